Source: an optimization exercise on an open RTL-to-GDS flow (aim: small area and few clock cycles). Production flows keep margins and buffers that such runs may drop. The RTL was checked by simulation tests, not by an equivalence proof against the original design. Order is by start time. A run may have started before the one above it ended, and the first run may already hold edits. Not every run is shown, and edits may drop behaviour that the tests do not exercise.

===== design/flow/run.sh =====
#!/bin/bash
# synth_recipe.tcl (not shown) runs the flow's synth.tcl, then flattens the netlist and writes it again
# the make line also repeats each setting of config.mk as NAME=value (left out here)
make -C /OpenROAD-flow-scripts/flow DESIGN_CONFIG=/design/flow/config.mk WORK_HOME=/design/flow/orfs CLKGATE_MAP_FILE= SYNTH_SCRIPT=/design/flow/synth_recipe.tcl finish

===== design/flow/config.mk =====
export PLATFORM = sky130hd
export DESIGN_NAME = uBlock_enc_top
export DESIGN_NICKNAME = uBlock_enc_top
export VERILOG_FILES = /design/flow/design.v
export SDC_FILE = /design/flow/constraint.sdc
export NUM_CORES = 4
export LEC_CHECK = 0
export CAP_MARGIN = 20
export CORE_MARGIN = 2
export CORE_UTILIZATION = 40
export SLEW_MARGIN = 20

===== design/flow/constraint.sdc =====
create_clock -name core_clock -period 10.0 [get_ports {clk}]
set_input_delay 2.0000 -clock core_clock [delete_from_list [all_inputs] [get_ports {clk}]]
set_output_delay 2.0000 -clock core_clock [all_outputs]
set_load 0.01 [all_outputs]

===== design/flow/design.v =====
`timescale 1ns / 1ps
module round_constant_gen(
	input 			clk,
    input 			rst_n,
    input 			round_const_ena,
    output [31:0] 	round_constant
    );
	wire [7:0] 	round_constant_p3, round_constant_p2, round_constant_p1, round_constant_p0;
	wire [8:0] 	LFSR_d;
	reg  [7:0] 	LFSR_q;
	assign LFSR_d = {LFSR_q,
                 LFSR_q[7] ^ LFSR_q[6] ^ LFSR_q[2] ^ LFSR_q[1]
    };
	assign round_constant_p3 = {LFSR_d[7], ~LFSR_d[6], LFSR_d[5:0]};
	assign round_constant_p2 = {LFSR_d[7], ~LFSR_d[6], LFSR_d[5], ~LFSR_d[4], LFSR_d[3], ~LFSR_d[2], LFSR_d[1:0]};
	assign round_constant_p1 = {LFSR_d[7:5], ~LFSR_d[4], LFSR_d[3:1], ~LFSR_d[0]};
	assign round_constant_p0 = {LFSR_d[7:3], ~LFSR_d[2], LFSR_d[1], ~LFSR_d[0]};
	assign round_constant = {round_constant_p3,
							round_constant_p2,
							round_constant_p1,
							round_constant_p0
	};
	always@(posedge clk or negedge rst_n) begin
		if (!rst_n) begin
			LFSR_q <= 8'b0;
		end        
		else if (!round_const_ena) begin
			LFSR_q <= 8'b01101100;
		end
		else if (round_const_ena) begin
			LFSR_q <= LFSR_d[7:0];
		end
	end
endmodule
`timescale 1ns / 1ps
module shared_block_left_circular_shift_20bit(
	input [63:0] block_left_circular_shift_input0,
	input [63:0] block_left_circular_shift_input1,
    output [63:0] block_left_circular_shift_output0,
    output [63:0] block_left_circular_shift_output1
    );
	genvar i;
	generate
	for (i=0 ;i<2;i=i+1) begin: for_shift_block
		assign block_left_circular_shift_output0[(i+1)*32-1:i*32] = {block_left_circular_shift_input0[(i+1)*32-21:i*32], 
																	 block_left_circular_shift_input0[(i+1)*32-1:(i+1)*32-20]
																	};
		assign block_left_circular_shift_output1[(i+1)*32-1:i*32] = {block_left_circular_shift_input1[(i+1)*32-21:i*32], 
																	 block_left_circular_shift_input1[(i+1)*32-1:(i+1)*32-20]
																	};
	end
	endgenerate
endmodule
`timescale 1ns / 1ps
module shared_block_left_circular_shift_4bit(
	input 	[63:0] block_left_circular_shift_input0,
	input 	[63:0] block_left_circular_shift_input1,
    output 	[63:0] block_left_circular_shift_output0,
    output 	[63:0] block_left_circular_shift_output1
    );
	genvar i;
	generate
	for (i=0 ;i<2;i=i+1) begin: for_shift_block
		assign block_left_circular_shift_output0[(i+1)*32-1:i*32] = {block_left_circular_shift_input0[(i+1)*32-5:i*32], 
																	 block_left_circular_shift_input0[(i+1)*32-1:(i+1)*32-4]};
		assign block_left_circular_shift_output1[(i+1)*32-1:i*32] = {block_left_circular_shift_input1[(i+1)*32-5:i*32], 
																	 block_left_circular_shift_input1[(i+1)*32-1:(i+1)*32-4]};
	end
	endgenerate
endmodule
`timescale 1ns / 1ps
module shared_block_left_circular_shift_8bit(
	input [63:0] block_left_circular_shift_input0,
	input [63:0] block_left_circular_shift_input1,
    output [63:0] block_left_circular_shift_output0,
    output [63:0] block_left_circular_shift_output1
    );
	genvar i;
	generate
	for (i=0 ;i<2;i=i+1) begin: for_shift_block
		assign block_left_circular_shift_output0[(i+1)*32-1:i*32] = {block_left_circular_shift_input0[(i+1)*32-9:i*32], 
																	 block_left_circular_shift_input0[(i+1)*32-1:(i+1)*32-8]
																	};
		assign block_left_circular_shift_output1[(i+1)*32-1:i*32] = {block_left_circular_shift_input1[(i+1)*32-9:i*32], 
																	 block_left_circular_shift_input1[(i+1)*32-1:(i+1)*32-8]
																	};															
	end
	endgenerate
endmodule
`timescale 1ns / 1ps
module shared_permutation_key(
	input	[63:0]	permutation_input0,
	input	[63:0]	permutation_input1,
	output	[63:0]	permutation_output0,
	output	[63:0]	permutation_output1
    );
	assign permutation_output0[63:60] = permutation_input0[39:36];
	assign permutation_output0[59:56] = permutation_input0[63:60];
	assign permutation_output0[55:52] = permutation_input0[31:28];
	assign permutation_output0[51:48] = permutation_input0[11:08];
	assign permutation_output0[47:44] = permutation_input0[59:56];
	assign permutation_output0[43:40] = permutation_input0[03:00];
	assign permutation_output0[39:36] = permutation_input0[43:40];
	assign permutation_output0[35:32] = permutation_input0[23:20];
	assign permutation_output0[31:28] = permutation_input0[47:44];
	assign permutation_output0[27:24] = permutation_input0[27:24];
	assign permutation_output0[23:20] = permutation_input0[15:12];
	assign permutation_output0[19:16] = permutation_input0[55:52];
	assign permutation_output0[15:12] = permutation_input0[19:16];
	assign permutation_output0[11:08] = permutation_input0[51:48];
	assign permutation_output0[07:04] = permutation_input0[35:32];
	assign permutation_output0[03:00] = permutation_input0[07:04];
	assign permutation_output1[63:60] = permutation_input1[39:36];
	assign permutation_output1[59:56] = permutation_input1[63:60];
	assign permutation_output1[55:52] = permutation_input1[31:28];
	assign permutation_output1[51:48] = permutation_input1[11:08];
	assign permutation_output1[47:44] = permutation_input1[59:56];
	assign permutation_output1[43:40] = permutation_input1[03:00];
	assign permutation_output1[39:36] = permutation_input1[43:40];
	assign permutation_output1[35:32] = permutation_input1[23:20];
	assign permutation_output1[31:28] = permutation_input1[47:44];
	assign permutation_output1[27:24] = permutation_input1[27:24];
	assign permutation_output1[23:20] = permutation_input1[15:12];
	assign permutation_output1[19:16] = permutation_input1[55:52];
	assign permutation_output1[15:12] = permutation_input1[19:16];
	assign permutation_output1[11:08] = permutation_input1[51:48];
	assign permutation_output1[07:04] = permutation_input1[35:32];
	assign permutation_output1[03:00] = permutation_input1[07:04];
endmodule
`timescale 1ns / 1ps
module shared_permutation_left(
	input [63:0] permutation_input0,
	input [63:0] permutation_input1,
    output [63:0] permutation_output0,
    output [63:0] permutation_output1
    );
	assign permutation_output0 = {permutation_input0[55:48],
								  permutation_input0[39:32],
								  permutation_input0[31:24],
								  permutation_input0[15:08],
								  permutation_input0[63:56],
								  permutation_input0[47:40],
								  permutation_input0[07:00],
								  permutation_input0[23:16]
    };
	assign permutation_output1 = {permutation_input1[55:48],
                                  permutation_input1[39:32],
                                  permutation_input1[31:24],
                                  permutation_input1[15:08],
                                  permutation_input1[63:56],
                                  permutation_input1[47:40],
                                  permutation_input1[07:00],
                                  permutation_input1[23:16]
    };
endmodule
`timescale 1ns / 1ps
module shared_permutation_right(
	input [63:0] permutation_input0,
	input [63:0] permutation_input1,
    output [63:0] permutation_output0,
    output [63:0] permutation_output1
    );
	assign permutation_output0 = {permutation_input0[47:40],
                                  permutation_input0[07:00],
                                  permutation_input0[23:16],
                                  permutation_input0[63:56],
                                  permutation_input0[55:48],
                                  permutation_input0[15:08],
                                  permutation_input0[31:24],
                                  permutation_input0[39:32]
    };
	assign permutation_output1 = {permutation_input1[47:40],
                                  permutation_input1[07:00],
                                  permutation_input1[23:16],
                                  permutation_input1[63:56],
                                  permutation_input1[55:48],
                                  permutation_input1[15:08],
                                  permutation_input1[31:24],
                                  permutation_input1[39:32]
    };
endmodule
`timescale 1ns / 1ps
module shared_transformation_array(
	input	[31:00]	transformation_array_input0,
	input	[31:00]	transformation_array_input1,
	output	[31:00]	transformation_array_output0,
	output	[31:00]	transformation_array_output1
    );
	shared_transformation shared_transformation_Inst0(
	.transformation_input0		(transformation_array_input0[31:28]),
	.transformation_input1		(transformation_array_input1[31:28]),
	.transformation_output0		(transformation_array_output0[31:28]),
	.transformation_output1		(transformation_array_output1[31:28])
	);
	shared_transformation shared_transformation_Inst1(
	.transformation_input0		(transformation_array_input0[27:24]),
	.transformation_input1		(transformation_array_input1[27:24]),
	.transformation_output0		(transformation_array_output0[27:24]),
	.transformation_output1		(transformation_array_output1[27:24])
	);
	shared_transformation shared_transformation_Inst2(
	.transformation_input0		(transformation_array_input0[23:20]),
	.transformation_input1		(transformation_array_input1[23:20]),
	.transformation_output0		(transformation_array_output0[23:20]),
	.transformation_output1		(transformation_array_output1[23:20])
	);
	shared_transformation shared_transformation_Inst3(
	.transformation_input0		(transformation_array_input0[19:16]),
	.transformation_input1		(transformation_array_input1[19:16]),
	.transformation_output0		(transformation_array_output0[19:16]),
	.transformation_output1		(transformation_array_output1[19:16])
	);
	shared_transformation shared_transformation_Inst4(
	.transformation_input0		(transformation_array_input0[15:12]),
	.transformation_input1		(transformation_array_input1[15:12]),
	.transformation_output0		(transformation_array_output0[15:12]),
	.transformation_output1		(transformation_array_output1[15:12])
	);
	shared_transformation shared_transformation_Inst5(
	.transformation_input0		(transformation_array_input0[11:08]),
	.transformation_input1		(transformation_array_input1[11:08]),
	.transformation_output0		(transformation_array_output0[11:08]),
	.transformation_output1		(transformation_array_output1[11:08])
	);
	shared_transformation shared_transformation_Inst6(
	.transformation_input0		(transformation_array_input0[07:04]),
	.transformation_input1		(transformation_array_input1[07:04]),
	.transformation_output0		(transformation_array_output0[07:04]),
	.transformation_output1		(transformation_array_output1[07:04])
	);
	shared_transformation shared_transformation_Inst7(
	.transformation_input0		(transformation_array_input0[03:00]),
	.transformation_input1		(transformation_array_input1[03:00]),
	.transformation_output0		(transformation_array_output0[03:00]),
	.transformation_output1		(transformation_array_output1[03:00])
	);
endmodule
module shared_transformation(
	input	[03:00]	transformation_input0,
	input	[03:00]	transformation_input1,
	output reg	[03:00]	transformation_output0,
	output reg	[03:00]	transformation_output1
	);
	always @(transformation_input0) 
	begin
		if(transformation_input0[3] == 1'b1)
			transformation_output0 = {transformation_input0[2:0], 1'b0} ^ 4'b0011;
		else 
			transformation_output0 = {transformation_input0[2:0], 1'b0};
	end
	always @(transformation_input1) 
	begin
		if(transformation_input1[3] == 1'b1)
			transformation_output1 = {transformation_input1[2:0], 1'b0} ^ 4'b0011;
		else
			transformation_output1 = {transformation_input1[2:0], 1'b0};
	end
endmodule
`timescale 1ns / 1ps
module shared_sbox(
	input				clk,
	input	[03:00]		d0c0b0a0,
	input	[03:00]		d1c1b1a1,
	input	[09:00]		guards,
	output	[03:00]		h0g0f0e0,
	output	[03:00]		h1g1f1e1
    );
	wire 				d0, d1;
	wire 				c0, c1;
	wire 				b0, b1;
	wire 				a0, a1;
	wire				e0, e1, e2, e3;
	wire				f0, f1, f2, f3;
	wire				f4, f5, f6, f7;
	wire				g0, g1, g2, g3;
	wire				g4, g5, g6, g7;
	wire				h0, h1, h2, h3;
	reg					e0_r, e1_r, e2_r, e3_r;
	reg					f0_r, f1_r, f2_r, f3_r;
	reg					f4_r, f5_r, f6_r, f7_r;
	reg					g0_r, g1_r, g2_r, g3_r;
	reg					g4_r, g5_r, g6_r, g7_r;
	reg					h0_r, h1_r, h2_r, h3_r;
	wire				e0e1, e2e3;
	wire				f0f1f2f3, f4f5f6f7;
	wire				g0g1g2g3, g4g5g6g7;
	wire				h0h1, h2h3;
	wire 				rj;
	wire 				ri;
	wire 				rh;
	wire 				rg;
	wire 				rf;
	wire 				re;
	wire 				rd;
	wire 				rc;
	wire 				rb;
	wire 				ra;
	assign rj = guards[9];
	assign ri = guards[8];
	assign rh = guards[7];
	assign rg = guards[6];
	assign rf = guards[5];
	assign re = guards[4];
	assign rd = guards[3];
	assign rc = guards[2];
	assign rb = guards[1];
	assign ra = guards[0];
	assign d0 = d0c0b0a0[3];
	assign c0 = d0c0b0a0[2];
	assign b0 = d0c0b0a0[1];
	assign a0 = d0c0b0a0[0];
	assign d1 = d1c1b1a1[3];
	assign c1 = d1c1b1a1[2];
	assign b1 = d1c1b1a1[1];
	assign a1 = d1c1b1a1[0];
	assign e0 = (c0 & d0) ^ 1'b1 ^ rj;
	assign e1 = (c1 & d1) ^ a0   ^ rj;
	assign e2 = (c0 & d1)        ^ rj;
	assign e3 = (c1 & d0) ^ a1   ^ rj;
	assign f0 = (a0 & b0 & c0) ^ (a0 & b0) ^ (a0 & d0)                         ^ a0 ^ 1'b1    ^ rh ^ rg;
	assign f1 = (a0 & b0 & c1)                         ^ (b0 & c1)             ^ a0 ^ c1      ^ rg ^ rf;
	assign f2 = (a0 & b1 & c0)             ^ (a0 & c0)                         ^ a0 ^ d1      ^ rf ^ re;
	assign f3 = (a0 & b1 & c1) ^ (a0 & b1) ^ (a0 & c1) ^ (b1 & c1) ^ (a0 & d1) ^ b1 ^ c1 ^ d1 ^ re ^ rh;
	assign f4 = (a1 & b0 & c0) ^ (a1 & d0) ^ (c0 & d0) 						   ^ a1 ^ c0 ^ d0 ^ rh ^ rg;
	assign f5 = (a1 & b0 & c1) ^ (a1 & b0) ^ (b0 & c1) ^ (c1 & d0) 			   ^ b0 ^ d0      ^ rg ^ rf;
	assign f6 = (a1 & b1 & c0) ^ (a1 & b1) ^ (a1 & c0) ^ (a1 & d1) ^ (c0 & d1) ^ c0           ^ rf ^ re;
	assign f7 = (a1 & b1 & c1) ^ (a1 & c1) ^ (b1 & c1) ^ (c1 & d1)                            ^ re ^ rh;
	assign g0 = (b0 & c0 & d1) ^ (c0 & d1) 											^ 1'b1    ^ rd ^ rc;
	assign g1 = (b1 & c0 & d0) ^ a0 ^ b1 ^ d0 												  ^ rc ^ rb;
	assign g2 = (b0 & c1 & d0) ^ (b0 & c1) 													  ^ rb ^ ra;
	assign g3 = (b1 & c1 & d1) ^ (b1 & c1) ^ (c1 & d1) ^ a1 ^ c1 ^ d1 						  ^ ra ^ rd;
	assign g4 = (b0 & c0 & d0) ^ (a0 & b0) ^ a0 ^ b0 										  ^ rd ^ rc;
	assign g5 = (b1 & c0 & d1) ^ (a0 & b1) ^ (c0 & d1) ^ b1 ^ c0 ^ d1 						  ^ rc ^ rb;
	assign g6 = (b0 & c1 & d1) ^ (a1 & b0) ^ (b0 & c1) ^ (c1 & d1) 							  ^ rb ^ ra;
	assign g7 = (b1 & c1 & d0) ^ (a1 & b1) ^ (b1 & c1) ^ a1 ^ b1 ^ d0 						  ^ ra ^ rd;
	assign h0 = (b0 & c0)           ^ ri;
	assign h1 = (b0 & c1) ^ b0 ^ d1 ^ ri;
	assign h2 = (b1 & c0) ^ c0 ^ d0 ^ ri;
	assign h3 = (b1 & c1) ^ b1 ^ c1 ^ ri;
	always @(posedge clk) e0_r <= e0;
	always @(posedge clk) e1_r <= e1;
	always @(posedge clk) e2_r <= e2;
	always @(posedge clk) e3_r <= e3;
	always @(posedge clk) f0_r <= f0;
	always @(posedge clk) f1_r <= f1;
	always @(posedge clk) f2_r <= f2;
	always @(posedge clk) f3_r <= f3;
	always @(posedge clk) f4_r <= f4;
	always @(posedge clk) f5_r <= f5;
	always @(posedge clk) f6_r <= f6;
	always @(posedge clk) f7_r <= f7;
	always @(posedge clk) g0_r <= g0;
	always @(posedge clk) g1_r <= g1;
	always @(posedge clk) g2_r <= g2;
	always @(posedge clk) g3_r <= g3;
	always @(posedge clk) g4_r <= g4;
	always @(posedge clk) g5_r <= g5;
	always @(posedge clk) g6_r <= g6;
	always @(posedge clk) g7_r <= g7;
	always @(posedge clk) h0_r <= h0;
	always @(posedge clk) h1_r <= h1;
	always @(posedge clk) h2_r <= h2;
	always @(posedge clk) h3_r <= h3;
	assign e0e1 = e0_r ^ e1_r;
	assign e2e3 = e2_r ^ e3_r;
	assign f0f1f2f3 = f0_r ^ f1_r ^ f2_r ^ f3_r;
	assign f4f5f6f7 = f4_r ^ f5_r ^ f6_r ^ f7_r;
	assign g0g1g2g3 = g0_r ^ g1_r ^ g2_r ^ g3_r;
	assign g4g5g6g7 = g4_r ^ g5_r ^ g6_r ^ g7_r;
	assign h0h1 = h0_r ^ h1_r;
	assign h2h3 = h2_r ^ h3_r;
	assign h0g0f0e0 = {h0h1, g0g1g2g3, f0f1f2f3, e0e1};
	assign h1g1f1e1 = {h2h3, g4g5g6g7, f4f5f6f7, e2e3};
endmodule
`timescale 1ns / 1ps
module shared_s_box_array(
	input			clk,
	input	[63:0]	sbox_array_input0,
	input	[63:0]	sbox_array_input1,
	output	[63:0]	sbox_array_output0,
	output	[63:0]	sbox_array_output1
    );
	shared_sbox shared_sbox_Inst0(
	.clk			(clk),
	.d0c0b0a0		(sbox_array_input0[63:60]),
	.d1c1b1a1		(sbox_array_input1[63:60]),
	.guards			(sbox_array_input0[59:50]),
	.h0g0f0e0		(sbox_array_output0[63:60]),
	.h1g1f1e1		(sbox_array_output1[63:60])
    );
	shared_sbox shared_sbox_Inst1(
	.clk			(clk),
	.d0c0b0a0		(sbox_array_input0[59:56]),
	.d1c1b1a1		(sbox_array_input1[59:56]),
	.guards			(sbox_array_input0[55:46]),
	.h0g0f0e0		(sbox_array_output0[59:56]),
	.h1g1f1e1		(sbox_array_output1[59:56])
    );
	shared_sbox shared_sbox_Inst2(
	.clk			(clk),
	.d0c0b0a0		(sbox_array_input0[55:52]),
	.d1c1b1a1		(sbox_array_input1[55:52]),
	.guards			(sbox_array_input0[51:42]),
	.h0g0f0e0		(sbox_array_output0[55:52]),
	.h1g1f1e1		(sbox_array_output1[55:52])
    );
	shared_sbox shared_sbox_Inst3(
	.clk			(clk),
	.d0c0b0a0		(sbox_array_input0[51:48]),
	.d1c1b1a1		(sbox_array_input1[51:48]),
	.guards			(sbox_array_input0[47:38]),
	.h0g0f0e0		(sbox_array_output0[51:48]),
	.h1g1f1e1		(sbox_array_output1[51:48])
    );
	shared_sbox shared_sbox_Inst4(
	.clk			(clk),
	.d0c0b0a0		(sbox_array_input0[47:44]),
	.d1c1b1a1		(sbox_array_input1[47:44]),
	.guards			(sbox_array_input0[43:34]),
	.h0g0f0e0		(sbox_array_output0[47:44]),
	.h1g1f1e1		(sbox_array_output1[47:44])
    );
	shared_sbox shared_sbox_Inst5(
	.clk			(clk),
	.d0c0b0a0		(sbox_array_input0[43:40]),
	.d1c1b1a1		(sbox_array_input1[43:40]),
	.guards			(sbox_array_input0[39:30]),
	.h0g0f0e0		(sbox_array_output0[43:40]),
	.h1g1f1e1		(sbox_array_output1[43:40])
    );
	shared_sbox shared_sbox_Inst6(
	.clk			(clk),
	.d0c0b0a0		(sbox_array_input0[39:36]),
	.d1c1b1a1		(sbox_array_input1[39:36]),
	.guards			(sbox_array_input0[35:26]),
	.h0g0f0e0		(sbox_array_output0[39:36]),
	.h1g1f1e1		(sbox_array_output1[39:36])
    );
	shared_sbox shared_sbox_Inst7(
	.clk			(clk),
	.d0c0b0a0		(sbox_array_input0[35:32]),
	.d1c1b1a1		(sbox_array_input1[35:32]),
	.guards			(sbox_array_input0[31:22]),
	.h0g0f0e0		(sbox_array_output0[35:32]),
	.h1g1f1e1		(sbox_array_output1[35:32])
    );
	shared_sbox shared_sbox_Inst8(
	.clk			(clk),
	.d0c0b0a0		(sbox_array_input0[31:28]),
	.d1c1b1a1		(sbox_array_input1[31:28]),
	.guards			(sbox_array_input0[27:18]),
	.h0g0f0e0		(sbox_array_output0[31:28]),
	.h1g1f1e1		(sbox_array_output1[31:28])
    );
	shared_sbox shared_sbox_Inst9(
	.clk			(clk),
	.d0c0b0a0		(sbox_array_input0[27:24]),
	.d1c1b1a1		(sbox_array_input1[27:24]),
	.guards			(sbox_array_input0[23:14]),
	.h0g0f0e0		(sbox_array_output0[27:24]),
	.h1g1f1e1		(sbox_array_output1[27:24])
    );
	shared_sbox shared_sbox_Insta(
	.clk			(clk),
	.d0c0b0a0		(sbox_array_input0[23:20]),
	.d1c1b1a1		(sbox_array_input1[23:20]),
	.guards			(sbox_array_input0[19:10]),
	.h0g0f0e0		(sbox_array_output0[23:20]),
	.h1g1f1e1		(sbox_array_output1[23:20])
    );
	shared_sbox shared_sbox_Instb(
	.clk			(clk),
	.d0c0b0a0		(sbox_array_input0[19:16]),
	.d1c1b1a1		(sbox_array_input1[19:16]),
	.guards			(sbox_array_input0[15: 6]),
	.h0g0f0e0		(sbox_array_output0[19:16]),
	.h1g1f1e1		(sbox_array_output1[19:16])
    );
	shared_sbox shared_sbox_Instc(
	.clk			(clk),
	.d0c0b0a0		(sbox_array_input0[15:12]),
	.d1c1b1a1		(sbox_array_input1[15:12]),
	.guards			(sbox_array_input0[11: 2]),
	.h0g0f0e0		(sbox_array_output0[15:12]),
	.h1g1f1e1		(sbox_array_output1[15:12])
    );
	shared_sbox shared_sbox_Instd(
	.clk			(clk),
	.d0c0b0a0		(sbox_array_input0[11:08]),
	.d1c1b1a1		(sbox_array_input1[11:08]),
	.guards			({sbox_array_input0[07:00], sbox_array_input0[63:62]}),
	.h0g0f0e0		(sbox_array_output0[11:08]),
	.h1g1f1e1		(sbox_array_output1[11:08])
    );
	shared_sbox shared_sbox_Inste(
	.clk			(clk),
	.d0c0b0a0		(sbox_array_input0[07:04]),
	.d1c1b1a1		(sbox_array_input1[07:04]),
	.guards			({sbox_array_input0[03:00], sbox_array_input0[63:58]}),
	.h0g0f0e0		(sbox_array_output0[07:04]),
	.h1g1f1e1		(sbox_array_output1[07:04])
    );
	shared_sbox shared_sbox_Instf(
	.clk			(clk),
	.d0c0b0a0		(sbox_array_input0[03:00]),
	.d1c1b1a1		(sbox_array_input1[03:00]),
	.guards			(sbox_array_input0[63:54]),
	.h0g0f0e0		(sbox_array_output0[03:00]),
	.h1g1f1e1		(sbox_array_output1[03:00])
    );
endmodule
`timescale 1ns / 1ps
module shared_sbox_array_for_key(
	input				clk,
	input	[31:0]	sbox_array_input0,
	input	[31:0]	sbox_array_input1,
	output	[31:0]	sbox_array_output0,
	output	[31:0]	sbox_array_output1
    );
	shared_sbox shared_sbox_Inst0(
	.clk			(clk),
	.d0c0b0a0		(sbox_array_input0[31:28]),
	.d1c1b1a1		(sbox_array_input1[31:28]),
	.guards			(sbox_array_input0[27:18]),
	.h0g0f0e0		(sbox_array_output0[31:28]),
	.h1g1f1e1		(sbox_array_output1[31:28])
    );
	shared_sbox shared_sbox_Inst1(
	.clk			(clk),
	.d0c0b0a0		(sbox_array_input0[27:24]),
	.d1c1b1a1		(sbox_array_input1[27:24]),
	.guards			(sbox_array_input0[23:14]),
	.h0g0f0e0		(sbox_array_output0[27:24]),
	.h1g1f1e1		(sbox_array_output1[27:24])
    );
	shared_sbox shared_sbox_Inst2(
	.clk			(clk),
	.d0c0b0a0		(sbox_array_input0[23:20]),
	.d1c1b1a1		(sbox_array_input1[23:20]),
	.guards			(sbox_array_input0[19:10]),
	.h0g0f0e0		(sbox_array_output0[23:20]),
	.h1g1f1e1		(sbox_array_output1[23:20])
    );
	shared_sbox shared_sbox_Inst3(
	.clk			(clk),
	.d0c0b0a0		(sbox_array_input0[19:16]),
	.d1c1b1a1		(sbox_array_input1[19:16]),
	.guards			(sbox_array_input0[15:06]),
	.h0g0f0e0		(sbox_array_output0[19:16]),
	.h1g1f1e1		(sbox_array_output1[19:16])
    );
	shared_sbox shared_sbox_Inst4(
	.clk			(clk),
	.d0c0b0a0		(sbox_array_input0[15:12]),
	.d1c1b1a1		(sbox_array_input1[15:12]),
	.guards			(sbox_array_input0[11:02]),
	.h0g0f0e0		(sbox_array_output0[15:12]),
	.h1g1f1e1		(sbox_array_output1[15:12])
    );
	shared_sbox shared_sbox_Inst5(
	.clk			(clk),
	.d0c0b0a0		(sbox_array_input0[11:08]),
	.d1c1b1a1		(sbox_array_input1[11:08]),
	.guards			({sbox_array_input0[07:00], sbox_array_input0[31:30]}),
	.h0g0f0e0		(sbox_array_output0[11:08]),
	.h1g1f1e1		(sbox_array_output1[11:08])
    );
	shared_sbox shared_sbox_Inst6(
	.clk			(clk),
	.d0c0b0a0		(sbox_array_input0[07:04]),
	.d1c1b1a1		(sbox_array_input1[07:04]),
	.guards			({sbox_array_input0[03:00], sbox_array_input0[31:26]}),
	.h0g0f0e0		(sbox_array_output0[07:04]),
	.h1g1f1e1		(sbox_array_output1[07:04])
    );
	shared_sbox shared_sbox_Inst7(
	.clk			(clk),
	.d0c0b0a0		(sbox_array_input0[03:00]),
	.d1c1b1a1		(sbox_array_input1[03:00]),
	.guards			(sbox_array_input0[31:22]),
	.h0g0f0e0		(sbox_array_output0[03:00]),
	.h1g1f1e1		(sbox_array_output1[03:00])
    );
endmodule
`timescale 1ns / 1ps
module shared_enc_round_func(
	input				clk,
	input		[127:0]	round_input0,
	input		[127:0]	round_input1,
	input		[127:0]	round_key0,
	input		[127:0]	round_key1,
	output		[127:0]	round_output0,
	output		[127:0]	round_output1
    );
	wire	[63:0]	text_msb_00;
	wire	[63:0]	text_msb_01;
	wire	[63:0]	text_lsb_00;
	wire	[63:0]	text_lsb_01;
	wire	[63:0]	text_msb_10;
	wire	[63:0]	text_msb_11;
	wire	[63:0]	text_lsb_10;
	wire	[63:0]	text_lsb_11;
	wire	[63:0]	text_msb_20;
	wire	[63:0]	text_msb_21;
	wire	[63:0]	text_lsb_20;
	wire	[63:0]	text_lsb_21;
	wire	[63:0]	text_msb_30;
	wire	[63:0]	text_msb_31;
	wire	[63:0]	text_lsb_30;
	wire	[63:0]	text_lsb_31;
	wire	[63:0]	text_msb_40;
	wire	[63:0]	text_msb_41;
	wire	[63:0]	text_lsb_40;
	wire	[63:0]	text_lsb_41;
	wire	[63:0]	text_msb_50;
	wire	[63:0]	text_msb_51;
	wire	[63:0]	text_lsb_50;
	wire	[63:0]	text_lsb_51;
	wire	[63:0]	text_msb_60;
	wire	[63:0]	text_msb_61;
	wire	[63:0]	text_lsb_60;
	wire	[63:0]	text_lsb_61;
	wire	[63:0]	text_msb_70;
	wire	[63:0]	text_msb_71;
	wire	[63:0]	text_lsb_70;
	wire	[63:0]	text_lsb_71;
	assign text_msb_00 = round_input0[127:64] ^ round_key0[127:64];
	assign text_msb_01 = round_input1[127:64] ^ round_key1[127:64];
	assign text_lsb_00 = round_input0[63:00] ^ round_key0[63:00];
	assign text_lsb_01 = round_input1[63:00] ^ round_key1[63:00];
	assign text_lsb_20 = text_msb_10 ^ text_lsb_10;
	assign text_lsb_21 = text_msb_11 ^ text_lsb_11;
	assign text_msb_20 = text_msb_10 ^ text_lsb_30;
	assign text_msb_21 = text_msb_11 ^ text_lsb_31;
	assign text_lsb_40 = text_msb_30 ^ text_lsb_20;
	assign text_lsb_41 = text_msb_31 ^ text_lsb_21;
	assign text_msb_40 = text_msb_20 ^ text_lsb_50;
	assign text_msb_41 = text_msb_21 ^ text_lsb_51;
	assign text_lsb_60 = text_msb_50 ^ text_lsb_40;
	assign text_lsb_61 = text_msb_51 ^ text_lsb_41;
	assign text_msb_60 = text_msb_40 ^ text_lsb_60;
	assign text_msb_61 = text_msb_41 ^ text_lsb_61;
	assign round_output0[127:64] = text_msb_70;
	assign round_output1[127:64] = text_msb_71;
	assign round_output0[63:00] = text_lsb_70;
	assign round_output1[63:00] = text_lsb_71;
	shared_s_box_array shared_s_box_array_msb(
	.clk				(clk),
	.sbox_array_input0	(text_msb_00),
	.sbox_array_input1	(text_msb_01),
	.sbox_array_output0	(text_msb_10),
	.sbox_array_output1	(text_msb_11)
    );
	shared_s_box_array shared_s_box_array_lsb(
	.clk				(clk),
	.sbox_array_input0	(text_lsb_00),
	.sbox_array_input1	(text_lsb_01),
	.sbox_array_output0	(text_lsb_10),
	.sbox_array_output1	(text_lsb_11)
    );
	shared_block_left_circular_shift_4bit shared_block_left_circular_shift_4bit_Inst(
	.block_left_circular_shift_input0		(text_lsb_20),
	.block_left_circular_shift_input1		(text_lsb_21),
    .block_left_circular_shift_output0		(text_lsb_30),
    .block_left_circular_shift_output1		(text_lsb_31)
    );
	shared_block_left_circular_shift_8bit shared_block_left_circular_shift_8bit_Inst0(
	.block_left_circular_shift_input0		(text_msb_20),
	.block_left_circular_shift_input1		(text_msb_21),
    .block_left_circular_shift_output0		(text_msb_30),
    .block_left_circular_shift_output1		(text_msb_31)
    );
	shared_block_left_circular_shift_8bit shared_block_left_circular_shift_8bit_Inst1(
	.block_left_circular_shift_input0		(text_lsb_40),
	.block_left_circular_shift_input1		(text_lsb_41),
    .block_left_circular_shift_output0		(text_lsb_50),
    .block_left_circular_shift_output1		(text_lsb_51)
    );
	shared_block_left_circular_shift_20bit shared_block_left_circular_shift_20bit_Inst(
	.block_left_circular_shift_input0		(text_msb_40),
	.block_left_circular_shift_input1		(text_msb_41),
    .block_left_circular_shift_output0		(text_msb_50),
    .block_left_circular_shift_output1		(text_msb_51)
    );
	shared_permutation_left shared_permutation_left_Inst(
	.permutation_input0						(text_msb_60),
	.permutation_input1						(text_msb_61),
    .permutation_output0					(text_msb_70),
    .permutation_output1					(text_msb_71)
    );
	shared_permutation_right shared_permutation_right_Inst(
	.permutation_input0						(text_lsb_60),
	.permutation_input1						(text_lsb_61),
    .permutation_output0					(text_lsb_70),
    .permutation_output1					(text_lsb_71)
    );
endmodule
`timescale 1ns / 1ps
module shared_enc_core(
	input				clk,
	input				rstn,
	input				enc_ena,
	input		[04:00]	enc_round_cnt,
	input		[127:0]	plain0,
	input		[127:0]	plain1,
	input		[127:0]	round_key0,
	input		[127:0]	round_key1,
	output  	[127:0]	cipher0,
	output 	 	[127:0]	cipher1
    );
	wire		[127:0]	enc_round_result_q0;
	wire		[127:0]	enc_round_result_q1;
	wire		[127:0]	enc_round_result_d0;
	wire		[127:0]	enc_round_result_d1;
	assign enc_round_result_q0 = (enc_round_cnt == 5'd0) ? plain0 : enc_round_result_d0;
	assign enc_round_result_q1 = (enc_round_cnt == 5'd0) ? plain1 : enc_round_result_d1;
	assign cipher0 = enc_round_result_d0 ^ round_key0;
	assign cipher1 = enc_round_result_d1 ^ round_key1;
	shared_enc_round_func shared_enc_round_func_Inst(
	.clk				(clk),
	.round_input0		(enc_round_result_q0),
	.round_input1		(enc_round_result_q1),
	.round_key0			(round_key0),
	.round_key1			(round_key1),
	.round_output0		(enc_round_result_d0),
	.round_output1		(enc_round_result_d1)
    );
endmodule
`timescale 1ns / 1ps
module shared_key_expansion_round_func(
	input			clk,
	input			rstn,
	input			round_const_ena,
	input	[127:0]	full_pre_round_key_input0,
	input	[127:0]	full_pre_round_key_input1,
	input	[127:0]	full_round_key_input0,
	input	[127:0]	full_round_key_input1,
	output	[127:0]	full_round_key_output0,
	output	[127:0]	full_round_key_output1
    );
	wire	[31:0]	round_constant;
	wire	[31:0]	inter_round_key_p3_00;
	wire	[31:0]	inter_round_key_p3_01;
	wire	[31:0]	inter_pre_round_key_p3_00;
	wire	[31:0]	inter_pre_round_key_p3_01;
	wire	[31:0]	inter_round_key_p3_10;
	wire	[31:0]	inter_round_key_p3_11;
	wire	[31:0]	inter_round_key_p3_20;
	wire	[31:0]	inter_round_key_p3_21;
	wire	[31:0]	inter_round_key_p2_00;
	wire	[31:0]	inter_round_key_p2_01;
	wire	[31:0]	inter_pre_round_key_p2_00;
	wire	[31:0]	inter_pre_round_key_p2_01;
	wire	[31:0]	inter_pre_round_key_p2_10;
	wire	[31:0]	inter_pre_round_key_p2_11;
	wire	[31:0]	inter_round_key_p1_00;
	wire	[31:0]	inter_round_key_p1_01;
	wire	[31:0]	inter_round_key_p0_00;
	wire	[31:0]	inter_round_key_p0_01;
	assign inter_round_key_p3_10 = inter_round_key_p3_00 ^ round_constant;
	assign inter_round_key_p3_11 = inter_round_key_p3_01;
	assign inter_round_key_p1_00 = inter_round_key_p3_20 ^ full_pre_round_key_input0[63:32];
	assign inter_round_key_p1_01 = inter_round_key_p3_21 ^ full_pre_round_key_input1[63:32];
	assign inter_round_key_p0_00 = inter_pre_round_key_p2_10 ^ full_pre_round_key_input0[31:00];
	assign inter_round_key_p0_01 = inter_pre_round_key_p2_11 ^ full_pre_round_key_input1[31:00];
	assign full_round_key_output0[127:096] = inter_round_key_p1_00;
	assign full_round_key_output0[095:064] = inter_round_key_p0_00;
	assign full_round_key_output0[063:032] = inter_pre_round_key_p2_00;
	assign full_round_key_output0[031:000] = inter_pre_round_key_p3_00;
	assign full_round_key_output1[127:096] = inter_round_key_p1_01;
	assign full_round_key_output1[095:064] = inter_round_key_p0_01;
	assign full_round_key_output1[063:032] = inter_pre_round_key_p2_01;
	assign full_round_key_output1[031:000] = inter_pre_round_key_p3_01;
	shared_permutation_key shared_permutation_key_Inst0(
	.permutation_input0				(full_round_key_input0[127:64]),
	.permutation_input1				(full_round_key_input1[127:64]),
	.permutation_output0			({inter_round_key_p3_00, inter_round_key_p2_00}),
	.permutation_output1			({inter_round_key_p3_01, inter_round_key_p2_01})
    );
	shared_permutation_key shared_permutation_key_Inst1(
	.permutation_input0				(full_pre_round_key_input0[127:64]),
	.permutation_input1				(full_pre_round_key_input1[127:64]),
	.permutation_output0			({inter_pre_round_key_p3_00, inter_pre_round_key_p2_00}),
	.permutation_output1			({inter_pre_round_key_p3_01, inter_pre_round_key_p2_01})
    );
	round_constant_gen round_constant_gen_Inst(
	.clk							(clk),
    .rst_n							(rstn),
    .round_const_ena				(round_const_ena),
    .round_constant					(round_constant)
    );
	shared_sbox_array_for_key shared_sbox_array_for_key_Inst(
	.clk							(clk),
	.sbox_array_input0				(inter_round_key_p3_10),
	.sbox_array_input1				(inter_round_key_p3_11),
	.sbox_array_output0				(inter_round_key_p3_20),
	.sbox_array_output1				(inter_round_key_p3_21)
    );
	shared_transformation_array shared_transformation_array_Inst(
	.transformation_array_input0	(inter_pre_round_key_p2_00),
	.transformation_array_input1	(inter_pre_round_key_p2_01),
	.transformation_array_output0	(inter_pre_round_key_p2_10),
	.transformation_array_output1	(inter_pre_round_key_p2_11)
    );
endmodule
`timescale 1ns / 1ps
module shared_key_expansion(
	input					clk,
	input					rstn,
	input					key_exp_ena,
	input		[04:00]		key_exp_round_cnt,
	input		[127:0]		mkey0,
	input		[127:0]		mkey1,
	output 		[127:0]		full_round_key0,
	output 		[127:0]		full_round_key1
    );
	wire		[127:0]		full_round_key_q0;
	wire		[127:0]		full_round_key_q1;
	wire		[127:0]		full_round_key_d0;
	wire		[127:0]		full_round_key_d1;
	reg 		[127:0]		full_round_keyr_0;
	reg 		[127:0]		full_round_keyr_1;
	assign full_round_key0 = (key_exp_round_cnt == 5'd0) ? mkey0 : full_round_key_d0;
	assign full_round_key1 = (key_exp_round_cnt == 5'd0) ? mkey1 : full_round_key_d1;
	assign full_round_key_q0 = (key_exp_round_cnt == 5'd0) ? mkey0 : full_round_key_d0;
	assign full_round_key_q1 = (key_exp_round_cnt == 5'd0) ? mkey1 : full_round_key_d1;
	shared_key_expansion_round_func shared_key_expansion_round_func_Inst(
	.clk						(clk),
	.rstn						(rstn),
	.round_const_ena			(key_exp_ena),
	.full_pre_round_key_input0	(full_round_keyr_0),
	.full_pre_round_key_input1	(full_round_keyr_1),
	.full_round_key_input0		(full_round_key_q0),
	.full_round_key_input1		(full_round_key_q1),
	.full_round_key_output0		(full_round_key_d0),
	.full_round_key_output1		(full_round_key_d1)
    );
	always @(posedge clk or negedge rstn)
	begin
		if(~rstn) begin
			full_round_keyr_0 <= 128'd0;
			full_round_keyr_1 <= 128'd0;
		end
		else if(key_exp_round_cnt == 0) begin
			full_round_keyr_0 <= mkey0;
			full_round_keyr_1 <= mkey1;
		end
		else begin
			full_round_keyr_0 <= full_round_key_d0;
			full_round_keyr_1 <= full_round_key_d1;
		end
	end
endmodule
`timescale 1ns / 1ps
module uBlock_enc_top(
	input			clk,
	input			rstn,
	input	[127:0]	plain0,
	input	[127:0]	plain1,
	input	[127:0]	key0,
	input	[127:0]	key1,
	input			start,
	output	[127:0]	cipher0,
	output	[127:0]	cipher1,
	output			done,
	output	reg		occupied
    );
	wire	[127:0]	enc_full_round_key0;
	wire	[127:0]	enc_full_round_key1;
	reg		[04:00]	round_cnt;
	assign done = (round_cnt == 16) ? 1'b1 : 1'b0;
	shared_key_expansion shared_key_expansion_Inst(
	.clk				(clk),
	.rstn				(rstn),
	.key_exp_ena		(occupied),
	.key_exp_round_cnt	(round_cnt),
	.mkey0				(key0),
	.mkey1				(key1),
	.full_round_key0	(enc_full_round_key0),
	.full_round_key1	(enc_full_round_key1)
    );
	shared_enc_core shared_enc_core_Inst(
	.clk				(clk),
	.rstn				(rstn),
	.enc_ena			(occupied),
	.enc_round_cnt		(round_cnt),
	.plain0				(plain0),
	.plain1				(plain1),
	.round_key0			(enc_full_round_key0),
	.round_key1			(enc_full_round_key1),
	.cipher0			(cipher0),
	.cipher1			(cipher1)
    );
	always @(posedge clk or negedge rstn)
	begin
		if(~rstn) begin
			occupied <= 1'b0;
		end
		else if(start & ~occupied) begin
			occupied <= 1'b1;
		end
		else if(done) begin
			occupied <= 1'b0;
		end
		else begin
			occupied <= occupied;
		end
	end
	always @(posedge clk or negedge rstn)
	begin
		if(~rstn) begin
			round_cnt <= 0;
		end
		else if(round_cnt == 5'd16) begin
			round_cnt <= 5'd0;
		end
		else if(occupied) begin
			round_cnt <= round_cnt + 1'b1;
		end
		else begin
			round_cnt <= 5'd0;
		end
	end
endmodule

==> results of run 1 <==
-- stage by stage --
step / instances / worst slack [ns]
floorplan: 8233 / 4.931
global placement: 11640 / 3.295
detailed placement: 11640 / 3.285
CTS: 11920 / 2.495
global route: 11930 / 2.478
finish: 11940 / 2.464
-- cell usage in the layout (no fill, tap or decap), drive strengths merged, types with 71 or more instances in the layout --
master	synthesis	layout
dfxtp	960	960
nor3	87	87
a21oi	355	355
xor2	902	902
buf	187	350
xnor2	2805	2805
mux2i	347	347
xnor3	111	111
clkdlybuf4s50	0	771
dfrtp	270	270
nand2	498	498
clkbuf	178	247
nand3	71	71
inv	276	280
nor2	545	545
o21ai	231	231
-- critical path: cells and delay by family, from the launching register on --
family,cells,cell delay [ns]
XOR/XNOR,7,3.70
buffers and inverters,1,0.68
flip-flops,1,0.30
-- path summary, 6_finish.rpt --
kind | startpoint | slack (ns) | depth (start not counted) | endpoint
hold / removal | round_cnt[0] | 0.49 | 1 | round_cnt[0]
setup / recovery | flip-flop | 2.46 | 8 | cipher1[118]
setup reg to reg | round_cnt[0] | 4.32 | 15 | flip-flop
min in group asynchronous | rstn | 1.22 | 1 | shared_key_expansion_Inst.full_round_keyr_1[70]
hold reg to reg | round_cnt[0] | 0.49 | 1 | round_cnt[0]
max in group asynchronous | rstn | 6.60 | 3 | shared_key_expansion_Inst.full_round_keyr_0[25]
-- layout make-up --
| type | count | area, µm² | area share, % |
|---|---|---|---|
| antenna | 12 | 30.03 | 0.03054 |
| clock buffer | 247 | 4659 | 4.739 |
| inverter | 287 | 1077 | 1.096 |
| timing repair buffer | 1121 | 10430 | 10.61 |
| tap | 2656 | 3323 | 3.380 |
| sequential | 1230 | 25970 | 26.42 |
| clock inverter | 31 | 400.4 | 0.4072 |
| multi-input combinational | 6351 | 52440 | 53.33 |
-- Yosys cell counts, types with 13 or more instances --
master,number
mux2i_1,328
xnor2_2,189
and2_1,18
o21ai_1,35
xnor3_1,105
buf_1,42
xnor2_1,2591
dfxtp_1,960
xor2_1,852
o22ai_1,19
nor2b_1,58
nor3_1,87
xor3_1,26
a21oi_1,351
nor2_1,545
nand2b_1,39
o21a_1,13
a31oi_1,37
xnor2_4,25
clkbuf_1,178
buf_2,135
xor2_2,49
nand2_1,498
dfrtp_1,270
and3_1,18
o21ai_0,194
inv_1,266
nand3_1,71
or3_1,23
nand3b_1,13
nor3b_1,23
-- routing by layer --
layer	routed length (µm)	track usage [%]	vias up
li1	-	-	27850
met1	159200	47.22	31330
met2	186100	61.59	3022
met3	28470	6.986	821
met4	46460	37.05	6
met5	42	0	-
-- cell families after synthesis --
logic type	count (synthesis)	synth area share (%)
AOI/OAI and AO/OA	724	4.945
buffers and inverters	652	3.299
DFF	1230	32.29
muxes	353	4.566
adders and majority gates	2	0.03110
xor gates and xnor gates	3847	47.16
and+or+nand+nor	1425	7.712
==> flow_summary.json, run 1 <==
{
  "globalRouteOverflowTotal": 0,
  "drive_above_1_share_pct": 10.69,
  "layout.nets": 9659,
  "ys_seq_area_share_pct": 32.29,
  "num_rows": 164,
  "hold_viol_final": 0,
  "drtPass1Iterations": 6,
  "tightest_slew_ns": 1.288,
  "grt.total_usage_pct": 39.96,
  "fin_area_um2": 98330,
  "dieArea_um2": 204700,
  "cts_tree": "done",
  "holdCritPathClass": "reg -> reg",
  "synthFlopType": "dfxtp_1",
  "hold_slack_ns": 0.4946,
  "synthArstFlopShare_pct": 21.95,
  "dieWidth_um": 452.5,
  "end_kind": "output pin",
  "pin_count": 773,
  "clk_pin_slew_ns": 0.06,
  "max_freq_ghz": 0.1327,
  "final_core_util_pct": 49.20,
  "synth_area_um2": 80450,
  "drc": 0,
  "place_area_um2": 93140,
  "start_kind": "flip-flop",
  "arrival_ns": 5.54,
  "clock_path_buffers": 3,
  "max-slew-margin-rel_pct": 13.54,
  "antenna_found_initial": 32,
  "ys_ff_latch": 1230,
  "hold_buffers": 0,
  "ys_warn_count": 5,
  "clkSinkCount": 1230,
  "status": "complete, no violations",
  "crit_slowest_cell": "xnor2_1",
  "syn_avg_cell_area_um2": 9.772,
  "final-setup-viol-count": 0,
  "yosysTopAreaCellShare_pct": 28.21,
  "synth_top_area_cell": "xnor2_1",
  "drt_wl_total_mm": 420.3,
  "portBuffers": 772,
  "grt_start_max_net_pins": 122,
  "required_ns": 8.00,
  "cts_made_buffers": 151,
  "slowest_delay_ns": 0.75,
  "synth_nets": 8750,
  "syn_to_final_growth_pct": 22.22,
  "core_region_area_um2": 199900,
  "skew_ns": 0.03985,
  "post_cts_resized": 0,
  "postCtsSetupRepairBufs": 0,
  "fin_setup_tns_ns": 0,
  "wl_per_cell_um": 35.21,
  "place_congestion": 1.059,
  "vias": 63030,
  "critical_path.max_fanout": 4,
  "synth.area.top_cells": "xnor2_1 28%, dfxtp_1 24%, xor2_1 9.3%",
  "synth_cell_types": 75,
  "final_max_slew_viol_count": 0,
  "period_needed_ns": 7.536,
  "drt-initial-drc-count": 6964,
  "fill_cells": 18880,
  "clock_latency_ns": 0.84,
  "cts-root-buf": "clkbuf_16",
  "start_util_pct": 40.25,
  "drtAntennaViolNets": 0,
  "syn_inst": 8233,
  "grt_pass1_vias": 60310,
  "criticalPathCategory": "reg -> out",
  "fin_crit_sh_pct": 75.36,
  "die_y_um": 452.5,
  "grt_pass1_wl_mm": 547.0,
  "maxCapViolations": 0,
  "htreeDepth": 4,
  "dp_hpwl_mm": 353.0,
  "viasPerCell": 5.281,
  "rsz0062_at_grt": "false",
  "crit_chain": "xor2_1 -> xnor2_2 -> xnor3_1 -> xor3_1 -> xor2_1 -> xnor2_1 -> xnor2_1 -> clkdlybuf4s50_1",
  "synth_edf_count": 0
}
Testbench counts, summed over its fixed seeds: cycles 6,912.
Power of run 1 is left out: the tool's default activity adds up to more than one toggle a clock period on the data nets, which glitch-free logic cannot reach.
==> inputs of run 2 (changes only) <==
--- a/design/flow/design.v
+++ b/design/flow/design.v
@@ -1,36 +1,20 @@
 `timescale 1ns / 1ps
 module round_constant_gen(
 	input 			clk,
-    input 			rst_n,
-    input 			round_const_ena,
+    input 			advance,
+	output reg [7:0] lfsr,
     output [31:0] 	round_constant
     );
 	wire [7:0] 	round_constant_p3, round_constant_p2, round_constant_p1, round_constant_p0;
-	wire [8:0] 	LFSR_d;
-	reg  [7:0] 	LFSR_q;
-	assign LFSR_d = {LFSR_q,
-                 LFSR_q[7] ^ LFSR_q[6] ^ LFSR_q[2] ^ LFSR_q[1]
-    };
+	wire [7:0] 	LFSR_d;
+	assign LFSR_d = {lfsr[6:0], lfsr[7] ^ lfsr[6] ^ lfsr[2] ^ lfsr[1]};
 	assign round_constant_p3 = {LFSR_d[7], ~LFSR_d[6], LFSR_d[5:0]};
 	assign round_constant_p2 = {LFSR_d[7], ~LFSR_d[6], LFSR_d[5], ~LFSR_d[4], LFSR_d[3], ~LFSR_d[2], LFSR_d[1:0]};
 	assign round_constant_p1 = {LFSR_d[7:5], ~LFSR_d[4], LFSR_d[3:1], ~LFSR_d[0]};
 	assign round_constant_p0 = {LFSR_d[7:3], ~LFSR_d[2], LFSR_d[1], ~LFSR_d[0]};
-	assign round_constant = {round_constant_p3,
-							round_constant_p2,
-							round_constant_p1,
-							round_constant_p0
-	};
-	always@(posedge clk or negedge rst_n) begin
-		if (!rst_n) begin
-			LFSR_q <= 8'b0;
-		end        
-		else if (!round_const_ena) begin
-			LFSR_q <= 8'b01101100;
-		end
-		else if (round_const_ena) begin
-			LFSR_q <= LFSR_d[7:0];
-		end
-	end
+	assign round_constant = {round_constant_p3, round_constant_p2, round_constant_p1, round_constant_p0};
+	always @(posedge clk)
+		lfsr <= advance ? LFSR_d : 8'b01101100;
 endmodule
 `timescale 1ns / 1ps
 module shared_block_left_circular_shift_20bit(
@@ -585,49 +569,23 @@
 `timescale 1ns / 1ps
 module shared_enc_round_func(
 	input				clk,
-	input		[127:0]	round_input0,
-	input		[127:0]	round_input1,
-	input		[127:0]	round_key0,
-	input		[127:0]	round_key1,
+	input		[127:0]	sbox_input0,
+	input		[127:0]	sbox_input1,
 	output		[127:0]	round_output0,
 	output		[127:0]	round_output1
     );
-	wire	[63:0]	text_msb_00;
-	wire	[63:0]	text_msb_01;
-	wire	[63:0]	text_lsb_00;
-	wire	[63:0]	text_lsb_01;
-	wire	[63:0]	text_msb_10;
-	wire	[63:0]	text_msb_11;
-	wire	[63:0]	text_lsb_10;
-	wire	[63:0]	text_lsb_11;
-	wire	[63:0]	text_msb_20;
-	wire	[63:0]	text_msb_21;
-	wire	[63:0]	text_lsb_20;
-	wire	[63:0]	text_lsb_21;
-	wire	[63:0]	text_msb_30;
-	wire	[63:0]	text_msb_31;
-	wire	[63:0]	text_lsb_30;
-	wire	[63:0]	text_lsb_31;
-	wire	[63:0]	text_msb_40;
-	wire	[63:0]	text_msb_41;
-	wire	[63:0]	text_lsb_40;
-	wire	[63:0]	text_lsb_41;
-	wire	[63:0]	text_msb_50;
-	wire	[63:0]	text_msb_51;
-	wire	[63:0]	text_lsb_50;
-	wire	[63:0]	text_lsb_51;
-	wire	[63:0]	text_msb_60;
-	wire	[63:0]	text_msb_61;
-	wire	[63:0]	text_lsb_60;
-	wire	[63:0]	text_lsb_61;
-	wire	[63:0]	text_msb_70;
-	wire	[63:0]	text_msb_71;
-	wire	[63:0]	text_lsb_70;
-	wire	[63:0]	text_lsb_71;
-	assign text_msb_00 = round_input0[127:64] ^ round_key0[127:64];
-	assign text_msb_01 = round_input1[127:64] ^ round_key1[127:64];
-	assign text_lsb_00 = round_input0[63:00] ^ round_key0[63:00];
-	assign text_lsb_01 = round_input1[63:00] ^ round_key1[63:00];
+	wire	[63:0]	text_msb_10, text_msb_11;
+	wire	[63:0]	text_lsb_10, text_lsb_11;
+	wire	[63:0]	text_msb_20, text_msb_21;
+	wire	[63:0]	text_lsb_20, text_lsb_21;
+	wire	[63:0]	text_msb_30, text_msb_31;
+	wire	[63:0]	text_lsb_30, text_lsb_31;
+	wire	[63:0]	text_msb_40, text_msb_41;
+	wire	[63:0]	text_lsb_40, text_lsb_41;
+	wire	[63:0]	text_msb_50, text_msb_51;
+	wire	[63:0]	text_lsb_50, text_lsb_51;
+	wire	[63:0]	text_msb_60, text_msb_61;
+	wire	[63:0]	text_lsb_60, text_lsb_61;
 	assign text_lsb_20 = text_msb_10 ^ text_lsb_10;
 	assign text_lsb_21 = text_msb_11 ^ text_lsb_11;
 	assign text_msb_20 = text_msb_10 ^ text_lsb_30;
@@ -640,21 +598,17 @@
 	assign text_lsb_61 = text_msb_51 ^ text_lsb_41;
 	assign text_msb_60 = text_msb_40 ^ text_lsb_60;
 	assign text_msb_61 = text_msb_41 ^ text_lsb_61;
-	assign round_output0[127:64] = text_msb_70;
-	assign round_output1[127:64] = text_msb_71;
-	assign round_output0[63:00] = text_lsb_70;
-	assign round_output1[63:00] = text_lsb_71;
 	shared_s_box_array shared_s_box_array_msb(
 	.clk				(clk),
-	.sbox_array_input0	(text_msb_00),
-	.sbox_array_input1	(text_msb_01),
+	.sbox_array_input0	(sbox_input0[127:64]),
+	.sbox_array_input1	(sbox_input1[127:64]),
 	.sbox_array_output0	(text_msb_10),
 	.sbox_array_output1	(text_msb_11)
     );
 	shared_s_box_array shared_s_box_array_lsb(
 	.clk				(clk),
-	.sbox_array_input0	(text_lsb_00),
-	.sbox_array_input1	(text_lsb_01),
+	.sbox_array_input0	(sbox_input0[63:0]),
+	.sbox_array_input1	(sbox_input1[63:0]),
 	.sbox_array_output0	(text_lsb_10),
 	.sbox_array_output1	(text_lsb_11)
     );
@@ -685,22 +639,20 @@
 	shared_permutation_left shared_permutation_left_Inst(
 	.permutation_input0						(text_msb_60),
 	.permutation_input1						(text_msb_61),
-    .permutation_output0					(text_msb_70),
-    .permutation_output1					(text_msb_71)
+    .permutation_output0					(round_output0[127:64]),
+    .permutation_output1					(round_output1[127:64])
     );
 	shared_permutation_right shared_permutation_right_Inst(
 	.permutation_input0						(text_lsb_60),
 	.permutation_input1						(text_lsb_61),
-    .permutation_output0					(text_lsb_70),
-    .permutation_output1					(text_lsb_71)
+    .permutation_output0					(round_output0[63:0]),
+    .permutation_output1					(round_output1[63:0])
     );
 endmodule
 `timescale 1ns / 1ps
 module shared_enc_core(
 	input				clk,
-	input				rstn,
-	input				enc_ena,
-	input		[04:00]	enc_round_cnt,
+	input				busy,
 	input		[127:0]	plain0,
 	input		[127:0]	plain1,
 	input		[127:0]	round_key0,
@@ -708,148 +660,107 @@
 	output  	[127:0]	cipher0,
 	output 	 	[127:0]	cipher1
     );
-	wire		[127:0]	enc_round_result_q0;
-	wire		[127:0]	enc_round_result_q1;
-	wire		[127:0]	enc_round_result_d0;
-	wire		[127:0]	enc_round_result_d1;
-	assign enc_round_result_q0 = (enc_round_cnt == 5'd0) ? plain0 : enc_round_result_d0;
-	assign enc_round_result_q1 = (enc_round_cnt == 5'd0) ? plain1 : enc_round_result_d1;
-	assign cipher0 = enc_round_result_d0 ^ round_key0;
-	assign cipher1 = enc_round_result_d1 ^ round_key1;
+	wire		[127:0]	state0;
+	wire		[127:0]	state1;
+	wire		[127:0]	sin0;
+	wire		[127:0]	sin1;
+	assign sin0 = (busy ? state0 : plain0) ^ round_key0;
+	assign sin1 = (busy ? state1 : plain1) ^ round_key1;
+	assign cipher0 = sin0;
+	assign cipher1 = sin1;
 	shared_enc_round_func shared_enc_round_func_Inst(
 	.clk				(clk),
-	.round_input0		(enc_round_result_q0),
-	.round_input1		(enc_round_result_q1),
-	.round_key0			(round_key0),
-	.round_key1			(round_key1),
-	.round_output0		(enc_round_result_d0),
-	.round_output1		(enc_round_result_d1)
+	.sbox_input0		(sin0),
+	.sbox_input1		(sin1),
+	.round_output0		(state0),
+	.round_output1		(state1)
     );
 endmodule
 `timescale 1ns / 1ps
 module shared_key_expansion_round_func(
 	input			clk,
-	input			rstn,
-	input			round_const_ena,
-	input	[127:0]	full_pre_round_key_input0,
-	input	[127:0]	full_pre_round_key_input1,
-	input	[127:0]	full_round_key_input0,
-	input	[127:0]	full_round_key_input1,
-	output	[127:0]	full_round_key_output0,
-	output	[127:0]	full_round_key_output1
-    );
-	wire	[31:0]	round_constant;
-	wire	[31:0]	inter_round_key_p3_00;
-	wire	[31:0]	inter_round_key_p3_01;
-	wire	[31:0]	inter_pre_round_key_p3_00;
-	wire	[31:0]	inter_pre_round_key_p3_01;
-	wire	[31:0]	inter_round_key_p3_10;
-	wire	[31:0]	inter_round_key_p3_11;
-	wire	[31:0]	inter_round_key_p3_20;
-	wire	[31:0]	inter_round_key_p3_21;
-	wire	[31:0]	inter_round_key_p2_00;
-	wire	[31:0]	inter_round_key_p2_01;
-	wire	[31:0]	inter_pre_round_key_p2_00;
-	wire	[31:0]	inter_pre_round_key_p2_01;
-	wire	[31:0]	inter_pre_round_key_p2_10;
-	wire	[31:0]	inter_pre_round_key_p2_11;
-	wire	[31:0]	inter_round_key_p1_00;
-	wire	[31:0]	inter_round_key_p1_01;
-	wire	[31:0]	inter_round_key_p0_00;
-	wire	[31:0]	inter_round_key_p0_01;
-	assign inter_round_key_p3_10 = inter_round_key_p3_00 ^ round_constant;
-	assign inter_round_key_p3_11 = inter_round_key_p3_01;
-	assign inter_round_key_p1_00 = inter_round_key_p3_20 ^ full_pre_round_key_input0[63:32];
-	assign inter_round_key_p1_01 = inter_round_key_p3_21 ^ full_pre_round_key_input1[63:32];
-	assign inter_round_key_p0_00 = inter_pre_round_key_p2_10 ^ full_pre_round_key_input0[31:00];
-	assign inter_round_key_p0_01 = inter_pre_round_key_p2_11 ^ full_pre_round_key_input1[31:00];
-	assign full_round_key_output0[127:096] = inter_round_key_p1_00;
-	assign full_round_key_output0[095:064] = inter_round_key_p0_00;
-	assign full_round_key_output0[063:032] = inter_pre_round_key_p2_00;
-	assign full_round_key_output0[031:000] = inter_pre_round_key_p3_00;
-	assign full_round_key_output1[127:096] = inter_round_key_p1_01;
-	assign full_round_key_output1[095:064] = inter_round_key_p0_01;
-	assign full_round_key_output1[063:032] = inter_pre_round_key_p2_01;
-	assign full_round_key_output1[031:000] = inter_pre_round_key_p3_01;
+	input	[31:0]	round_constant,
+	input	[127:0]	cur_key0,
+	input	[127:0]	cur_key1,
+	input	[127:0]	pre_key0,
+	input	[127:0]	pre_key1,
+	output	[127:0]	next_key0,
+	output	[127:0]	next_key1
+    );
+	wire	[31:0]	cur_p3_0, cur_p3_1;
+	wire	[31:0]	cur_p2_0, cur_p2_1;
+	wire	[31:0]	pre_p3_0, pre_p3_1;
+	wire	[31:0]	pre_p2_0, pre_p2_1;
+	wire	[31:0]	pre_t2_0, pre_t2_1;
+	wire	[31:0]	s_0, s_1;
+	assign next_key0 = {s_0 ^ pre_key0[63:32], pre_t2_0 ^ pre_key0[31:0], pre_p2_0, pre_p3_0};
+	assign next_key1 = {s_1 ^ pre_key1[63:32], pre_t2_1 ^ pre_key1[31:0], pre_p2_1, pre_p3_1};
 	shared_permutation_key shared_permutation_key_Inst0(
-	.permutation_input0				(full_round_key_input0[127:64]),
-	.permutation_input1				(full_round_key_input1[127:64]),
-	.permutation_output0			({inter_round_key_p3_00, inter_round_key_p2_00}),
-	.permutation_output1			({inter_round_key_p3_01, inter_round_key_p2_01})
+	.permutation_input0				(cur_key0[127:64]),
+	.permutation_input1				(cur_key1[127:64]),
+	.permutation_output0			({cur_p3_0, cur_p2_0}),
+	.permutation_output1			({cur_p3_1, cur_p2_1})
     );
 	shared_permutation_key shared_permutation_key_Inst1(
-	.permutation_input0				(full_pre_round_key_input0[127:64]),
-	.permutation_input1				(full_pre_round_key_input1[127:64]),
-	.permutation_output0			({inter_pre_round_key_p3_00, inter_pre_round_key_p2_00}),
-	.permutation_output1			({inter_pre_round_key_p3_01, inter_pre_round_key_p2_01})
-    );
-	round_constant_gen round_constant_gen_Inst(
-	.clk							(clk),
-    .rst_n							(rstn),
-    .round_const_ena				(round_const_ena),
-    .round_constant					(round_constant)
+	.permutation_input0				(pre_key0[127:64]),
+	.permutation_input1				(pre_key1[127:64]),
+	.permutation_output0			({pre_p3_0, pre_p2_0}),
+	.permutation_output1			({pre_p3_1, pre_p2_1})
     );
 	shared_sbox_array_for_key shared_sbox_array_for_key_Inst(
 	.clk							(clk),
-	.sbox_array_input0				(inter_round_key_p3_10),
-	.sbox_array_input1				(inter_round_key_p3_11),
-	.sbox_array_output0				(inter_round_key_p3_20),
-	.sbox_array_output1				(inter_round_key_p3_21)
+	.sbox_array_input0				(cur_p3_0 ^ round_constant),
+	.sbox_array_input1				(cur_p3_1),
+	.sbox_array_output0				(s_0),
+	.sbox_array_output1				(s_1)
     );
 	shared_transformation_array shared_transformation_array_Inst(
-	.transformation_array_input0	(inter_pre_round_key_p2_00),
-	.transformation_array_input1	(inter_pre_round_key_p2_01),
-	.transformation_array_output0	(inter_pre_round_key_p2_10),
-	.transformation_array_output1	(inter_pre_round_key_p2_11)
+	.transformation_array_input0	(pre_p2_0),
+	.transformation_array_input1	(pre_p2_1),
+	.transformation_array_output0	(pre_t2_0),
+	.transformation_array_output1	(pre_t2_1)
     );
 endmodule
 `timescale 1ns / 1ps
 module shared_key_expansion(
 	input					clk,
-	input					rstn,
-	input					key_exp_ena,
-	input		[04:00]		key_exp_round_cnt,
+	input					start,
+	input					busy,
+	input					done,
 	input		[127:0]		mkey0,
 	input		[127:0]		mkey1,
-	output 		[127:0]		full_round_key0,
-	output 		[127:0]		full_round_key1
+	output		[7:0]		lfsr,
+	output 		[127:0]		round_key0,
+	output 		[127:0]		round_key1
+    );
+	wire		[127:0]		next_key0;
+	wire		[127:0]		next_key1;
+	wire		[31:0]		round_constant;
+	reg 		[127:0]		keyr0;
+	reg 		[127:0]		keyr1;
+	assign round_key0 = busy ? next_key0 : mkey0;
+	assign round_key1 = busy ? next_key1 : mkey1;
+	always @(posedge clk)
+	begin
+		keyr0 <= round_key0;
+		keyr1 <= round_key1;
+	end
+	round_constant_gen round_constant_gen_Inst(
+	.clk							(clk),
+	.advance						((start | busy) & ~done),
+	.lfsr							(lfsr),
+	.round_constant					(round_constant)
     );
-	wire		[127:0]		full_round_key_q0;
-	wire		[127:0]		full_round_key_q1;
-	wire		[127:0]		full_round_key_d0;
-	wire		[127:0]		full_round_key_d1;
-	reg 		[127:0]		full_round_keyr_0;
-	reg 		[127:0]		full_round_keyr_1;
-	assign full_round_key0 = (key_exp_round_cnt == 5'd0) ? mkey0 : full_round_key_d0;
-	assign full_round_key1 = (key_exp_round_cnt == 5'd0) ? mkey1 : full_round_key_d1;
-	assign full_round_key_q0 = (key_exp_round_cnt == 5'd0) ? mkey0 : full_round_key_d0;
-	assign full_round_key_q1 = (key_exp_round_cnt == 5'd0) ? mkey1 : full_round_key_d1;
 	shared_key_expansion_round_func shared_key_expansion_round_func_Inst(
 	.clk						(clk),
-	.rstn						(rstn),
-	.round_const_ena			(key_exp_ena),
-	.full_pre_round_key_input0	(full_round_keyr_0),
-	.full_pre_round_key_input1	(full_round_keyr_1),
-	.full_round_key_input0		(full_round_key_q0),
-	.full_round_key_input1		(full_round_key_q1),
-	.full_round_key_output0		(full_round_key_d0),
-	.full_round_key_output1		(full_round_key_d1)
+	.round_constant				(round_constant),
+	.cur_key0					(round_key0),
+	.cur_key1					(round_key1),
+	.pre_key0					(keyr0),
+	.pre_key1					(keyr1),
+	.next_key0					(next_key0),
+	.next_key1					(next_key1)
     );
-	always @(posedge clk or negedge rstn)
-	begin
-		if(~rstn) begin
-			full_round_keyr_0 <= 128'd0;
-			full_round_keyr_1 <= 128'd0;
-		end
-		else if(key_exp_round_cnt == 0) begin
-			full_round_keyr_0 <= mkey0;
-			full_round_keyr_1 <= mkey1;
-		end
-		else begin
-			full_round_keyr_0 <= full_round_key_d0;
-			full_round_keyr_1 <= full_round_key_d1;
-		end
-	end
 endmodule
 `timescale 1ns / 1ps
 module uBlock_enc_top(
@@ -865,60 +776,38 @@
 	output			done,
 	output	reg		occupied
     );
-	wire	[127:0]	enc_full_round_key0;
-	wire	[127:0]	enc_full_round_key1;
-	reg		[04:00]	round_cnt;
-	assign done = (round_cnt == 16) ? 1'b1 : 1'b0;
+	wire	[127:0]	rk0;
+	wire	[127:0]	rk1;
+	wire	[7:0]	lfsr;
+	assign done = occupied & (lfsr == 8'he1);
 	shared_key_expansion shared_key_expansion_Inst(
 	.clk				(clk),
-	.rstn				(rstn),
-	.key_exp_ena		(occupied),
-	.key_exp_round_cnt	(round_cnt),
+	.start				(start),
+	.busy				(occupied),
+	.done				(done),
 	.mkey0				(key0),
 	.mkey1				(key1),
-	.full_round_key0	(enc_full_round_key0),
-	.full_round_key1	(enc_full_round_key1)
+	.lfsr				(lfsr),
+	.round_key0			(rk0),
+	.round_key1			(rk1)
     );
 	shared_enc_core shared_enc_core_Inst(
 	.clk				(clk),
-	.rstn				(rstn),
-	.enc_ena			(occupied),
-	.enc_round_cnt		(round_cnt),
+	.busy				(occupied),
 	.plain0				(plain0),
 	.plain1				(plain1),
-	.round_key0			(enc_full_round_key0),
-	.round_key1			(enc_full_round_key1),
+	.round_key0			(rk0),
+	.round_key1			(rk1),
 	.cipher0			(cipher0),
 	.cipher1			(cipher1)
     );
 	always @(posedge clk or negedge rstn)
 	begin
-		if(~rstn) begin
+		if(~rstn)
 			occupied <= 1'b0;
-		end
-		else if(start & ~occupied) begin
+		else if(start & ~occupied)
 			occupied <= 1'b1;
-		end
-		else if(done) begin
+		else if(done)
 			occupied <= 1'b0;
-		end
-		else begin
-			occupied <= occupied;
-		end
-	end
-	always @(posedge clk or negedge rstn)
-	begin
-		if(~rstn) begin
-			round_cnt <= 0;
-		end
-		else if(round_cnt == 5'd16) begin
-			round_cnt <= 5'd0;
-		end
-		else if(occupied) begin
-			round_cnt <= round_cnt + 1'b1;
-		end
-		else begin
-			round_cnt <= 5'd0;
-		end
 	end
 endmodule
==> run 2 against run 1 <==
  * Still clean
  * Die area is 1.2% lower
  * Sequential cell count is 5 lower
  * First-iteration DRC count is 9.7% lower
  * Cell count is 3.2% lower
  * Clock skew is 0.0041 ns lower
  * Design area is 3.5% lower
  * Global-route usage is 3.8 points lower
  * Critical path depth is 2 lower
  * Register-to-register slack better by 0.57 ns
  * Critical path type is now in -> out
==> flow_summary.json, run 2 <==
{
  "criticalPathCategory": "in -> out",
  "die_y_um": 449.8,
  "skew_ns": 0.03577,
  "fin_crit_sh_pct": 77.38,
  "viasPerCell": 5.198,
  "clock_latency_ns": 0.84,
  "hold_buffers": 0,
  "required_ns": 8.00,
  "crit_slowest_cell": "mux2i_1",
  "final-setup-viol-count": 0,
  "drive_above_1_share_pct": 10.14,
  "multiInputGateArea_um2": 50470,
  "clkSinkCount": 1225,
  "hold_viol_final": 0,
  "portBuffers": 772,
  "yosysTopAreaCellShare_pct": 30.82,
  "status": "complete, no violations",
  "core_region_area_um2": 197400,
  "place_congestion": 1.052,
  "syn_to_final_growth_pct": 19.43,
  "start_util_pct": 40.27,
  "period_needed_ns": 7.738,
  "htreeDepth": 4,
  "synth_nets": 8679,
  "dp_hpwl_mm": 317.8,
  "post_cts_resized": 0,
  "drt-initial-drc-count": 6291,
  "num_rows": 163,
  "layout.nets": 9303,
  "clock_path_buffers": 3,
  "globalRouteOverflowTotal": 0,
  "holdCritPathClass": "reg -> reg",
  "crit_chain": "clkdlybuf4s50_1 -> mux2i_1 -> clkinv_1 -> xnor2_2 -> clkinv_1 -> clkdlybuf4s50_1",
  "drt_wl_total_mm": 377.8,
  "wl_per_cell_um": 32.69,
  "drtAntennaViolNets": 0,
  "synthFlopType": "dfxtp_1",
  "cts_made_buffers": 148,
  "final_max_slew_viol_count": 0,
  "pin_count": 773,
  "clk_pin_slew_ns": 0.06,
  "grt.total_usage_pct": 36.14,
  "drtPass1Iterations": 5,
  "fill_cells": 18700,
  "vias": 60050,
  "syn_inst": 8163,
  "mostFrequentLayoutCell": "xnor2_1",
  "maxCapViolations": 0,
  "ff_latch_area_um2": 24530,
  "max-slew-margin-rel_pct": 9.241,
  "ys_seq_area_share_pct": 30.86,
  "fin_setup_tns_ns": 0,
  "end_kind": "output pin",
  "critical_path.max_fanout": 11,
  "rsz0062_at_grt": "false",
  "drc": 0,
  "crit_family": "buffers and inverters",
  "max_freq_ghz": 0.1292,
  "synth.area.top_cells": "dfxtp_1 31%, xnor2_1 27%, xor2_1 6.4%",
  "start_kind": "input pin",
  "tightest_slew_ns": 1.324,
  "synth_cell_types": 72,
  "grt_pass1_vias": 57630,
  "synth_area_um2": 79490,
  "final_cell_mix": "2360 x xnor2_1, 1224 x dfxtp_1, 772 x clkdlybuf4s50_1",
  "dieArea_um2": 202300,
  "grt_start_max_net_pins": 112,
  "crit_buf_inv": 4,
  "synth_edf_count": 0,
  "ys_ff_latch": 1225,
  "synth_most_common_cell": "xnor2_1",
  "cts_tree": "done",
  "dieWidth_um": 449.8,
  "slowest_delay_ns": 0.84,
  "grt_pass1_wl_mm": 497.2,
  "postCtsSetupRepairBufs": 0,
  "cts-root-buf": "clkbuf_16",
  "syn_avg_cell_area_um2": 9.738,
  "synth_top_area_cell": "dfxtp_1",
  "yosys-top-cells-count": "2407 x xnor2_1, 1224 x dfxtp_1, 582 x xor2_1",
  "ys_warn_count": 5,
  "antenna_found_initial": 17,
  "arrival_ns": 5.74,
  "synthArstFlopShare_pct": 0.08163
}
run 2: cell count changes after synthesis, moves of 54 or more:
cell / previous run / this run
buf_4: 10 / 261
dfrtp_1: 270 / 1
dfxtp_1: 960 / 1224
inv_1: 266 / 386
nand2_1: 498 / 342
nand3_1: 71 / 125
xnor2_1: 2591 / 2407
xnor3_1: 105 / 224
xor2_1: 852 / 582
run 2: tightest hold or removal path: cells and delay by family, from the launching register on:
kind / cells / cell delay [ns]
muxes: 1 / 0.06
DFF: 1 / 0.31
buffers and inverters: 1 / 0.09
run 2: metal layers:
layer	GRT usage (%)	wire length, µm	vias up	part of all wire, %
li1	-	-	26990	-
met1	43.11	144400	29580	38
met2	57.15	170300	2776	45
met3	5.790	25540	699	6.8
met4	30.16	37480	6	9.9
met5	0	45	-	0.012
run 2: worst paths after layout:
path,slack [ns],end,cells past startpoint,from
setup / recovery,2.26,cipher1[127],6,key1[127]
hold / removal,0.49,shared_key_expansion_Inst.keyr1[3],2,shared_key_expansion_Inst.keyr1[87]
setup reg to reg,4.89,flip-flop,12,flip-flop
hold reg to reg,0.49,shared_key_expansion_Inst.keyr1[3],2,shared_key_expansion_Inst.keyr1[87]
max in group asynchronous,8.58,occupied,1,rstn
min in group asynchronous,1.31,occupied,1,rstn
run 2: metrics by stage:
step / utilization (%) / setup WS [ns] / cell area [µm²] / cells / hold slack [ns]
4_1_cts: 48.05 / 2.368 / 94870 / 11540 / 0.4777
6_report: 48.09 / 2.262 / 94940 / 11550 / 0.4930
5_1_grt: 48.09 / 2.145 / 94930 / 11550 / 0.5059
3_5_place_dp: 45.47 / 2.369 / 89760 / 11280 / 0.4693
3_3_place_gp: 45.45 / 2.519 / 89730 / 11270 / 0.4677
2_1_floorplan: - / 4.388 / 79500 / 8163 / 0.4422
run 2: logic make-up (layout without fill, tap and decap cells):
logic type	Yosys count	after routing	share of synthesized area, %
fa+ha+maj	1	1	0.01574
simple gates	1297	1297	7.100
flops	1225	1225	30.86
compound gates	757	757	5.310
mux	362	362	4.632
xor+xnor	3495	3495	45.86
other cells	0	8	0
buf+inv	1026	1769	6.226
run 2: layout make-up:
cell class,count,share of cell area [%]
clock inverter,55,0.8026
inverter,467,1.857
clock buffer,214,4.578
tap,2640,3.479
sequential,1225,25.84
antenna,8,0.02109
multi-input combinational,5912,53.16
timing repair buffer,1033,10.26
Testbench counts for the RTL of run 2, summed over its fixed seeds: cycles 6,528.
Power of run 2 is left out for the same reason.
==> inputs of run 3 (changes only) <==
--- a/design/flow/config.mk
+++ b/design/flow/config.mk
@@ -7,5 +7,6 @@
 export LEC_CHECK = 0
 export CAP_MARGIN = 20
 export CORE_MARGIN = 2
-export CORE_UTILIZATION = 40
+export CORE_UTILIZATION = 60
+export GPL_TIMING_DRIVEN = 0
 export SLEW_MARGIN = 20
==> run 3 against run 2 <==
  * Cell count shrank 5.0%
  * Sequential share of layout area is essentially flat
  * Design area grew 0.14%
  * Highest routed layer unchanged
  * Register-to-register slack lost 1.5 ns
  * Clock skew grew 0.0010 ns
  * Still clean on timing, DRC and antenna
  * Sequential cell count is the same
  * Non-clock buffer count grew 322
  * Critical endpoint is now cipher1[104]
==> flow_summary.json, run 3 <==
{
  "required_ns": 8.00,
  "viasPerCell": 6.266,
  "final_cell_mix": "2346 x xnor2_1, 1224 x dfxtp_1, 772 x clkdlybuf4s50_1",
  "dieArea_um2": 135400,
  "layout.nets": 9612,
  "slowest_delay_ns": 1.16,
  "final_max_slew_viol_count": 0,
  "grt_start_max_net_pins": 17,
  "fin_crit_sh_pct": 94.83,
  "status": "complete, no violations",
  "drive_above_1_share_pct": 11.45,
  "hold_viol_final": 0,
  "maxCapViolations": 0,
  "synth_top_area_cell": "dfxtp_1",
  "drt-initial-drc-count": 12860,
  "cts-root-buf": "clkbuf_16",
  "synthArstFlopShare_pct": 0.08163,
  "place_congestion": 1.166,
  "wl_per_cell_um": 37.10,
  "clock_latency_ns": 0.83,
  "max-slew-margin-rel_pct": 8.415,
  "syn_avg_cell_area_um2": 9.738,
  "grt_pass1_vias": 63910,
  "timing.rr.start": "occupied",
  "skew_ns": 0.03681,
  "synth_cell_types": 72,
  "synth_area_um2": 79490,
  "final-setup-viol-count": 0,
  "post_cts_resized": 0,
  "yosysTopAreaCellShare_pct": 30.82,
  "drc": 0,
  "worst-path-stages": 10,
  "die_y_um": 368.0,
  "clock_path_buffers": 3,
  "portBuffers": 772,
  "crit_path_start": "occupied",
  "dp_hpwl_mm": 328.4,
  "grt_pass1_wl_mm": 532.6,
  "mostFrequentLayoutCell": "xnor2_1",
  "ys_seq_area_share_pct": 30.86,
  "core_region_area_um2": 131500,
  "vias": 68740,
  "grt.total_usage_pct": 58.24,
  "drtPass1Iterations": 12,
  "ys_warn_count": 5,
  "fill_cells": 9519,
  "cts_tree": "done",
  "clkSinkCount": 1225,
  "cts_made_buffers": 135,
  "cpMostUsedCell": "buf_2",
  "ys_ff_latch": 1225,
  "crit_buf_inv": 8,
  "drtAntennaViolNets": 0,
  "crit_chain": "buf_2 -> buf_2 -> buf_2 -> clkbuf_1 -> clkbuf_1 -> a21oi_1 -> xor2_1 -> buf_2 -> buf_4 -> clkdlybuf4s50_1",
  "antenna_found_initial": 28,
  "start_util_pct": 60.47,
  "globalRouteOverflowTotal": 0,
  "end_kind": "output pin",
  "syn_to_final_growth_pct": 19.59,
  "max_freq_ghz": 0.1055,
  "period_needed_ns": 9.483,
  "rsz0062_at_grt": "false",
  "fin_setup_tns_ns": 0,
  "hold_buffers": 0,
  "crit_slowest_cell": "xor2_1",
  "synth_nets": 8679,
  "postCtsSetupRepairBufs": 0,
  "crit_family": "buffers and inverters",
  "rrSetupSlack_ns": 3.36,
  "critical_path.max_fanout": 10,
  "drt_wl_total_mm": 407.0,
  "htreeDepth": 4,
  "synth_edf_count": 0,
  "pin_count": 773,
  "arrival_ns": 7.48,
  "clk_pin_slew_ns": 0.06,
  "num_rows": 133,
  "syn_inst": 8163,
  "dieWidth_um": 368.0,
  "synth.area.top_cells": "dfxtp_1 31%, xnor2_1 27%, xor2_1 6.4%",
  "synth_most_common_cell": "xnor2_1",
  "crit_end": "cipher1[104]",
  "criticalPathCategory": "reg -> out",
  "tightest_slew_ns": 1.364,
  "start_kind": "flip-flop",
  "holdCritPathClass": "reg -> reg",
  "yosys-top-cells-count": "2407 x xnor2_1, 1224 x dfxtp_1, 582 x xor2_1",
  "synthFlopType": "dfxtp_1",
  "worst-r2r-cell-count": 12
}
## run 3: changes by cell type in the layout (fill, tap and decap cells not counted), sizes merged
cell	previous run	this run
inv	452	456
bufinv	15	13
diode	8	12
buf	261	413
clkbuf	214	357
clkinv	48	49
## run 3: how the worst min path moves through the flow
stage,start,end,slack [ns],cells past startpoint
after floorplan,shared_key_expansion_Inst.keyr0[84],shared_key_expansion_Inst.keyr0[0],0.44,2
after global placement,shared_key_expansion_Inst.keyr1[87],shared_key_expansion_Inst.keyr1[3],0.45,2
after detailed placement,shared_key_expansion_Inst.keyr1[87],shared_key_expansion_Inst.keyr1[3],0.46,2
after CTS,shared_key_expansion_Inst.keyr0[84],shared_key_expansion_Inst.keyr0[0],0.49,2
after global routing,shared_key_expansion_Inst.keyr0[84],shared_key_expansion_Inst.keyr0[0],0.52,2
final,shared_key_expansion_Inst.keyr0[84],shared_key_expansion_Inst.keyr0[0],0.49,2
## run 3: worst min-delay path, cell delays in order (launching register included)
cell and delay (ns):
dfxtp_1 0.31, mux2i_1 0.06, inv_1 0.08
## run 3: per-stage QoR
stage	instances	utilization, %	setup slack [ns]	hold WS (ns)	area (µm²)
5_1_grt	10960	72.30	1.027	0.5197	95040
2_1_floorplan	8163	-	4.388	0.4422	79500
4_1_cts	10960	72.14	1.129	0.4854	94840
6_report	10970	72.32	0.5173	0.4931	95070
3_5_place_dp	10710	68.64	2.007	0.4588	90240
3_3_place_gp	10690	68.02	0.9662	0.4523	89420
## run 3: kinds of logic (layout without fill, tap and decap cells)
| family | Yosys count | after routing | share of synthesized area [%] |
|---|---|---|---|
| AOI/OAI and AO/OA | 757 | 757 | 5.310 |
| xor gates and xnor gates | 3495 | 3495 | 45.86 |
| adders and majority gates | 1 | 1 | 0.01574 |
| buffers and inverters | 1026 | 2067 | 6.226 |
| DFF | 1225 | 1225 | 30.86 |
| muxes | 362 | 362 | 4.632 |
| other | 0 | 12 | 0 |
| and+or+nand+nor | 1297 | 1297 | 7.100 |
## run 3: cell type report
| cell class | count | area (µm²) | area share [%] |
|---|---|---|---|
| antenna | 12 | 30.03 | 0.03159 |
| buffer | 559 | 3252 | 3.421 |
| clock buffer | 187 | 3794 | 3.990 |
| clock inverter | 58 | 799.5 | 0.8410 |
| inverter | 467 | 1758 | 1.849 |
| multi-input combinational | 5912 | 50630 | 53.26 |
| sequential | 1225 | 24530 | 25.80 |
| tap | 1755 | 2196 | 2.310 |
| timing repair buffer | 796 | 8082 | 8.501 |
## run 3: routing by layer
| metal | part of all wire (%) | vias to the layer above | GRT usage (%) |
|---|---|---|---|
| li1 | - | 27590 | - |
| met1 | 33 | 32620 | 65.95 |
| met2 | 39 | 6694 | 79.84 |
| met3 | 17 | 1827 | 28.50 |
| met4 | 12 | 14 | 53.29 |
| met5 | 0.024 | - | 0.1781 |
Power of run 3 is left out for the same reason.
==> inputs of run 4 (changes only) <==
==> design/flow/flow/run.sh (new file) <==
#!/bin/bash
# Standard layout, except: area-oriented ABC mapping in synthesis, buf_1
# port buffers, and a clock tree of small clock buffers without dummy loads.
set -euo pipefail
W=$PWD
export FLOW_WORK=$W
export FLOW_ABC_SCRIPT=$W/flow/area.script
bash standard.sh \
  SYNTH_SCRIPT=$W/flow/synth.tcl \
  "BUFFER_PORTS_ARGS=-buffer_cell sky130_fd_sc_hd__buf_1" \
  "CTS_ARGS=-sink_clustering_enable -repair_clock_nets -dont_use_dummy_load -buf_list {sky130_fd_sc_hd__clkbuf_4 sky130_fd_sc_hd__clkbuf_8} -sink_clustering_size 20 -sink_clustering_max_diameter 60" \
  finish > $W/flow_make.log 2>&1
==> design/flow/flow/area.script (new file) <==
strash
&get -n
&st
&dch -f
&nf -a -R 1000
&put
==> design/flow/flow/synth.tcl (new file) <==
# The standard synthesis, with an area-oriented ABC script in place of
# the speed script; everything else (registers, names, flattening) is unchanged.
proc abc {args} {
  set i [lsearch -exact $args -script]
  if {$i >= 0} { lset args [expr {$i + 1}] $::env(FLOW_ABC_SCRIPT) }
  yosys abc {*}$args
}
source $::env(FLOW_WORK)/synth_recipe.tcl
==> design/flow/standard.sh (new file) <==
#!/bin/bash
# synth_recipe.tcl (not shown) runs the flow's synth.tcl, then flattens the netlist and writes it again
# the make line also repeats each setting of config.mk as NAME=value (left out here)
make -C /OpenROAD-flow-scripts/flow DESIGN_CONFIG=/design/flow/config.mk WORK_HOME=/design/flow/orfs CLKGATE_MAP_FILE= SYNTH_SCRIPT=/design/flow/synth_recipe.tcl "${@:-finish}"
--- a/design/flow/config.mk
+++ b/design/flow/config.mk
@@ -7,6 +7,6 @@
 export LEC_CHECK = 0
 export CAP_MARGIN = 20
 export CORE_MARGIN = 2
-export CORE_UTILIZATION = 60
+export CORE_UTILIZATION = 40
 export GPL_TIMING_DRIVEN = 0
 export SLEW_MARGIN = 20
removed: design/flow/run.sh
==> run 4 against run 3 <==
  * Utilization shrank 25 points
  * Area after synthesis is 11% lower
  * Register-to-register slack better by 0.55 ns
  * Sequential cell count unchanged
  * Die area rose by 33%
  * Global-route usage shrank 19 points
  * First-iteration DRC count decreased by 52%
  * Worst hold slack got worse by 0.0090 ns
==> flow_summary.json, run 4 <==
{
  "status": "complete, no violations",
  "synth-compound-area-share_pct": 7.500,
  "core_region_area_um2": 175700,
  "dieArea_um2": 179700,
  "synthArstFlopShare_pct": 0.08163,
  "ys_warn_count": 5,
  "hold_viol_final": 0,
  "dp_hpwl_mm": 308.1,
  "slowest_delay_ns": 1.09,
  "placed_cells": 11180,
  "vias": 58880,
  "die_y_um": 423.9,
  "cts_made_buffers": 121,
  "yosysTopAreaCellShare_pct": 34.74,
  "fin_setup_tns_ns": 0,
  "syn_to_final_growth_pct": 18.81,
  "start_util_pct": 40.14,
  "postCtsSetupRepairBufs": 0,
  "drt_wl_total_mm": 361.9,
  "place_congestion": 1.027,
  "dieWidth_um": 423.9,
  "ys_ff_latch": 1225,
  "dp_slack_ns": 2.802,
  "synth_nets": 8312,
  "num_rows": 154,
  "final_cell_count_no_fill": 11320,
  "fill_cells": 17200,
  "layout.nets": 9477,
  "fin_crit_sh_pct": 83.78,
  "hold_slack_ns": 0.4841,
  "synth_edf_count": 0,
  "synth.area.mux_share_pct": 2.274,
  "antenna_found_initial": 25,
  "rsz0062_at_grt": "false",
  "end_kind": "output pin",
  "crit_buf_inv": 3,
  "synth_most_common_cell": "xnor2_1",
  "wl_per_cell_um": 31.98,
  "globalRouteOverflowTotal": 0,
  "ys_seq_area_share_pct": 34.78,
  "cts_tree": "done",
  "yosys-top-cells-count": "2440 x xnor2_1, 1224 x dfxtp_1, 996 x xor2_1",
  "cpMostUsedCell": "xnor2_1",
  "ff_latch_area_um2": 24530,
  "drtPass1Iterations": 9,
  "period_needed_ns": 8.378,
  "holdCritPathClass": "reg -> reg",
  "drtAntennaViolNets": 0,
  "skew_ns": 0.1484,
  "drc": 0,
  "drive_above_1_share_pct": 10.53,
  "max_freq_ghz": 0.1194,
  "grt_pass1_wl_mm": 473.8,
  "viasPerCell": 5.203,
  "clock_path_buffers": 3,
  "final-setup-viol-count": 0,
  "multiInputGateArea_um2": 44910,
  "cts-root-buf": "clkbuf_8",
  "final_max_slew_viol_count": 0,
  "synth_top_area_cell": "dfxtp_1",
  "synth.area.top_cells": "dfxtp_1 35%, xnor2_1 30%, xor2_1 12%",
  "grt_pass1_vias": 55540,
  "hold_buffers": 0,
  "synth_top_family_by_area": "XOR/XNOR gates",
  "critical_path.max_fanout": 9,
  "drt-initial-drc-count": 6148,
  "mostFrequentLayoutCell": "xnor2_1",
  "synth_xor_area_share_pct": 42.67,
  "synth_area_um2": 70530,
  "synth_cell_types": 45,
  "synth-simple-area-share_pct": 8.182,
  "synthAdderAreaFrac_pct": 0.01774,
  "crit_family": "XOR/XNOR gates",
  "htreeDepth": 3,
  "worst_slack_ns": 1.622,
  "clock_latency_ns": 0.98,
  "crit_slowest_cell": "xnor2_1",
  "final_cell_mix": "2199 x xnor2_1, 1224 x dfxtp_1, 980 x xor2_1",
  "syn_inst": 7796,
  "syn_avg_cell_area_um2": 9.047,
  "grt_start_max_net_pins": 89,
  "pin_count": 773,
  "clkSinkCount": 1225,
  "required_ns": 8.00,
  "criticalPathCategory": "reg -> out",
  "max-slew-margin-rel_pct": 10.12,
  "clk_pin_slew_ns": 0.10,
  "portBuffers": 772,
  "arrival_ns": 6.38,
  "grt.total_usage_pct": 38.93,
  "post_cts_resized": 0,
  "maxCapViolations": 0,
  "synthFlopType": "dfxtp_1",
  "start_kind": "flip-flop",
  "crit_chain": "xor2_1 -> xnor2_1 -> xnor2_1 -> xnor2_1 -> xnor2_1 -> xnor2_1 -> nand2_1 -> o21ai_0 -> xnor2_1 -> clkinv_1 -> buf_4 -> buf_1",
  "tightest_slew_ns": 1.339
}
[run 4: changes by cell type after synthesis, moves of 81 or more]
cell,before,now
a21oi_1,367,286
xor2_1,582,996
xnor2_2,189,0
clkinv_1,17,349
o21ai_0,186,526
inv_1,386,0
clkbuf_1,168,0
xnor3_1,224,0
nand3_1,125,37
mux2i_1,334,158
buf_2,85,0
nor2_1,543,424
nand2_1,342,724
[run 4: area by class of cell]
class	instances	share of cell area, %
Antenna cell	17	0.05077
Timing Repair Buffer	1042	7.745
Tap cell	2340	3.494
Inverter	349	1.563
Multi-Input combinational cell	5966	53.59
Clock buffer	121	1.987
Buffer	256	2.293
Sequential cell	1225	29.28
[run 4: per-layer routing]
metal | track usage (%) | vias up | share of wire (%)
met5 | 0 | - | 0.0086
met4 | 36.27 | 4 | 11
met3 | 5.946 | 779 | 6.5
met2 | 61.60 | 2686 | 45
met1 | 45.14 | 28630 | 37
li1 | - | 26780 | -
[run 4: through the flow]
step                util, %  cell area, µm²
finish                47.69           83800
global route          47.67           83770
floorplan                 -           70540
detailed placement    46.67           82020
CTS                   47.62           83680
global placement      43.45           76360
[run 4: cell families after synthesis]
| logic type | after synthesis |
|---|---|
| flops | 1225 |
| mux | 160 |
| simple gates | 1398 |
| fa+ha+maj | 1 |
| compound gates | 971 |
| buf+inv | 605 |
| xor+xnor | 3436 |
[run 4: path summary, 6_finish.rpt]
path,slack [ns],cells after the start,startpoint,end
worst max-delay path,1.62,12,flip-flop,cipher0[37]
worst min-delay path,0.48,2,shared_key_expansion_Inst.keyr0[72],shared_key_expansion_Inst.keyr0[16]
worst max register to register,3.91,12,flip-flop,flip-flop
worst min register to register,0.48,2,shared_key_expansion_Inst.keyr0[72],shared_key_expansion_Inst.keyr0[16]
max in group asynchronous,9.13,1,rstn,occupied
min in group asynchronous,0.77,1,rstn,occupied
[run 4: tightest hold or removal path: cells and delay by family, from the launching register on]
kind,cells,cell delay (ns)
multiplexers,1,0.06
buffers and inverters,1,0.08
flip-flops,1,0.31
Power of run 4 is left out for the same reason.
==> inputs of run 5 (changes only) <==
==> design/flow/flow/run.sh (replaced) <==
#!/bin/bash
# Standard layout, except: area-oriented ABC mapping in synthesis, buf_1
# port buffers, and CTS without dummy loads.
set -euo pipefail
W=$PWD
export FLOW_WORK=$W
export FLOW_ABC_SCRIPT=$W/flow/area.script
bash standard.sh \
  SYNTH_SCRIPT=$W/flow/synth.tcl \
  "BUFFER_PORTS_ARGS=-buffer_cell sky130_fd_sc_hd__buf_1" \
  "CTS_ARGS=-sink_clustering_enable -repair_clock_nets -dont_use_dummy_load" \
  finish > $W/flow_make.log 2>&1
--- a/design/flow/config.mk
+++ b/design/flow/config.mk
@@ -8,5 +8,4 @@
 export CAP_MARGIN = 20
 export CORE_MARGIN = 2
 export CORE_UTILIZATION = 40
-export GPL_TIMING_DRIVEN = 0
 export SLEW_MARGIN = 20
==> run 5 against run 4 <==
  * Register-to-register slack gained 0.38 ns
  * Still clean on timing, DRC and antenna
  * Utilization fell by 1.1 points
  * Worst hold slack worse by 0.019 ns
  * Synthesized cell count stayed put
  * Sequential cell count did not move
  * Design area shrank 2.2%
  * Count of clock-buffer cells in the layout increased by 27
  * Critical path type unchanged
  * Maximum frequency is 7.1% higher
  * Critical path depth is 1 higher
  * Global-route usage is 1.6 points higher
  * Routed wire length grew 3.8%
  * Worst setup slack gained 0.56 ns
==> flow_summary.json, run 5 <==
{
  "criticalPathCategory": "reg -> out",
  "pin_count": 773,
  "clkSinkCount": 1225,
  "fin_area_um2": 81950,
  "globalRouteOverflowTotal": 0,
  "syn_inst": 7796,
  "hold_viol_final": 0,
  "final_cell_mix": "2299 x xnor2_1, 1224 x dfxtp_1, 990 x xor2_1",
  "antenna_found_initial": 24,
  "tightest_slew_ns": 1.341,
  "postCtsSetupRepairBufs": 0,
  "cts_made_buffers": 148,
  "yosysTopAreaCellShare_pct": 34.74,
  "synthFlopType": "dfxtp_1",
  "start_kind": "flip-flop",
  "synth_nets": 8312,
  "cts-root-buf": "clkbuf_16",
  "drt_wl_total_mm": 375.8,
  "synth.area.top_cells": "dfxtp_1 35%, xnor2_1 30%, xor2_1 12%",
  "place_area_um2": 78100,
  "place_congestion": 1.076,
  "hold_buffers": 0,
  "critical_path.max_fanout": 8,
  "synthArstFlopShare_pct": 0.08163,
  "htreeDepth": 4,
  "holdCritPathClass": "reg -> reg",
  "worst-r2r-cell-count": 13,
  "synth_cell_types": 45,
  "rsz0062_at_grt": "false",
  "end_kind": "output pin",
  "grt_pass1_vias": 56150,
  "grt_start_max_net_pins": 117,
  "required_ns": 8.00,
  "grt_pass1_wl_mm": 490.0,
  "ys_ff_latch": 1225,
  "synth_area_um2": 70530,
  "layout.nets": 9315,
  "hold_path_depth": 2,
  "drtPass1Iterations": 5,
  "vias": 59400,
  "viasPerCell": 5.321,
  "yosys-top-cells-count": "2440 x xnor2_1, 1224 x dfxtp_1, 996 x xor2_1",
  "final_cell_count_no_fill": 11160,
  "synth_edf_count": 0,
  "core_region_area_um2": 175700,
  "syn_to_final_growth_pct": 16.19,
  "ys_warn_count": 5,
  "cts_tree": "done",
  "wl_per_cell_um": 33.67,
  "final-setup-viol-count": 0,
  "dieWidth_um": 423.9,
  "final_max_slew_viol_count": 0,
  "clk_pin_slew_ns": 0.06,
  "skew_ns": 0.06219,
  "rrSetupSlack_ns": 4.29,
  "portBuffers": 772,
  "clock_path_buffers": 3,
  "max-slew-margin-rel_pct": 8.010,
  "crit_end": "cipher1[126]",
  "post_cts_resized": 0,
  "drtAntennaViolNets": 0,
  "maxCapViolations": 0,
  "num_rows": 154,
  "clock_latency_ns": 0.83,
  "status": "complete, no violations",
  "ys_seq_area_share_pct": 34.78,
  "start_util_pct": 40.14,
  "max_freq_ghz": 0.1279,
  "fin_crit_sh_pct": 78.21,
  "dieArea_um2": 179700,
  "synth_top_area_cell": "dfxtp_1",
  "grt.total_usage_pct": 40.48,
  "dp_hpwl_mm": 312.2,
  "period_needed_ns": 7.821,
  "die_y_um": 423.9,
  "arrival_ns": 5.82,
  "drive_above_1_share_pct": 7.309,
  "drt-initial-drc-count": 6672,
  "placed_cells": 10990,
  "syn_avg_cell_area_um2": 9.047,
  "synth_most_common_cell": "xnor2_1",
  "mostFrequentLayoutCell": "xnor2_1",
  "fin_setup_tns_ns": 0,
  "final_core_util_pct": 46.63,
  "drc": 0
}
run 5: cell counts after synthesis:
Identical to the previous run, type by type.
run 5: how the worst min path moves through the flow:
stage,start,to
after CTS,shared_key_expansion_Inst.keyr1[72],shared_key_expansion_Inst.keyr1[16]
after global placement,shared_key_expansion_Inst.keyr1[72],shared_key_expansion_Inst.keyr1[16]
after detailed placement,shared_key_expansion_Inst.keyr1[72],shared_key_expansion_Inst.keyr1[16]
final,shared_key_expansion_Inst.keyr1[72],shared_key_expansion_Inst.keyr1[16]
after global routing,shared_key_expansion_Inst.keyr1[72],shared_key_expansion_Inst.keyr1[16]
after floorplan,shared_key_expansion_Inst.keyr0[84],shared_key_expansion_Inst.keyr0[0]
run 5: per-layer routing:
layer | part of all wire [%] | vias up | global-route usage (%)
met2 | 44 | 2995 | 63.13
met5 | 0.025 | - | 0
met4 | 12 | 10 | 39.95
met3 | 6.7 | 900 | 6.541
met1 | 37 | 28980 | 46.62
li1 | - | 26520 | -
run 5: layout make-up:
type                            count  area [µm²]
Timing Repair Buffer             1109        5472
Fill cell                       17430       93780
Clock buffer                      148        3704
Inverter                          349        1310
Tap cell                         2340        2928
Multi-Input combinational cell   5966       43930
Antenna cell                       27       67.56
Sequential cell                  1225       24530
run 5: worst max-delay path, stage by stage, from the launching register on:
cell	delay, ns
dfxtp_1	0.30
xor2_1	0.15
xnor2_1	0.61
xnor2_1	0.28
xnor2_1	0.45
xor2_1	0.34
xnor2_1	0.25
xor2_1	0.62
xnor2_1	0.21
nand2_1	0.12
o21ai_0	0.12
xnor2_1	0.76
clkinv_1	0.50
buf_1	0.28
run 5: logic make-up (layout without fill, tap and decap cells):
kind of cell	after synthesis	after routing	share of synthesized area [%]
buffers and inverters	605	1606	4.582
AOI/OAI and AO/OA	971	971	7.500
other	0	27	0
muxes	160	160	2.274
adders and majority gates	1	1	0.01774
xor gates and xnor gates	3436	3436	42.67
DFF	1225	1225	34.78
and+or+nand+nor	1398	1398	8.182
run 5: metrics by stage:
stage	hold WS, ns	setup slack (ns)
floorplan	0.4313	0.05705
global placement	0.4487	2.928
detailed placement	0.4615	3.177
CTS	0.4623	2.293
global route	0.4824	2.204
finish	0.4653	2.179
Power of run 5 is left out for the same reason.
==> inputs of run 6 (changes only) <==
==> design/flow/flow/run.sh (replaced) <==
#!/bin/bash
# Standard layout, except: area-oriented ABC mapping in synthesis, buf_1
# port buffers, and a clock tree of small clock buffers without dummy loads.
set -euo pipefail
W=$PWD
export FLOW_WORK=$W
export FLOW_ABC_SCRIPT=$W/flow/area.script
bash standard.sh \
  SYNTH_SCRIPT=$W/flow/synth.tcl \
  "BUFFER_PORTS_ARGS=-buffer_cell sky130_fd_sc_hd__buf_1" \
  "CTS_ARGS=-sink_clustering_enable -repair_clock_nets -dont_use_dummy_load -buf_list {sky130_fd_sc_hd__clkbuf_4 sky130_fd_sc_hd__clkbuf_8} -sink_clustering_size 16 -sink_clustering_max_diameter 50" \
  finish > $W/flow_make.log 2>&1
==> run 6 against run 5 <==
  * Still clean
  * Critical path depth is the same
  * Worst setup slack lost 0.17 ns
  * Maximum frequency shrank 2.1%
  * Critical endpoint unchanged
  * Via count shrank 0.50%
  * Cell count is essentially flat
  * Critical path type unchanged
==> flow_summary.json, run 6 <==
{
  "cts_made_buffers": 158,
  "ys_ff_latch": 1225,
  "vias": 59110,
  "crit_chain": "xor2_1 -> xnor2_1 -> xnor2_1 -> xnor2_1 -> xor2_1 -> xnor2_1 -> xor2_1 -> xnor2_1 -> nand2_1 -> o21ai_0 -> xnor2_1 -> clkinv_1 -> buf_1",
  "hold_viol_final": 0,
  "maxCapViolations": 0,
  "end_kind": "output pin",
  "slowest_delay_ns": 0.76,
  "dp_hpwl_mm": 312.2,
  "synth_top_area_cell": "dfxtp_1",
  "drt-initial-drc-count": 6165,
  "placed_cells": 10990,
  "synth.area.top_cells": "dfxtp_1 35%, xnor2_1 30%, xor2_1 12%",
  "rrSetupSlack_ns": 4.44,
  "syn_to_final_growth_pct": 13.98,
  "required_ns": 8.00,
  "grt_pass1_vias": 56030,
  "dieWidth_um": 423.9,
  "fin_crit_sh_pct": 79.87,
  "mostFrequentLayoutCell": "xnor2_1",
  "arrival_ns": 5.99,
  "clock_path_buffers": 3,
  "yosysTopAreaCellShare_pct": 34.74,
  "tightest_slew_ns": 1.344,
  "synthArstFlopShare_pct": 0.08163,
  "final_core_util_pct": 45.75,
  "grt_pass1_wl_mm": 487.8,
  "clk_pin_slew_ns": 0.11,
  "worst-r2r-cell-count": 15,
  "holdCritPathClass": "reg -> reg",
  "critical_path.max_fanout": 8,
  "syn_avg_cell_area_um2": 9.047,
  "clock_latency_ns": 0.99,
  "cpMostUsedCell": "xnor2_1",
  "final_cell_mix": "2301 x xnor2_1, 1224 x dfxtp_1, 990 x xor2_1",
  "drtPass1Iterations": 6,
  "criticalPathCategory": "reg -> out",
  "die_y_um": 423.9,
  "grt.total_usage_pct": 40.31,
  "max_freq_ghz": 0.1252,
  "fin_setup_tns_ns": 0,
  "core_region_area_um2": 175700,
  "crit_end": "cipher1[126]",
  "synth_edf_count": 0,
  "final_cell_count_no_fill": 11170,
  "drtAntennaViolNets": 0,
  "max-slew-margin-rel_pct": 9.480,
  "ys_warn_count": 5,
  "start_kind": "flip-flop",
  "final_max_slew_viol_count": 0,
  "start_util_pct": 40.14,
  "ys_seq_area_share_pct": 34.78,
  "post_cts_resized": 0,
  "antenna_found_initial": 25,
  "status": "complete, no violations",
  "wl_per_cell_um": 33.58,
  "postCtsSetupRepairBufs": 0,
  "crit_slowest_cell": "xnor2_1",
  "portBuffers": 772,
  "drive_above_1_share_pct": 7.393,
  "synth_area_um2": 70530,
  "pin_count": 773,
  "hold_buffers": 0,
  "final-setup-viol-count": 0,
  "syn_inst": 7796,
  "drc": 0,
  "dieArea_um2": 179700,
  "synth_cell_types": 45,
  "synthFlopType": "dfxtp_1",
  "viasPerCell": 5.291,
  "synth_nets": 8312,
  "layout.nets": 9324,
  "globalRouteOverflowTotal": 0,
  "cts-root-buf": "clkbuf_8",
  "rsz0062_at_grt": "false",
  "cts_tree": "done",
  "place_congestion": 1.076,
  "grt_start_max_net_pins": 117,
  "htreeDepth": 4,
  "clkSinkCount": 1225,
  "period_needed_ns": 7.987,
  "synth_most_common_cell": "xnor2_1",
  "drt_wl_total_mm": 375.1,
  "num_rows": 154,
  "skew_ns": 0.1445,
  "yosys-top-cells-count": "2440 x xnor2_1, 1224 x dfxtp_1, 996 x xor2_1"
}
run 6: cell counts after synthesis:
Identical to the previous run, type by type.
run 6: metrics by stage:
step                area, µm²  worst slack, ns  hold WS, ns
global placement        77990            2.928       0.4487
detailed placement      78100            3.177       0.4615
finish                  80390            2.013       0.4499
floorplan               70540          0.05705       0.4313
CTS                     80280            2.114       0.4496
global route            80360            2.034       0.4576
run 6: area by class of cell:
type / count / area, µm²
Inverter: 349 / 1310
Multi-Input combinational cell: 5966 / 43920
Tap cell: 2340 / 2928
Sequential cell: 1225 / 24530
Antenna cell: 25 / 62.56
Timing Repair Buffer: 1108 / 5460
Fill cell: 17650 / 95340
Clock buffer: 158 / 2175
run 6: worst min path at each step:
stage | from | endpoint | slack (ns) | cells after the start
finish | shared_key_expansion_Inst.keyr1[72] | shared_key_expansion_Inst.keyr1[16] | 0.45 | 2
global route | shared_key_expansion_Inst.keyr1[72] | shared_key_expansion_Inst.keyr1[16] | 0.46 | 2
floorplan | shared_key_expansion_Inst.keyr0[84] | shared_key_expansion_Inst.keyr0[0] | 0.43 | 2
detailed placement | shared_key_expansion_Inst.keyr1[72] | shared_key_expansion_Inst.keyr1[16] | 0.46 | 2
CTS | shared_key_expansion_Inst.keyr1[72] | shared_key_expansion_Inst.keyr1[16] | 0.45 | 2
global placement | shared_key_expansion_Inst.keyr1[72] | shared_key_expansion_Inst.keyr1[16] | 0.45 | 2
run 6: metal layers:
layer  wire length (µm)  share of wire [%]  track usage, %  up-vias
li1                   -                  -               -    26500
met1             139800                 37           46.10    28740
met2             166300                 44           63.09     2969
met3              24580                6.6           6.627      898
met4              44380                 12           39.93        6
met5                 39              0.010               0        -
run 6: cells by family (layout without fill, tap and decap cells):
logic type,after synthesis,in the layout,share of synthesized area (%)
XOR/XNOR,3436,3436,42.67
AND/OR/NAND/NOR,1398,1398,8.182
flip-flops,1225,1225,34.78
AO/OA/AOI/OAI,971,971,7.500
buffers and inverters,605,1615,4.582
multiplexers,160,160,2.274
adder cells (fa/ha/maj),1,1,0.01774
other,0,25,0
run 6: critical path, delay by kind of cell, from the launching register on:
kind	cells	cell delay, ns
compound gates	1	0.11
simple gates	1	0.12
buf+inv	2	0.77
flops	1	0.32
xor+xnor	9	3.67
Power of run 6 is left out for the same reason.
==> inputs of run 7 (changes only) <==
--- a/design/flow/design.v
+++ b/design/flow/design.v
@@ -298,28 +298,28 @@
 	assign b1 = d1c1b1a1[1];
 	assign a1 = d1c1b1a1[0];
 	assign e0 = (c0 & d0) ^ 1'b1 ^ rj;
-	assign e1 = (c1 & d1) ^ a0   ^ rj;
+	assign e1 = (c1 & d1) ^ (a0 ^ rj);
 	assign e2 = (c0 & d1)        ^ rj;
 	assign e3 = (c1 & d0) ^ a1   ^ rj;
-	assign f0 = (a0 & b0 & c0) ^ (a0 & b0) ^ (a0 & d0)                         ^ a0 ^ 1'b1    ^ rh ^ rg;
-	assign f1 = (a0 & b0 & c1)                         ^ (b0 & c1)             ^ a0 ^ c1      ^ rg ^ rf;
-	assign f2 = (a0 & b1 & c0)             ^ (a0 & c0)                         ^ a0 ^ d1      ^ rf ^ re;
-	assign f3 = (a0 & b1 & c1) ^ (a0 & b1) ^ (a0 & c1) ^ (b1 & c1) ^ (a0 & d1) ^ b1 ^ c1 ^ d1 ^ re ^ rh;
-	assign f4 = (a1 & b0 & c0) ^ (a1 & d0) ^ (c0 & d0) 						   ^ a1 ^ c0 ^ d0 ^ rh ^ rg;
-	assign f5 = (a1 & b0 & c1) ^ (a1 & b0) ^ (b0 & c1) ^ (c1 & d0) 			   ^ b0 ^ d0      ^ rg ^ rf;
-	assign f6 = (a1 & b1 & c0) ^ (a1 & b1) ^ (a1 & c0) ^ (a1 & d1) ^ (c0 & d1) ^ c0           ^ rf ^ re;
-	assign f7 = (a1 & b1 & c1) ^ (a1 & c1) ^ (b1 & c1) ^ (c1 & d1)                            ^ re ^ rh;
-	assign g0 = (b0 & c0 & d1) ^ (c0 & d1) 											^ 1'b1    ^ rd ^ rc;
-	assign g1 = (b1 & c0 & d0) ^ a0 ^ b1 ^ d0 												  ^ rc ^ rb;
-	assign g2 = (b0 & c1 & d0) ^ (b0 & c1) 													  ^ rb ^ ra;
-	assign g3 = (b1 & c1 & d1) ^ (b1 & c1) ^ (c1 & d1) ^ a1 ^ c1 ^ d1 						  ^ ra ^ rd;
-	assign g4 = (b0 & c0 & d0) ^ (a0 & b0) ^ a0 ^ b0 										  ^ rd ^ rc;
-	assign g5 = (b1 & c0 & d1) ^ (a0 & b1) ^ (c0 & d1) ^ b1 ^ c0 ^ d1 						  ^ rc ^ rb;
-	assign g6 = (b0 & c1 & d1) ^ (a1 & b0) ^ (b0 & c1) ^ (c1 & d1) 							  ^ rb ^ ra;
-	assign g7 = (b1 & c1 & d0) ^ (a1 & b1) ^ (b1 & c1) ^ a1 ^ b1 ^ d0 						  ^ ra ^ rd;
+	assign f0 = (a0 & b0 & c0) ^ (a0 & b0) ^ (a0 & d0) ^ a0 ^ 1'b1 ^ (rh ^ rg);
+	assign f1 = (a0 & b0 & c1) ^ (b0 & c1) ^ a0 ^ c1 ^ (rg ^ rf);
+	assign f2 = (a0 & b1 & c0) ^ (a0 & c0) ^ a0 ^ d1 ^ (rf ^ re);
+	assign f3 = (a0 & b1 & c1) ^ (a0 & b1) ^ (a0 & c1) ^ (b1 & c1) ^ (a0 & d1) ^ b1 ^ c1 ^ d1 ^ (re ^ rh);
+	assign f4 = (a1 & b0 & c0) ^ (a1 & d0) ^ (c0 & d0) ^ a1 ^ (c0 ^ d0) ^ (rh ^ rg);
+	assign f5 = (a1 & b0 & c1) ^ (a1 & b0) ^ (b0 & c1) ^ (c1 & d0) ^ b0 ^ d0 ^ (rg ^ rf);
+	assign f6 = (a1 & b1 & c0) ^ (a1 & b1) ^ (a1 & c0) ^ (a1 & d1) ^ (c0 & d1) ^ c0 ^ (rf ^ re);
+	assign f7 = (a1 & b1 & c1) ^ (a1 & c1) ^ (b1 & c1) ^ (c1 & d1) ^ (re ^ rh);
+	assign g0 = (b0 & c0 & d1) ^ (c0 & d1) ^ 1'b1 ^ (rd ^ rc);
+	assign g1 = (b1 & c0 & d0) ^ a0 ^ b1 ^ d0 ^ (rc ^ rb);
+	assign g2 = (b0 & c1 & d0) ^ (b0 & c1) ^ (rb ^ ra);
+	assign g3 = (b1 & c1 & d1) ^ (b1 & c1) ^ (c1 & d1) ^ a1 ^ c1 ^ d1 ^ (ra ^ rd);
+	assign g4 = (b0 & c0 & d0) ^ (a0 & b0) ^ (a0 ^ b0) ^ (rd ^ rc);
+	assign g5 = (b1 & c0 & d1) ^ (a0 & b1) ^ (c0 & d1) ^ b1 ^ c0 ^ d1 ^ (rc ^ rb);
+	assign g6 = (b0 & c1 & d1) ^ (a1 & b0) ^ (b0 & c1) ^ (c1 & d1) ^ (rb ^ ra);
+	assign g7 = (b1 & c1 & d0) ^ (a1 & b1) ^ (b1 & c1) ^ a1 ^ b1 ^ d0 ^ (ra ^ rd);
 	assign h0 = (b0 & c0)           ^ ri;
 	assign h1 = (b0 & c1) ^ b0 ^ d1 ^ ri;
-	assign h2 = (b1 & c0) ^ c0 ^ d0 ^ ri;
+	assign h2 = (b1 & c0) ^ (c0 ^ d0) ^ ri;
 	assign h3 = (b1 & c1) ^ b1 ^ c1 ^ ri;
 	always @(posedge clk) e0_r <= e0;
 	always @(posedge clk) e1_r <= e1;
==> design/flow/flow/run.sh (replaced) <==
#!/bin/bash
# Standard layout, except: area-oriented ABC mapping in synthesis, buf_1
# port buffers, and a clock tree of small clock buffers without dummy loads.
set -euo pipefail
W=$PWD
export FLOW_WORK=$W
export FLOW_ABC_SCRIPT=$W/flow/area.script
bash standard.sh \
  SYNTH_SCRIPT=$W/flow/synth.tcl \
  "BUFFER_PORTS_ARGS=-buffer_cell sky130_fd_sc_hd__buf_1" \
  "CTS_ARGS=-sink_clustering_enable -repair_clock_nets -dont_use_dummy_load -buf_list {sky130_fd_sc_hd__clkbuf_8}" \
  finish > $W/flow_make.log 2>&1
==> run 7 against run 6 <==
  * Count of clock-buffer cells in the layout grew 62
  * Via count shrank 0.60%
  * Synthesized cell count grew 0.74%
  * Routed wire length shrank 3.0%
  * Utilization grew 0.43 points
  * Register-to-register slack lost 0.21 ns
  * Die area grew 1.8%
  * Global-route usage shrank 1.8 points
  * Cell count grew 1.1%
  * Sequential share of layout area shrank 0.74 points
  * Critical endpoint is now cipher1[89]
==> flow_summary.json, run 7 <==
{
  "final_cell_mix": "2398 x xnor2_1, 1224 x dfxtp_1, 975 x xor2_1",
  "rsz0062_at_grt": "false",
  "synth_area_um2": 71800,
  "clkSinkCount": 1225,
  "post_cts_resized": 0,
  "end_kind": "output pin",
  "synthFlopType": "dfxtp_1",
  "start_kind": "flip-flop",
  "syn_inst": 7854,
  "ys_seq_area_share_pct": 34.16,
  "portBuffers": 772,
  "synth.area.top_cells": "dfxtp_1 34%, xnor2_1 31%, xor2_1 12%",
  "max_freq_ghz": 0.1219,
  "drtAntennaViolNets": 0,
  "synth_most_common_cell": "xnor2_1",
  "critical_path.max_fanout": 8,
  "grt_pass1_vias": 56170,
  "syn_avg_cell_area_um2": 9.142,
  "ys_ff_latch": 1225,
  "period_needed_ns": 8.203,
  "clock_path_buffers": 3,
  "pin_count": 773,
  "synth_cell_types": 39,
  "final_max_slew_viol_count": 0,
  "core_region_area_um2": 178400,
  "synthArstFlopShare_pct": 0.08163,
  "vias": 58750,
  "grt.total_usage_pct": 38.54,
  "skew_ns": 0.1158,
  "synth_top_area_cell": "dfxtp_1",
  "globalRouteOverflowTotal": 0,
  "layout.nets": 9505,
  "drc": 0,
  "die_y_um": 427.7,
  "hold_buffers": 0,
  "hold_viol_final": 0,
  "slowest_delay_ns": 0.95,
  "cpMostUsedCell": "xnor2_1",
  "holdCritPathClass": "reg -> reg",
  "tightest_slew_ns": 1.374,
  "maxCapViolations": 0,
  "crit_chain": "xor2_1 -> xnor2_1 -> xnor2_1 -> xnor2_1 -> xor2_1 -> xor2_1 -> xnor2_1 -> xnor2_1 -> nand2_1 -> o21ai_0 -> xnor2_1 -> clkinv_1 -> buf_1",
  "drt_wl_total_mm": 363.9,
  "cts-root-buf": "clkbuf_8",
  "drtPass1Iterations": 5,
  "grt_pass1_wl_mm": 475.0,
  "cts_tree": "done",
  "required_ns": 8.00,
  "ys_warn_count": 5,
  "yosysTopAreaCellShare_pct": 34.13,
  "wl_per_cell_um": 32.23,
  "drt-initial-drc-count": 6032,
  "crit_family": "XOR/XNOR gates",
  "clk_pin_slew_ns": 0.07,
  "max-slew-margin-rel_pct": 7.404,
  "htreeDepth": 4,
  "criticalPathCategory": "reg -> out",
  "final_core_util_pct": 46.17,
  "clock_latency_ns": 1.00,
  "dieWidth_um": 427.7,
  "mostFrequentLayoutCell": "xnor2_1",
  "start_util_pct": 40.24,
  "grt_start_max_net_pins": 175,
  "cts_made_buffers": 220,
  "syn_to_final_growth_pct": 14.73,
  "yosys-top-cells-count": "2543 x xnor2_1, 1224 x dfxtp_1, 978 x xor2_1",
  "place_congestion": 1.070,
  "crit_slowest_cell": "xnor2_1",
  "fin_crit_sh_pct": 82.03,
  "antenna_found_initial": 34,
  "crit_buf_inv": 2,
  "dp_hpwl_mm": 304.6,
  "drive_above_1_share_pct": 7.747,
  "postCtsSetupRepairBufs": 0,
  "dieArea_um2": 182900,
  "viasPerCell": 5.204,
  "fin_setup_tns_ns": 0,
  "status": "complete, no violations",
  "synth_nets": 8450,
  "num_rows": 155,
  "final-setup-viol-count": 0,
  "arrival_ns": 6.20,
  "synth_edf_count": 0
}
run 7: changes by cell type in the layout (fill, tap and decap cells not counted), sizes merged, moves of 31 or more:
cell    before   now
clkbuf     158   220
ha           1    81
nor2       424   363
nor3        51    20
o21ai      526   557
xnor2     2440  2543
run 7: cell families after synthesis:
kind of cell,after synthesis,synth area share [%]
buffers and inverters,616,4.559
DFF,1225,34.16
muxes,181,2.553
xor gates and xnor gates,3521,42.95
and+or+nand+nor,1273,7.270
adders and majority gates,81,1.411
AOI/OAI and AO/OA,957,7.097
run 7: cell type report:
cell class	count	area, µm²
Multi-Input combinational cell	6013	45140
Sequential cell	1225	24530
Clock buffer	220	3028
Tap cell	2355	2947
Antenna cell	28	70.07
Timing Repair Buffer	1089	5315
Fill cell	17830	96040
Inverter	360	1351
run 7: routing by layer:
layer | up-vias | wire, µm | part of all wire (%) | global-route usage [%]
met5 | - | 34 | 0.0093 | 0
met4 | 6 | 39700 | 11 | 35.50
met3 | 882 | 24500 | 6.7 | 7.309
met2 | 2691 | 164200 | 45 | 61.09
met1 | 28440 | 135400 | 37 | 43.88
li1 | 26740 | - | - | -
run 7: worst min-delay path: stages (launching register included):
cell,delay (ns)
dfxtp_1,0.31
mux2i_1,0.10
clkinv_1,0.05
run 7: worst paths after layout:
check | start | cells after the start | end | slack (ns)
max | flip-flop | 13 | cipher1[89] | 1.80
min | shared_key_expansion_Inst.keyr0[84] | 2 | shared_key_expansion_Inst.keyr0[0] | 0.47
max reg2reg | flip-flop | 14 | flip-flop | 4.23
min reg2reg | shared_key_expansion_Inst.keyr0[84] | 2 | shared_key_expansion_Inst.keyr0[0] | 0.47
max in group asynchronous | rstn | 1 | occupied | 9.10
min in group asynchronous | rstn | 1 | occupied | 0.79
run 7: stage by stage:
step | instance area, µm² | hold WS (ns) | worst slack [ns] | instances
finish | 82380 | 0.4743 | 1.797 | 11290
global route | 82360 | 0.5070 | 1.861 | 11280
CTS | 82280 | 0.4761 | 2.013 | 11260
detailed placement | 79250 | 0.4651 | 3.146 | 11040
global placement | 79220 | 0.4592 | 3.172 | 11040
floorplan | 71810 | 0.4313 | 0.03039 | 7854
Testbench counts for the RTL of run 7, summed over its fixed seeds: cycles 6,528.
Power of run 7 is left out for the same reason.
==> inputs of run 8 (changes only) <==
==> design/flow/flow/run.sh (replaced) <==
#!/bin/bash
# The standard layout (standard.sh), except:
#  - synthesis maps with an area-oriented ABC script (flow/area.script, via
#    flow/synth.tcl) and without the adder-extraction step; registers,
#    names and flattening are those of the standard synthesis;
#  - every port gets a buf_1 buffer instead of a clkdlybuf4s50_1;
#  - the clock tree uses small clock buffers and no dummy loads.
set -euo pipefail
W=$PWD
export FLOW_WORK=$W
export FLOW_ABC_SCRIPT=$W/flow/area.script
bash standard.sh \
  SYNTH_SCRIPT=$W/flow/synth.tcl ADDER_MAP_FILE= \
  "BUFFER_PORTS_ARGS=-buffer_cell sky130_fd_sc_hd__buf_1" \
  "CTS_ARGS=-sink_clustering_enable -repair_clock_nets -dont_use_dummy_load -buf_list {sky130_fd_sc_hd__clkbuf_4 sky130_fd_sc_hd__clkbuf_8} -sink_clustering_size 16 -sink_clustering_max_diameter 50" \
  finish > $W/flow_make.log 2>&1
--- a/design/flow/config.mk
+++ b/design/flow/config.mk
@@ -7,5 +7,5 @@
 export LEC_CHECK = 0
 export CAP_MARGIN = 20
 export CORE_MARGIN = 2
-export CORE_UTILIZATION = 40
+export CORE_UTILIZATION = 50
 export SLEW_MARGIN = 20
==> run 8 against run 7 <==
  * Routed wire length decreased by 7.6%
  * Utilization grew 10 points
  * Worst hold slack improved by 0.0094 ns
  * Count of clock-buffer cells in the layout is 76 lower
  * Die area decreased by 22%
  * Maximum frequency rose by 10%
  * Register-to-register slack lost 0.04 ns
  * Non-clock buffer count decreased by 1
  * Sequential cell count stayed put
  * Worst setup slack gained 0.76 ns
  * Synthesized cell count shrank 1.9%
  * Largest cell class unchanged
==> flow_summary.json, run 8 <==
{
  "synth_xor_area_share_pct": 42.14,
  "drt_wl_total_mm": 336.3,
  "antenna_found_initial": 30,
  "multiInputGateArea_um2": 43140,
  "viasPerCell": 5.525,
  "critical_path.max_fanout": 12,
  "layout.nets": 9194,
  "wl_per_cell_um": 31.85,
  "max_freq_ghz": 0.1343,
  "required_ns": 8.00,
  "criticalPathCategory": "reg -> out",
  "grt.total_usage_pct": 45.61,
  "core_region_area_um2": 139200,
  "clk_pin_slew_ns": 0.09,
  "clock_latency_ns": 0.95,
  "cts_tree": "done",
  "max-slew-margin-rel_pct": 7.843,
  "final_max_slew_viol_count": 0,
  "worst-r2r-cell-count": 15,
  "synthArstFlopShare_pct": 0.08163,
  "hold_path_depth": 2,
  "die_y_um": 378.0,
  "synth_top_family_by_area": "XOR/XNOR gates",
  "grt_pass1_wl_mm": 441.5,
  "drc": 0,
  "synth_area_um2": 69920,
  "drtAntennaViolNets": 0,
  "clkSinkCount": 1225,
  "synth-simple-area-share_pct": 7.485,
  "status": "complete, no violations",
  "skew_ns": 0.09453,
  "holdCritPathClass": "reg -> reg",
  "min-delay-start": "shared_key_expansion_Inst.keyr0[104]",
  "synth_most_common_cell": "xnor2_1",
  "fill_cells": 13230,
  "place_congestion": 1.058,
  "synthFlopType": "dfxtp_1",
  "num_rows": 137,
  "period_needed_ns": 7.447,
  "syn_inst": 7701,
  "rsz0062_at_grt": "false",
  "end_kind": "output pin",
  "place_area_um2": 76710,
  "synth_edf_count": 0,
  "synth.area.top_cells": "dfxtp_1 35%, xnor2_1 30%, xor2_1 13%",
  "ys_ff_latch": 1225,
  "cts-root-buf": "clkbuf_8",
  "htreeDepth": 4,
  "syn_to_final_growth_pct": 12.62,
  "post_cts_resized": 0,
  "min_to": "shared_key_expansion_Inst.keyr0[4]",
  "ys_seq_area_share_pct": 35.08,
  "synth_cell_types": 42,
  "grt_start_max_net_pins": 196,
  "maxCapViolations": 0,
  "globalRouteOverflowTotal": 0,
  "clock_path_buffers": 3,
  "yosysTopAreaCellShare_pct": 35.04,
  "pin_count": 773,
  "vias": 58330,
  "hold_buffers": 0,
  "fin_setup_tns_ns": 0,
  "dieWidth_um": 378.0,
  "rrSetupSlack_ns": 4.19,
  "fin_area_um2": 78750,
  "postCtsSetupRepairBufs": 0,
  "dp_hpwl_mm": 279.6,
  "hold_viol_final": 0,
  "tightest_slew_ns": 1.368,
  "synthAdderAreaFrac_pct": 0,
  "ff_latch_area_um2": 24530,
  "mostFrequentLayoutCell": "xnor2_1",
  "final-setup-viol-count": 0,
  "synth_top_area_cell": "dfxtp_1",
  "synth-compound-area-share_pct": 7.950,
  "yosys-top-cells-count": "2358 x xnor2_1, 1224 x dfxtp_1, 1006 x xor2_1",
  "synth_nets": 8216,
  "start_util_pct": 50.24,
  "fin_crit_sh_pct": 74.47,
  "grt_pass1_vias": 53940,
  "dieArea_um2": 142900,
  "start_kind": "flip-flop",
  "final_cell_mix": "2227 x xnor2_1, 1224 x dfxtp_1, 998 x xor2_1",
  "drt-initial-drc-count": 6288,
  "synth.area.mux_share_pct": 2.577,
  "syn_avg_cell_area_um2": 9.080,
  "drive_above_1_share_pct": 6.961,
  "ys_warn_count": 5,
  "drtPass1Iterations": 5,
  "arrival_ns": 5.45,
  "cts_made_buffers": 144,
  "portBuffers": 772
}
-- run 8: cell count changes after synthesis, moves of 18 or more --
| cell | before | now |
|---|---|---|
| a211oi_1 | 15 | 39 |
| nand2_1 | 700 | 662 |
| xor2_1 | 978 | 1006 |
| xnor2_1 | 2543 | 2358 |
| nor3_1 | 20 | 45 |
| and3_1 | 25 | 7 |
| nor2_1 | 363 | 413 |
| nor2b_1 | 47 | 27 |
| o311ai_0 | 0 | 31 |
| ha_1 | 81 | 0 |
-- run 8: how the worst max path moves through the flow --
| stage | depth (start not counted) | to | start |
|---|---|---|---|
| floorplan | 4 | cipher1[103] | occupied |
| global placement | 6 | cipher0[123] | key0[123] |
| detailed placement | 5 | cipher1[73] | key1[73] |
| CTS | 13 | cipher1[66] | flip-flop |
| global route | 12 | cipher1[81] | flip-flop |
| finish | 12 | cipher1[81] | flip-flop |
-- run 8: layout make-up --
class / instances / share of cell area [%]
Antenna cell: 5 / 0.01589
Clock buffer: 144 / 2.517
Inverter: 377 / 1.797
Multi-Input combinational cell: 5843 / 54.78
Sequential cell: 1225 / 31.15
Tap cell: 1876 / 2.981
Timing Repair Buffer: 1088 / 6.753
-- run 8: worst max-delay path: stages, from the launching register on --
cell	delay, ns
dfxtp_1	0.32
xnor2_1	0.14
xnor2_1	0.77
xnor2_1	0.25
xnor2_1	0.31
xor2_1	0.27
xnor2_1	0.21
xor2_1	0.28
xor2_1	0.23
nand2_1	0.51
o21ai_0	0.22
xnor2_1	0.81
buf_1	0.22
-- run 8: cells by family after synthesis --
| kind of cell | Yosys count |
|---|---|
| flip-flops | 1225 |
| AO/OA/AOI/OAI | 1013 |
| buffers and inverters | 633 |
| XOR/XNOR | 3364 |
| AND/OR/NAND/NOR | 1286 |
| multiplexers | 180 |
-- run 8: layer usage --
metal	up-vias	track usage, %	part of all wire [%]
met1	28220	57.30	39
met4	14	33.59	8.7
met3	737	9.883	9.4
li1	26180	-	-
met5	-	0	0.031
met2	3183	68.74	43
-- run 8: per-stage QoR --
| step | util [%] | cells | hold WS, ns | setup WS, ns |
|---|---|---|---|---|
| 2_1_floorplan | - | 7701 | 0.4313 | 0.1269 |
| 3_3_place_gp | 55.02 | 10400 | 0.4463 | 3.236 |
| 3_5_place_dp | 55.11 | 10410 | 0.4522 | 3.395 |
| 4_1_cts | 56.53 | 10550 | 0.4712 | 2.687 |
| 5_1_grt | 56.57 | 10550 | 0.4817 | 2.452 |
| 6_report | 56.57 | 10560 | 0.4837 | 2.553 |
Power of run 8 is left out for the same reason.
==> inputs of run 9 (changes only) <==
--- a/design/flow/config.mk
+++ b/design/flow/config.mk
@@ -7,5 +7,5 @@
 export LEC_CHECK = 0
 export CAP_MARGIN = 20
 export CORE_MARGIN = 2
-export CORE_UTILIZATION = 50
+export CORE_UTILIZATION = 45
 export SLEW_MARGIN = 20
==> run 9 against run 8 <==
  * Still clean
  * Synthesized cell count did not move
  * Non-clock buffer count fell by 5
  * Utilization fell by 5.3 points
  * Clock skew rose by 0.021 ns
  * Die area rose by 11%
  * Global-route usage fell by 3.3 points
  * Critical path depth rose by 2
  * Maximum frequency fell by 2.6%
  * Routed wire length rose by 2.9%
  * Register-to-register slack barely moved
  * Largest cell class unchanged
  * Highest routed layer unchanged
==> flow_summary.json, run 9 <==
{
  "yosys-top-cells-count": "2358 x xnor2_1, 1224 x dfxtp_1, 1006 x xor2_1",
  "synthArstFlopShare_pct": 0.08163,
  "use_met1_pct": 54.68,
  "synth_top_area_cell": "dfxtp_1",
  "status": "complete, no violations",
  "rsz0062_at_grt": "false",
  "dieArea_um2": 158600,
  "maxCapViolations": 0,
  "clock_latency_ns": 0.96,
  "ys_warn_count": 5,
  "drtPass1Iterations": 6,
  "cts_tree": "done",
  "syn_avg_cell_area_um2": 9.080,
  "end_kind": "output pin",
  "max_freq_ghz": 0.1307,
  "dp_hpwl_mm": 288.5,
  "final-setup-viol-count": 0,
  "ys_ff_latch": 1225,
  "worst-r2r-cell-count": 10,
  "dieWidth_um": 398.2,
  "postCtsSetupRepairBufs": 0,
  "synth.area.top_cells": "dfxtp_1 35%, xnor2_1 30%, xor2_1 13%",
  "globalRouteOverflowTotal": 0,
  "criticalPathCategory": "reg -> out",
  "multiInputGateArea_um2": 43220,
  "hold_buffers": 0,
  "antenna_found_initial": 36,
  "synth_most_common_cell": "xnor2_1",
  "final_max_slew_viol_count": 0,
  "place_congestion": 1.056,
  "grt_busiest_layer": "met2",
  "portBuffers": 772,
  "synth_edf_count": 0,
  "core_region_area_um2": 154200,
  "viasPerCell": 5.458,
  "holdCritPathClass": "reg -> reg",
  "ys_seq_area_share_pct": 35.08,
  "synth_area_um2": 69920,
  "post_cts_resized": 0,
  "ff_latch_area_um2": 24530,
  "syn_inst": 7701,
  "die_y_um": 398.2,
  "grt_start_max_net_pins": 156,
  "fin_setup_tns_ns": 0,
  "timing.rr.start": "occupied",
  "htreeDepth": 4,
  "min-delay-start": "shared_key_expansion_Inst.keyr0[64]",
  "required_ns": 8.00,
  "fin_crit_sh_pct": 76.48,
  "cts_made_buffers": 148,
  "final_cell_mix": "2216 x xnor2_1, 1224 x dfxtp_1, 1004 x xor2_1",
  "clock_path_buffers": 3,
  "start_kind": "flip-flop",
  "met3_usage_pct": 9.434,
  "tightest_slew_ns": 1.303,
  "period_needed_ns": 7.648,
  "grt_pass1_wl_mm": 454.8,
  "use_met2_pct": 63.45,
  "vias": 58570,
  "syn_to_final_growth_pct": 13.09,
  "drt_wl_total_mm": 345.9,
  "critical_path.max_fanout": 13,
  "hold_viol_final": 0,
  "clkSinkCount": 1225,
  "start_util_pct": 45.34,
  "drt-initial-drc-count": 7114,
  "grt.total_usage_pct": 42.35,
  "rrSetupSlack_ns": 4.20,
  "max-slew-margin-rel_pct": 12.49,
  "synth_cell_types": 42,
  "wl_per_cell_um": 32.23,
  "yosysTopAreaCellShare_pct": 35.04,
  "grt_pass1_vias": 54630,
  "fill_cells": 15100,
  "drive_above_1_share_pct": 7.065,
  "crit_end": "cipher0[106]",
  "num_rows": 144,
  "arrival_ns": 5.65,
  "layout.nets": 9193,
  "mostFrequentLayoutCell": "xnor2_1",
  "clk_pin_slew_ns": 0.11,
  "pin_count": 773,
  "drc": 0,
  "synthFlopType": "dfxtp_1",
  "synth_nets": 8216,
  "skew_ns": 0.1157,
  "cts-root-buf": "clkbuf_8",
  "drtAntennaViolNets": 0
}
[run 9: routing by layer]
layer / share of wire [%] / wire length, µm
met4: 7.7 / 26800
met3: 10 / 34420
met5: 0.038 / 132
met2: 42 / 147000
met1: 40 / 137600
[run 9: per-stage QoR]
stage          utilization, %  setup slack, ns  instances  instance area [µm²]  hold slack [ns]
5_1_grt                 51.26            2.234      10730                79060           0.4803
4_1_cts                 51.21            2.364      10720                78980           0.4524
2_1_floorplan               -           0.1269       7701                69930           0.4313
6_report                51.27            2.352      10730                79080           0.4645
3_3_place_gp            49.85            3.246      10570                76890           0.4568
3_5_place_dp            49.89            3.405      10570                76940           0.4630
[run 9: worst min-delay path by stage]
stage	end	slack, ns	depth (start not counted)
2_1_floorplan	shared_key_expansion_Inst.keyr0[13]	0.43	2
3_3_place_gp	shared_key_expansion_Inst.keyr1[12]	0.46	2
3_5_place_dp	shared_key_expansion_Inst.keyr1[12]	0.46	2
4_1_cts	shared_key_expansion_Inst.keyr0[8]	0.45	2
5_1_grt	shared_key_expansion_Inst.keyr0[8]	0.48	2
6_report	shared_key_expansion_Inst.keyr0[8]	0.46	2
[run 9: final cells by class]
cell class | instances | share of cell area (%)
multi-input combinational | 5843 | 54.65
tap | 2044 | 3.234
clock buffer | 148 | 2.576
antenna | 11 | 0.03481
sequential | 1225 | 31.02
timing repair buffer | 1083 | 6.690
inverter | 377 | 1.790
[run 9: kinds of logic (layout without fill, tap and decap cells)]
| logic type | Yosys count | count (layout) | synth area share (%) |
|---|---|---|---|
| AOI/OAI and AO/OA | 1013 | 1013 | 7.950 |
| DFF | 1225 | 1225 | 35.08 |
| xor gates and xnor gates | 3364 | 3364 | 42.14 |
| muxes | 180 | 180 | 2.577 |
| buffers and inverters | 633 | 1608 | 4.772 |
| other | 0 | 11 | 0 |
| and+or+nand+nor | 1286 | 1286 | 7.485 |
[run 9: critical path: stages, from the launching register on]
cell and delay [ns]:
dfxtp_1 0.32, xor2_1 0.16, xnor2_1 0.60, xnor2_1 0.28
xnor2_1 0.32, xnor2_1 0.23, xnor2_1 0.20, xnor2_1 0.77
xor2_1 0.15, nand2_1 0.36, o21ai_0 0.24, xnor2_2 0.20
buf_4 0.30, clkinv_1 0.32, buf_1 0.21
Power of run 9 is left out for the same reason.
==> inputs of run 10 (changes only) <==
--- a/design/flow/flow/run.sh
+++ b/design/flow/flow/run.sh
@@ -10,7 +10,7 @@
 export FLOW_WORK=$W
 export FLOW_ABC_SCRIPT=$W/flow/area.script
 bash standard.sh \
-  SYNTH_SCRIPT=$W/flow/synth.tcl ADDER_MAP_FILE= \
+  SYNTH_SCRIPT=$W/flow/synth.tcl ADDER_MAP_FILE= GPL_KEEP_OVERFLOW=0 \
   "BUFFER_PORTS_ARGS=-buffer_cell sky130_fd_sc_hd__buf_1" \
   "CTS_ARGS=-sink_clustering_enable -repair_clock_nets -dont_use_dummy_load -buf_list {sky130_fd_sc_hd__clkbuf_4 sky130_fd_sc_hd__clkbuf_8} -sink_clustering_size 16 -sink_clustering_max_diameter 50" \
   finish > $W/flow_make.log 2>&1
--- a/design/flow/config.mk
+++ b/design/flow/config.mk
@@ -7,5 +7,5 @@
 export LEC_CHECK = 0
 export CAP_MARGIN = 20
 export CORE_MARGIN = 2
-export CORE_UTILIZATION = 45
+export CORE_UTILIZATION = 50
 export SLEW_MARGIN = 20
==> run 10 against run 9 <==
  * Die area down 9.9%
  * Worst setup slack worse by 0.17 ns
  * Maximum frequency decreased by 2.2%
  * Routed wire length decreased by 3.7%
  * Clock skew shrank 0.020 ns
  * Design area increased by 1.6%
  * Largest cell class unchanged
==> flow_summary.json, run 10 <==
{
  "dp_hpwl_mm": 282.5,
  "clock_path_buffers": 3,
  "grt_start_max_net_pins": 75,
  "yosysTopAreaCellShare_pct": 35.04,
  "layout.nets": 9096,
  "crit_buf_inv": 2,
  "criticalPathCategory": "reg -> out",
  "die_y_um": 378.0,
  "worst_slack_ns": 2.183,
  "skew_ns": 0.09587,
  "vias": 58210,
  "ys_seq_area_share_pct": 35.08,
  "synthFlopType": "dfxtp_1",
  "dp_slack_ns": 3.178,
  "synth_top_family_by_area": "XOR/XNOR gates",
  "final_max_slew_viol_count": 0,
  "yosys-top-cells-count": "2358 x xnor2_1, 1224 x dfxtp_1, 1006 x xor2_1",
  "drc": 0,
  "dieWidth_um": 378.0,
  "ys_ff_latch": 1225,
  "holdCritPathClass": "reg -> reg",
  "grt.total_usage_pct": 45.33,
  "status": "complete, no violations",
  "cts_made_buffers": 152,
  "hold_viol_final": 0,
  "grt_pass1_wl_mm": 440.2,
  "synth-compound-area-share_pct": 7.950,
  "postCtsSetupRepairBufs": 0,
  "post_cts_resized": 0,
  "drtAntennaViolNets": 0,
  "cts_tree": "done",
  "synth.area.mux_share_pct": 2.577,
  "synth_most_common_cell": "xnor2_1",
  "synth_edf_count": 0,
  "final_cell_count_no_fill": 10460,
  "synthArstFlopShare_pct": 0.08163,
  "required_ns": 8.00,
  "clkSinkCount": 1225,
  "num_rows": 137,
  "crit_chain": "xnor2_1 -> xnor2_1 -> xnor2_1 -> xor2_1 -> xnor2_1 -> xnor2_1 -> xor2_1 -> nand2_1 -> o21ai_0 -> xnor2_1 -> clkinv_1 -> buf_1",
  "tightest_slew_ns": 1.349,
  "antenna_found_initial": 23,
  "dieArea_um2": 142900,
  "synth-simple-area-share_pct": 7.485,
  "synth_cell_types": 42,
  "synth_nets": 8216,
  "clk_pin_slew_ns": 0.10,
  "rsz0062_at_grt": "false",
  "slowest_delay_ns": 0.92,
  "cpMostUsedCell": "xnor2_1",
  "max_freq_ghz": 0.1279,
  "ys_warn_count": 5,
  "critical_path.max_fanout": 9,
  "maxCapViolations": 0,
  "drive_above_1_share_pct": 7.553,
  "end_kind": "output pin",
  "fill_cells": 13060,
  "drt-initial-drc-count": 6819,
  "fin_crit_sh_pct": 78.17,
  "start_kind": "flip-flop",
  "htreeDepth": 4,
  "place_congestion": 1.063,
  "synthAdderAreaFrac_pct": 0,
  "cts-root-buf": "clkbuf_8",
  "start_util_pct": 50.24,
  "final-setup-viol-count": 0,
  "final_cell_mix": "2116 x xnor2_1, 1224 x dfxtp_1, 982 x xor2_1",
  "core_region_area_um2": 139200,
  "drtPass1Iterations": 6,
  "synth_top_area_cell": "dfxtp_1",
  "viasPerCell": 5.563,
  "placed_cells": 10300,
  "max-slew-margin-rel_pct": 9.853,
  "rrSetupSlack_ns": 4.25,
  "crit_family": "XOR/XNOR gates",
  "hold_buffers": 0,
  "syn_avg_cell_area_um2": 9.080,
  "period_needed_ns": 7.817,
  "clock_latency_ns": 0.94,
  "portBuffers": 772,
  "arrival_ns": 5.82,
  "grt_pass1_vias": 54120,
  "mostFrequentLayoutCell": "xnor2_1",
  "syn_inst": 7701,
  "fin_setup_tns_ns": 0,
  "pin_count": 773,
  "drt_wl_total_mm": 333.2,
  "syn_to_final_growth_pct": 14.86,
  "synth_area_um2": 69920,
  "globalRouteOverflowTotal": 0,
  "crit_slowest_cell": "xnor2_1",
  "wl_per_cell_um": 31.84,
  "synth.area.top_cells": "dfxtp_1 35%, xnor2_1 30%, xor2_1 13%",
  "synth_xor_area_share_pct": 42.14
}
==> run 10: cell counts after synthesis <==
Identical to the previous run, type by type.
==> run 10: final cells by class <==
class                           instances  area, µm²  share of cell area (%)
Multi-Input combinational cell       5843      44140                   54.96
Clock buffer                          152       2092                   2.605
Timing Repair Buffer                  982       5762                   7.174
Tap cell                             1876       2347                   2.923
Inverter                              377       1415                   1.762
Antenna cell                            9      22.52                 0.02804
Sequential cell                      1225      24530                   30.54
==> run 10: kinds of logic after synthesis <==
kind of cell    count (synthesis)
compound gates               1013
xor+xnor                     3364
buf+inv                       633
flops                        1225
mux                           180
simple gates                 1286
==> run 10: tightest hold or removal path, stage by stage (launching register included) <==
cell      delay, ns
dfxtp_1        0.31
mux2i_1        0.06
clkinv_1       0.08
==> run 10: worst paths after layout <==
| path | start | endpoint | cells after the start |
|---|---|---|---|
| worst max-delay path | flip-flop | cipher0[113] | 12 |
| worst min-delay path | shared_key_expansion_Inst.keyr0[124] | shared_key_expansion_Inst.keyr0[24] | 2 |
| worst max register to register | flip-flop | flip-flop | 14 |
| worst min register to register | shared_key_expansion_Inst.keyr0[124] | shared_key_expansion_Inst.keyr0[24] | 2 |
| max in group asynchronous | rstn | occupied | 1 |
| min in group asynchronous | rstn | occupied | 1 |
==> run 10: metal layers <==
metal  wire length (µm)  global-route usage [%]  vias up
met3              31450                   8.793      737
met2             140800                   67.53     3313
met5                 84                       0        -
met1             130100                   57.65    28190
li1                   -                       -    25960
met4              30680                   35.00        8
==> run 10: through the flow <==
stage,area (µm²),utilization [%],hold WS (ns)
after global routing,80300,57.69,0.5001
after floorplan,69930,-,0.4313
after detailed placement,78100,56.11,0.4649
after global placement,73260,52.63,0.4438
after CTS,80200,57.62,0.4709
final,80320,57.70,0.4759
Power of run 10 is left out for the same reason.
==> inputs of run 11 (changes only) <==
--- a/design/flow/flow/run.sh
+++ b/design/flow/flow/run.sh
@@ -10,7 +10,7 @@
 export FLOW_WORK=$W
 export FLOW_ABC_SCRIPT=$W/flow/area.script
 bash standard.sh \
-  SYNTH_SCRIPT=$W/flow/synth.tcl ADDER_MAP_FILE= GPL_KEEP_OVERFLOW=0 \
+  SYNTH_SCRIPT=$W/flow/synth.tcl ADDER_MAP_FILE= \
   "BUFFER_PORTS_ARGS=-buffer_cell sky130_fd_sc_hd__buf_1" \
   "CTS_ARGS=-sink_clustering_enable -repair_clock_nets -dont_use_dummy_load -buf_list {sky130_fd_sc_hd__clkbuf_4 sky130_fd_sc_hd__clkbuf_8} -sink_clustering_size 16 -sink_clustering_max_diameter 50" \
   finish > $W/flow_make.log 2>&1
--- a/design/flow/config.mk
+++ b/design/flow/config.mk
@@ -8,4 +8,5 @@
 export CAP_MARGIN = 20
 export CORE_MARGIN = 2
 export CORE_UTILIZATION = 50
+export PLACE_DENSITY = 0.7
 export SLEW_MARGIN = 20
==> run 11 against run 10 <==
  * Utilization fell by 0.93 points
  * Sequential share of layout area is 0.50 points higher
  * Area after synthesis is the same
  * Critical path depth up 1
  * Maximum frequency up 1.8%
  * Worst setup slack improved by 0.14 ns
  * Count of clock-buffer cells in the layout is 1 lower
  * Via count increased by 2.8%
  * Non-clock buffer count grew 123
  * Cell count up 1.3%
  * Die area is the same
  * Largest cell class unchanged
  * Highest routed layer unchanged
==> flow_summary.json, run 11 <==
{
  "clock_latency_ns": 0.95,
  "vias": 59840,
  "ys_ff_latch": 1225,
  "status": "complete, no violations",
  "holdCritPathClass": "reg -> reg",
  "synth_cell_types": 42,
  "use_met1_pct": 60.55,
  "synth_top_family_by_area": "XOR/XNOR gates",
  "rrSetupSlack_ns": 4.41,
  "min-delay-start": "shared_key_expansion_Inst.keyr1[120]",
  "tightest_slew_ns": 1.323,
  "cts-root-buf": "clkbuf_8",
  "synth_xor_area_share_pct": 42.14,
  "dieWidth_um": 378.0,
  "clk_pin_slew_ns": 0.08,
  "final_core_util_pct": 56.78,
  "syn_to_final_growth_pct": 13.02,
  "synth_nets": 8216,
  "hold_path_depth": 2,
  "final_max_slew_viol_count": 0,
  "period_needed_ns": 7.679,
  "skew_ns": 0.1168,
  "core_region_area_um2": 139200,
  "maxCapViolations": 0,
  "synth-simple-area-share_pct": 7.485,
  "cts_made_buffers": 151,
  "grt_pass1_wl_mm": 452.5,
  "cts_tree": "done",
  "wl_per_cell_um": 32.59,
  "fin_crit_sh_pct": 76.79,
  "globalRouteOverflowTotal": 0,
  "required_ns": 8.00,
  "min_to": "shared_key_expansion_Inst.keyr1[12]",
  "synth_edf_count": 0,
  "final_cell_mix": "2229 x xnor2_1, 1224 x dfxtp_1, 1003 x xor2_1",
  "viasPerCell": 5.648,
  "synth.area.mux_share_pct": 2.577,
  "ys_seq_area_share_pct": 35.08,
  "fin_setup_tns_ns": 0,
  "place_congestion": 1.066,
  "dp_hpwl_mm": 286.6,
  "final-setup-viol-count": 0,
  "start_util_pct": 50.24,
  "drtPass1Iterations": 9,
  "drt-initial-drc-count": 8429,
  "drt_wl_total_mm": 345.2,
  "grt_busiest_layer": "met2",
  "clkSinkCount": 1225,
  "arrival_ns": 5.68,
  "grt.total_usage_pct": 46.82,
  "max_freq_ghz": 0.1302,
  "synth.area.top_cells": "dfxtp_1 35%, xnor2_1 30%, xor2_1 13%",
  "yosys-top-cells-count": "2358 x xnor2_1, 1224 x dfxtp_1, 1006 x xor2_1",
  "yosysTopAreaCellShare_pct": 35.04,
  "hold_buffers": 0,
  "drtAntennaViolNets": 0,
  "place_area_um2": 76860,
  "criticalPathCategory": "reg -> out",
  "critical_path.max_fanout": 13,
  "grt_start_max_net_pins": 146,
  "post_cts_resized": 0,
  "layout.nets": 9218,
  "fin_area_um2": 79030,
  "mostFrequentLayoutCell": "xnor2_1",
  "pin_count": 773,
  "max-slew-margin-rel_pct": 9.256,
  "num_rows": 137,
  "drive_above_1_share_pct": 7.206,
  "worst-r2r-cell-count": 13,
  "synth-compound-area-share_pct": 7.950,
  "synth_most_common_cell": "xnor2_1",
  "rsz0062_at_grt": "false",
  "synthFlopType": "dfxtp_1",
  "synthArstFlopShare_pct": 0.08163,
  "ys_warn_count": 5,
  "end_kind": "output pin",
  "drc": 0,
  "grt_pass1_vias": 54950,
  "portBuffers": 772,
  "synth_top_area_cell": "dfxtp_1",
  "start_kind": "flip-flop",
  "clock_path_buffers": 3,
  "synth_area_um2": 69920,
  "use_met2_pct": 67.67,
  "syn_inst": 7701,
  "postCtsSetupRepairBufs": 0,
  "antenna_found_initial": 27,
  "dieArea_um2": 142900,
  "synthAdderAreaFrac_pct": 0,
  "syn_avg_cell_area_um2": 9.080,
  "hold_viol_final": 0,
  "htreeDepth": 4,
  "met3_usage_pct": 10.84,
  "die_y_um": 378.0
}
## run 11: area by class of cell
| class | count | area (µm²) |
|---|---|---|
| timing repair buffer | 1105 | 5455 |
| fill | 13080 | 60160 |
| multi-input combinational | 5843 | 43150 |
| clock buffer | 151 | 2078 |
| inverter | 377 | 1415 |
| antenna | 18 | 45.04 |
| sequential | 1225 | 24530 |
| tap | 1876 | 2347 |
## run 11: layer usage
metal  vias to the layer above  share of wire (%)
met5                         -              0.076
met4                        14                8.8
met3                       797                 11
met2                      3815                 41
met1                     28950                 39
li1                      26260                  -
## run 11: how the worst max path moves through the flow
stage               startpoint            to  slack (ns)  cells after the start
finish               flip-flop  cipher0[106]        2.32                     13
floorplan             occupied  cipher1[103]        0.13                      4
global placement      key0[66]   cipher0[66]        3.10                      5
global route         flip-flop  cipher0[106]        2.32                     13
detailed placement   flip-flop  cipher0[106]        3.37                     13
CTS                  flip-flop  cipher0[106]        2.36                     13
## run 11: cell families after synthesis
group           Yosys count
xor+xnor               3364
simple gates           1286
flops                  1225
compound gates         1013
buf+inv                 633
mux                     180
## run 11: stage by stage
stage | setup slack, ns | hold slack [ns] | cells
global placement | 3.104 | 0.4420 | 10420
floorplan | 0.1269 | 0.4313 | 7701
detailed placement | 3.368 | 0.4495 | 10430
finish | 2.321 | 0.4632 | 10600
global route | 2.319 | 0.4968 | 10580
CTS | 2.365 | 0.4624 | 10580
## run 11: critical path, cell delays in order, from the launching register on
cell	delay, ns
dfxtp_1	0.32
xnor2_1	0.14
xnor2_1	0.70
xnor2_1	0.33
xnor2_1	0.44
xnor2_1	0.19
xnor2_1	0.47
xor2_1	0.66
nand2_1	0.35
o21ai_0	0.19
xnor2_1	0.14
buf_4	0.26
clkinv_1	0.33
buf_1	0.22
Power of run 11 is left out for the same reason.
==> inputs of run 12 (changes only) <==
--- a/design/flow/config.mk
+++ b/design/flow/config.mk
@@ -8,5 +8,4 @@
 export CAP_MARGIN = 20
 export CORE_MARGIN = 2
 export CORE_UTILIZATION = 50
-export PLACE_DENSITY = 0.7
-export SLEW_MARGIN = 20
+export SLEW_MARGIN = 10
==> run 12 against run 11 <==
  * Still clean
  * Non-clock buffer count is 1 lower
  * Worst hold slack better by 0.025 ns
  * Global-route usage is 1.1 points lower
  * Die area stayed put
==> flow_summary.json, run 12 <==
{
  "yosys-top-cells-count": "2358 x xnor2_1, 1224 x dfxtp_1, 1006 x xor2_1",
  "cts_made_buffers": 144,
  "period_needed_ns": 7.363,
  "max-slew-margin-rel_pct": 11.31,
  "grt_pass1_wl_mm": 443.2,
  "rsz0062_at_grt": "false",
  "die_y_um": 378.0,
  "drt_wl_total_mm": 336.4,
  "cts-root-buf": "clkbuf_8",
  "pin_count": 773,
  "arrival_ns": 5.36,
  "hold_buffers": 0,
  "final-setup-viol-count": 0,
  "crit_slowest_cell": "xnor2_1",
  "synth_cell_types": 42,
  "start_kind": "flip-flop",
  "worst-r2r-cell-count": 15,
  "fill_cells": 13330,
  "dieArea_um2": 142900,
  "synth.area.top_cells": "dfxtp_1 35%, xnor2_1 30%, xor2_1 13%",
  "status": "complete, no violations",
  "end_kind": "output pin",
  "ys_seq_area_share_pct": 35.08,
  "core_region_area_um2": 139200,
  "place_congestion": 1.058,
  "clock_path_buffers": 3,
  "worst-path-stages": 13,
  "maxCapViolations": 0,
  "syn_to_final_growth_pct": 12.67,
  "hold_viol_final": 0,
  "fin_setup_tns_ns": 0,
  "final_cell_mix": "2239 x xnor2_1, 1224 x dfxtp_1, 1000 x xor2_1",
  "ff_latch_area_um2": 24530,
  "viasPerCell": 5.522,
  "clkSinkCount": 1225,
  "syn_avg_cell_area_um2": 9.080,
  "critical_path.max_fanout": 8,
  "clk_pin_slew_ns": 0.10,
  "slowest_delay_ns": 0.73,
  "wl_per_cell_um": 31.79,
  "start_util_pct": 50.24,
  "postCtsSetupRepairBufs": 0,
  "dp_hpwl_mm": 279.5,
  "synth_top_area_cell": "dfxtp_1",
  "grt.total_usage_pct": 45.73,
  "crit_family": "XOR/XNOR gates",
  "drtPass1Iterations": 8,
  "post_cts_resized": 0,
  "tightest_slew_ns": 1.316,
  "htreeDepth": 4,
  "cts_tree": "done",
  "max_freq_ghz": 0.1358,
  "globalRouteOverflowTotal": 0,
  "dieWidth_um": 378.0,
  "multiInputGateArea_um2": 43030,
  "synth_area_um2": 69920,
  "final_max_slew_viol_count": 0,
  "synth_edf_count": 0,
  "synthFlopType": "dfxtp_1",
  "fin_crit_sh_pct": 73.63,
  "drive_above_1_share_pct": 6.983,
  "num_rows": 137,
  "drt-initial-drc-count": 6871,
  "vias": 58420,
  "layout.nets": 9210,
  "ys_warn_count": 5,
  "synth_nets": 8216,
  "criticalPathCategory": "reg -> out",
  "mostFrequentLayoutCell": "xnor2_1",
  "antenna_found_initial": 34,
  "hold_path_depth": 2,
  "skew_ns": 0.1064,
  "grt_pass1_vias": 54470,
  "required_ns": 8.00,
  "ys_ff_latch": 1225,
  "holdCritPathClass": "reg -> reg",
  "drtAntennaViolNets": 0,
  "drc": 0,
  "crit_buf_inv": 2,
  "syn_inst": 7701,
  "clock_latency_ns": 0.95,
  "portBuffers": 772,
  "crit_chain": "xor2_1 -> xnor2_1 -> xnor2_1 -> xnor2_1 -> xor2_1 -> xnor2_1 -> xnor2_1 -> xnor2_1 -> nand2_1 -> o21ai_0 -> xnor2_1 -> clkinv_1 -> buf_1",
  "synthArstFlopShare_pct": 0.08163,
  "cpMostUsedCell": "xnor2_1",
  "grt_start_max_net_pins": 196,
  "yosysTopAreaCellShare_pct": 35.04,
  "synth_most_common_cell": "xnor2_1"
}
run 12: layout make-up:
cell class / count / share of cell area, %
Timing Repair Buffer: 1104 / 6.920
Multi-Input combinational cell: 5843 / 54.62
Sequential cell: 1225 / 31.14
Tap cell: 1876 / 2.980
Inverter: 377 / 1.796
Clock buffer: 144 / 2.516
Antenna cell: 10 / 0.03176
run 12: per-layer routing:
metal	wire length [µm]	up-vias	part of all wire, %	track usage, %
li1	-	26220	-	-
met1	130100	28160	39	56.96
met2	143400	3291	43	68.47
met3	32920	747	9.8	10.74
met4	29810	12	8.9	34.56
met5	66	-	0.020	0
run 12: logic make-up (layout without fill, tap and decap cells):
family | Yosys count | count (layout) | share of synthesized area (%)
compound gates | 1013 | 1013 | 7.950
other cells | 0 | 10 | 0
simple gates | 1286 | 1286 | 7.485
flops | 1225 | 1225 | 35.08
mux | 180 | 180 | 2.577
xor+xnor | 3364 | 3364 | 42.14
buf+inv | 633 | 1625 | 4.772
run 12: worst reg2reg max path: cells and delay by family (launching register included):
kind	cells	cell delay [ns]
and+or+nand+nor	1	0.08
buffers and inverters	1	0.43
AOI/OAI and AO/OA	1	0.23
xor gates and xnor gates	12	4.88
DFF	1	0.32
run 12: through the flow:
step | std cells | util (%) | hold slack [ns] | setup WS [ns] | cell area (µm²)
CTS | 10560 | 56.54 | 0.4868 | 2.644 | 78700
global placement | 10400 | 55.02 | 0.4463 | 3.236 | 76580
detailed placement | 10420 | 55.12 | 0.4504 | 3.408 | 76720
global route | 10570 | 56.58 | 0.4915 | 2.529 | 78760
finish | 10580 | 56.60 | 0.4881 | 2.637 | 78780
floorplan | 7701 | - | 0.4313 | 0.1269 | 69930
run 12: path summary, 6_finish.rpt:
path                                                      start                                   to  slack (ns)
setup / recovery                                      flip-flop                          cipher1[66]        2.64
hold / removal             shared_key_expansion_Inst.keyr1[125]  shared_key_expansion_Inst.keyr1[25]        0.49
setup reg to reg                                      flip-flop                            flip-flop        3.98
hold reg to reg            shared_key_expansion_Inst.keyr1[125]  shared_key_expansion_Inst.keyr1[25]        0.49
max in group asynchronous                                  rstn                             occupied        8.77
min in group asynchronous                                  rstn                             occupied        0.94
Power of run 12 is left out for the same reason.
==> inputs of run 13 (changes only) <==
--- a/design/flow/flow/run.sh
+++ b/design/flow/flow/run.sh
@@ -12,5 +12,5 @@
 bash standard.sh \
   SYNTH_SCRIPT=$W/flow/synth.tcl ADDER_MAP_FILE= \
   "BUFFER_PORTS_ARGS=-buffer_cell sky130_fd_sc_hd__buf_1" \
-  "CTS_ARGS=-sink_clustering_enable -repair_clock_nets -dont_use_dummy_load -buf_list {sky130_fd_sc_hd__clkbuf_4 sky130_fd_sc_hd__clkbuf_8} -sink_clustering_size 16 -sink_clustering_max_diameter 50" \
+  "CTS_ARGS=-sink_clustering_enable -repair_clock_nets -dont_use_dummy_load -buf_list {sky130_fd_sc_hd__clkbuf_4} -sink_clustering_size 10 -sink_clustering_max_diameter 40" \
   finish > $W/flow_make.log 2>&1
--- a/design/flow/config.mk
+++ b/design/flow/config.mk
@@ -8,4 +8,4 @@
 export CAP_MARGIN = 20
 export CORE_MARGIN = 2
 export CORE_UTILIZATION = 50
-export SLEW_MARGIN = 10
+export SLEW_MARGIN = 20
==> run 13 against run 12 <==
  * Global-route usage barely moved
  * Count of clock-buffer cells in the layout rose by 53
  * First-iteration DRC count fell by 4.2%
  * Utilization fell by 0.36 points
  * Routed wire length rose by 0.27%
  * Via count rose by 0.97%
  * Maximum frequency fell by 5.8%
  * Sequential share of layout area rose by 0.20 points
==> flow_summary.json, run 13 <==
{
  "mostFrequentLayoutCell": "xnor2_1",
  "crit_slowest_cell": "xnor2_1",
  "grt_pass1_vias": 54560,
  "wl_met3_mm": 31.09,
  "clock_latency_ns": 1.36,
  "core_region_area_um2": 139200,
  "cpMostUsedCell": "xnor2_1",
  "clkSinkCount": 1225,
  "dp_slack_ns": 3.395,
  "final_cell_mix": "2228 x xnor2_1, 1224 x dfxtp_1, 998 x xor2_1",
  "pin_count": 773,
  "multiInputGateArea_um2": 43130,
  "crit_family": "XOR/XNOR gates",
  "hold_path_depth": 2,
  "hold_slack_ns": 0.4307,
  "maxCapViolations": 0,
  "viasPerCell": 5.551,
  "grt_pass1_wl_mm": 443.2,
  "synthFlopType": "dfxtp_1",
  "antenna_found_initial": 30,
  "start_util_pct": 50.24,
  "synth_nets": 8216,
  "synth_edf_count": 0,
  "syn_avg_cell_area_um2": 9.080,
  "fill_cells": 13300,
  "worst_slack_ns": 2.186,
  "crit_buf_inv": 1,
  "yosys-top-cells-count": "2358 x xnor2_1, 1224 x dfxtp_1, 1006 x xor2_1",
  "drive_above_1_share_pct": 7.514,
  "cts-root-buf": "clkbuf_4",
  "dieArea_um2": 142900,
  "routed.top_layer": "met5",
  "ys_seq_area_share_pct": 35.08,
  "drtAntennaViolNets": 0,
  "final-setup-viol-count": 0,
  "arrival_ns": 5.81,
  "synth_most_common_cell": "xnor2_1",
  "holdCritPathClass": "reg -> reg",
  "num_rows": 137,
  "hold_buffers": 0,
  "clock_path_buffers": 3,
  "final_max_slew_viol_count": 0,
  "synthArstFlopShare_pct": 0.08163,
  "grt_start_max_net_pins": 196,
  "crit_chain": "xor2_1 -> xnor2_1 -> xnor2_1 -> xnor2_1 -> xor2_1 -> xnor2_1 -> xor2_1 -> xor2_1 -> nand2_1 -> o21ai_0 -> xnor2_1 -> buf_1",
  "drt-initial-drc-count": 6585,
  "ys_ff_latch": 1225,
  "drtPass1Iterations": 12,
  "max_freq_ghz": 0.1280,
  "globalRouteOverflowTotal": 0,
  "fin_crit_sh_pct": 78.14,
  "synth_area_um2": 69920,
  "wl_per_cell_um": 31.74,
  "met1Wirelength_mm": 132.6,
  "critical_path.max_fanout": 12,
  "rsz0062_at_grt": "false",
  "die_y_um": 378.0,
  "postCtsSetupRepairBufs": 0,
  "synth.area.top_cells": "dfxtp_1 35%, xnor2_1 30%, xor2_1 13%",
  "cts_tree": "done",
  "syn_to_final_growth_pct": 11.94,
  "criticalPathCategory": "reg -> out",
  "wl_met2_mm": 143.8,
  "hold_viol_final": 0,
  "tightest_slew_ns": 1.372,
  "vias": 58990,
  "dp_hpwl_mm": 279.6,
  "ys_warn_count": 5,
  "min_to": "shared_key_expansion_Inst.keyr0[9]",
  "clk_pin_slew_ns": 0.11,
  "status": "complete, no violations",
  "min-delay-start": "shared_key_expansion_Inst.keyr0[65]",
  "portBuffers": 772,
  "dieWidth_um": 378.0,
  "fin_setup_tns_ns": 0,
  "grt.total_usage_pct": 45.75,
  "cts_made_buffers": 197,
  "rrSetupSlack_ns": 4.17,
  "ff_latch_area_um2": 24530,
  "drt_wl_total_mm": 337.3,
  "yosysTopAreaCellShare_pct": 35.04,
  "place_congestion": 1.058,
  "max-slew-margin-rel_pct": 7.538,
  "post_cts_resized": 0,
  "start_kind": "flip-flop",
  "drc": 0,
  "skew_ns": 0.1481,
  "htreeDepth": 4,
  "synth_top_area_cell": "dfxtp_1",
  "period_needed_ns": 7.814,
  "synth_cell_types": 42,
  "end_kind": "output pin",
  "required_ns": 8.00,
  "slowest_delay_ns": 0.77,
  "syn_inst": 7701,
  "worst-r2r-cell-count": 15,
  "layout.nets": 9247
}
## run 13: cell count changes in the layout (fill, tap and decap cells not counted), moves of 2 or more
| cell | previous run | this run |
|---|---|---|
| buf_4 | 324 | 310 |
| clkbuf_4 | 2 | 198 |
| clkbuf_8 | 144 | 0 |
| diode_2 | 10 | 20 |
| o21ai_0 | 555 | 553 |
| o21ai_1 | 8 | 10 |
| xnor2_1 | 2239 | 2228 |
| xnor2_2 | 118 | 128 |
| xor2_1 | 1000 | 998 |
| xor2_2 | 6 | 8 |
## run 13: layout make-up
cell class                      count  share of cell area (%)
Timing Repair Buffer             1088                   6.794
Inverter                          377                   1.808
Clock buffer                      197                   1.889
Antenna cell                       20                 0.06394
Multi-Input combinational cell   5843                   55.10
Sequential cell                  1225                   31.34
Tap cell                         1876                   2.999
## run 13: worst max-delay path by stage
stage              endpoint  slack [ns]  cells past startpoint
6_report        cipher1[81]        2.19                     12
5_1_grt         cipher1[81]        1.99                     12
4_1_cts         cipher1[81]        2.25                     12
3_5_place_dp    cipher1[73]        3.39                      5
3_3_place_gp   cipher0[123]        3.24                      6
2_1_floorplan  cipher1[103]        0.13                      4
## run 13: worst min-delay path: cells and delay by family, from the launching register on
| family | cells | cell delay (ns) |
|---|---|---|
| flip-flops | 1 | 0.31 |
| buffers and inverters | 1 | 0.06 |
| multiplexers | 1 | 0.06 |
## run 13: cells by family after synthesis
family | share of synthesized area (%)
xor gates and xnor gates | 42.14
and+or+nand+nor | 7.485
DFF | 35.08
AOI/OAI and AO/OA | 7.950
buffers and inverters | 4.772
muxes | 2.577
## run 13: per-layer routing
metal / vias up / track usage, %
met5: - / 0
met4: 16 / 34.14
met3: 747 / 9.292
met2: 3357 / 68.85
met1: 28540 / 57.79
li1: 26330 / -
## run 13: metrics by stage
stage / cells / util [%] / instance area, µm²
global placement: 10400 / 55.02 / 76580
finish: 10630 / 56.23 / 78270
global route: 10620 / 56.22 / 78250
floorplan: 7701 / - / 69930
CTS: 10610 / 56.17 / 78190
detailed placement: 10410 / 55.11 / 76710
Power of run 13 is left out for the same reason.
==> inputs of run 14 (changes only) <==
--- a/design/flow/flow/run.sh
+++ b/design/flow/flow/run.sh
@@ -10,7 +10,7 @@
 export FLOW_WORK=$W
 export FLOW_ABC_SCRIPT=$W/flow/area.script
 bash standard.sh \
-  SYNTH_SCRIPT=$W/flow/synth.tcl ADDER_MAP_FILE= \
+  SYNTH_SCRIPT=$W/flow/synth.tcl ADDER_MAP_FILE= SYNTH_INSBUF=0 \
   "BUFFER_PORTS_ARGS=-buffer_cell sky130_fd_sc_hd__buf_1" \
-  "CTS_ARGS=-sink_clustering_enable -repair_clock_nets -dont_use_dummy_load -buf_list {sky130_fd_sc_hd__clkbuf_4} -sink_clustering_size 10 -sink_clustering_max_diameter 40" \
+  "CTS_ARGS=-sink_clustering_enable -repair_clock_nets -dont_use_dummy_load -buf_list {sky130_fd_sc_hd__clkbuf_4 sky130_fd_sc_hd__clkbuf_8} -sink_clustering_size 16 -sink_clustering_max_diameter 50" \
   finish > $W/flow_make.log 2>&1
--- a/design/flow/config.mk
+++ b/design/flow/config.mk
@@ -8,4 +8,5 @@
 export CAP_MARGIN = 20
 export CORE_MARGIN = 2
 export CORE_UTILIZATION = 50
-export SLEW_MARGIN = 20
+export GPL_TIMING_DRIVEN = 0
+export SLEW_MARGIN = 10
==> run 14 against run 13 <==
  * Design area grew 2.4%
  * Worst setup slack worse by 0.49 ns
  * Clock skew down 0.035 ns
  * Area after synthesis decreased by 2.7%
  * Routed wire length up 0.38%
  * Largest cell class unchanged
  * Via count down 0.39%
  * Cell count down 1.9%
  * Critical path depth unchanged
  * Sequential cell count unchanged
  * Worst hold slack improved by 0.017 ns
  * Maximum frequency down 5.9%
  * First-iteration DRC count up 16%
==> flow_summary.json, run 14 <==
{
  "status": "complete, no violations",
  "hold_viol_final": 0,
  "end_kind": "output pin",
  "htreeDepth": 4,
  "tightest_slew_ns": 1.346,
  "cts_tree": "done",
  "ys_warn_count": 5,
  "max-slew-margin-rel_pct": 7.734,
  "clock_path_buffers": 3,
  "synth_most_common_cell": "xnor2_1",
  "holdCritPathClass": "reg -> reg",
  "grt_pass1_wl_mm": 449.1,
  "placed_cells": 10250,
  "layout.nets": 9149,
  "final_cell_count_no_fill": 10420,
  "viasPerCell": 5.639,
  "place_area_um2": 77980,
  "required_ns": 8.00,
  "dp_hpwl_mm": 286.0,
  "multiInputGateArea_um2": 43750,
  "place_congestion": 1.048,
  "yosysTopAreaCellShare_pct": 36.03,
  "post_cts_resized": 0,
  "maxCapViolations": 0,
  "worst-r2r-cell-count": 14,
  "ys_seq_area_share_pct": 36.07,
  "crit_buf_inv": 1,
  "portBuffers": 772,
  "synth_cell_types": 41,
  "cpMostUsedCell": "xnor2_1",
  "synth.area.top_cells": "dfxtp_1 36%, xnor2_1 30%, xor2_1 13%",
  "wl_per_cell_um": 32.49,
  "synthArstFlopShare_pct": 0.08163,
  "final_max_slew_viol_count": 0,
  "core_region_area_um2": 135300,
  "hold_slack_ns": 0.4480,
  "crit_slowest_cell": "xnor2_2",
  "grt_pass1_vias": 54490,
  "ff_latch_area_um2": 24530,
  "num_rows": 135,
  "ys_ff_latch": 1225,
  "antenna_found_initial": 22,
  "crit_end": "cipher1[97]",
  "postCtsSetupRepairBufs": 0,
  "clock_latency_ns": 0.94,
  "dieArea_um2": 139000,
  "drt_wl_total_mm": 338.5,
  "drt-initial-drc-count": 7657,
  "max_freq_ghz": 0.1204,
  "mostFrequentLayoutCell": "xnor2_1",
  "crit_chain": "xor2_1 -> xnor2_1 -> xnor2_1 -> xnor2_1 -> xnor2_1 -> xor2_1 -> xnor2_1 -> xnor2_1 -> nand2_1 -> o21ai_0 -> xnor2_2 -> buf_1",
  "dieWidth_um": 372.8,
  "grt.total_usage_pct": 47.21,
  "final-setup-viol-count": 0,
  "synth_top_area_cell": "dfxtp_1",
  "fin_crit_sh_pct": 83.03,
  "drive_above_1_share_pct": 7.495,
  "start_kind": "flip-flop",
  "slowest_delay_ns": 0.84,
  "crit_family": "XOR/XNOR gates",
  "grt_start_max_net_pins": 90,
  "start_util_pct": 50.26,
  "final_cell_mix": "2159 x xnor2_1, 1224 x dfxtp_1, 989 x xor2_1",
  "die_y_um": 372.8,
  "fin_area_um2": 80120,
  "cts-root-buf": "clkbuf_8",
  "syn_avg_cell_area_um2": 9.134,
  "critical_path.max_fanout": 11,
  "vias": 58760,
  "yosys-top-cells-count": "2358 x xnor2_1, 1224 x dfxtp_1, 1006 x xor2_1",
  "period_needed_ns": 8.303,
  "drtPass1Iterations": 6,
  "hold_buffers": 0,
  "worst-path-stages": 12,
  "rrSetupSlack_ns": 3.74,
  "fill_cells": 12440,
  "drc": 0,
  "syn_inst": 7445,
  "synthFlopType": "dfxtp_1",
  "rsz0062_at_grt": "false",
  "pin_count": 773,
  "drtAntennaViolNets": 0,
  "clk_pin_slew_ns": 0.08,
  "globalRouteOverflowTotal": 0,
  "cts_made_buffers": 143,
  "synth_nets": 7960,
  "clkSinkCount": 1225,
  "criticalPathCategory": "reg -> out",
  "synth_edf_count": 0,
  "synth_area_um2": 68000,
  "skew_ns": 0.1127,
  "arrival_ns": 6.30,
  "syn_to_final_growth_pct": 17.82
}
[run 14: changes by cell type after synthesis]
cell / before / now
buf_4: 256 / 0
[run 14: cell families after synthesis]
family | after synthesis | share of synthesized area [%]
xor gates and xnor gates | 3364 | 43.33
and+or+nand+nor | 1286 | 7.697
DFF | 1225 | 36.07
AOI/OAI and AO/OA | 1013 | 8.175
buffers and inverters | 377 | 2.081
muxes | 180 | 2.650
[run 14: metal layers]
| layer | up-vias | GRT usage, % | routed length (µm) |
|---|---|---|---|
| met4 | 10 | 35.84 | 31140 |
| met3 | 747 | 11.53 | 37320 |
| met5 | - | 0 | 64 |
| met1 | 28390 | 60.41 | 131000 |
| met2 | 3528 | 68.46 | 139100 |
| li1 | 26080 | - | - |
[run 14: how the worst min path moves through the flow]
stage                                                    start                                   to  cells past startpoint
final                      shared_key_expansion_Inst.keyr0[66]  shared_key_expansion_Inst.keyr0[10]                      2
after global routing       shared_key_expansion_Inst.keyr0[66]  shared_key_expansion_Inst.keyr0[10]                      2
after CTS                  shared_key_expansion_Inst.keyr0[66]  shared_key_expansion_Inst.keyr0[10]                      2
after detailed placement  shared_key_expansion_Inst.keyr1[103]  shared_key_expansion_Inst.keyr1[31]                      2
after global placement    shared_key_expansion_Inst.keyr1[120]  shared_key_expansion_Inst.keyr1[12]                      2
after floorplan           shared_key_expansion_Inst.keyr0[121]  shared_key_expansion_Inst.keyr0[13]                      2
[run 14: worst register-to-register path, cell delays in order (launching register included)]
cell and delay [ns]:
dfxtp_1 0.31, xor2_1 0.16, xnor2_1 0.98, xnor2_1 0.52
xnor2_1 0.62, xnor2_1 0.21, xnor2_1 0.30, xnor2_1 0.12
nand2_1 0.08, o21ai_0 0.43, xnor2_2 0.89, buf_6 0.27
xor2_1 0.86, xnor2_1 0.21, xnor2_1 0.16
[run 14: final cells by class]
class	instances	area share, %
inverter	377	1.766
sequential	1225	30.62
antenna	6	0.01874
tap	1781	2.781
clock buffer	143	2.457
multi-input combinational	5843	54.60
timing repair buffer	1044	7.757
[run 14: stage by stage]
stage | setup TNS (ns) | util (%) | setup WS (ns)
detailed placement | 0 | 57.64 | 2.760
CTS | 0 | 59.09 | 1.725
global placement | -3311.42 | 54.05 | -6.668
floorplan | 0 | - | 0.01577
global route | 0 | 59.21 | 1.876
finish | 0 | 59.22 | 1.697
Power of run 14 is left out for the same reason.

==> static timing again, ports no longer ideal <==
Ports are ideal in the flow. The routed layouts listed here were re-timed in OpenROAD.
Step 1, drivers: a clkbuf_16 drives clk and a buf_2 each remaining input, both assumed.
Step 2 also shifts input and output timing later by t, the mid clock arrival at the registers, as if the neighbouring blocks saw the same clock.
a / b / c = ideal / step 1 / step 2; a / b = the first two.
| run | t (ns) | setup slack, ns | worst setup path after step 2 | worst data-port slew with drivers (ns) |
|---|---|---|---|---|
| run 1 | 0.913 | 2.464 / 2.370 / 3.149 | input to output | 0.27 |
| run 2 | 0.903 | 2.262 / 2.227 / 2.227 | input to output | 0.21 |
| run 3 | 0.914 | 0.517 / 0.416 / 1.330 | register to output | 0.09 |
| run 4 | 1.000 | 1.622 / 1.530 / 2.530 | register to output | 0.25 |
| run 5 | 0.894 | 2.179 / 2.080 / 2.974 | register to output | 0.30 |
| run 6 | 1.018 | 2.013 / 1.918 / 2.936 | register to output | 0.27 |
| run 7 | 1.033 | 1.797 / 1.706 / 2.739 | register to output | 0.28 |
| run 8 | 0.996 | 2.553 / 2.459 / 3.258 | input to output | 0.09 |
| run 9 | 0.996 | 2.352 / 2.262 / 3.258 | register to output | 0.12 |
| run 10 | 0.980 | 2.183 / 2.090 / 3.070 | register to output | 0.09 |
| run 11 | 0.968 | 2.321 / 2.242 / 3.210 | register to output | 0.20 |
| run 12 | 0.992 | 2.637 / 2.545 / 3.220 | input to output | 0.09 |
| run 13 | 1.377 | 2.186 / 2.094 / 3.263 | input to output | 0.09 |
| run 14 | 0.974 | 1.697 / 1.610 / 2.584 | register to output | 0.10 |
After both steps every run listed still meets setup and hold. For run 2, which loses most, drivers alone change the setup slack by -0.035 ns; drivers and shift together by -0.035 ns.
